Source: an optimization exercise on an open RTL-to-GDS flow (aim: small area). Production flows keep margins and buffers that such runs may drop.
Function was checked by simulation only, so behaviour that the tests miss may differ from the original.
Order is by start time. A run may have started before the one above it ended, and the first run may already hold edits.
Not every run is shown, and edits may drop behaviour that the tests do not exercise.
In runs 11 to 23 the design's own scripts or RTL, not TritonCTS, make the clock network.
The clock port is modelled as an ideal driver, which makes a skipped or thinned clock tree look cheaper than it is; a real chip needs a root buffer or a tree.

[design.v]
module square(
		input clk,
		input rst,
		input [2:0] colour,
		input [7:0] in_x,
		input [6:0] in_y,
		input [7:0] width,
		input [6:0] height,
		input go_draw,
		output reg finish_draw,
		output reg [7:0] out_x,
		output reg [6:0] out_y,
		output reg [2:0] out_colour
	);
	reg [9:0] draw_twice;
	reg [7:0] offset_x;
	reg [6:0] offset_y;
	reg continue_draw;  
	always@(posedge clk) begin
		if (go_draw) begin
			continue_draw <= go_draw;
		end
		if(continue_draw) begin
			finish_draw <= 1'b0;
			out_x <= in_x + offset_x[7:0];
			out_y <= in_y + offset_y[6:0];
			out_colour <= colour;
			offset_x <= offset_x + 1'b1;
			if(offset_x == width)begin
				offset_x <= 8'b0;
				offset_y <= offset_y + 1'b1;
			end
			if(offset_y == height) begin  
				offset_y <= 7'b0;
				draw_twice <= draw_twice + 1'b1;
				if(draw_twice == 10'd700)
					finish_draw <= 1'b1;
				out_x <= in_x;
				out_y <= in_y;
			end
		end
		if (rst) begin draw_twice <= 0; offset_x <= 0; offset_y <= 0; continue_draw <= 0; finish_draw <= 0; out_x <= 0; out_y <= 0; out_colour <= 0; end
	end
endmodule
module square2(
		input clk,
		input rst,
		input [2:0] colour,
		input [7:0] in_x,
		input [6:0] in_y,
		input [7:0] width,
		input [6:0] height,
		input go_draw,
		output reg finish_draw,
		output reg [7:0] out_x,
		output reg [6:0] out_y,
		output reg [2:0] out_colour
	);
	reg [4:0] draw_twice;
	reg [7:0] offset_x;
	reg [6:0] offset_y;
	reg continue_draw;  
	always@(posedge clk) begin
		if (go_draw) begin
			continue_draw <= go_draw;		 
		end
		if(continue_draw) begin  
			finish_draw <= 1'b0;
			out_x <= in_x + offset_x[7:0];
			out_y <= in_y + offset_y[6:0];
			out_colour <= colour;
			offset_x <= offset_x + 1'b1;
			if(offset_x == width)begin
				offset_x <= 8'b0;
				offset_y <= offset_y + 1'b1;
			end
			if(offset_y == height) begin  
				offset_y <= 7'b0;
				draw_twice <= draw_twice + 1'b1;
				if(draw_twice == 5'd16)
					finish_draw <= 1'b1;
				out_x <= in_x;
				out_y <= in_y;
			end
		end
		if (rst) begin draw_twice <= 0; offset_x <= 0; offset_y <= 0; continue_draw <= 0; finish_draw <= 0; out_x <= 0; out_y <= 0; out_colour <= 0; end
	end
endmodule
module down_right_pipe(
		input clk,
		input rst,
		input [2:0] colour,
		input [7:0] in_x,
		input [6:0] in_y,
		input go_draw,
		output reg finish_draw,
		output reg [7:0] out_x,
		output reg [6:0] out_y,
		output reg [2:0] out_colour
	);
	wire f1, f2, f3, f4;
	wire [7:0] out_x1, out_x2, out_x3;
	wire [6:0] out_y1, out_y2, out_y3;
	wire [2:0] out_colour1, out_colour2, out_colour3;
	reg [1:0] counter;
	always@(posedge clk) begin
		finish_draw <= 1'b0;
		if (go_draw && (counter == 2'b000)) begin
			counter <= counter + 1'b1;
		end
		if (f1 && (counter == 2'b001)) begin
			counter <= counter + 1'b1;
		end
		if (f2 && (counter == 2'b010)) begin
			counter <= counter + 1'b1;
		end
		if (f3 && (counter == 2'b11)) begin
			finish_draw <= 1'b1;
			counter <= 2'b00;
		end
		if (rst) begin counter <= 0; finish_draw <= 0; end
	end
	always @(*)
	begin: display
		case (counter)
			2'b01: begin  
				out_x = out_x1;
				out_y = out_y1;
				out_colour = out_colour1;
			end
			2'b10: begin  
				out_x = out_x2;
				out_y = out_y2;
				out_colour = out_colour2;
			end
			2'b11: begin  
				out_x = out_x3;
				out_y = out_y3;
				out_colour = out_colour3;
			end
			default: begin  
				out_x = in_x+7'd4;
				out_y = in_y+7'd4;
				out_colour = colour;
			end
		endcase
	end
	square2 bg(
		.clk(clk),
		.rst(rst),
		.colour(3'b000),
		.in_x(in_x),
		.in_y(in_y),
		.width(8'd7),
		.height(7'd10),
		.go_draw(go_draw),
		.finish_draw(f1),
		.out_x(out_x1),
		.out_y(out_y1),
		.out_colour(out_colour1)
	);
	square dr1(
		.clk(clk),
		.rst(rst),
		.colour(colour),
		.in_x(in_x+7'd2),
		.in_y(in_y+7'd3),
		.width(8'd5),
		.height(7'd7),
		.go_draw(f1),
		.finish_draw(f2),
		.out_x(out_x2),
		.out_y(out_y2),
		.out_colour(out_colour2)
	);
	square dr2(
		.clk(clk),
		.rst(rst),
		.colour(3'b000),
		.in_x(in_x+7'd6),
		.in_y(in_y+7'd7),
		.width(8'd1),
		.height(7'd3),
		.go_draw(f2),
		.finish_draw(f3),
		.out_x(out_x3),
		.out_y(out_y3),
		.out_colour(out_colour3)
	);
endmodule
module up_right_pipe(
		input clk,
		input rst,
		input [2:0] colour,
		input [7:0] in_x,
		input [6:0] in_y,
		input go_draw,
		output reg finish_draw,
		output reg [7:0] out_x,
		output reg [6:0] out_y,
		output reg [2:0] out_colour
	);
	wire f1, f2, f3;
	wire [7:0] out_x1, out_x2, out_x3;
	wire [6:0] out_y1, out_y2, out_y3;
	wire [2:0] out_colour1, out_colour2, out_colour3;
	reg [2:0] counter;
	always@(posedge clk) begin
		finish_draw <= 1'b0;
		if (go_draw && (counter == 3'b000)) begin
			counter <= counter + 1'b1;
		end
		if (f1 && (counter == 3'b001)) begin
			counter <= counter + 1'b1;
		end
		if (f2 && (counter == 3'b010)) begin
			counter <= counter + 1'b1;
		end
		if (f3 && (counter == 3'b011)) begin
			finish_draw <= 1'b1;
			counter <= 3'd0;
		end
		if (rst) begin counter <= 0; finish_draw <= 0; end
	end
	always @(*)
	begin: display
		case (counter)
			3'b001: begin  
				out_x = out_x1;
				out_y = out_y1;
				out_colour = out_colour1;
			end
			3'b010: begin  
				out_x = out_x2;
				out_y = out_y2;
				out_colour = out_colour2;
			end
			3'b011: begin  
				out_x = out_x3;
				out_y = out_y3;
				out_colour = out_colour3;
			end
			default: begin  
				out_x = in_x+7'd4;
				out_y = in_y+7'd4;
				out_colour = colour;
			end
		endcase
	end
	square2 bg(
		.clk(clk),
		.rst(rst),
		.colour(3'b000),
		.in_x(in_x),
		.in_y(in_y),
		.width(8'd7),
		.height(7'd10),
		.go_draw(go_draw),
		.finish_draw(f1),
		.out_x(out_x1),
		.out_y(out_y1),
		.out_colour(out_colour1)
	);
	square ur1(
		.clk(clk),
		.rst(rst),
		.colour(colour),
		.in_x(in_x+7'd2),
		.in_y(in_y),
		.width(8'd5),
		.height(7'd7),
		.go_draw(f1),
		.finish_draw(f2),
		.out_x(out_x2),
		.out_y(out_y2),
		.out_colour(out_colour2)
	);
	square ur2(
		.clk(clk),
		.rst(rst),
		.colour(3'b000),
		.in_x(in_x+7'd6),
		.in_y(in_y),
		.width(8'd1),
		.height(7'd3),
		.go_draw(f2),
		.finish_draw(f3),
		.out_x(out_x3),
		.out_y(out_y3),
		.out_colour(out_colour3)
	);
endmodule
module down_left_pipe(
		input clk,
		input rst,
		input [2:0] colour,
		input [7:0] in_x,
		input [6:0] in_y,
		input go_draw,
		output reg finish_draw,
		output reg [7:0] out_x,
		output reg [6:0] out_y,
		output reg [2:0] out_colour
	);
	wire f1, f2, f3;
	wire [7:0] out_x1, out_x2, out_x3;
	wire [6:0] out_y1, out_y2, out_y3;
	wire [2:0] out_colour1, out_colour2, out_colour3;
	reg [1:0] counter;
	always@(posedge clk) begin
		finish_draw <= 1'b0;
		if (go_draw && (counter == 2'b00)) begin
			counter <= counter + 1'b1;
		end
		if (f1 && (counter == 2'b01)) begin
			counter <= counter + 1'b1;
		end
		if (f2 && (counter == 2'b10)) begin
			counter <= counter + 1'b1;
		end
		if (f3 && (counter == 2'b11)) begin
			finish_draw <= 1'b1;
			counter <= 2'b00;
		end
		if (rst) begin counter <= 0; finish_draw <= 0; end
	end
	always @(*)
	begin: display
		case (counter)
			2'b01: begin  
				out_x = out_x1;
				out_y = out_y1;
				out_colour = out_colour1;
			end
			2'b10: begin  
				out_x = out_x2;
				out_y = out_y2;
				out_colour = out_colour2;
			end
			2'b11: begin  
				out_x = out_x3;
				out_y = out_y3;
				out_colour = out_colour3;
			end
			default: begin  
				out_x = in_x+7'd4;
				out_y = in_y+7'd4;
				out_colour = colour;
			end
		endcase
	end
	square2 bg(
		.clk(clk),
		.rst(rst),
		.colour(3'b000),
		.in_x(in_x),
		.in_y(in_y),
		.width(8'd7),
		.height(7'd10),
		.go_draw(go_draw),
		.finish_draw(f1),
		.out_x(out_x1),
		.out_y(out_y1),
		.out_colour(out_colour1)
	);
	square dl1(
		.clk(clk),
		.rst(rst),
		.colour(colour),
		.in_x(in_x),
		.in_y(in_y+7'd3),
		.width(8'd5),
		.height(7'd7),
		.go_draw(f1),
		.finish_draw(f2),
		.out_x(out_x2),
		.out_y(out_y2),
		.out_colour(out_colour2)
	);
	square dl2(
		.clk(clk),
		.rst(rst),
		.colour(3'b000),
		.in_x(in_x),
		.in_y(in_y+7'd7),
		.width(8'd1),
		.height(7'd3),
		.go_draw(f2),
		.finish_draw(f3),
		.out_x(out_x3),
		.out_y(out_y3),
		.out_colour(out_colour3)
	);
endmodule
module up_left_pipe(
		input clk,
		input rst,
		input [2:0] colour,
		input [7:0] in_x,
		input [6:0] in_y,
		input go_draw,
		output reg finish_draw,
		output reg [7:0] out_x,
		output reg [6:0] out_y,
		output reg [2:0] out_colour
	);
	wire f1, f2, f3;
	wire [7:0] out_x1, out_x2, out_x3;
	wire [6:0] out_y1, out_y2, out_y3;
	wire [2:0] out_colour1, out_colour2, out_colour3;
	reg [1:0] counter;
	always@(posedge clk) begin
		finish_draw <= 1'b0;
		if (go_draw && (counter == 2'b00)) begin
			counter <= counter + 1'b1;
		end
		if (f1 && (counter == 2'b01)) begin
			counter <= counter + 1'b1;
		end
		if (f2 && (counter == 2'b10)) begin
			counter <= counter + 1'b1;
		end
		if (f3 && (counter == 2'b11)) begin
			finish_draw <= 1'b1;
			counter <= 2'b00;
		end
		if (rst) begin counter <= 0; finish_draw <= 0; end
	end
	always @(*)
	begin: display
		case (counter)
			2'b01: begin  
				out_x = out_x1;
				out_y = out_y1;
				out_colour = out_colour1;
			end
			2'b10: begin  
				out_x = out_x2;
				out_y = out_y2;
				out_colour = out_colour2;
			end
			2'b11: begin  
				out_x = out_x3;
				out_y = out_y3;
				out_colour = out_colour3;
			end
			default: begin  
				out_x = in_x+7'd4;
				out_y = in_y+7'd4;
				out_colour = colour;
			end
		endcase
	end
	square2 bg(
		.clk(clk),
		.rst(rst),
		.colour(3'b000),
		.in_x(in_x),
		.in_y(in_y),
		.width(8'd7),
		.height(7'd10),
		.go_draw(go_draw),
		.finish_draw(f1),
		.out_x(out_x1),
		.out_y(out_y1),
		.out_colour(out_colour1)
	);
	square ul1(
		.clk(clk),
		.rst(rst),
		.colour(colour),
		.in_x(in_x),
		.in_y(in_y),
		.width(8'd5),
		.height(7'd7),
		.go_draw(f1),
		.finish_draw(f2),
		.out_x(out_x2),
		.out_y(out_y2),
		.out_colour(out_colour2)
	);
	square ul2(
		.clk(clk),
		.rst(rst),
		.colour(3'b000),
		.in_x(in_x),
		.in_y(in_y),
		.width(8'd1),
		.height(7'd3),
		.go_draw(f2),
		.finish_draw(f3),
		.out_x(out_x3),
		.out_y(out_y3),
		.out_colour(out_colour3)
	);
endmodule
module hor_pipe(
		input clk,
		input rst,
		input [2:0] colour,
		input [7:0] in_x,
		input [6:0] in_y,
		input go_draw,
		output reg finish_draw,
		output reg [7:0] out_x,
		output reg [6:0] out_y,
		output reg [2:0] out_colour
	);
	wire f1, f2, f3;
	wire [7:0] out_x1, out_x2, out_x3;
	wire [6:0] out_y1, out_y2, out_y3;
	wire [2:0] out_colour1, out_colour2, out_colour3;
	reg [1:0] counter;
	always@(posedge clk) begin
		finish_draw <= 1'b0;
		if (go_draw && (counter == 2'b00)) begin
			counter <= counter + 1'b1;
		end
		if (f1 && (counter == 2'b01)) begin
			counter <= counter + 1'b1;
		end
		if (f2 && (counter == 2'b10)) begin
			counter <= counter + 1'b1;
		end
		if (f3 && (counter == 2'b11)) begin
			finish_draw <= 1'b1;
			counter <= 2'b00;
		end
		if (rst) begin counter <= 0; finish_draw <= 0; end
	end
	always @(*)
	begin: display
		case (counter)
			2'b01: begin  
				out_x = out_x1;
				out_y = out_y1;
				out_colour = out_colour1;
			end
			2'b10: begin  
				out_x = out_x2;
				out_y = out_y2;
				out_colour = out_colour2;
			end
			2'b11: begin  
				out_x = out_x3;
				out_y = out_y3;
				out_colour = out_colour3;
			end
			default: begin  
				out_x = in_x+7'd4;
				out_y = in_y+7'd4;
				out_colour = colour;
			end
		endcase
	end
	square2 bg(
		.clk(clk),
		.rst(rst),
		.colour(3'b000),
		.in_x(in_x),
		.in_y(in_y),
		.width(8'd7),
		.height(7'd10),
		.go_draw(go_draw),
		.finish_draw(f1),
		.out_x(out_x1),
		.out_y(out_y1),
		.out_colour(out_colour1)
	);
	square h1(
		.clk(clk),
		.rst(rst),
		.colour(colour),
		.in_x(in_x),
		.in_y(in_y+7'd3),
		.width(8'd7),
		.height(7'd4),
		.go_draw(f1),
		.finish_draw(f2),
		.out_x(out_x2),
		.out_y(out_y2),
		.out_colour(out_colour2)
	);
	square h2(
		.clk(clk),
		.rst(rst),
		.colour(3'b000),
		.in_x(in_x),
		.in_y(in_y),
		.width(8'd1),
		.height(7'd1),
		.go_draw(f2),
		.finish_draw(f3),
		.out_x(out_x3),
		.out_y(out_y3),
		.out_colour(out_colour3)
	);
endmodule
module ver_pipe(
		input clk,
		input rst,
		input [2:0] colour,
		input [7:0] in_x,
		input [6:0] in_y,
		input go_draw,
		output reg finish_draw,
		output reg [7:0] out_x,
		output reg [6:0] out_y,
		output reg [2:0] out_colour
	);
	wire f1, f2, f3;
	wire [7:0] out_x1, out_x2, out_x3;
	wire [6:0] out_y1, out_y2, out_y3;
	wire [2:0] out_colour1, out_colour2, out_colour3;
	reg [1:0] counter;
	always@(posedge clk) begin
		finish_draw <= 1'b0;
		if (go_draw && (counter == 2'b00)) begin
			counter <= counter + 1'b1;
		end
		if (f1 && (counter == 2'b01)) begin
			counter <= counter + 1'b1;
		end
		if (f2 && (counter == 2'b10)) begin
			counter <= counter + 1'b1;
		end
		if (f3 && (counter == 2'b11)) begin
			finish_draw <= 1'b1;
			counter <= 2'b00;
		end
		if (rst) begin counter <= 0; finish_draw <= 0; end
	end
	always @(*)
	begin: display
		case (counter)
			2'b01: begin  
				out_x = out_x1;
				out_y = out_y1;
				out_colour = out_colour1;
			end
			2'b10: begin  
				out_x = out_x2;
				out_y = out_y2;
				out_colour = out_colour2;
			end
			2'b11: begin  
				out_x = out_x3;
				out_y = out_y3;
				out_colour = out_colour3;
			end
			default: begin  
				out_x = in_x+7'd4;
				out_y = in_y+7'd4;
				out_colour = colour;
			end
		endcase
	end
	square2 bg(
		.clk(clk),
		.rst(rst),
		.colour(3'b000),
		.in_x(in_x),
		.in_y(in_y),
		.width(8'd7),
		.height(7'd10),
		.go_draw(go_draw),
		.finish_draw(f1),
		.out_x(out_x1),
		.out_y(out_y1),
		.out_colour(out_colour1)
	);
	square v1(
		.clk(clk),
		.rst(rst),
		.colour(colour),
		.in_x(in_x+7'd2),
		.in_y(in_y),
		.width(8'd3),
		.height(7'd10),
		.go_draw(f1),
		.finish_draw(f2),
		.out_x(out_x2),
		.out_y(out_y2),
		.out_colour(out_colour2)
	);
	square v2(
		.clk(clk),
		.rst(rst),
		.colour(3'b000),
		.in_x(in_x),
		.in_y(in_y),
		.width(8'd1),
		.height(7'd1),
		.go_draw(f2),
		.finish_draw(f3),
		.out_x(out_x3),
		.out_y(out_y3),
		.out_colour(out_colour3)
	);
endmodule
module pipe_make(
		input clk,
		input rst,
		input [2:0] colour,
		input [7:0] in_x,
		input [6:0] in_y,
		input [7:0] width,
		input [6:0] height,
		input go_draw,
		input [3:0] pipe_type,
		output reg finish_draw,
		output reg [7:0] out_x,
		output reg [6:0] out_y,
		output reg [2:0] out_colour
	);
	reg g0, g1, g2, g3 ,g4, g5;  
	wire f0, f1, f2, f3 ,f4, f5;  
	wire [7:0] out_x0, out_x1, out_x2, out_x3, out_x4, out_x5;
	wire [6:0] out_y0, out_y1, out_y2, out_y3, out_y4, out_y5;
	wire [2:0] out_colour0, out_colour1, out_colour2, out_colour3, out_colour4, out_colour5;
	always @(*)
	begin: display
		{g0, g1, g2, g3, g4, g5} = 6'b0;
		case (pipe_type)
			3'd0: begin  
				g0 = go_draw;
				out_x = out_x0;
				out_y = out_y0;
				out_colour = out_colour0;
				finish_draw = f0;
			end
			3'd1: begin  
				g1 = go_draw;
				out_x = out_x1;
				out_y = out_y1;
				out_colour = out_colour1;
				finish_draw = f1;
			end
			3'd2: begin  
				g2 = go_draw;
				out_x = out_x2;
				out_y = out_y2;
				out_colour = out_colour2;
				finish_draw = f2;
			end
			3'd3: begin  
				g3 = go_draw;
				out_x = out_x3;
				out_y = out_y3;
				out_colour = out_colour3;
				finish_draw = f3;
			end
			3'd4: begin  
				g4 = go_draw;
				out_x = out_x4;
				out_y = out_y4;
				out_colour = out_colour4;
				finish_draw = f4;
			end
			3'd5: begin  
				g5 = go_draw;
				out_x = out_x5;
				out_y = out_y5;
				out_colour = out_colour5;
				finish_draw = f5;
			end
			default: begin  
				g0 = go_draw;
				out_x = out_x0;
				out_y = out_y0;
				out_colour = out_colour0;
				finish_draw = f0;
			end
		endcase
	end
	ver_pipe vp(
		.clk(clk),
		.rst(rst),
		.colour(3'b010),
		.in_x(in_x),
		.in_y(in_y),
		.go_draw(g0),
		.finish_draw(f0),
		.out_x(out_x0),
		.out_y(out_y0),
		.out_colour(out_colour0)
	);
	hor_pipe hp(
		.clk(clk),
		.rst(rst),
		.colour(3'b010),
		.in_x(in_x),
		.in_y(in_y),
		.go_draw(g1),
		.finish_draw(f1),
		.out_x(out_x1),
		.out_y(out_y1),
		.out_colour(out_colour1)
	);
	up_left_pipe ulp(
		.clk(clk),
		.rst(rst),
		.colour(3'b010),
		.in_x(in_x),
		.in_y(in_y),
		.go_draw(g2),
		.finish_draw(f2),
		.out_x(out_x2),
		.out_y(out_y2),
		.out_colour(out_colour2)
	);
	up_right_pipe urp(
		.clk(clk),
		.rst(rst),
		.colour(3'b010),
		.in_x(in_x),
		.in_y(in_y),
		.go_draw(g3),
		.finish_draw(f3),
		.out_x(out_x3),
		.out_y(out_y3),
		.out_colour(out_colour3)
	);
	down_left_pipe dlp(
		.clk(clk),
		.rst(rst),
		.colour(3'b010),
		.in_x(in_x),
		.in_y(in_y),
		.go_draw(g4),
		.finish_draw(f4),
		.out_x(out_x4),
		.out_y(out_y4),
		.out_colour(out_colour4)
	);
	down_right_pipe drp(
		.clk(clk),
		.rst(rst),
		.colour(3'b010),
		.in_x(in_x),
		.in_y(in_y),
		.go_draw(g5),
		.finish_draw(f5),
		.out_x(out_x5),
		.out_y(out_y5),
		.out_colour(out_colour5)
	);
endmodule
[run.sh]
#!/bin/bash
# synth_recipe.tcl (not shown) runs the flow's synth.tcl, then flattens the netlist and writes it again
# the make line also repeats each setting of config.mk as NAME=value (left out here)
make -C /OpenROAD-flow-scripts/flow DESIGN_CONFIG=/design/flow/config.mk WORK_HOME=/design/flow/orfs CLKGATE_MAP_FILE= SYNTH_SCRIPT=/design/flow/synth_recipe.tcl finish
[config.mk]
export PLATFORM = sky130hd
export DESIGN_NAME = pipe_make
export DESIGN_NICKNAME = pipe_make
export VERILOG_FILES = /design/flow/design.v
export SDC_FILE = /design/flow/constraint.sdc
export NUM_CORES = 4
export LEC_CHECK = 0
export CAP_MARGIN = 20
export CORE_MARGIN = 2
export CORE_UTILIZATION = 40
export SLEW_MARGIN = 20
[constraint.sdc]
create_clock -name core_clock -period 10.0 [get_ports {clk}]
set_input_delay 2.0000 -clock core_clock [delete_from_list [all_inputs] [get_ports {clk}]]
set_output_delay 2.0000 -clock core_clock [all_outputs]
set_load 0.01 [all_outputs]
==> results of run 1 <==
[sequential cells by signal, indices dropped and copies added (netlist names), 10 cells and up]
name                flops
dlp.dl1.draw_twice     10
hp.h2.draw_twice       10
urp.ur2.draw_twice     10
ulp.ul2.draw_twice     10
vp.v1.draw_twice       10
drp.dr2.draw_twice     10
urp.ur1.draw_twice     10
dlp.dl2.draw_twice     10
hp.h1.draw_twice       10
ulp.ul1.draw_twice     10
vp.v2.draw_twice       10
drp.dr1.draw_twice     10
[per-layer routing]
layer / vias up / GRT usage
li1: 19700 / -
met1: 18900 / 0.317
met2: 1034 / 0.349
met3: 217 / 0.0394
met4: 6 / 0.0725
met5: - / 0
[cells by family after synthesis]
family	Yosys count
other	1
xor gates and xnor gates	449
adders and majority gates	401
and+or+nand+nor	2178
buffers and inverters	533
DFF	751
AOI/OAI and AO/OA	1128
muxes	141
[Yosys cell counts, drive strengths merged (74+ instances only)]
master / n / area, um2
dfxtp: 751 / 15000
nor2: 801 / 3030
inv: 215 / 807
a311oi: 106 / 928
mux2i: 110 / 1100
and3: 74 / 463
xnor2: 182 / 1590
o21ai: 236 / 1180
nor3: 161 / 862
clkbuf: 264 / 991
nand3: 176 / 881
nand2: 499 / 1870
nor2b: 96 / 601
nand4: 114 / 713
a222oi: 90 / 901
a211oi: 105 / 793
xor2: 267 / 2340
a21oi: 247 / 1240
ha: 365 / 4570
[path summary, 6_finish.rpt]
path,startpoint,to,slack [ns],cells past startpoint
worst max register to register,drp.dr1.continue_draw$_SDFFE_PP0P_,drp.dr1.draw_twice[8]$_SDFFE_PP0P_,7.13,8
worst max-delay path,pipe_type[3],out_colour[1],2.58,8
worst min-delay path,vp.v2.out_x[1]$_SDFFE_PP0P_,vp.v2.out_x[1]$_SDFFE_PP0P_,0.47,2
worst min register to register,vp.v2.out_x[1]$_SDFFE_PP0P_,vp.v2.out_x[1]$_SDFFE_PP0P_,0.47,2
[metrics by stage]
stage | cells | hold slack (ns)
after floorplan | 5583 | 0.432
after global placement | 6871 | 0.446
after detailed placement | 6871 | 0.455
after CTS | 7032 | 0.465
after global routing | 7033 | 0.490
final | 7035 | 0.467
[critical path, stage by stage]
cell	delay [ns]
clkdlybuf4s50_1	0.61
nor2_1	0.26
nand3b_1	0.43
o22ai_1	0.31
a221oi_1	0.09
o211ai_1	0.19
a21boi_0	0.81
clkdlybuf4s50_1	0.70
[cell type report]
cell class	instances	share of cell area
clock buffer	135	0.0545
inverter	218	0.0163
timing repair buffer	92	0.0147
sequential	751	0.299
clock inverter	26	0.00505
multi-input combinational	4299	0.573
antenna	2	0.0000995
tap	1512	0.0376
==> results.py, run 1 <==
metrics = {
    "floorplanning": {
        "coreArea_mm2": 0.114,
        "ios": 59,
        "initial_core_util": 0.402,
        "rows": 124,
        "dieArea_mm2": 0.117,
        "dieHeight_um": 343,
        "die_w_um": 343,
    },
    "setup_path": {
        "crit_type": "input pin to primary output",
        "crit_arrival_ns": 5.42,
        "cp-start-kind": "input pin",
        "critPathMaxFanout": 11,
        "worstPathRequired_ns": 8.00,
        "crit_path_end_kind": "primary output",
    },
    "cts": {
        "post_cts_buffers": 0,
        "clk_pin_slew_worst_paths_ns": 0.06,
        "clock_latency_ns": 0.67,
        "hold_buffers": 0,
        "clkSinkCount": 751,
        "h-tree-depth": 3,
        "cts_tree": "done",
        "cts_made_buffers": 88,
        "clockBufferDepth": 3,
        "ctsResizeCount": 0,
        "cts_root_buffer": "clkbuf_16",
    },
    "timing": {
        "rsz0062_at_grt": "no",
        "finalSetupTns_ns": 0,
        "fin_ws_ns": 2.58,
        "fmax_ghz": 0.135,
        "hold_viol_final": 0,
        "fin_crit_sh": 0.742,
        "slew_viol_final": 0,
        "setup_viol": 0,
        "fin_skew_ns": 0.0288,
        "relSlewSlack": 0.277,
        "worst_slew_pin_slew_ns": 1.08,
        "min_period_ns": 7.42,
    },
    "cells_and_area": {
        "multiInputGateArea_mm2": 0.0288,
        "fin_nets": 5891,
        "register_area_mm2": 0.0150,
        "utilization": 0.441,
        "mostFrequentLayoutCells": "nor2_1 (798), dfxtp_1 (751), nand2_1 (499)",
        "fillers": 11300,
        "layout_commonest_cell": "nor2_1",
        "drive_above_1_share": 0.0518,
        "syn_to_final_growth_pct": 9.73,
        "final_area_mm2": 0.0503,
    },
    "global_route": {
        "track_usage": 0.225,
        "grt_max_degree": 174,
        "overflow": 0,
        "grt_pass1_wl_um": 210000,
        "grt_pass1_vias": 36200,
        "antenna_found_initial": 4,
    },
    "synthesis": {
        "synth_simple_gate_area_frac": 0.226,
        "ys_async_sr_fraction": 0,
        "synth_cells": 5582,
        "ys_warn_count": 9,
        "synth_compound_area_frac": 0.169,
        "ys_ff_latch": 751,
        "postSynthAreaPerCell_um2": 8.22,
        "synthMuxAreaShare": 0.0316,
        "syn_area_mm2": 0.0459,
        "synth_cell_types": 73,
        "ys_seq_area_frac": 0.328,
        "synth_fa_ha_area_frac": 0.115,
        "synth_xor_xnor_area_share": 0.0857,
        "synth_flop_cell": "dfxtp_1",
        "synth_top_family_by_area": "simple AND/OR/NAND/NOR gates",
        "synth-edff-count": 0,
    },
    "route": {
        "viasPerCell": 5.66,
        "dr_wl_met2_um": 59500,
        "drcViolationCount": 0,
        "ant_nets": 0,
        "highest_layer": "met5",
        "met1Wirelength_um": 62600,
        "vias": 39800,
        "wl_met3_um": 9630,
        "wire_per_inst_um": 19.3,
        "firstDrtPassIters": 10,
        "routed_wl_um": 136000,
        "drtIter0Drc": 3413,
    },
    "placement": {
        "routabilityCongestion": 0.934,
        "placed_area_mm2": 0.0473,
        "post-place-ws_ns": 2.80,
        "portBuffers": 38,
        "dp_hpwl_um": 92900,
    },
    "run": {
        "cap_violations": 0,
    },
    "run_status": {
        "status": "timing/DRC/antenna clean",
    },
    "hold_path": {
        "hold_class": "flop to flop",
    },
}
Power of run 1 is not shown: the default activity estimate is doubtful for this run.
==> run 2: changes to the inputs <==
==> design.v (replaced) <==
module pm_shape #(
		parameter KIND = 0            
	) (
		input clk,
		input rst,
		input go,
		output reg [1:0] cnt,         
		output reg fin,
		output reg v1,                
		output reg v2,                
		output [4:0] t5,              
		output reg [2:0] u5,
		output [1:0] m3o,
		output [2:0] y7o
	);
	reg [1:0] m3;
	reg [2:0] y7;
	assign m3o = (KIND == 2) ? m3 : 2'd0;
	assign y7o = (KIND == 2) ? y7 : 3'd0;
	localparam N = (KIND == 0) ? 13 : (KIND == 1) ? 15 : 11;
	reg        run;       
	reg [N-1:0] T;
	assign t5 = T[4:0];
	reg f0, f1, f2, set1, set2;
	always @(*) begin
		f0 = (T[8:0] == 9'd336) && (u5 == 3'd0);             
		set1 = (T[8:0] == 9'd337) && (u5 == 3'd0);           
		case (KIND)
			0: begin  
				f1 = (T == 13'd4826) && (u5 == 3'd2);        
				set2 = (T == 13'd4827) && (u5 == 3'd2);
				f2 = v2 && (T[10:0] == 11'd86);              
			end
			1: begin  
				f1 = (T == 15'd23794);                       
				set2 = (T == 15'd23795);
				f2 = v2 && (T[10:0] == 11'd622);             
			end
			default: begin  
				f1 = (T[10:0] == 11'd84) && (m3 == 2'd0) && (y7 == 3'd0);   
				set2 = (T[10:0] == 11'd85) && (m3 == 2'd1) && (y7 == 3'd0);
				f2 = v2 && (T[10:0] == 11'd196) && (m3 == 2'd2);           
			end
		endcase
	end
	wire start = go & !run;
	always @(posedge clk) begin
		if (start) begin
			T <= {N{1'b1}}; u5 <= 3'd7; m3 <= 2'd3; y7 <= 3'd4;
		end else begin
			T <= T + 1'b1;
			if (&T[3:0]) u5 <= (u5 == 3'd4) ? 3'd0 : u5 + 1'b1;
			m3 <= (m3 == 2'd2) ? 2'd0 : m3 + 1'b1;
			if (T[0] && m3 == 2'd2) y7 <= (y7 == 3'd6) ? 3'd0 : y7 + 1'b1;
		end
		if (go) run <= 1'b1;
		if (run) begin
			if (set1) v1 <= 1'b1;
			if (set2) v2 <= 1'b1;
		end
		fin <= 1'b0;
		case (cnt)
			2'd0: if (go) cnt <= 2'd1;
			2'd1: if (f0) cnt <= 2'd2;
			2'd2: if (f1) cnt <= 2'd3;
			2'd3: if (f2) begin cnt <= 2'd0; fin <= 1'b1; end
		endcase
		if (rst) begin
			run <= 1'b0; v1 <= 1'b0; v2 <= 1'b0; cnt <= 2'd0; fin <= 1'b0;
		end
	end
endmodule
module pipe_make(
		input clk,
		input rst,
		input [2:0] colour,
		input [7:0] in_x,
		input [6:0] in_y,
		input [7:0] width,
		input [6:0] height,
		input go_draw,
		input [3:0] pipe_type,
		output finish_draw,
		output [7:0] out_x,
		output [6:0] out_y,
		output [2:0] out_colour
	);
	wire [2:0] s = (pipe_type > 4'd5) ? 3'd0 : pipe_type[2:0];
	wire [1:0] cnt [0:5];
	wire [5:0] fin, v1, v2;
	wire [4:0] t5 [0:5];
	wire [2:0] u5 [0:5];
	wire [1:0] m3 [0:5];
	wire [2:0] y7 [0:5];
	genvar i;
	generate
		for (i = 0; i < 6; i = i + 1) begin : shape
			pm_shape #(.KIND(i == 0 ? 0 : i == 1 ? 1 : 2)) u(
				.clk(clk), .rst(rst), .go(go_draw && s == i),
				.cnt(cnt[i]), .fin(fin[i]), .v1(v1[i]), .v2(v2[i]),
				.t5(t5[i]), .u5(u5[i]), .m3o(m3[i]), .y7o(y7[i]));
		end
	endgenerate
	wire [1:0] c = cnt[s];
	wire [4:0] t = t5[s];
	wire [2:0] u = u5[s];
	wire [1:0] m = m3[s];
	wire [2:0] y = y7[s];
	wire ver = (s == 3'd0);
	wire hor = (s == 3'd1);
	wire right = (s == 3'd3) || (s == 3'd5);
	wire down = (s == 3'd4) || (s == 3'd5);
	reg [6:0] j;
	reg [2:0] m6;
	reg [2:0] dx;
	reg [3:0] dy;
	reg zero, green;
	always @(*) begin
		j = 7'd0; m6 = 3'd0;
		zero = 1'b0; green = 1'b0;
		m6 = (t[0] ? 3'd3 : 3'd0) + (m == 2'd1 ? 3'd4 : m == 2'd2 ? 3'd2 : 3'd0);
		if (m6 >= 3'd6) m6 = m6 - 3'd6;
		case (c)
			2'd0: begin  
				dx = 3'd4; dy = 4'd4; green = 1'b1;
			end
			2'd1: begin  
				dx = t[2:0]; dy = {u, t[3]}; zero = (u == 3'd7);
			end
			2'd2: begin  
				zero = !v1[s]; green = v1[s];
				if (ver) begin         
					j = {u, t[3:0]} + 7'd38;
					if (j >= 7'd80) j = j - 7'd80;
					if (j >= 7'd40) j = j - 7'd40;
					dx = 3'd2 + j[1:0]; dy = j[5:2];
				end else if (hor) begin  
					j = {2'b0, t} - 7'd18;
					dx = j[2:0]; dy = 4'd3 + j[4:3];
				end else begin           
					dx = (right ? 3'd2 : 3'd0) + m6;
					dy = (down ? 4'd3 : 4'd0) + y;
				end
			end
			default: begin  
				zero = !v2[s];
				if (ver || hor) begin    
					dx = {2'b0, t[0]}; dy = 4'd0;
				end else begin           
					dx = (right ? 3'd6 : 3'd0) + m6[0];
					dy = (down ? 4'd7 : 4'd0) + ((m6 >= 3'd2) ? (m6 - 3'd2) >> 1 : (m6 + 3'd4) >> 1);
				end
			end
		endcase
	end
	wire [7:0] sx = in_x + dx;
	wire [6:0] sy = in_y + dy;
	assign finish_draw = fin[s];
	assign out_x = zero ? 8'd0 : sx;
	assign out_y = zero ? 7'd0 : sy;
	assign out_colour = {1'b0, green, 1'b0};
endmodule
==> run 2 against run 1 <==
  * First-iteration DRC count fell by 86%
  * Register-to-register slack improved by 0.48 ns
  * Worst setup slack got worse by 2.2 ns
  * Die area is 79% lower
  * Utilization grew 3.1 points
==> results.py, run 2 <==
metrics = {
    "run_status": {
        "status": "timing/DRC/antenna clean",
    },
    "timing": {
        "finalSetupTns_ns": 0,
        "fin_crit_sh": 0.965,
        "min_period_ns": 9.65,
        "fmax_ghz": 0.104,
        "setup_viol": 0,
        "slew_viol_final": 0,
        "hold_viol_final": 0,
        "fin_ws_ns": 0.355,
        "relSlewSlack": 0.452,
        "worst_slew_pin_slew_ns": 0.814,
        "fin_skew_ns": 0.00819,
    },
    "cells_and_area": {
        "fin_nets": 1294,
        "final_area_mm2": 0.0108,
        "largest_register_ffs": 72,
        "top_regs": "shape.u.T: 72 flops, shape.u.u5: 18 flops",
        "utilization": 0.472,
        "drive_above_1_share": 0.0842,
        "top_register": "shape.u.T",
        "diodes": 0,
        "layout_commonest_cell": "nand2_1",
        "mostFrequentLayoutCells": "nand2_1 (149), dfxtp_1 (146), nor2_1 (91)",
        "syn_to_final_growth_pct": 14.9,
    },
    "setup_path": {
        "worstPathRequired_ns": 8.00,
        "crit_type": "input pin to primary output",
        "cp_num_buf_inv": 3,
        "cp-start-kind": "input pin",
        "crit_slowest_cell": "clkdlybuf4s50_1",
        "crit_path_end_kind": "primary output",
        "max_stage_delay_ns": 0.53,
        "crit_family": "adder cells",
        "critPathMaxFanout": 30,
        "crit_arrival_ns": 7.65,
    },
    "synthesis": {
        "synth_cell_types": 87,
        "ys_async_sr_fraction": 0,
        "synth_cells": 1140,
        "synth_area_leader_cell": "dfxtp_1",
        "synth_flop_cell": "dfxtp_1",
        "postSynthAreaPerCell_um2": 8.21,
        "ys_seq_area_frac": 0.312,
        "ys_top_cells_by_area": "dfxtp_1 (31%), ha_1 (10%), nand2_1 (6.0%)",
        "syn_area_mm2": 0.00936,
        "synth_common_cells": "nand2_1 (149), dfxtp_1 (146), nor2_1 (91), ha_1 (76), inv_1 (61)",
        "ys_ff_latch": 146,
        "synth-edff-count": 0,
        "yosysMostFrequentCell": "nand2_1",
        "ys_warn_count": 4,
        "synth_top_area_frac": 0.312,
    },
    "global_route": {
        "track_usage": 0.195,
        "grt_pass1_vias": 7397,
        "grt_pass1_wl_um": 38200,
        "grt_max_degree": 43,
        "overflow": 0,
        "antenna_found_initial": 0,
    },
    "floorplanning": {
        "initial_core_util": 0.411,
        "dieArea_mm2": 0.0247,
        "coreArea_mm2": 0.0228,
        "ios": 59,
        "rows": 55,
        "die_w_um": 157,
        "dieHeight_um": 157,
    },
    "cts": {
        "cts_root_buffer": "clkbuf_16",
        "clkSinkCount": 146,
        "cts_made_buffers": 17,
        "h-tree-depth": 4,
        "clk_pin_slew_worst_paths_ns": 0.06,
        "hold_buffers": 0,
        "cts_tree": "done",
        "clockBufferDepth": 2,
        "clock_latency_ns": 0.43,
    },
    "placement": {
        "routabilityCongestion": 0.859,
        "dp_hpwl_um": 17600,
        "placed_area_mm2": 0.0101,
        "post-place-ws_ns": 0.157,
        "portBuffers": 38,
    },
    "route": {
        "routed_wl_um": 23700,
        "viasPerCell": 5.42,
        "firstDrtPassIters": 5,
        "drcViolationCount": 0,
        "drtIter0Drc": 461,
        "ant_nets": 0,
        "wire_per_inst_um": 15.8,
        "vias": 8135,
    },
    "run": {
        "cap_violations": 0,
    },
    "hold_path": {
        "hold_class": "flop to flop",
    },
}
run 2: cell types whose count changed after synthesis, sizes merged, moves of 237 or more:
cell,before,now
dfxtp,751,146
nand2,499,149
xor2,267,30
clkbuf,264,27
nor2,801,92
ha,365,76
run 2: cells by family (layout without fill, tap and decap cells):
| group | count (synthesis) | after routing | share of synthesized area |
|---|---|---|---|
| muxes | 23 | 23 | 0.0254 |
| AOI/OAI and AO/OA | 238 | 238 | 0.176 |
| DFF | 146 | 146 | 0.312 |
| buffers and inverters | 115 | 161 | 0.0547 |
| xor gates and xnor gates | 65 | 65 | 0.0608 |
| and+or+nand+nor | 472 | 472 | 0.261 |
| adders and majority gates | 80 | 80 | 0.110 |
| other | 1 | 2 | 0.000400 |
run 2: layer usage:
metal  routed length (um)  track usage  vias to the layer above  share of wire
met5                    0            0                        -              0
met2                10100        0.292                      176           0.43
met3                 1140       0.0306                       39          0.048
met4                  858       0.0931                        0          0.036
met1                11600        0.274                     3788           0.49
li1                     -            -                     4132              -
run 2: through the flow:
stage | hold WS [ns] | cells
after CTS | 0.442 | 1498
after global routing | 0.462 | 1500
after global placement | 0.423 | 1466
after detailed placement | 0.428 | 1466
final | 0.437 | 1500
after floorplan | 0.400 | 1141
run 2: path summary, 6_finish.rpt:
check / to / depth (start not counted) / from / slack, ns
worst max-delay path: out_y[6] / 26 / pipe_type[1] / 0.35
worst min-delay path: shape[0].u.T[0]$_SDFF_PP1_ / 1 / shape[0].u.T[0]$_SDFF_PP1_ / 0.44
worst max register to register: shape[2].u.cnt[1]$_SDFFE_PP0P_ / 7 / shape[2].u.T[3]$_SDFF_PP1_ / 7.61
worst min register to register: shape[0].u.T[0]$_SDFF_PP1_ / 1 / shape[0].u.T[0]$_SDFF_PP1_ / 0.44
run 2: final cells by class:
cell class                 instances  area [um2]
clock inverter                    13         175
clock buffer                      19         443
inverter                          64         240
sequential                       146        2920
tap                              313         392
timing repair buffer              65         631
multi-input combinational        880        5960
fill                            2219       12000
run 2: worst reg2reg max path, delay by kind of cell, from the launching register on:
kind             cells  cell delay (ns)
multiplexers         1             0.18
AO/OA/AOI/OAI        3             0.63
AND/OR/NAND/NOR      3             1.07
flip-flops           1             0.38
run 2: timing repair:
action | 4_1_cts | 5_1_grt
setup buffers | 0 | 1
endpoints found under the setup margin | 0 | 4
resized for setup | 0 | 6
endpoints found under the hold margin | 0 | 0
Power of run 2 is not shown: the default activity estimate is doubtful for this run.
==> run 3: changes to the inputs <==
--- a/config.mk
+++ b/config.mk
@@ -8,4 +8,7 @@
 export CAP_MARGIN = 20
 export CORE_MARGIN = 2
 export CORE_UTILIZATION = 40
+export CTS_BUF_LIST = sky130_fd_sc_hd__clkbuf_8
+export CTS_CLUSTER_DIAMETER = 200
+export CTS_CLUSTER_SIZE = 50
 export SLEW_MARGIN = 20
==> run 3 against run 2 <==
  * Hold slack better by 0.0075 ns
  * Still clean
  * Count of clock-buffer cells in the layout fell by 1
  * Critical path type unchanged
  * Worst setup slack better by 0.013 ns
  * Cell count stayed put
  * Via count barely moved
  * Routed wire length decreased by 0.34%
  * Synthesized cell count unchanged
  * Flip-flop and latch count did not move
==> results.py, run 3 <==
metrics = {
    "route": {
        "firstDrtPassIters": 5,
        "routed_wl_um": 23600,
        "wire_per_inst_um": 15.8,
        "drtIter0Drc": 446,
        "drcViolationCount": 0,
        "viasPerCell": 5.42,
        "vias": 8129,
        "ant_nets": 0,
    },
    "hold_path": {
        "hold_class": "flop to flop",
    },
    "timing": {
        "hold_viol_final": 0,
        "fin_crit_sh": 0.963,
        "fin_skew_ns": 0.0108,
        "slew_viol_final": 0,
        "min_period_ns": 9.63,
        "fin_ws_ns": 0.367,
        "hold_ws_ns": 0.444,
        "setup_viol": 0,
        "fmax_ghz": 0.104,
        "worst_slew_pin_slew_ns": 0.830,
        "relSlewSlack": 0.442,
    },
    "placement": {
        "routabilityCongestion": 0.859,
        "dp_cells": 1466,
        "post-place-ws_ns": 0.157,
        "portBuffers": 38,
        "dp_hpwl_um": 17600,
    },
    "setup_path": {
        "crit_arrival_ns": 7.63,
        "crit_start": "pipe_type[1]",
        "crit_path_end_kind": "primary output",
        "crit_slowest_cell": "clkdlybuf4s50_1",
        "ff2ff_setup_slack_ns": 7.61,
        "r2r-start": "shape[2].u.T[3]$_SDFF_PP1_",
        "max_stage_delay_ns": 0.53,
        "r2r.worst_path.cells": 7,
        "timing.critical_path.to": "out_y[6]",
        "critPathMaxFanout": 30,
        "cp-start-kind": "input pin",
        "timing.rr.end": "shape[2].u.cnt[1]$_SDFFE_PP0P_",
        "worstPathRequired_ns": 8.00,
        "crit_type": "input pin to primary output",
    },
    "synthesis": {
        "synth_simple_gate_area_frac": 0.261,
        "synth_top_area_frac": 0.312,
        "syn_area_mm2": 0.00936,
        "ys_top_cells_by_area": "dfxtp_1 (31%), ha_1 (10%), nand2_1 (6.0%)",
        "synth_cell_types": 87,
        "synth_fa_ha_area_frac": 0.110,
        "synth_flop_cell": "dfxtp_1",
        "ys_warn_count": 4,
        "postSynthAreaPerCell_um2": 8.21,
        "ys_ff_latch": 146,
        "yosysMostFrequentCell": "nand2_1",
        "synth_cells": 1140,
        "ys_async_sr_fraction": 0,
        "synth_common_cells": "nand2_1 (149), dfxtp_1 (146), nor2_1 (91), ha_1 (76), inv_1 (61)",
        "synthMuxAreaShare": 0.0254,
        "synth-edff-count": 0,
        "synth_compound_area_frac": 0.176,
        "synth_xor_xnor_area_share": 0.0608,
        "synth_area_leader_cell": "dfxtp_1",
        "ys_seq_area_frac": 0.312,
        "synth_top_family_by_area": "simple AND/OR/NAND/NOR gates",
    },
    "cells_and_area": {
        "finalNonFillerCells": 1500,
        "fin_nets": 1294,
        "register_area_mm2": 0.00292,
        "drive_above_1_share": 0.0842,
        "layout_commonest_cell": "nand2_1",
        "mostFrequentLayoutCells": "nand2_1 (149), dfxtp_1 (146), nor2_1 (91)",
        "top_register": "shape.u.T",
        "multiInputGateArea_mm2": 0.00596,
        "largest_register_ffs": 72,
        "top_regs": "shape.u.T: 72 flops, shape.u.u5: 18 flops",
        "diodes": 0,
        "syn_to_final_growth_pct": 12.9,
        "fillers": 2243,
    },
    "floorplanning": {
        "dieHeight_um": 157,
        "initial_core_util": 0.411,
        "ios": 59,
        "coreArea_mm2": 0.0228,
        "die_w_um": 157,
        "rows": 55,
        "dieArea_mm2": 0.0247,
    },
    "global_route": {
        "track_usage": 0.194,
        "grt_pass1_vias": 7392,
        "grt_max_degree": 43,
        "overflow": 0,
        "grt_pass1_wl_um": 38100,
        "antenna_found_initial": 0,
    },
    "cts": {
        "clock_latency_ns": 0.45,
        "clockBufferDepth": 2,
        "cts_made_buffers": 17,
        "clk_pin_slew_worst_paths_ns": 0.08,
        "cts_tree": "done",
        "h-tree-depth": 4,
        "clkSinkCount": 146,
        "hold_buffers": 0,
        "cts_root_buffer": "clkbuf_8",
    },
    "run": {
        "cap_violations": 0,
    },
    "run_status": {
        "status": "timing/DRC/antenna clean",
    },
}
[run 3: cell families (layout without fill, tap and decap cells)]
kind of cell | count (synthesis) | after routing
xor gates and xnor gates | 65 | 65
AOI/OAI and AO/OA | 238 | 238
muxes | 23 | 23
and+or+nand+nor | 472 | 472
DFF | 146 | 146
buffers and inverters | 115 | 161
adders and majority gates | 80 | 80
other | 1 | 2
[run 3: area by class of cell]
| cell class | count | share of cell area |
|---|---|---|
| Sequential cell | 146 | 0.277 |
| Timing Repair Buffer | 65 | 0.0597 |
| Tap cell | 313 | 0.0371 |
| Clock inverter | 14 | 0.0169 |
| Multi-Input combinational cell | 880 | 0.564 |
| Clock buffer | 18 | 0.0234 |
| Inverter | 64 | 0.0227 |
[run 3: worst max-delay path: cells and delay by family]
kind	cells	cell delay, ns
mux	1	0.16
buf+inv	3	1.23
xor+xnor	3	0.40
fa+ha+maj	5	1.68
compound gates	6	1.42
simple gates	8	0.72
[run 3: how the worst min path moves through the flow]
| stage | depth (start not counted) | startpoint | to |
|---|---|---|---|
| 2_1_floorplan | 1 | shape[0].u.T[0]$_SDFF_PP1_ | shape[0].u.T[0]$_SDFF_PP1_ |
| 3_3_place_gp | 1 | shape[0].u.T[0]$_SDFF_PP1_ | shape[0].u.T[0]$_SDFF_PP1_ |
| 3_5_place_dp | 1 | shape[0].u.T[0]$_SDFF_PP1_ | shape[0].u.T[0]$_SDFF_PP1_ |
| 4_1_cts | 1 | shape[0].u.T[0]$_SDFF_PP1_ | shape[0].u.T[0]$_SDFF_PP1_ |
| 5_1_grt | 1 | shape[0].u.T[0]$_SDFF_PP1_ | shape[0].u.T[0]$_SDFF_PP1_ |
| 6_report | 1 | shape[0].u.T[0]$_SDFF_PP1_ | shape[0].u.T[0]$_SDFF_PP1_ |
[run 3: through the flow]
stage / setup TNS [ns] / instance area [um2] / utilization
after floorplan: 0 / 9370 / -
after global placement: 0 / 10100 / 0.443
after detailed placement: 0 / 10100 / 0.443
after CTS: 0 / 10500 / 0.461
after global routing: -0.00592 / 10600 / 0.464
final: 0 / 10600 / 0.464
[run 3: per-layer routing]
layer  global-route usage  wire length [um]  up-vias
li1                     -                 -     4124
met5                    0                 0        -
met2                0.298             10100      185
met3               0.0344              1270       30
met4               0.0633               535        0
met1                0.275             11700     3790
[run 3: what timing repair did]
item,in CTS,in global routing
buffers inserted,0,1
resized for setup,0,6
endpoints found under the setup margin,0,4
Power of run 3 is not shown: the default activity estimate is doubtful for this run.
==> run 4: changes to the inputs <==
==> flow/run.sh (new file) <==
#!/bin/bash
# Own layout flow: the standard ORFS flow with three changes to how the
# layout is made:
#  - synthesis leaves adders to ABC instead of mapping them to the library's
#    half/full adder cells first (ADDER_MAP_FILE empty); registers, their
#    names and cell types are the same as in the standard synthesis;
#  - the port buffers are the smallest buffer (buf_1) instead of a delay cell;
#  - clock tree synthesis uses clkbuf_8 and no dummy loads.
set -euo pipefail
bash standard.sh \
  ADDER_MAP_FILE= \
  "BUFFER_PORTS_ARGS=-buffer_cell sky130_fd_sc_hd__buf_1" \
  "CTS_ARGS=-sink_clustering_enable -repair_clock_nets -buf_list sky130_fd_sc_hd__clkbuf_8 -dont_use_dummy_load -sink_clustering_size 40 -sink_clustering_max_diameter 150" \
  finish > flow_make.log 2>&1
==> standard.sh (new file) <==
#!/bin/bash
# synth_recipe.tcl (not shown) runs the flow's synth.tcl, then flattens the netlist and writes it again
# the make line also repeats each setting of config.mk as NAME=value (left out here)
make -C /OpenROAD-flow-scripts/flow DESIGN_CONFIG=/design/flow/config.mk WORK_HOME=/design/flow/orfs CLKGATE_MAP_FILE= SYNTH_SCRIPT=/design/flow/synth_recipe.tcl "${@:-finish}"
--- a/config.mk
+++ b/config.mk
@@ -8,7 +8,4 @@
 export CAP_MARGIN = 20
 export CORE_MARGIN = 2
 export CORE_UTILIZATION = 40
-export CTS_BUF_LIST = sky130_fd_sc_hd__clkbuf_8
-export CTS_CLUSTER_DIAMETER = 200
-export CTS_CLUSTER_SIZE = 50
 export SLEW_MARGIN = 20
removed: run.sh
==> run 4 against run 3 <==
  * Still clean on timing, DRC and antenna
  * Cell area decreased by 18%
  * Hold slack improved by 0.029 ns
  * Clock skew increased by 0.018 ns
  * Die area decreased by 13%
  * First-iteration DRC count increased by 26%
  * Area after synthesis decreased by 13%
  * Count of clock-buffer cells in the layout decreased by 1
  * Critical path depth decreased by 12
  * Worst setup slack improved by 1.5 ns
  * Non-clock buffer count decreased by 21
  * Synthesized cell count decreased by 12%
  * Routed wire length decreased by 13%
  * Highest routed layer unchanged
==> results.py, run 4 <==
metrics = {
    "run_status": {
        "status": "timing/DRC/antenna clean",
    },
    "synthesis": {
        "synth_xor_xnor_area_share": 0.0604,
        "synth_cell_types": 88,
        "yosysMostFrequentCell": "dfxtp_1",
        "ys_warn_count": 4,
        "synth_common_cells": "dfxtp_1 (146), nand2_1 (112), nor2_1 (103), a21oi_1 (73), o21ai_0 (70)",
        "synth_area_leader_cell": "dfxtp_1",
        "synthMuxAreaShare": 0.0452,
        "ys_top_cells_by_area": "dfxtp_1 (36%), nand2_1 (5.2%), nor2_1 (4.8%)",
        "ys_seq_area_frac": 0.361,
        "synth_top_area_frac": 0.361,
        "synth_cells": 1005,
        "synth_top_family_by_area": "simple AND/OR/NAND/NOR gates",
        "ys_ff_latch": 146,
        "ys_async_sr_fraction": 0,
        "synth_flop_cell": "dfxtp_1",
        "syn_area_mm2": 0.00810,
        "synth-edff-count": 0,
        "postSynthAreaPerCell_um2": 8.06,
        "synth_compound_area_frac": 0.198,
        "synth_simple_gate_area_frac": 0.290,
        "synth_fa_ha_area_frac": 0.00664,
    },
    "floorplanning": {
        "rows": 52,
        "initial_core_util": 0.404,
        "die_w_um": 146,
        "dieArea_mm2": 0.0214,
        "ios": 59,
        "dieHeight_um": 146,
        "coreArea_mm2": 0.0200,
    },
    "timing": {
        "rsz0062_at_grt": "no",
        "fmax_ghz": 0.123,
        "fin_skew_ns": 0.0283,
        "hold_viol_final": 0,
        "finalSetupTns_ns": 0,
        "fin_crit_sh": 0.811,
        "setup_viol": 0,
        "min_period_ns": 8.11,
        "slew_viol_final": 0,
        "worst_slew_pin_slew_ns": 0.927,
        "relSlewSlack": 0.382,
    },
    "cts": {
        "hold_buffers": 0,
        "cts_root_buffer": "clkbuf_8",
        "clkSinkCount": 146,
        "post_cts_buffers": 0,
        "cts_made_buffers": 17,
        "cts_tree": "done",
        "ctsResizeCount": 0,
        "clockBufferDepth": 2,
        "clk_pin_slew_worst_paths_ns": 0.06,
        "clock_latency_ns": 0.47,
        "h-tree-depth": 4,
    },
    "setup_path": {
        "ff2ff_setup_slack_ns": 7.61,
        "cp-start-kind": "input pin",
        "crit_arrival_ns": 6.11,
        "critPathMaxFanout": 29,
        "worstPathRequired_ns": 8.00,
        "crit_path_end_kind": "primary output",
        "r2r.worst_path.cells": 9,
        "crit_type": "input pin to primary output",
    },
    "cells_and_area": {
        "top_register": "shape.u.T",
        "top_regs": "shape.u.T: 72 flops, shape.u.u5: 18 flops",
        "drive_above_1_share": 0.0637,
        "mostFrequentLayoutCells": "dfxtp_1 (146), nand2_1 (112), nor2_1 (103)",
        "diodes": 0,
        "syn_to_final_growth_pct": 6.56,
        "layout_commonest_cell": "dfxtp_1",
        "largest_register_ffs": 72,
        "fin_nets": 1062,
        "fillers": 2088,
    },
    "route": {
        "drtIter0Drc": 563,
        "ant_nets": 0,
        "routed_wl_um": 20700,
        "drcViolationCount": 0,
        "firstDrtPassIters": 6,
        "wire_per_inst_um": 16.0,
        "vias": 7267,
        "viasPerCell": 5.63,
    },
    "global_route": {
        "overflow": 0,
        "track_usage": 0.197,
        "grt_pass1_vias": 6616,
        "antenna_found_initial": 0,
        "grt_pass1_wl_um": 34000,
        "grt_max_degree": 37,
    },
    "hold_path": {
        "hold_class": "flop to flop",
        "worstHoldPathCells": 2,
    },
    "placement": {
        "routabilityCongestion": 0.964,
        "portBuffers": 38,
        "dp_hpwl_um": 15200,
    },
    "run": {
        "cap_violations": 0,
    },
}
## run 4: cell families (layout without fill, tap and decap cells)
family	after synthesis	in the layout
fa+ha+maj	5	5
xor+xnor	55	55
simple gates	453	453
buf+inv	70	84
mux	32	32
other cells	1	2
compound gates	243	243
flops	146	146
## run 4: final cells by class
| cell class | count | area [um2] | share of cell area |
|---|---|---|---|
| Multi-Input combinational cell | 790 | 4870 | 0.563 |
| Tap cell | 270 | 338 | 0.0391 |
| Inverter | 23 | 86.3 | 0.0100 |
| Clock buffer | 17 | 234 | 0.0271 |
| Sequential cell | 146 | 2920 | 0.338 |
| Timing Repair Buffer | 44 | 189 | 0.0219 |
## run 4: through the flow
stage               hold WS (ns)  utilization  area, um2  cells  worst slack, ns
finish                     0.473        0.431       8640   1290             1.89
global route               0.515        0.431       8640   1290             1.55
floorplan                  0.403            -       8110   1006             3.24
CTS                        0.477        0.431       8640   1290             1.94
detailed placement         0.463        0.419       8400   1273             1.96
global placement           0.448        0.419       8400   1273             1.97
## run 4: critical path, stage by stage
cell       delay, ns
clkbuf_2        0.52
buf_4           0.34
or3_1           0.15
and2_1          0.56
o221ai_1        0.40
or3_1           0.43
nor2_1          0.19
a2111oi_4       0.07
a211oi_2        0.38
a21o_1          0.22
nand4_1         0.12
a21boi_1        0.22
mux2_1          0.35
buf_1           0.13
## run 4: path summary, 6_finish.rpt
check	start	end
worst max register to register	shape[1].u.T[1]$_SDFF_PP1_	shape[1].u.T[12]$_SDFF_PP1_
worst max-delay path	pipe_type[0]	out_y[5]
worst min register to register	shape[1].u.run$_SDFFE_PP0P_	shape[1].u.run$_SDFFE_PP0P_
worst min-delay path	shape[1].u.run$_SDFFE_PP0P_	shape[1].u.run$_SDFFE_PP0P_
## run 4: routing by layer
layer | track usage | vias to the layer above | wire (um)
li1 | - | 3643 | -
met1 | 0.275 | 3399 | 10000
met2 | 0.295 | 193 | 8880
met3 | 0.0506 | 32 | 1260
met4 | 0.0660 | 0 | 503
met5 | 0 | - | 0
Power of run 4 is not shown: the default activity estimate is doubtful for this run.
==> run 5: changes to the inputs <==
--- a/flow/run.sh
+++ b/flow/run.sh
@@ -10,5 +10,5 @@
 bash standard.sh \
   ADDER_MAP_FILE= \
   "BUFFER_PORTS_ARGS=-buffer_cell sky130_fd_sc_hd__buf_1" \
-  "CTS_ARGS=-sink_clustering_enable -repair_clock_nets -buf_list sky130_fd_sc_hd__clkbuf_8 -dont_use_dummy_load -sink_clustering_size 40 -sink_clustering_max_diameter 150" \
+  "CTS_ARGS=-sink_clustering_enable -repair_clock_nets -buf_list sky130_fd_sc_hd__clkbuf_8 -dont_use_dummy_load" \
   finish > flow_make.log 2>&1
==> run 5 against run 4 <==
  * Cell count is the same
  * Register-to-register slack is essentially flat
  * First-iteration DRC count is the same
  * Die area is the same
  * Area after synthesis is the same
  * Global-route usage is the same
  * Via count is the same
  * Critical path depth is the same
  * Routed wire length is the same
  * Count of clock-buffer cells in the layout is the same
  * Clock skew is the same
  * Worst setup slack is the same
  * Largest cell class unchanged
  * Highest routed layer unchanged
==> results.py, run 5 <==
metrics = {
    "run_status": {
        "status": "timing/DRC/antenna clean",
    },
    "setup_path": {
        "crit_arrival_ns": 6.11,
        "critPathMaxFanout": 29,
        "cp-start-kind": "input pin",
        "r2r-start": "shape[1].u.T[1]$_SDFF_PP1_",
        "crit_start": "pipe_type[0]",
        "crit_path_end_kind": "primary output",
        "ff2ff_setup_slack_ns": 7.61,
        "worstPathRequired_ns": 8.00,
        "r2r.worst_path.cells": 9,
        "timing.critical_path.to": "out_y[5]",
        "crit_type": "input pin to primary output",
        "timing.rr.end": "shape[1].u.T[12]$_SDFF_PP1_",
    },
    "global_route": {
        "grt_max_degree": 37,
        "overflow": 0,
        "grt_pass1_vias": 6616,
        "track_usage": 0.197,
        "grt_pass1_wl_um": 34000,
        "antenna_found_initial": 0,
    },
    "synthesis": {
        "synth_common_cells": "dfxtp_1 (146), nand2_1 (112), nor2_1 (103), a21oi_1 (73), o21ai_0 (70)",
        "synth_flop_cell": "dfxtp_1",
        "synth_cells": 1005,
        "ys_ff_latch": 146,
        "synth-edff-count": 0,
        "postSynthAreaPerCell_um2": 8.06,
        "syn_area_mm2": 0.00810,
        "ys_warn_count": 4,
        "ys_async_sr_fraction": 0,
        "yosysMostFrequentCell": "dfxtp_1",
        "synth_area_leader_cell": "dfxtp_1",
        "synth_top_area_frac": 0.361,
        "synth_cell_types": 88,
        "ys_seq_area_frac": 0.361,
        "ys_top_cells_by_area": "dfxtp_1 (36%), nand2_1 (5.2%), nor2_1 (4.8%)",
    },
    "cells_and_area": {
        "mostFrequentLayoutCells": "dfxtp_1 (146), nand2_1 (112), nor2_1 (103)",
        "top_register": "shape.u.T",
        "largest_register_ffs": 72,
        "top_regs": "shape.u.T: 72 flops, shape.u.u5: 18 flops",
        "fin_nets": 1062,
        "diodes": 0,
        "layout_commonest_cell": "dfxtp_1",
        "syn_to_final_growth_pct": 6.56,
        "drive_above_1_share": 0.0637,
    },
    "cts": {
        "clock_latency_ns": 0.47,
        "clkSinkCount": 146,
        "post_cts_buffers": 0,
        "h-tree-depth": 4,
        "cts_tree": "done",
        "cts_root_buffer": "clkbuf_8",
        "cts_made_buffers": 17,
        "ctsResizeCount": 0,
        "clk_pin_slew_worst_paths_ns": 0.06,
        "hold_buffers": 0,
        "clockBufferDepth": 2,
    },
    "timing": {
        "fin_crit_sh": 0.811,
        "rsz0062_at_grt": "no",
        "fin_skew_ns": 0.0283,
        "setup_viol": 0,
        "finalSetupTns_ns": 0,
        "fmax_ghz": 0.123,
        "relSlewSlack": 0.382,
        "slew_viol_final": 0,
        "min_period_ns": 8.11,
        "hold_viol_final": 0,
        "worst_slew_pin_slew_ns": 0.927,
    },
    "route": {
        "firstDrtPassIters": 6,
        "wire_per_inst_um": 16.0,
        "viasPerCell": 5.63,
        "drcViolationCount": 0,
        "drtIter0Drc": 563,
        "routed_wl_um": 20700,
        "ant_nets": 0,
        "vias": 7267,
    },
    "placement": {
        "routabilityCongestion": 0.964,
        "portBuffers": 38,
        "dp_hpwl_um": 15200,
    },
    "floorplanning": {
        "coreArea_mm2": 0.0200,
        "rows": 52,
        "dieHeight_um": 146,
        "dieArea_mm2": 0.0214,
        "ios": 59,
        "initial_core_util": 0.404,
        "die_w_um": 146,
    },
    "hold_path": {
        "hold_class": "flop to flop",
    },
    "run": {
        "cap_violations": 0,
    },
}
## run 5: cell counts after synthesis
Identical to the previous run, type by type.
## run 5: cell type report
| class | count | area, um2 |
|---|---|---|
| Fill cell | 2088 | 11400 |
| Clock buffer | 17 | 234 |
| Multi-Input combinational cell | 790 | 4870 |
| Inverter | 23 | 86.3 |
| Sequential cell | 146 | 2920 |
| Timing Repair Buffer | 44 | 189 |
| Tap cell | 270 | 338 |
## run 5: cell families (layout without fill, tap and decap cells)
family	after synthesis	after routing	synth area share
adder cells (fa/ha/maj)	5	5	0.00664
AND/OR/NAND/NOR	453	453	0.290
XOR/XNOR	55	55	0.0604
other	1	2	0.000463
multiplexers	32	32	0.0452
buffers and inverters	70	84	0.0394
flip-flops	146	146	0.361
AO/OA/AOI/OAI	243	243	0.198
## run 5: how the worst min path moves through the flow
stage	from	to	slack (ns)	depth (start not counted)
finish	shape[1].u.run$_SDFFE_PP0P_	shape[1].u.run$_SDFFE_PP0P_	0.47	2
floorplan	shape[3].u.T[0]$_SDFF_PP1_	shape[3].u.T[0]$_SDFF_PP1_	0.40	1
detailed placement	shape[1].u.run$_SDFFE_PP0P_	shape[1].u.run$_SDFFE_PP0P_	0.46	2
CTS	shape[1].u.run$_SDFFE_PP0P_	shape[1].u.run$_SDFFE_PP0P_	0.48	2
global placement	shape[1].u.run$_SDFFE_PP0P_	shape[1].u.run$_SDFFE_PP0P_	0.45	2
global route	shape[5].u.run$_SDFFE_PP0P_	shape[5].u.run$_SDFFE_PP0P_	0.51	2
## run 5: routing by layer
metal,GRT usage,part of all wire,vias up
li1,-,-,3643
met1,0.275,0.48,3399
met2,0.295,0.43,193
met3,0.0506,0.061,32
met4,0.0660,0.024,0
met5,0,0,-
## run 5: worst max-delay path: stages
cell,delay (ns)
clkbuf_2,0.52
buf_4,0.34
or3_1,0.15
and2_1,0.56
o221ai_1,0.40
or3_1,0.43
nor2_1,0.19
a2111oi_4,0.07
a211oi_2,0.38
a21o_1,0.22
nand4_1,0.12
a21boi_1,0.22
mux2_1,0.35
buf_1,0.13
## run 5: through the flow
stage	instance area, um2	setup slack (ns)	utilization	std cells	hold WS [ns]
6_report	8640	1.89	0.431	1290	0.473
5_1_grt	8640	1.55	0.431	1290	0.515
4_1_cts	8640	1.94	0.431	1290	0.477
3_5_place_dp	8400	1.96	0.419	1273	0.463
3_3_place_gp	8400	1.97	0.419	1273	0.448
2_1_floorplan	8110	3.24	-	1006	0.403
Power of run 5 is not shown: the default activity estimate is doubtful for this run.
==> run 6: changes to the inputs <==
--- a/design.v
+++ b/design.v
@@ -6,8 +6,8 @@
 		input go,
 		output reg [1:0] cnt,         
 		output reg fin,
-		output reg v1,                
-		output reg v2,                
+		output v1,                    
+		output v2,                    
 		output [4:0] t5,              
 		output reg [2:0] u5,
 		output [1:0] m3o,
@@ -18,7 +18,10 @@
 	assign m3o = (KIND == 2) ? m3 : 2'd0;
 	assign y7o = (KIND == 2) ? y7 : 3'd0;
 	localparam N = (KIND == 0) ? 13 : (KIND == 1) ? 15 : 11;
-	reg        run;       
+	reg [1:0]  ph;
+	wire run = (ph != 2'd0);
+	assign v1 = ph[1];
+	assign v2 = (ph == 2'd3);
 	reg [N-1:0] T;
 	assign t5 = T[4:0];
 	reg f0, f1, f2, set1, set2;
@@ -53,11 +56,12 @@
 			m3 <= (m3 == 2'd2) ? 2'd0 : m3 + 1'b1;
 			if (T[0] && m3 == 2'd2) y7 <= (y7 == 3'd6) ? 3'd0 : y7 + 1'b1;
 		end
-		if (go) run <= 1'b1;
-		if (run) begin
-			if (set1) v1 <= 1'b1;
-			if (set2) v2 <= 1'b1;
-		end
+		case (ph)
+			2'd0: if (go) ph <= 2'd1;
+			2'd1: if (set1) ph <= 2'd2;
+			2'd2: if (set2) ph <= 2'd3;
+			default: ;
+		endcase
 		fin <= 1'b0;
 		case (cnt)
 			2'd0: if (go) cnt <= 2'd1;
@@ -66,7 +70,7 @@
 			2'd3: if (f2) begin cnt <= 2'd0; fin <= 1'b1; end
 		endcase
 		if (rst) begin
-			run <= 1'b0; v1 <= 1'b0; v2 <= 1'b0; cnt <= 2'd0; fin <= 1'b0;
+			ph <= 2'd0; cnt <= 2'd0; fin <= 1'b0;
 		end
 	end
 endmodule
==> flow/run.sh (replaced) <==
#!/bin/bash
# Own layout flow: the standard ORFS flow (standard.sh) with these changes
# to how the layout is made:
#  - synthesis (flow/synth.tcl) is the standard synthesis script, but
#    adders are left to ABC instead of being mapped to the library's adder
#    cells first (ADDER_MAP_FILE empty), and ABC uses an area-oriented script;
#    registers, their names and cell types are those of the standard synthesis;
#  - the port buffers are the smallest buffer (buf_1) instead of a delay cell;
#  - clock tree synthesis uses clkbuf_8 and no dummy loads.
# The make output goes to flow_make.log; each ORFS step logs to orfs/logs/.
set -euo pipefail
export OWN_WORK_DIR="$(pwd)"
export OWN_FLOW_DIR="$(pwd)/flow"
bash standard.sh \
  SYNTH_SCRIPT="$OWN_FLOW_DIR/synth.tcl" \
  ADDER_MAP_FILE= \
  "BUFFER_PORTS_ARGS=-buffer_cell sky130_fd_sc_hd__buf_1" \
  "CTS_ARGS=-sink_clustering_enable -repair_clock_nets -buf_list sky130_fd_sc_hd__clkbuf_8 -dont_use_dummy_load" \
  finish > flow_make.log 2>&1
==> flow/abc_area.script (new file) <==
strash
&get -n
&st
&dc2
&dch -f
&nf -a -R 1000
&st
&dc2
&dch -f
&nf -a -R 1000
&st
&dc2
&dch -f
&nf -a -R 1000
&put
==> flow/synth.tcl (new file) <==
# The standard synthesis (synth_recipe.tcl, which sources ORFS's synth.tcl
# and then flattens and renames), with one change: ABC maps the logic with an
# area-oriented script (flow/abc_area.script). Registers are mapped before
# ABC runs, so their count, names and cells are the standard synthesis's.
proc abc {args} {
  set i [lsearch -exact $args -script]
  if {$i >= 0} { lset args [expr {$i + 1}] $::env(OWN_FLOW_DIR)/abc_area.script }
  yosys abc {*}$args
}
source $::env(OWN_WORK_DIR)/synth_recipe.tcl
==> run 6 against run 5 <==
  * Area after synthesis down 13%
  * Still clean on timing, DRC and antenna
  * Via count down 6.5%
  * Largest cell class unchanged
  * Maximum frequency down 14%
  * Utilization up 2.1 points
==> results.py, run 6 <==
metrics = {
    "cells_and_area": {
        "syn_to_final_growth_pct": 10.9,
        "multiInputGateArea_mm2": 0.00415,
        "top_regs": "shape.u.T: 72 flops, shape.u.u5: 18 flops",
        "layout_commonest_cell": "nand2_1",
        "largest_register_ffs": 72,
        "final_area_mm2": 0.00779,
        "fin_nets": 1014,
        "register_area_mm2": 0.00280,
        "diodes": 0,
        "top_register": "shape.u.T",
        "fillers": 1768,
        "mostFrequentLayoutCells": "nand2_1 (154), dfxtp_1 (140), nor2_1 (94)",
        "drive_above_1_share": 0.0360,
    },
    "timing": {
        "fmax_ghz": 0.106,
        "hold_ws_ns": 0.480,
        "min_period_ns": 9.43,
        "finalSetupTns_ns": 0,
        "setup_viol": 0,
        "fin_crit_sh": 0.943,
        "relSlewSlack": 0.552,
        "worst_slew_pin_slew_ns": 0.667,
        "hold_viol_final": 0,
        "fin_skew_ns": 0.0265,
        "rsz0062_at_grt": "no",
        "slew_viol_final": 0,
    },
    "synthesis": {
        "synth_top_family_by_area": "simple AND/OR/NAND/NOR gates",
        "synth_common_cells": "nand2_1 (154), dfxtp_1 (140), nor2_1 (95), o21ai_0 (82), a21oi_1 (51)",
        "ys_warn_count": 4,
        "postSynthAreaPerCell_um2": 7.75,
        "synth_cells": 906,
        "yosysMostFrequentCell": "nand2_1",
        "ys_top_cells_by_area": "dfxtp_1 (40%), nand2_1 (8.2%), o21ai_0 (5.8%)",
        "syn_area_mm2": 0.00702,
        "synth_area_leader_cell": "dfxtp_1",
        "synth_xor_xnor_area_share": 0.0674,
        "synth_flop_cell": "dfxtp_1",
        "synth_top_area_frac": 0.399,
        "ys_async_sr_fraction": 0,
        "synth-edff-count": 0,
        "synth_simple_gate_area_frac": 0.315,
        "synthMuxAreaShare": 0,
        "ys_seq_area_frac": 0.399,
        "synth_cell_types": 45,
        "ys_ff_latch": 140,
        "synth_compound_area_frac": 0.204,
        "synth_fa_ha_area_frac": 0,
    },
    "setup_path": {
        "critPathMaxFanout": 8,
        "worstPathRequired_ns": 8.00,
        "cp_num_buf_inv": 3,
        "cp-start-kind": "input pin",
        "crit_path_end_kind": "primary output",
        "r2r-start": "shape[3].u.T[8]$_SDFF_PP1_",
        "path_common_cell": "nand2_1",
        "crit_family": "simple AND/OR/NAND/NOR gates",
        "max_stage_delay_ns": 0.39,
        "worst-path-stages": 31,
        "crit_arrival_ns": 7.43,
        "crit_type": "input pin to primary output",
        "crit_slowest_cell": "nor3_4",
        "timing.rr.end": "shape[3].u.cnt[0]$_SDFFE_PP0P_",
        "ff2ff_setup_slack_ns": 7.53,
        "r2r.worst_path.cells": 8,
    },
    "run": {
        "cap_violations": 0,
    },
    "hold_path": {
        "hold_class": "flop to flop",
        "worst_hold_path.endpoint": "shape[1].u.T[14]$_SDFF_PP1_",
        "worstHoldPathCells": 1,
        "hold_path_startpoint": "shape[1].u.T[14]$_SDFF_PP1_",
    },
    "cts": {
        "clkSinkCount": 140,
        "cts_made_buffers": 17,
        "cts_root_buffer": "clkbuf_8",
        "clock_latency_ns": 0.46,
        "h-tree-depth": 4,
        "cts_tree": "done",
        "clockBufferDepth": 2,
        "clk_pin_slew_worst_paths_ns": 0.05,
    },
    "floorplanning": {
        "ios": 59,
        "die_w_um": 136,
        "dieHeight_um": 136,
        "coreArea_mm2": 0.0172,
        "rows": 48,
        "initial_core_util": 0.407,
        "dieArea_mm2": 0.0186,
    },
    "route": {
        "wire_per_inst_um": 15.8,
        "drcViolationCount": 0,
        "drtIter0Drc": 637,
        "ant_nets": 0,
        "firstDrtPassIters": 5,
        "routed_wl_um": 18900,
        "viasPerCell": 5.68,
        "vias": 6793,
    },
    "placement": {
        "dp_hpwl_um": 14100,
        "portBuffers": 38,
        "placed_area_mm2": 0.00752,
        "routabilityCongestion": 0.998,
    },
    "global_route": {
        "overflow": 0,
        "grt_max_degree": 30,
        "track_usage": 0.206,
        "grt_pass1_vias": 5839,
        "grt_pass1_wl_um": 30000,
        "antenna_found_initial": 0,
    },
    "run_status": {
        "status": "timing/DRC/antenna clean",
    },
}
==> run 6: changes by cell type in the layout (fill, tap and decap cells not counted), moves of 16 or more <==
cell / previous run / this run
inv_1: 21 / 0
nand2_1: 112 / 154
a21oi_1: 73 / 49
clkinv_1: 0 / 20
mux2i_1: 22 / 0
and2_1: 17 / 1
==> run 6: per-layer routing <==
layer / global-route usage / part of all wire
met2: 0.309 / 0.44
met1: 0.286 / 0.47
met5: 0 / 0
met4: 0.0752 / 0.026
met3: 0.0511 / 0.061
==> run 6: logic make-up after synthesis <==
group,count (synthesis)
buffers and inverters,23
AOI/OAI and AO/OA,231
other,1
xor gates and xnor gates,54
and+or+nand+nor,457
DFF,140
==> run 6: worst max path at each step <==
stage                  from       end  slack (ns)
3_3_place_gp   pipe_type[1]  out_y[6]        0.43
5_1_grt        pipe_type[1]  out_y[6]       0.008
2_1_floorplan  pipe_type[1]  out_y[6]        0.99
4_1_cts        pipe_type[1]  out_y[6]        0.26
3_5_place_dp   pipe_type[1]  out_y[6]        0.29
6_report       pipe_type[1]  out_y[6]        0.57
==> run 6: layout make-up <==
type	count	share of cell area
Inverter	20	0.00964
Tap cell	225	0.0362
Multi-Input combinational cell	744	0.533
Clock buffer	17	0.0300
Timing Repair Buffer	51	0.0309
Sequential cell	140	0.360
==> run 6: what timing repair did <==
| item | CTS | global route |
|---|---|---|
| endpoints found under the setup margin | 0 | 3 |
| resized for setup | 0 | 7 |
| hold buffers | 0 | 0 |
| setup buffers | 0 | 0 |
==> run 6: stage by stage <==
stage,std cells,worst slack (ns),util
after global placement,1180,0.432,0.437
after floorplan,907,0.994,-
final,1197,0.571,0.452
after global routing,1197,0.00846,0.452
after detailed placement,1180,0.292,0.437
after CTS,1197,0.258,0.450
Power of run 6 is not shown: the default activity estimate is doubtful for this run.
==> run 7: changes to the inputs <==
--- a/flow/run.sh
+++ b/flow/run.sh
@@ -15,5 +15,5 @@
   SYNTH_SCRIPT="$OWN_FLOW_DIR/synth.tcl" \
   ADDER_MAP_FILE= \
   "BUFFER_PORTS_ARGS=-buffer_cell sky130_fd_sc_hd__buf_1" \
-  "CTS_ARGS=-sink_clustering_enable -repair_clock_nets -buf_list sky130_fd_sc_hd__clkbuf_8 -dont_use_dummy_load" \
+  "CTS_ARGS=-sink_clustering_enable -repair_clock_nets -buf_list sky130_fd_sc_hd__clkbuf_4 -root_buf sky130_fd_sc_hd__clkbuf_16 -dont_use_dummy_load" \
   finish > flow_make.log 2>&1
==> run 7 against run 6 <==
  * Still clean on timing, DRC and antenna
  * Sequential share of layout area increased by 0.42 points
  * Critical path depth unchanged
  * Clock skew increased by 0.013 ns
  * Worst setup slack improved by 0.032 ns
  * Count of clock-buffer cells in the layout unchanged
  * Flip-flop and latch count unchanged
  * Maximum frequency increased by 0.34%
  * Critical path type unchanged
  * Highest routed layer unchanged
==> results.py, run 7 <==
metrics = {
    "run": {
        "cap_violations": 0,
    },
    "timing": {
        "worst_slew_pin_slew_ns": 0.675,
        "hold_viol_final": 0,
        "rsz0062_at_grt": "no",
        "min_period_ns": 9.40,
        "finalSetupTns_ns": 0,
        "setup_viol": 0,
        "relSlewSlack": 0.546,
        "fin_skew_ns": 0.0393,
        "fmax_ghz": 0.106,
        "slew_viol_final": 0,
        "fin_crit_sh": 0.940,
        "fin_ws_ns": 0.603,
    },
    "global_route": {
        "grt_max_degree": 30,
        "grt_pass1_wl_um": 29900,
        "overflow": 0,
        "track_usage": 0.206,
        "grt_pass1_vias": 5842,
        "antenna_found_initial": 0,
    },
    "setup_path": {
        "cp-start-kind": "input pin",
        "critPathMaxFanout": 8,
        "crit_arrival_ns": 7.40,
        "worstPathRequired_ns": 8.00,
        "crit_family": "simple AND/OR/NAND/NOR gates",
        "crit_type": "input pin to primary output",
        "crit_slowest_cell": "nor3_4",
        "cp_num_buf_inv": 3,
        "path_common_cell": "nand2_1",
        "max_stage_delay_ns": 0.38,
        "crit_path_end_kind": "primary output",
    },
    "cells_and_area": {
        "fin_nets": 1014,
        "layout_commonest_cell": "nand2_1",
        "register_area_mm2": 0.00280,
        "multiInputGateArea_mm2": 0.00415,
        "drive_above_1_share": 0.0360,
        "diodes": 0,
        "mostFrequentLayoutCells": "nand2_1 (154), dfxtp_1 (140), nor2_1 (94)",
        "syn_to_final_growth_pct": 9.62,
        "largest_register_ffs": 72,
        "fillers": 1785,
        "top_register": "shape.u.T",
        "top_regs": "shape.u.T: 72 flops, shape.u.u5: 18 flops",
    },
    "synthesis": {
        "synth_common_cells": "nand2_1 (154), dfxtp_1 (140), nor2_1 (95), o21ai_0 (82), a21oi_1 (51)",
        "synth_top_family_by_area": "simple AND/OR/NAND/NOR gates",
        "synth_simple_gate_area_frac": 0.315,
        "ys_async_sr_fraction": 0,
        "ys_ff_latch": 140,
        "syn_area_mm2": 0.00702,
        "synth_area_leader_cell": "dfxtp_1",
        "ys_warn_count": 4,
        "synth-edff-count": 0,
        "synth_fa_ha_area_frac": 0,
        "ys_top_cells_by_area": "dfxtp_1 (40%), nand2_1 (8.2%), o21ai_0 (5.8%)",
        "yosysMostFrequentCell": "nand2_1",
        "postSynthAreaPerCell_um2": 7.75,
        "synth_compound_area_frac": 0.204,
        "synth_cells": 906,
        "synth_top_area_frac": 0.399,
        "synth_flop_cell": "dfxtp_1",
        "synth_xor_xnor_area_share": 0.0674,
        "synth_cell_types": 45,
        "ys_seq_area_frac": 0.399,
        "synthMuxAreaShare": 0,
    },
    "cts": {
        "cts_root_buffer": "clkbuf_16",
        "clock_latency_ns": 0.39,
        "clk_pin_slew_worst_paths_ns": 0.07,
        "cts_made_buffers": 17,
        "h-tree-depth": 4,
        "clkSinkCount": 140,
        "cts_tree": "done",
        "clockBufferDepth": 2,
        "post_cts_buffers": 0,
    },
    "placement": {
        "routabilityCongestion": 0.998,
        "post-place-ws_ns": 0.292,
        "portBuffers": 38,
        "dp_hpwl_um": 14100,
    },
    "floorplanning": {
        "ios": 59,
        "die_w_um": 136,
        "dieArea_mm2": 0.0186,
        "initial_core_util": 0.407,
        "coreArea_mm2": 0.0172,
        "dieHeight_um": 136,
        "rows": 48,
    },
    "route": {
        "ant_nets": 0,
        "viasPerCell": 5.69,
        "vias": 6810,
        "drcViolationCount": 0,
        "routed_wl_um": 18800,
        "firstDrtPassIters": 7,
        "drtIter0Drc": 644,
        "wire_per_inst_um": 15.7,
    },
    "hold_path": {
        "hold_class": "flop to flop",
    },
    "run_status": {
        "status": "timing/DRC/antenna clean",
    },
}
-- run 7: cell types whose count changed in the layout (fill, tap and decap cells not counted) --
cell	delta
clkbuf_4	+16
clkbuf_16	+1
clkbuf_8	-17
-- run 7: path summary, 6_finish.rpt --
kind / start / end / slack (ns) / depth (start not counted)
worst max-delay path: pipe_type[1] / out_y[6] / 0.60 / 31
worst min register to register: shape[1].u.T[14]$_SDFF_PP1_ / shape[1].u.T[14]$_SDFF_PP1_ / 0.48 / 1
worst max register to register: shape[3].u.T[8]$_SDFF_PP1_ / shape[3].u.cnt[0]$_SDFFE_PP0P_ / 7.50 / 8
worst min-delay path: shape[1].u.T[14]$_SDFF_PP1_ / shape[1].u.T[14]$_SDFF_PP1_ / 0.48 / 1
-- run 7: cell type report --
type / count / area share
multi-input combinational: 744 / 0.539
sequential: 140 / 0.364
tap: 225 / 0.0366
timing repair buffer: 51 / 0.0312
clock buffer: 17 / 0.0189
inverter: 20 / 0.00975
-- run 7: kinds of logic (layout without fill, tap and decap cells) --
| group | after synthesis | count (layout) |
|---|---|---|
| AOI/OAI and AO/OA | 231 | 231 |
| xor gates and xnor gates | 54 | 54 |
| buffers and inverters | 23 | 88 |
| DFF | 140 | 140 |
| other | 1 | 2 |
| and+or+nand+nor | 457 | 457 |
-- run 7: what timing repair did --
action	in CTS	in global routing
resized for setup	0	7
setup endpoints to repair	0	3
hold buffers	0	0
-- run 7: layer usage --
metal	track usage	up-vias	part of all wire
met3	0.0467	35	0.064
met1	0.286	3175	0.47
met5	0	-	0
li1	-	3424	-
met4	0.0856	0	0.026
met2	0.307	176	0.44
-- run 7: metrics by stage --
step / utilization / hold slack (ns) / std cells / area [um2]
2_1_floorplan: - / 0.420 / 907 / 7030
3_3_place_gp: 0.437 / 0.459 / 1180 / 7520
3_5_place_dp: 0.437 / 0.468 / 1180 / 7520
4_1_cts: 0.445 / 0.481 / 1197 / 7670
5_1_grt: 0.447 / 0.512 / 1197 / 7700
6_report: 0.447 / 0.483 / 1197 / 7700
Power of run 7 is not shown: the default activity estimate is doubtful for this run.
==> run 8: changes to the inputs <==
--- a/flow/run.sh
+++ b/flow/run.sh
@@ -15,5 +15,5 @@
   SYNTH_SCRIPT="$OWN_FLOW_DIR/synth.tcl" \
   ADDER_MAP_FILE= \
   "BUFFER_PORTS_ARGS=-buffer_cell sky130_fd_sc_hd__buf_1" \
-  "CTS_ARGS=-sink_clustering_enable -repair_clock_nets -buf_list sky130_fd_sc_hd__clkbuf_4 -root_buf sky130_fd_sc_hd__clkbuf_16 -dont_use_dummy_load" \
+  "CTS_ARGS=-sink_clustering_enable -repair_clock_nets -buf_list sky130_fd_sc_hd__clkbuf_4 sky130_fd_sc_hd__clkbuf_8 -root_buf sky130_fd_sc_hd__clkbuf_16 -dont_use_dummy_load" \
   finish > flow_make.log 2>&1
==> run 8 against run 7 <==
  * The run now fails in 4_1_cts
  * Synthesized cell count unchanged
  * Area after synthesis unchanged
==> results.py, run 8 <==
metrics = {
    "run_status": {
        "status": "aborted with a tool error",
        "lastStage": "4_1_cts",
        "first-error": "[ERROR STA-0564] clock_tree_synthesis positional arguments not supported.",
    },
    "floorplanning": {
        "rows": 48,
        "dieHeight_um": 136,
        "ios": 59,
        "die_w_um": 136,
        "initial_core_util": 0.407,
    },
    "synthesis": {
        "synth_cells": 906,
        "synth_flop_cell": "dfxtp_1",
        "ys_warn_count": 4,
        "synth_common_cells": "nand2_1 (154), dfxtp_1 (140), nor2_1 (95), o21ai_0 (82), a21oi_1 (51)",
        "syn_area_mm2": 0.00702,
        "synth_cell_types": 45,
        "synth_area_leader_cell": "dfxtp_1",
        "ys_ff_latch": 140,
        "ys_async_sr_fraction": 0,
        "ys_top_cells_by_area": "dfxtp_1 (40%), nand2_1 (8.2%), o21ai_0 (5.8%)",
        "postSynthAreaPerCell_um2": 7.75,
        "ys_seq_area_frac": 0.399,
        "yosysMostFrequentCell": "nand2_1",
        "synth_top_area_frac": 0.399,
        "synth-edff-count": 0,
    },
    "placement": {
        "dp_cells": 1180,
        "portBuffers": 38,
        "dp_hpwl_um": 14100,
        "routabilityCongestion": 0.998,
        "post-place-ws_ns": 0.292,
    },
}
-- run 8: cell counts after synthesis --
Identical to the previous run, type by type.
-- run 8: worst min path at each step --
stage / slack [ns] / cells after the start / endpoint / from
2_1_floorplan: 0.42 / 1 / shape[2].u.T[0]$_SDFF_PP1_ / shape[2].u.T[0]$_SDFF_PP1_
3_5_place_dp: 0.47 / 1 / shape[0].u.T[0]$_SDFF_PP1_ / shape[0].u.T[0]$_SDFF_PP1_
3_3_place_gp: 0.46 / 1 / shape[0].u.T[0]$_SDFF_PP1_ / shape[0].u.T[0]$_SDFF_PP1_
-- run 8: logic make-up after synthesis --
logic type / synth area share
compound gates: 0.204
buf+inv: 0.0139
flops: 0.399
simple gates: 0.315
xor+xnor: 0.0674
other cells: 0.000534
-- run 8: through the flow --
step            util  instance area (um2)
3_5_place_dp   0.437                 7520
2_1_floorplan      -                 7030
3_3_place_gp   0.437                 7520
==> run 9: changes to the inputs <==
--- a/flow/run.sh
+++ b/flow/run.sh
@@ -15,5 +15,5 @@
   SYNTH_SCRIPT="$OWN_FLOW_DIR/synth.tcl" \
   ADDER_MAP_FILE= \
   "BUFFER_PORTS_ARGS=-buffer_cell sky130_fd_sc_hd__buf_1" \
-  "CTS_ARGS=-sink_clustering_enable -repair_clock_nets -buf_list sky130_fd_sc_hd__clkbuf_4 sky130_fd_sc_hd__clkbuf_8 -root_buf sky130_fd_sc_hd__clkbuf_16 -dont_use_dummy_load" \
+  "CTS_ARGS=-sink_clustering_enable -repair_clock_nets -buf_list {sky130_fd_sc_hd__clkbuf_4 sky130_fd_sc_hd__clkbuf_8} -root_buf sky130_fd_sc_hd__clkbuf_16 -dont_use_dummy_load" \
   finish > flow_make.log 2>&1
==> run 9 against run 8 <==
  * The run now finishes clean
  * Synthesized cell count unchanged
  * Area after synthesis unchanged
==> results.py, run 9 <==
metrics = {
    "synthesis": {
        "yosysMostFrequentCell": "nand2_1",
        "synth_cells": 906,
        "synth_area_leader_cell": "dfxtp_1",
        "synth_top_area_frac": 0.399,
        "ys_async_sr_fraction": 0,
        "ys_top_cells_by_area": "dfxtp_1 (40%), nand2_1 (8.2%), o21ai_0 (5.8%)",
        "postSynthAreaPerCell_um2": 7.75,
        "synth_cell_types": 45,
        "synth_common_cells": "nand2_1 (154), dfxtp_1 (140), nor2_1 (95), o21ai_0 (82), a21oi_1 (51)",
        "synth_flop_cell": "dfxtp_1",
        "syn_area_mm2": 0.00702,
        "synth-edff-count": 0,
        "ys_seq_area_frac": 0.399,
        "ys_ff_latch": 140,
        "ys_warn_count": 4,
    },
    "timing": {
        "hold_viol_final": 0,
        "relSlewSlack": 0.552,
        "fmax_ghz": 0.106,
        "setup_viol": 0,
        "rsz0062_at_grt": "no",
        "min_period_ns": 9.41,
        "finalSetupTns_ns": 0,
        "fin_skew_ns": 0.0259,
        "worst_slew_pin_slew_ns": 0.667,
        "fin_crit_sh": 0.941,
        "slew_viol_final": 0,
    },
    "hold_path": {
        "hold_class": "flop to flop",
        "worstHoldPathCells": 1,
        "hold_path_startpoint": "shape[1].u.T[14]$_SDFF_PP1_",
        "worst_hold_path.endpoint": "shape[1].u.T[14]$_SDFF_PP1_",
    },
    "cells_and_area": {
        "layout_commonest_cell": "nand2_1",
        "mostFrequentLayoutCells": "nand2_1 (154), dfxtp_1 (140), nor2_1 (94)",
        "top_regs": "shape.u.T: 72 flops, shape.u.u5: 18 flops",
        "drive_above_1_share": 0.0360,
        "fillers": 1769,
        "fin_nets": 1014,
        "largest_register_ffs": 72,
        "top_register": "shape.u.T",
        "diodes": 0,
        "final_area_mm2": 0.00780,
        "syn_to_final_growth_pct": 11.0,
    },
    "route": {
        "viasPerCell": 5.67,
        "vias": 6789,
        "routed_wl_um": 18900,
        "drtIter0Drc": 637,
        "wire_per_inst_um": 15.8,
        "ant_nets": 0,
        "firstDrtPassIters": 7,
        "drcViolationCount": 0,
    },
    "floorplanning": {
        "coreArea_mm2": 0.0172,
        "initial_core_util": 0.407,
        "rows": 48,
        "dieHeight_um": 136,
        "die_w_um": 136,
        "dieArea_mm2": 0.0186,
        "ios": 59,
    },
    "setup_path": {
        "crit_start": "pipe_type[1]",
        "ff2ff_setup_slack_ns": 7.52,
        "max_stage_delay_ns": 0.37,
        "crit_slowest_cell": "nor3_4",
        "r2r.worst_path.cells": 8,
        "worstPathRequired_ns": 8.00,
        "path_common_cell": "nand2_1",
        "timing.rr.end": "shape[3].u.cnt[0]$_SDFFE_PP0P_",
        "cp-start-kind": "input pin",
        "r2r-start": "shape[3].u.T[8]$_SDFF_PP1_",
        "crit_path_end_kind": "primary output",
        "crit_type": "input pin to primary output",
        "crit_arrival_ns": 7.41,
        "critPathMaxFanout": 8,
    },
    "global_route": {
        "grt_max_degree": 30,
        "antenna_found_initial": 0,
        "track_usage": 0.206,
        "grt_pass1_wl_um": 30000,
        "grt_pass1_vias": 5839,
        "overflow": 0,
    },
    "cts": {
        "clock_latency_ns": 0.38,
        "h-tree-depth": 4,
        "cts_tree": "done",
        "cts_root_buffer": "clkbuf_16",
        "clk_pin_slew_worst_paths_ns": 0.05,
        "cts_made_buffers": 17,
        "clockBufferDepth": 2,
        "clkSinkCount": 140,
    },
    "placement": {
        "routabilityCongestion": 0.998,
        "portBuffers": 38,
        "dp_hpwl_um": 14100,
        "placed_area_mm2": 0.00752,
    },
    "run_status": {
        "status": "timing/DRC/antenna clean",
    },
    "run": {
        "cap_violations": 0,
    },
}
## run 9: cell counts after synthesis
Identical to the previous run, type by type.
## run 9: through the flow
stage	setup WS (ns)	hold WS, ns	util	cells
3_3_place_gp	0.432	0.459	0.437	1180
6_report	0.592	0.480	0.452	1197
4_1_cts	0.258	0.478	0.451	1197
3_5_place_dp	0.292	0.468	0.437	1180
2_1_floorplan	0.994	0.420	-	907
5_1_grt	0.00846	0.506	0.452	1197
## run 9: logic make-up (layout without fill, tap and decap cells)
logic type | count (synthesis) | count (layout) | share of synthesized area
buffers and inverters | 23 | 88 | 0.0139
AO/OA/AOI/OAI | 231 | 231 | 0.204
XOR/XNOR | 54 | 54 | 0.0674
flip-flops | 140 | 140 | 0.399
other | 1 | 2 | 0.000534
AND/OR/NAND/NOR | 457 | 457 | 0.315
## run 9: worst max-delay path: cells and delay by family
family | cells | cell delay (ns)
and+or+nand+nor | 15 | 2.42
AOI/OAI and AO/OA | 10 | 1.97
buffers and inverters | 3 | 0.55
xor gates and xnor gates | 3 | 0.46
## run 9: worst max-delay path by stage
stage / endpoint / depth (start not counted)
after floorplan: out_y[6] / 28
after global placement: out_y[6] / 31
after detailed placement: out_y[6] / 31
after CTS: out_y[6] / 31
after global routing: out_y[6] / 30
final: out_y[6] / 31
## run 9: area by class of cell
| type | instances | area, um2 | share of cell area |
|---|---|---|---|
| Multi-Input combinational cell | 744 | 4150 | 0.533 |
| Sequential cell | 140 | 2800 | 0.359 |
| Tap cell | 225 | 282 | 0.0361 |
| Clock buffer | 17 | 245 | 0.0315 |
| Timing Repair Buffer | 51 | 240 | 0.0308 |
| Inverter | 20 | 75.1 | 0.00963 |
## run 9: metal layers
layer  global-route usage  wire length, um  vias up
li1                     -                -     3423
met1                0.286             8860     3142
met2                0.309             8370      189
met3               0.0511             1200       35
met4               0.0752              498        0
met5                    0                0        -
## run 9: repair_timing
| action | CTS | global route |
|---|---|---|
| buffers inserted | 0 | 0 |
| gates resized for setup | 0 | 7 |
| hold buffers | 0 | 0 |
| endpoints found under the setup margin | 0 | 3 |
Power of run 9 is not shown: the default activity estimate is doubtful for this run.
==> run 10: changes to the inputs <==
--- a/flow/run.sh
+++ b/flow/run.sh
@@ -15,5 +15,5 @@
   SYNTH_SCRIPT="$OWN_FLOW_DIR/synth.tcl" \
   ADDER_MAP_FILE= \
   "BUFFER_PORTS_ARGS=-buffer_cell sky130_fd_sc_hd__buf_1" \
-  "CTS_ARGS=-sink_clustering_enable -repair_clock_nets -buf_list {sky130_fd_sc_hd__clkbuf_4 sky130_fd_sc_hd__clkbuf_8} -root_buf sky130_fd_sc_hd__clkbuf_16 -dont_use_dummy_load" \
+  "CTS_ARGS=-sink_clustering_enable -repair_clock_nets -buf_list sky130_fd_sc_hd__clkbuf_8 -dont_use_dummy_load" \
   finish > flow_make.log 2>&1
--- a/config.mk
+++ b/config.mk
@@ -5,7 +5,7 @@
 export SDC_FILE = /design/flow/constraint.sdc
 export NUM_CORES = 4
 export LEC_CHECK = 0
-export CAP_MARGIN = 20
+export CAP_MARGIN = 5
 export CORE_MARGIN = 2
 export CORE_UTILIZATION = 40
-export SLEW_MARGIN = 20
+export SLEW_MARGIN = 5
==> run 10 against run 9 <==
  * Still clean
  * Critical path depth unchanged
  * Maximum frequency decreased by 0.22%
  * Synthesized cell count unchanged
  * Sequential share of layout area increased by 0.052 points
  * Die area unchanged
  * Non-clock buffer count unchanged
  * Count of clock-buffer cells in the layout unchanged
  * Flip-flop and latch count unchanged
  * Routed wire length about the same
==> results.py, run 10 <==
metrics = {
    "floorplanning": {
        "coreArea_mm2": 0.0172,
        "dieArea_mm2": 0.0186,
        "die_w_um": 136,
        "initial_core_util": 0.407,
        "rows": 48,
        "ios": 59,
        "dieHeight_um": 136,
    },
    "setup_path": {
        "critPathMaxFanout": 8,
        "cp-start-kind": "input pin",
        "crit_slowest_cell": "nor3_4",
        "path_common_cell": "nand2_1",
        "crit_arrival_ns": 7.43,
        "crit_path_end_kind": "primary output",
        "max_stage_delay_ns": 0.39,
        "crit_type": "input pin to primary output",
        "worstPathRequired_ns": 8.00,
    },
    "timing": {
        "fmax_ghz": 0.106,
        "worst_slew_pin_slew_ns": 0.667,
        "slew_viol_final": 0,
        "fin_skew_ns": 0.0265,
        "relSlewSlack": 0.552,
        "rsz0062_at_grt": "no",
        "finalSetupTns_ns": 0,
        "setup_viol": 0,
        "hold_viol_final": 0,
        "min_period_ns": 9.43,
        "fin_crit_sh": 0.943,
    },
    "synthesis": {
        "synth_cell_types": 45,
        "synth_common_cells": "nand2_1 (154), dfxtp_1 (140), nor2_1 (95), o21ai_0 (82), a21oi_1 (51)",
        "yosysMostFrequentCell": "nand2_1",
        "synth_cells": 906,
        "ys_ff_latch": 140,
        "synth_flop_cell": "dfxtp_1",
        "ys_async_sr_fraction": 0,
        "syn_area_mm2": 0.00702,
        "synth-edff-count": 0,
        "ys_seq_area_frac": 0.399,
        "synth_top_area_frac": 0.399,
        "ys_warn_count": 4,
        "postSynthAreaPerCell_um2": 7.75,
        "ys_top_cells_by_area": "dfxtp_1 (40%), nand2_1 (8.2%), o21ai_0 (5.8%)",
        "synth_area_leader_cell": "dfxtp_1",
    },
    "global_route": {
        "grt_pass1_vias": 5839,
        "grt_max_degree": 30,
        "grt_pass1_wl_um": 30000,
        "track_usage": 0.206,
        "antenna_found_initial": 0,
        "overflow": 0,
    },
    "cts": {
        "hold_buffers": 0,
        "cts_tree": "done",
        "clockBufferDepth": 2,
        "cts_root_buffer": "clkbuf_8",
        "clkSinkCount": 140,
        "post_cts_buffers": 0,
        "h-tree-depth": 4,
        "ctsResizeCount": 0,
        "cts_made_buffers": 17,
        "clock_latency_ns": 0.46,
        "clk_pin_slew_worst_paths_ns": 0.05,
    },
    "cells_and_area": {
        "drive_above_1_share": 0.0360,
        "fin_nets": 1014,
        "layout_commonest_cell": "nand2_1",
        "mostFrequentLayoutCells": "nand2_1 (154), dfxtp_1 (140), nor2_1 (94)",
        "top_regs": "shape.u.T: 72 flops, shape.u.u5: 18 flops",
        "diodes": 0,
        "largest_register_ffs": 72,
        "syn_to_final_growth_pct": 10.9,
        "top_register": "shape.u.T",
    },
    "route": {
        "ant_nets": 0,
        "firstDrtPassIters": 5,
        "drtIter0Drc": 637,
        "viasPerCell": 5.68,
        "routed_wl_um": 18900,
        "vias": 6793,
        "drcViolationCount": 0,
        "wire_per_inst_um": 15.8,
    },
    "run": {
        "cap_violations": 0,
    },
    "run_status": {
        "status": "timing/DRC/antenna clean",
    },
    "hold_path": {
        "hold_class": "flop to flop",
    },
    "placement": {
        "portBuffers": 38,
        "routabilityCongestion": 0.998,
        "dp_hpwl_um": 14100,
    },
}
run 10: cell count changes in the layout (fill, tap and decap cells not counted):
cell       delta
clkbuf_16     -1
clkbuf_8      +1
run 10: final timing paths:
| kind | slack, ns | cells after the start | endpoint | startpoint |
|---|---|---|---|---|
| worst max-delay path | 0.57 | 31 | out_y[6] | pipe_type[1] |
| worst min-delay path | 0.48 | 1 | shape[1].u.T[14]$_SDFF_PP1_ | shape[1].u.T[14]$_SDFF_PP1_ |
| worst max register to register | 7.53 | 8 | shape[3].u.cnt[0]$_SDFFE_PP0P_ | shape[3].u.T[8]$_SDFF_PP1_ |
| worst min register to register | 0.48 | 1 | shape[1].u.T[14]$_SDFF_PP1_ | shape[1].u.T[14]$_SDFF_PP1_ |
run 10: worst max-delay path, delay by kind of cell:
kind / cells / cell delay [ns]
xor+xnor: 3 / 0.46
compound gates: 10 / 1.98
simple gates: 15 / 2.44
buf+inv: 3 / 0.55
run 10: metal layers:
layer	track usage	part of all wire
met2	0.309	0.44
met3	0.0511	0.061
met5	0	0
met4	0.0752	0.026
met1	0.286	0.47
run 10: cell families (layout without fill, tap and decap cells):
kind of cell,count (synthesis),count (layout),synth area share
compound gates,231,231,0.204
xor+xnor,54,54,0.0674
buf+inv,23,88,0.0139
flops,140,140,0.399
other cells,1,2,0.000534
simple gates,457,457,0.315
run 10: cell type report:
class | instances | area (um2)
Tap cell | 225 | 282
Clock buffer | 17 | 234
Timing Repair Buffer | 51 | 240
Sequential cell | 140 | 2800
Multi-Input combinational cell | 744 | 4150
Fill cell | 1768 | 9450
Inverter | 20 | 75.1
run 10: stage by stage:
step                      setup WS, ns  utilization  instance area [um2]  std cells  hold slack (ns)
final                            0.571        0.452                 7790       1197            0.480
after global routing           0.00846        0.452                 7790       1197            0.506
after detailed placement         0.292        0.437                 7520       1180            0.468
after global placement           0.432        0.437                 7520       1180            0.459
after CTS                        0.258        0.450                 7760       1197            0.478
after floorplan                  0.994            -                 7030        907            0.420
Power of run 10 is not shown: the default activity estimate is doubtful for this run.
==> run 11: changes to the inputs <==
--- a/flow/run.sh
+++ b/flow/run.sh
@@ -6,14 +6,18 @@
 #    cells first (ADDER_MAP_FILE empty), and ABC uses an area-oriented script;
 #    registers, their names and cell types are those of the standard synthesis;
 #  - the port buffers are the smallest buffer (buf_1) instead of a delay cell;
-#  - clock tree synthesis uses clkbuf_8 and no dummy loads.
+#  - the clock tree is built by flow/cts_manual.tcl: the clock port drives
+#    a few clock buffers, each driving a group of nearby flip-flops.
 # The make output goes to flow_make.log; each ORFS step logs to orfs/logs/.
 set -euo pipefail
 export OWN_WORK_DIR="$(pwd)"
 export OWN_FLOW_DIR="$(pwd)/flow"
+export OWN_CTS_LEAVES=6
+export OWN_CTS_CELL=sky130_fd_sc_hd__clkbuf_16
+export OWN_CTS_ROOT=sky130_fd_sc_hd__clkbuf_8
 bash standard.sh \
   SYNTH_SCRIPT="$OWN_FLOW_DIR/synth.tcl" \
   ADDER_MAP_FILE= \
   "BUFFER_PORTS_ARGS=-buffer_cell sky130_fd_sc_hd__buf_1" \
-  "CTS_ARGS=-sink_clustering_enable -repair_clock_nets -buf_list sky130_fd_sc_hd__clkbuf_8 -dont_use_dummy_load" \
+  PRE_CTS_TCL="$OWN_FLOW_DIR/cts_manual.tcl" \
   finish > flow_make.log 2>&1
==> flow/cts_manual.tcl (new file) <==
# Clock tree by hand: the clock port drives a few clock buffers (directly, or
# through one root buffer), each placed at the centre of a group of
# flip-flops found by balanced k-means on their positions, and each driving the clock
# pins of its group. ORFS's cts.tcl then
# legalises the buffers and repairs timing as usual.
rename clock_tree_synthesis orfs_clock_tree_synthesis
proc clock_tree_synthesis {args} {
  set nleaf $::env(OWN_CTS_LEAVES)
  set cell $::env(OWN_CTS_CELL)
  set db [ord::get_db]
  set block [ord::get_db_block]
  set clknet [$block findNet clk]
  set sinks {}
  set xs {}
  set ys {}
  foreach it [$clknet getITerms] {
    set inst [$it getInst]
    set bb [$inst getBBox]
    lappend sinks $it
    lappend xs [expr {([$bb xMin] + [$bb xMax]) / 2.0}]
    lappend ys [expr {([$bb yMin] + [$bb yMax]) / 2.0}]
  }
  set n [llength $sinks]
  puts "manual cts: $n sinks, $nleaf leaves of $cell"
  # k-means, started from sinks spread along x
  set order [lsort -real -indices $xs]
  set cx {}
  set cy {}
  for {set k 0} {$k < $nleaf} {incr k} {
    set i [lindex $order [expr {int(($k + 0.5) * $n / $nleaf)}]]
    lappend cx [lindex $xs $i]
    lappend cy [lindex $ys $i]
  }
  # balanced k-means: each group takes at most ceil(n / nleaf) flip-flops;
  # sinks are handed out nearest pair first
  set cap [expr {($n + $nleaf - 1) / $nleaf}]
  set asg {}
  for {set iter 0} {$iter < 30} {incr iter} {
    set pairs {}
    for {set i 0} {$i < $n} {incr i} {
      for {set k 0} {$k < $nleaf} {incr k} {
        set dx [expr {[lindex $xs $i] - [lindex $cx $k]}]
        set dy [expr {[lindex $ys $i] - [lindex $cy $k]}]
        lappend pairs [list [expr {$dx * $dx + $dy * $dy}] $i $k]
      }
    }
    set pairs [lsort -real -index 0 $pairs]
    set asg [lrepeat $n -1]
    set used [lrepeat $nleaf 0]
    foreach p $pairs {
      lassign $p d i k
      if {[lindex $asg $i] >= 0} continue
      if {[lindex $used $k] >= $cap} continue
      lset asg $i $k
      lset used $k [expr {[lindex $used $k] + 1}]
    }
    for {set k 0} {$k < $nleaf} {incr k} {
      set sx 0.0; set sy 0.0; set c 0
      for {set i 0} {$i < $n} {incr i} {
        if {[lindex $asg $i] == $k} {
          set sx [expr {$sx + [lindex $xs $i]}]
          set sy [expr {$sy + [lindex $ys $i]}]
          incr c
        }
      }
      if {$c > 0} {
        lset cx $k [expr {$sx / $c}]
        lset cy $k [expr {$sy / $c}]
      }
    }
  }
  set master [$db findMaster $cell]
  set leafdrv $clknet
  if {[info exists ::env(OWN_CTS_ROOT)] && $::env(OWN_CTS_ROOT) ne ""} {
    set rinst [odb::dbInst_create $block [$db findMaster $::env(OWN_CTS_ROOT)] "clkbuf_root"]
    set leafdrv [odb::dbNet_create $block "clk_root"]
    $leafdrv setSigType CLOCK
    [$rinst findITerm A] connect $clknet
    [$rinst findITerm X] connect $leafdrv
    set rx 0.0; set ry 0.0
    for {set k 0} {$k < $nleaf} {incr k} {
      set rx [expr {$rx + [lindex $cx $k] / $nleaf}]
      set ry [expr {$ry + [lindex $cy $k] / $nleaf}]
    }
    $rinst setLocation [expr {int($rx)}] [expr {int($ry)}]
    $rinst setPlacementStatus PLACED
  }
  for {set k 0} {$k < $nleaf} {incr k} {
    set inst [odb::dbInst_create $block $master "clkbuf_leaf_$k"]
    set net [odb::dbNet_create $block "clk_leaf_$k"]
    $net setSigType CLOCK
    [$inst findITerm A] connect $leafdrv
    [$inst findITerm X] connect $net
    set cnt 0
    for {set i 0} {$i < $n} {incr i} {
      if {[lindex $asg $i] == $k} {
        set it [lindex $sinks $i]
        $it disconnect
        $it connect $net
        incr cnt
      }
    }
    $inst setLocation [expr {int([lindex $cx $k])}] [expr {int([lindex $cy $k])}]
    $inst setPlacementStatus PLACED
    puts "manual cts: leaf $k drives $cnt sinks"
  }
  $clknet setSigType CLOCK
  set_propagated_clock [all_clocks]
}
--- a/config.mk
+++ b/config.mk
@@ -5,7 +5,7 @@
 export SDC_FILE = /design/flow/constraint.sdc
 export NUM_CORES = 4
 export LEC_CHECK = 0
-export CAP_MARGIN = 5
+export CAP_MARGIN = 20
 export CORE_MARGIN = 2
 export CORE_UTILIZATION = 40
-export SLEW_MARGIN = 5
+export SLEW_MARGIN = 20
==> run 11 against run 10 <==
  * Still clean on timing, DRC and antenna
  * Cell area shrank 0.90%
  * Global-route usage fell by 0.87 points
  * Cell count is 0.84% lower
  * Maximum frequency is essentially flat
  * First-iteration DRC count shrank 1.1%
  * Critical path depth did not move
  * Utilization down 0.41 points
  * Routed wire length grew 0.38%
  * Synthesized cell count stayed put
  * Die area stayed put
  * Register-to-register slack hardly changed
  * Via count fell by 0.26%
  * Critical endpoint unchanged
==> results.py, run 11 <==
metrics = {
    "run_status": {
        "status": "timing/DRC/antenna clean",
    },
    "setup_path": {
        "worstPathRequired_ns": 8.00,
        "crit_path_end_kind": "primary output",
        "critPathMaxFanout": 8,
        "crit_type": "input pin to primary output",
        "crit_arrival_ns": 7.42,
        "cp-start-kind": "input pin",
        "path_common_cell": "nand2_1",
        "max_stage_delay_ns": 0.38,
        "ff2ff_setup_slack_ns": 7.54,
        "crit_slowest_cell": "nor3_4",
    },
    "synthesis": {
        "synth_top_area_frac": 0.399,
        "synth_cell_types": 45,
        "ys_top_cells_by_area": "dfxtp_1 (40%), nand2_1 (8.2%), o21ai_0 (5.8%)",
        "synth-edff-count": 0,
        "yosysMostFrequentCell": "nand2_1",
        "syn_area_mm2": 0.00702,
        "synth_area_leader_cell": "dfxtp_1",
        "ys_warn_count": 4,
        "postSynthAreaPerCell_um2": 7.75,
        "ys_async_sr_fraction": 0,
        "synth_common_cells": "nand2_1 (154), dfxtp_1 (140), nor2_1 (95), o21ai_0 (82), a21oi_1 (51)",
        "ys_ff_latch": 140,
        "ys_seq_area_frac": 0.399,
        "synth_flop_cell": "dfxtp_1",
        "synth_cells": 906,
    },
    "floorplanning": {
        "ios": 59,
        "dieArea_mm2": 0.0186,
        "dieHeight_um": 136,
        "coreArea_mm2": 0.0172,
        "rows": 48,
        "die_w_um": 136,
        "initial_core_util": 0.407,
    },
    "hold_path": {
        "hold_class": "flop to flop",
    },
    "route": {
        "vias": 6775,
        "drcViolationCount": 0,
        "drtIter0Drc": 630,
        "wire_per_inst_um": 16.0,
        "viasPerCell": 5.71,
        "firstDrtPassIters": 6,
        "ant_nets": 0,
        "routed_wl_um": 19000,
    },
    "cts": {
        "hold_buffers": 0,
        "clock_latency_ns": 0.44,
        "clk_pin_slew_worst_paths_ns": 0.12,
        "ctsResizeCount": 0,
        "post_cts_buffers": 0,
    },
    "timing": {
        "worst_slew_pin_slew_ns": 0.689,
        "finalSetupTns_ns": 0,
        "fin_skew_ns": 0.0219,
        "hold_ws_ns": 0.484,
        "min_period_ns": 9.42,
        "fin_crit_sh": 0.942,
        "rsz0062_at_grt": "no",
        "hold_viol_final": 0,
        "fmax_ghz": 0.106,
        "setup_viol": 0,
        "relSlewSlack": 0.537,
        "slew_viol_final": 0,
    },
    "placement": {
        "portBuffers": 38,
        "routabilityCongestion": 0.998,
        "placed_area_mm2": 0.00752,
        "dp_hpwl_um": 14100,
    },
    "cells_and_area": {
        "top_register": "shape.u.T",
        "largest_register_ffs": 72,
        "fin_nets": 1004,
        "final_area_mm2": 0.00772,
        "mostFrequentLayoutCells": "nand2_1 (154), dfxtp_1 (140), nor2_1 (94)",
        "diodes": 0,
        "drive_above_1_share": 0.0260,
        "syn_to_final_growth_pct": 9.89,
        "layout_commonest_cell": "nand2_1",
        "top_regs": "shape.u.T: 72 flops, shape.u.u5: 18 flops",
    },
    "global_route": {
        "grt_pass1_vias": 5803,
        "antenna_found_initial": 0,
        "overflow": 0,
        "grt_max_degree": 30,
        "grt_pass1_wl_um": 30000,
        "track_usage": 0.197,
    },
    "run": {
        "cap_violations": 0,
    },
}
[run 11: cell counts after synthesis]
No cell type changed its count.
[run 11: worst max-delay path, delay by kind of cell]
kind | cells | cell delay [ns]
xor+xnor | 3 | 0.49
compound gates | 10 | 1.96
buf+inv | 3 | 0.54
simple gates | 15 | 2.45
[run 11: logic make-up (layout without fill, tap and decap cells)]
kind of cell | after synthesis | count (layout) | synth area share
simple gates | 457 | 457 | 0.315
compound gates | 231 | 231 | 0.204
flops | 140 | 140 | 0.399
xor+xnor | 54 | 54 | 0.0674
buf+inv | 23 | 78 | 0.0139
other cells | 1 | 2 | 0.000534
[run 11: area by class of cell]
type	count	area, um2
fill	1772	9520
multi-input combinational	744	4150
sequential	140	2800
tap	225	282
timing repair buffer	51	240
buffer	7	164
inverter	20	75.1
[run 11: path summary, 6_finish.rpt]
path / start / end / cells after the start
hold / removal: shape[1].u.T[14]$_SDFF_PP1_ / shape[1].u.T[14]$_SDFF_PP1_ / 1
setup / recovery: pipe_type[1] / out_y[6] / 31
setup reg to reg: shape[3].u.T[8]$_SDFF_PP1_ / shape[3].u.cnt[0]$_SDFFE_PP0P_ / 8
hold reg to reg: shape[1].u.T[14]$_SDFF_PP1_ / shape[1].u.T[14]$_SDFF_PP1_ / 1
[run 11: stage by stage]
step | setup slack [ns] | util | std cells
global placement | 0.432 | 0.437 | 1180
global route | 0.0202 | 0.448 | 1187
finish | 0.578 | 0.448 | 1187
detailed placement | 0.292 | 0.437 | 1180
floorplan | 0.994 | - | 907
CTS | 0.226 | 0.446 | 1187
[run 11: routing by layer]
metal,track usage,routed length [um]
met5,0,0
met4,0.0417,411
met3,0.0215,1070
met2,0.313,8440
met1,0.288,9070
Power of run 11 is not shown: the default activity estimate is doubtful for this run.
==> run 12: changes to the inputs <==
--- a/flow/run.sh
+++ b/flow/run.sh
@@ -12,7 +12,7 @@
 set -euo pipefail
 export OWN_WORK_DIR="$(pwd)"
 export OWN_FLOW_DIR="$(pwd)/flow"
-export OWN_CTS_LEAVES=6
+export OWN_CTS_LEAVES=5
 export OWN_CTS_CELL=sky130_fd_sc_hd__clkbuf_16
 export OWN_CTS_ROOT=sky130_fd_sc_hd__clkbuf_8
 bash standard.sh \
--- a/config.mk
+++ b/config.mk
@@ -8,4 +8,5 @@
 export CAP_MARGIN = 20
 export CORE_MARGIN = 2
 export CORE_UTILIZATION = 40
+export GPL_TIMING_DRIVEN = 0
 export SLEW_MARGIN = 20
==> run 12 against run 11 <==
  * Flip-flop and latch count is the same
  * Worst setup slack lost 0.0014 ns
  * Clock skew shrank 0.0088 ns
  * Cell count is essentially flat
  * Area after synthesis is the same
  * Critical path depth shrank 1
  * Maximum frequency is essentially flat
  * Die area is the same
  * Synthesized cell count is the same
  * Routed wire length shrank 2.9%
  * Utilization grew 0.29 points
  * Largest cell class unchanged
==> results.py, run 12 <==
metrics = {
    "cells_and_area": {
        "mostFrequentLayoutCells": "nand2_1 (153), dfxtp_1 (140), nor2_1 (93)",
        "top_regs": "shape.u.T: 72 flops, shape.u.u5: 18 flops",
        "diodes": 0,
        "largest_register_ffs": 72,
        "finalNonFillerCells": 1188,
        "register_area_mm2": 0.00280,
        "drive_above_1_share": 0.0343,
        "multiInputGateArea_mm2": 0.00420,
        "syn_to_final_growth_pct": 10.6,
        "layout_commonest_cell": "nand2_1",
        "fin_nets": 1005,
        "top_register": "shape.u.T",
        "fillers": 1755,
    },
    "hold_path": {
        "worst_hold_path.endpoint": "shape[1].u.T[14]$_SDFF_PP1_",
        "worstHoldPathCells": 1,
        "hold_path_startpoint": "shape[1].u.T[14]$_SDFF_PP1_",
        "hold_class": "flop to flop",
    },
    "placement": {
        "portBuffers": 38,
        "dp_hpwl_um": 13800,
        "routabilityCongestion": 0.916,
        "dp_cells": 1172,
    },
    "synthesis": {
        "synth_fa_ha_area_frac": 0,
        "synth_cells": 906,
        "ys_ff_latch": 140,
        "ys_top_cells_by_area": "dfxtp_1 (40%), nand2_1 (8.2%), o21ai_0 (5.8%)",
        "synth_cell_types": 45,
        "synth_xor_xnor_area_share": 0.0674,
        "syn_area_mm2": 0.00702,
        "ys_warn_count": 4,
        "synth_flop_cell": "dfxtp_1",
        "ys_async_sr_fraction": 0,
        "postSynthAreaPerCell_um2": 7.75,
        "ys_seq_area_frac": 0.399,
        "synth_simple_gate_area_frac": 0.315,
        "synth_area_leader_cell": "dfxtp_1",
        "synthMuxAreaShare": 0,
        "synth_compound_area_frac": 0.204,
        "synth_top_family_by_area": "simple AND/OR/NAND/NOR gates",
        "synth-edff-count": 0,
        "synth_top_area_frac": 0.399,
        "yosysMostFrequentCell": "nand2_1",
        "synth_common_cells": "nand2_1 (154), dfxtp_1 (140), nor2_1 (95), o21ai_0 (82), a21oi_1 (51)",
    },
    "setup_path": {
        "path_common_cell": "nand2_1",
        "crit_arrival_ns": 7.42,
        "crit_path_end_kind": "primary output",
        "r2r-start": "shape[3].u.T[8]$_SDFF_PP1_",
        "critPathMaxFanout": 18,
        "ff2ff_setup_slack_ns": 7.60,
        "max_stage_delay_ns": 0.49,
        "timing.rr.end": "shape[3].u.cnt[0]$_SDFFE_PP0P_",
        "cp-start-kind": "input pin",
        "r2r.worst_path.cells": 8,
        "crit_type": "input pin to primary output",
        "crit_slowest_cell": "a21oi_4",
        "worstPathRequired_ns": 8.00,
    },
    "cts": {
        "clock_latency_ns": 0.42,
        "hold_buffers": 0,
        "clk_pin_slew_worst_paths_ns": 0.10,
    },
    "route": {
        "vias": 6637,
        "drtIter0Drc": 491,
        "ant_nets": 0,
        "wire_per_inst_um": 15.5,
        "drcViolationCount": 0,
        "viasPerCell": 5.59,
        "firstDrtPassIters": 8,
        "routed_wl_um": 18400,
    },
    "floorplanning": {
        "coreArea_mm2": 0.0172,
        "die_w_um": 136,
        "dieArea_mm2": 0.0186,
        "rows": 48,
        "initial_core_util": 0.407,
        "ios": 59,
        "dieHeight_um": 136,
    },
    "global_route": {
        "grt_max_degree": 30,
        "grt_pass1_vias": 5818,
        "antenna_found_initial": 0,
        "overflow": 0,
        "grt_pass1_wl_um": 29300,
        "track_usage": 0.192,
    },
    "timing": {
        "fmax_ghz": 0.106,
        "worst_slew_pin_slew_ns": 0.699,
        "min_period_ns": 9.42,
        "fin_skew_ns": 0.0130,
        "fin_crit_sh": 0.942,
        "relSlewSlack": 0.530,
        "slew_viol_final": 0,
        "hold_viol_final": 0,
        "setup_viol": 0,
    },
    "run": {
        "cap_violations": 0,
    },
    "run_status": {
        "status": "timing/DRC/antenna clean",
    },
}
-- run 12: cell count changes in the layout (fill, tap and decap cells not counted), moves of 2 or more --
cell	change
o21ai_0	-2
nor2_4	+2
o21ai_1	+2
a21oi_1	-2
a21oi_4	+3
-- run 12: how the worst max path moves through the flow --
stage / start / slack, ns / depth (start not counted) / end
after global routing: pipe_type[1] / -0.03 / 31 / out_y[6]
after detailed placement: pipe_type[1] / -0.24 / 30 / out_y[6]
final: pipe_type[1] / 0.58 / 30 / out_y[6]
after global placement: pipe_type[1] / -0.38 / 30 / out_y[6]
after floorplan: pipe_type[1] / 0.99 / 28 / out_y[6]
after CTS: pipe_type[1] / 0.07 / 30 / out_y[6]
-- run 12: cell type report --
| type | count | share of cell area |
|---|---|---|
| repair buffers | 50 | 0.0317 |
| multi-input cells | 744 | 0.541 |
| plain buffers | 9 | 0.0208 |
| inverters | 20 | 0.00967 |
| flip-flops and latches | 140 | 0.361 |
| well taps | 225 | 0.0362 |
-- run 12: metal layers --
layer / global-route usage / wire [um] / vias to the layer above
met4: 0.0544 / 546 / 0
met1: 0.279 / 8860 / 3077
met2: 0.303 / 8180 / 120
li1: - / - / 3411
met5: 0 / 0 / -
met3: 0.0141 / 858 / 29
-- run 12: per-stage QoR --
step                area, um2  hold slack, ns  TNS, ns   util  worst slack [ns]
floorplan                7030           0.420        0      -             0.994
global placement         7450           0.464   -0.847  0.432            -0.378
detailed placement       7480           0.466   -0.464  0.434            -0.236
CTS                      7620           0.486        0  0.442            0.0674
global route             7770           0.501  -0.0289  0.451           -0.0289
finish                   7770           0.485        0  0.451             0.577
-- run 12: cells by family after synthesis --
group | after synthesis
other | 1
AOI/OAI and AO/OA | 231
buffers and inverters | 23
and+or+nand+nor | 457
xor gates and xnor gates | 54
DFF | 140
-- run 12: critical path: cells and delay by family --
kind | cells | cell delay, ns
simple gates | 14 | 2.01
xor+xnor | 3 | 0.47
buf+inv | 2 | 0.34
compound gates | 11 | 2.56
-- run 12: what timing repair did --
action,CTS,global route
pin swaps,0,1
resized for setup,2,14
setup buffers,0,10
endpoints found under the setup margin,3,5
Power of run 12 is not shown: the default activity estimate is doubtful for this run.
==> run 13: changes to the inputs <==
--- a/config.mk
+++ b/config.mk
@@ -8,5 +8,6 @@
 export CAP_MARGIN = 20
 export CORE_MARGIN = 2
 export CORE_UTILIZATION = 40
+export GPL_ROUTABILITY_DRIVEN = 0
 export GPL_TIMING_DRIVEN = 0
 export SLEW_MARGIN = 20
==> run 13 against run 12 <==
  * Utilization stayed put
  * Synthesized cell count stayed put
  * Cell count stayed put
  * Largest cell class unchanged
==> results.py, run 13 <==
metrics = {
    "global_route": {
        "grt_pass1_wl_um": 29300,
        "overflow": 0,
        "track_usage": 0.192,
        "grt_pass1_vias": 5818,
        "antenna_found_initial": 0,
        "grt_max_degree": 30,
    },
    "timing": {
        "relSlewSlack": 0.530,
        "slew_viol_final": 0,
        "fin_crit_sh": 0.942,
        "hold_viol_final": 0,
        "worst_slew_pin_slew_ns": 0.699,
        "fin_skew_ns": 0.0130,
        "fmax_ghz": 0.106,
        "min_period_ns": 9.42,
        "setup_viol": 0,
        "hold_ws_ns": 0.485,
    },
    "route": {
        "wire_per_inst_um": 15.5,
        "vias": 6637,
        "ant_nets": 0,
        "drtIter0Drc": 491,
        "viasPerCell": 5.59,
        "drcViolationCount": 0,
        "routed_wl_um": 18400,
        "firstDrtPassIters": 8,
    },
    "hold_path": {
        "hold_class": "flop to flop",
        "hold_path_startpoint": "shape[1].u.T[14]$_SDFF_PP1_",
        "worst_hold_path.endpoint": "shape[1].u.T[14]$_SDFF_PP1_",
        "worstHoldPathCells": 1,
    },
    "cells_and_area": {
        "largest_register_ffs": 72,
        "final_area_mm2": 0.00777,
        "drive_above_1_share": 0.0343,
        "layout_commonest_cell": "nand2_1",
        "fin_nets": 1005,
        "top_regs": "shape.u.T: 72 flops, shape.u.u5: 18 flops",
        "syn_to_final_growth_pct": 10.6,
        "top_register": "shape.u.T",
        "diodes": 0,
        "fillers": 1755,
        "finalNonFillerCells": 1188,
        "mostFrequentLayoutCells": "nand2_1 (153), dfxtp_1 (140), nor2_1 (93)",
        "utilization": 0.451,
    },
    "setup_path": {
        "ff2ff_setup_slack_ns": 7.60,
        "crit_slowest_cell": "a21oi_4",
        "max_stage_delay_ns": 0.49,
        "crit_arrival_ns": 7.42,
        "worstPathRequired_ns": 8.00,
        "crit_type": "input pin to primary output",
        "path_common_cell": "nand2_1",
        "crit_path_end_kind": "primary output",
        "cp-start-kind": "input pin",
        "r2r-start": "shape[3].u.T[8]$_SDFF_PP1_",
        "critPathMaxFanout": 18,
        "r2r.worst_path.cells": 8,
        "timing.rr.end": "shape[3].u.cnt[0]$_SDFFE_PP0P_",
    },
    "floorplanning": {
        "initial_core_util": 0.407,
        "ios": 59,
        "rows": 48,
        "die_w_um": 136,
        "dieArea_mm2": 0.0186,
        "dieHeight_um": 136,
        "coreArea_mm2": 0.0172,
    },
    "placement": {
        "dp_cells": 1172,
        "portBuffers": 38,
        "dp_hpwl_um": 13800,
        "placed_area_mm2": 0.00748,
    },
    "synthesis": {
        "postSynthAreaPerCell_um2": 7.75,
        "ys_async_sr_fraction": 0,
        "ys_seq_area_frac": 0.399,
        "syn_area_mm2": 0.00702,
        "yosysMostFrequentCell": "nand2_1",
        "synth_top_area_frac": 0.399,
        "synth_cells": 906,
        "ys_warn_count": 4,
        "ys_ff_latch": 140,
        "ys_top_cells_by_area": "dfxtp_1 (40%), nand2_1 (8.2%), o21ai_0 (5.8%)",
        "synth_common_cells": "nand2_1 (154), dfxtp_1 (140), nor2_1 (95), o21ai_0 (82), a21oi_1 (51)",
        "synth_flop_cell": "dfxtp_1",
        "synth_cell_types": 45,
        "synth-edff-count": 0,
        "synth_area_leader_cell": "dfxtp_1",
    },
    "run": {
        "cap_violations": 0,
    },
    "cts": {
        "clk_pin_slew_worst_paths_ns": 0.10,
        "clock_latency_ns": 0.42,
    },
    "run_status": {
        "status": "timing/DRC/antenna clean",
    },
}
## run 13: cells by family (layout without fill, tap and decap cells)
group                  after synthesis  count (layout)  share of synthesized area
AO/OA/AOI/OAI                      231             231                      0.204
flip-flops                         140             140                      0.399
buffers and inverters               23              79                     0.0139
AND/OR/NAND/NOR                    457             457                      0.315
XOR/XNOR                            54              54                     0.0674
other                                1               2                   0.000534
## run 13: worst max-delay path, delay by kind of cell
| kind | cells | cell delay [ns] |
|---|---|---|
| AOI/OAI and AO/OA | 11 | 2.56 |
| and+or+nand+nor | 14 | 2.01 |
| xor gates and xnor gates | 3 | 0.47 |
| buffers and inverters | 2 | 0.34 |
## run 13: routing by layer
layer	vias up	wire (um)	GRT usage
li1	3411	-	-
met5	-	0	0
met4	0	546	0.0544
met1	3077	8860	0.279
met3	29	858	0.0141
met2	120	8180	0.303
## run 13: area by class of cell
| cell class | count | area (um2) | area share |
|---|---|---|---|
| well taps | 225 | 282 | 0.0362 |
| multi-input cells | 744 | 4200 | 0.541 |
| inverters | 20 | 75.1 | 0.00967 |
| repair buffers | 50 | 246 | 0.0317 |
| flip-flops and latches | 140 | 2800 | 0.361 |
| plain buffers | 9 | 161 | 0.0208 |
## run 13: what timing repair did
action                     CTS  global route
hold buffers                 0             0
pin swaps                    0             1
resized for setup            2            14
buffers inserted             0            10
setup endpoints to repair    3             5
## run 13: worst max path at each step
stage / start / endpoint / depth (start not counted)
6_report: pipe_type[1] / out_y[6] / 30
5_1_grt: pipe_type[1] / out_y[6] / 31
4_1_cts: pipe_type[1] / out_y[6] / 30
3_5_place_dp: pipe_type[1] / out_y[6] / 30
3_3_place_gp: pipe_type[1] / out_y[6] / 30
2_1_floorplan: pipe_type[1] / out_y[6] / 28
## run 13: metrics by stage
step	setup WS (ns)	setup TNS, ns
global placement	-0.378	-0.847
finish	0.577	0
CTS	0.0674	0
floorplan	0.994	0
global route	-0.0289	-0.0289
detailed placement	-0.236	-0.464
Power of run 13 is not shown: the default activity estimate is doubtful for this run.
==> run 14: changes to the inputs <==
--- a/config.mk
+++ b/config.mk
@@ -8,6 +8,4 @@
 export CAP_MARGIN = 20
 export CORE_MARGIN = 2
 export CORE_UTILIZATION = 40
-export GPL_ROUTABILITY_DRIVEN = 0
-export GPL_TIMING_DRIVEN = 0
 export SLEW_MARGIN = 20
==> run 14 against run 13 <==
  * Sequential share of layout area increased by 0.35 points
  * Register-to-register slack got worse by 0.06 ns
  * Flip-flop and latch count stayed put
  * First-iteration DRC count is 30% higher
  * Hold slack got worse by 0.0026 ns
  * Critical path type unchanged
==> results.py, run 14 <==
metrics = {
    "global_route": {
        "grt_max_degree": 30,
        "track_usage": 0.194,
        "grt_pass1_wl_um": 29600,
        "grt_pass1_vias": 5760,
        "overflow": 0,
        "antenna_found_initial": 0,
    },
    "route": {
        "vias": 6725,
        "viasPerCell": 5.67,
        "ant_nets": 0,
        "routed_wl_um": 18800,
        "wire_per_inst_um": 15.8,
        "firstDrtPassIters": 6,
        "drcViolationCount": 0,
        "drtIter0Drc": 636,
    },
    "synthesis": {
        "synth_top_family_by_area": "simple AND/OR/NAND/NOR gates",
        "synth_fa_ha_area_frac": 0,
        "ys_top_cells_by_area": "dfxtp_1 (40%), nand2_1 (8.2%), o21ai_0 (5.8%)",
        "ys_ff_latch": 140,
        "synthMuxAreaShare": 0,
        "synth_flop_cell": "dfxtp_1",
        "ys_async_sr_fraction": 0,
        "synth_top_area_frac": 0.399,
        "syn_area_mm2": 0.00702,
        "synth_simple_gate_area_frac": 0.315,
        "synth_xor_xnor_area_share": 0.0674,
        "synth_compound_area_frac": 0.204,
        "ys_seq_area_frac": 0.399,
        "synth_common_cells": "nand2_1 (154), dfxtp_1 (140), nor2_1 (95), o21ai_0 (82), a21oi_1 (51)",
        "synth_cell_types": 45,
        "synth_cells": 906,
        "synth_area_leader_cell": "dfxtp_1",
        "ys_warn_count": 4,
        "yosysMostFrequentCell": "nand2_1",
        "synth-edff-count": 0,
        "postSynthAreaPerCell_um2": 7.75,
    },
    "cells_and_area": {
        "drive_above_1_share": 0.0250,
        "top_register": "shape.u.T",
        "largest_register_ffs": 72,
        "top_regs": "shape.u.T: 72 flops, shape.u.u5: 18 flops",
        "fin_nets": 1003,
        "diodes": 0,
        "utilization": 0.446,
        "layout_commonest_cell": "nand2_1",
        "multiInputGateArea_mm2": 0.00415,
        "mostFrequentLayoutCells": "nand2_1 (154), dfxtp_1 (140), nor2_1 (94)",
        "fillers": 1769,
        "register_area_mm2": 0.00280,
        "syn_to_final_growth_pct": 9.53,
    },
    "setup_path": {
        "max_stage_delay_ns": 0.38,
        "crit_arrival_ns": 7.43,
        "path_common_cell": "nand2_1",
        "worstPathRequired_ns": 8.00,
        "critPathMaxFanout": 8,
        "crit_type": "input pin to primary output",
        "r2r.worst_path.cells": 8,
        "cp-start-kind": "input pin",
        "timing.rr.end": "shape[3].u.cnt[0]$_SDFFE_PP0P_",
        "r2r-start": "shape[3].u.T[8]$_SDFF_PP1_",
        "ff2ff_setup_slack_ns": 7.54,
        "crit_slowest_cell": "nor3_4",
        "crit_path_end_kind": "primary output",
    },
    "cts": {
        "hold_buffers": 0,
        "clock_latency_ns": 0.40,
        "post_cts_buffers": 0,
        "clk_pin_slew_worst_paths_ns": 0.11,
        "ctsResizeCount": 0,
    },
    "floorplanning": {
        "die_w_um": 136,
        "dieHeight_um": 136,
        "coreArea_mm2": 0.0172,
        "rows": 48,
        "dieArea_mm2": 0.0186,
        "ios": 59,
        "initial_core_util": 0.407,
    },
    "hold_path": {
        "worst_hold_path.endpoint": "shape[1].u.T[14]$_SDFF_PP1_",
        "worstHoldPathCells": 1,
        "hold_path_startpoint": "shape[1].u.T[14]$_SDFF_PP1_",
        "hold_class": "flop to flop",
    },
    "timing": {
        "relSlewSlack": 0.546,
        "finalSetupTns_ns": 0,
        "hold_viol_final": 0,
        "rsz0062_at_grt": "no",
        "slew_viol_final": 0,
        "min_period_ns": 9.43,
        "fin_ws_ns": 0.575,
        "fin_crit_sh": 0.943,
        "fin_skew_ns": 0.00659,
        "worst_slew_pin_slew_ns": 0.676,
        "setup_viol": 0,
        "fmax_ghz": 0.106,
    },
    "run": {
        "cap_violations": 0,
    },
    "placement": {
        "portBuffers": 38,
        "routabilityCongestion": 0.998,
        "post-place-ws_ns": 0.292,
        "dp_hpwl_um": 14100,
    },
    "run_status": {
        "status": "timing/DRC/antenna clean",
    },
}
[run 14: cell counts after synthesis]
No cell type changed its count.
[run 14: layout make-up]
class,instances,share of cell area
multi-input combinational,744,0.540
sequential,140,0.364
tap,225,0.0366
timing repair buffer,51,0.0312
buffer,6,0.0181
inverter,20,0.00976
[run 14: worst max-delay path by stage]
stage	start	to	slack, ns
global placement	pipe_type[1]	out_y[6]	0.43
CTS	pipe_type[1]	out_y[6]	0.26
detailed placement	pipe_type[1]	out_y[6]	0.29
finish	pipe_type[1]	out_y[6]	0.57
global route	pipe_type[1]	out_y[6]	0.008
floorplan	pipe_type[1]	out_y[6]	0.99
[run 14: layer usage]
metal,vias to the layer above,global-route usage,wire length (um)
met5,-,0,0
met4,0,0.0405,461
met3,26,0.0170,1030
met2,165,0.310,8300
met1,3133,0.285,8970
li1,3401,-,-
[run 14: cells by family (layout without fill, tap and decap cells)]
family	Yosys count	in the layout
DFF	140	140
AOI/OAI and AO/OA	231	231
xor gates and xnor gates	54	54
buffers and inverters	23	77
other	1	2
and+or+nand+nor	457	457
[run 14: worst max-delay path, delay by kind of cell]
kind | cells | cell delay (ns)
and+or+nand+nor | 15 | 2.51
AOI/OAI and AO/OA | 10 | 1.82
buffers and inverters | 3 | 0.55
xor gates and xnor gates | 3 | 0.52
[run 14: through the flow]
step                      cells  area [um2]  hold slack, ns
after floorplan             907        7030           0.420
after global placement     1180        7520           0.459
after detailed placement   1180        7520           0.468
after CTS                  1186        7660           0.488
after global routing       1186        7690           0.511
final                      1186        7690           0.483
Power of run 14 is not shown: the default activity estimate is doubtful for this run.
==> run 15: changes to the inputs <==
--- a/flow/run.sh
+++ b/flow/run.sh
@@ -13,6 +13,9 @@
 export OWN_WORK_DIR="$(pwd)"
 export OWN_FLOW_DIR="$(pwd)/flow"
 export OWN_CTS_LEAVES=5
+export OWN_CTS_MAX_LEAVES=9
+export OWN_CTS_TRIES=16
+export OWN_CTS_SLEW=0.112
 export OWN_CTS_CELL=sky130_fd_sc_hd__clkbuf_16
 export OWN_CTS_ROOT=sky130_fd_sc_hd__clkbuf_8
 bash standard.sh \
--- a/flow/cts_manual.tcl
+++ b/flow/cts_manual.tcl
@@ -4,8 +4,8 @@
 # pins of its group. ORFS's cts.tcl then
 # legalises the buffers and repairs timing as usual.
 rename clock_tree_synthesis orfs_clock_tree_synthesis
-proc clock_tree_synthesis {args} {
-  set nleaf $::env(OWN_CTS_LEAVES)
+set ::own_cts_id 0
+proc own_cts_build {nleaf mode} {
   set cell $::env(OWN_CTS_CELL)
   set db [ord::get_db]
   set block [ord::get_db_block]
@@ -13,7 +13,14 @@
   set sinks {}
   set xs {}
   set ys {}
+  # sinks in name order, so that every start is the same whatever the order
+  # of the net's pins
+  set byname {}
   foreach it [$clknet getITerms] {
+    lappend byname [list [[$it getInst] getName] $it]
+  }
+  foreach pair [lsort -index 0 $byname] {
+    set it [lindex $pair 1]
     set inst [$it getInst]
     set bb [$inst getBBox]
     lappend sinks $it
@@ -21,9 +28,23 @@
     lappend ys [expr {([$bb yMin] + [$bb yMax]) / 2.0}]
   }
   set n [llength $sinks]
-  puts "manual cts: $n sinks, $nleaf leaves of $cell"
-  # k-means, started from sinks spread along x
-  set order [lsort -real -indices $xs]
+  puts "manual cts: $n sinks, $nleaf leaves of $cell, start $mode"
+  # k-means start: sinks spread along x, y, x+y or x-y (modes 0-3), or
+  # picked at random (modes 4 and up, seeded by the mode)
+  set keys {}
+  expr {srand($mode + 1)}
+  for {set i 0} {$i < $n} {incr i} {
+    set x [lindex $xs $i]
+    set y [lindex $ys $i]
+    switch -- $mode {
+      0 { lappend keys $x }
+      1 { lappend keys $y }
+      2 { lappend keys [expr {$x + $y}] }
+      3 { lappend keys [expr {$x - $y}] }
+      default { lappend keys [expr {rand()}] }
+    }
+  }
+  set order [lsort -real -indices $keys]
   set cx {}
   set cy {}
   for {set k 0} {$k < $nleaf} {incr k} {
@@ -72,8 +93,8 @@
   set master [$db findMaster $cell]
   set leafdrv $clknet
   if {[info exists ::env(OWN_CTS_ROOT)] && $::env(OWN_CTS_ROOT) ne ""} {
-    set rinst [odb::dbInst_create $block [$db findMaster $::env(OWN_CTS_ROOT)] "clkbuf_root"]
-    set leafdrv [odb::dbNet_create $block "clk_root"]
+    set rinst [odb::dbInst_create $block [$db findMaster $::env(OWN_CTS_ROOT)] "clkbuf_root_${::own_cts_id}"]
+    set leafdrv [odb::dbNet_create $block "clk_root_${::own_cts_id}"]
     $leafdrv setSigType CLOCK
     [$rinst findITerm A] connect $clknet
     [$rinst findITerm X] connect $leafdrv
@@ -86,8 +107,8 @@
     $rinst setPlacementStatus PLACED
   }
   for {set k 0} {$k < $nleaf} {incr k} {
-    set inst [odb::dbInst_create $block $master "clkbuf_leaf_$k"]
-    set net [odb::dbNet_create $block "clk_leaf_$k"]
+    set inst [odb::dbInst_create $block $master "clkbuf_leaf_${::own_cts_id}_$k"]
+    set net [odb::dbNet_create $block "clk_leaf_${::own_cts_id}_$k"]
     $net setSigType CLOCK
     [$inst findITerm A] connect $leafdrv
     [$inst findITerm X] connect $net
@@ -105,5 +126,62 @@
     puts "manual cts: leaf $k drives $cnt sinks"
   }
   $clknet setSigType CLOCK
+}
+
+# Undo own_cts_build: every clock pin back on the clock port's net.
+proc own_cts_remove {} {
+  incr ::own_cts_id
+  set block [ord::get_db_block]
+  set clknet [$block findNet clk]
+  foreach inst [$block getInsts] {
+    set name [$inst getName]
+    if {[string match clkbuf_leaf_* $name] || [string match clkbuf_root_* $name]} {
+      odb::dbInst_destroy $inst
+    }
+  }
+  foreach net [$block getNets] {
+    set name [$net getName]
+    if {[string match clk_leaf_* $name] || [string match clk_root_* $name]} {
+      foreach it [$net getITerms] {
+        $it disconnect
+        $it connect $clknet
+      }
+      odb::dbNet_destroy $net
+    }
+  }
+}
+
+# The worst slew at a flip-flop clock pin, from placement parasitics.
+proc own_cts_worst_slew {} {
+  estimate_parasitics -placement
+  set worst 0
+  foreach pin [get_pins -hierarchical */CLK] {
+    set s [get_property $pin slew_max]
+    if {$s > $worst} { set worst $s }
+  }
+  return $worst
+}
+
+# Use the fewest leaf buffers (from OWN_CTS_LEAVES up) whose estimated worst
+# clock-pin slew is within OWN_CTS_SLEW ns; for each count try OWN_CTS_TRIES
+# k-means starts and keep the one with the lowest estimated slew.
+proc clock_tree_synthesis {args} {
   set_propagated_clock [all_clocks]
+  set nleaf $::env(OWN_CTS_LEAVES)
+  while 1 {
+    set best -1
+    set bestw 1e9
+    for {set mode 0} {$mode < $::env(OWN_CTS_TRIES)} {incr mode} {
+      own_cts_build $nleaf $mode
+      set w [own_cts_worst_slew]
+      puts "manual cts: $nleaf leaves, start $mode, estimated worst clock-pin slew $w"
+      own_cts_remove
+      if {$w < $bestw} { set bestw $w; set best $mode }
+    }
+    if {$bestw <= $::env(OWN_CTS_SLEW) || $nleaf >= $::env(OWN_CTS_MAX_LEAVES)} break
+    incr nleaf
+  }
+  own_cts_build $nleaf $best
+  set w [own_cts_worst_slew]
+  puts "manual cts: chose $nleaf leaves, start $best, estimated worst clock-pin slew $w"
 }
==> run 15 against run 14 <==
  * Clock skew grew 0.0050 ns
  * Utilization grew 0.15 points
  * Worst setup slack gained 0.011 ns
  * Sequential share of layout area shrank 0.12 points
==> results.py, run 15 <==
metrics = {
    "run_status": {
        "status": "timing/DRC/antenna clean",
    },
    "setup_path": {
        "crit_arrival_ns": 7.41,
        "crit_slowest_cell": "nor3_4",
        "worstPathRequired_ns": 8.00,
        "crit_path_end_kind": "primary output",
        "path_common_cell": "nand2_1",
        "max_stage_delay_ns": 0.38,
        "crit_type": "input pin to primary output",
        "critPathMaxFanout": 8,
        "ff2ff_setup_slack_ns": 7.54,
        "cp-start-kind": "input pin",
    },
    "floorplanning": {
        "coreArea_mm2": 0.0172,
        "initial_core_util": 0.407,
        "dieHeight_um": 136,
        "dieArea_mm2": 0.0186,
        "die_w_um": 136,
        "rows": 48,
        "ios": 59,
    },
    "cells_and_area": {
        "mostFrequentLayoutCells": "nand2_1 (154), dfxtp_1 (140), nor2_1 (94)",
        "diodes": 0,
        "finalNonFillerCells": 1187,
        "fin_nets": 1004,
        "top_register": "shape.u.T",
        "top_regs": "shape.u.T: 72 flops, shape.u.u5: 18 flops",
        "drive_above_1_share": 0.0260,
        "layout_commonest_cell": "nand2_1",
        "utilization": 0.448,
        "syn_to_final_growth_pct": 9.89,
        "fillers": 1768,
        "largest_register_ffs": 72,
    },
    "timing": {
        "slew_viol_final": 0,
        "fin_crit_sh": 0.941,
        "hold_viol_final": 0,
        "min_period_ns": 9.41,
        "setup_viol": 0,
        "worst_slew_pin_slew_ns": 0.682,
        "fin_skew_ns": 0.0116,
        "fmax_ghz": 0.106,
        "relSlewSlack": 0.542,
        "rsz0062_at_grt": "no",
        "finalSetupTns_ns": 0,
    },
    "synthesis": {
        "ys_ff_latch": 140,
        "synth_simple_gate_area_frac": 0.315,
        "synth_cells": 906,
        "synth_top_area_frac": 0.399,
        "ys_seq_area_frac": 0.399,
        "yosysMostFrequentCell": "nand2_1",
        "synth_flop_cell": "dfxtp_1",
        "synthMuxAreaShare": 0,
        "synth_fa_ha_area_frac": 0,
        "synth-edff-count": 0,
        "synth_cell_types": 45,
        "synth_top_family_by_area": "simple AND/OR/NAND/NOR gates",
        "synth_xor_xnor_area_share": 0.0674,
        "synth_common_cells": "nand2_1 (154), dfxtp_1 (140), nor2_1 (95), o21ai_0 (82), a21oi_1 (51)",
        "syn_area_mm2": 0.00702,
        "synth_area_leader_cell": "dfxtp_1",
        "postSynthAreaPerCell_um2": 7.75,
        "ys_async_sr_fraction": 0,
        "ys_warn_count": 4,
        "synth_compound_area_frac": 0.204,
        "ys_top_cells_by_area": "dfxtp_1 (40%), nand2_1 (8.2%), o21ai_0 (5.8%)",
    },
    "placement": {
        "dp_hpwl_um": 14100,
        "portBuffers": 38,
        "dp_cells": 1180,
        "routabilityCongestion": 0.998,
    },
    "route": {
        "drcViolationCount": 0,
        "viasPerCell": 5.71,
        "wire_per_inst_um": 15.8,
        "vias": 6773,
        "firstDrtPassIters": 8,
        "drtIter0Drc": 547,
        "routed_wl_um": 18800,
        "ant_nets": 0,
    },
    "global_route": {
        "track_usage": 0.195,
        "grt_max_degree": 30,
        "grt_pass1_vias": 5768,
        "grt_pass1_wl_um": 29800,
        "overflow": 0,
        "antenna_found_initial": 0,
    },
    "run": {
        "cap_violations": 0,
    },
    "cts": {
        "clk_pin_slew_worst_paths_ns": 0.09,
        "hold_buffers": 0,
        "clock_latency_ns": 0.42,
        "post_cts_buffers": 0,
    },
    "hold_path": {
        "hold_class": "flop to flop",
    },
}
[run 15: stage by stage]
step | hold WS, ns | setup WS, ns | cell area, um2
after global placement | 0.459 | 0.432 | 7520
after detailed placement | 0.468 | 0.292 | 7520
after CTS | 0.485 | 0.258 | 7690
final | 0.486 | 0.586 | 7720
after global routing | 0.510 | 0.0239 | 7720
after floorplan | 0.420 | 0.994 | 7030
[run 15: layout make-up]
cell class / instances / area, um2 / area share
Inverter: 20 / 75.1 / 0.00973
Tap cell: 225 / 282 / 0.0365
Timing Repair Buffer: 51 / 240 / 0.0311
Sequential cell: 140 / 2800 / 0.363
Buffer: 7 / 164 / 0.0212
Multi-Input combinational cell: 744 / 4150 / 0.538
[run 15: kinds of logic (layout without fill, tap and decap cells)]
logic type      after synthesis  in the layout
compound gates              231            231
xor+xnor                     54             54
buf+inv                      23             78
flops                       140            140
other cells                   1              2
simple gates                457            457
[run 15: layer usage]
metal  up-vias  track usage  share of wire  routed length, um
li1       3406            -              -                  -
met1      3159        0.284           0.47               8910
met2       172        0.311           0.44               8340
met3        36       0.0189          0.055               1040
met4         0       0.0440          0.027                514
met5         -            0              0                  0
[run 15: final timing paths]
| check | from | endpoint | depth (start not counted) |
|---|---|---|---|
| max | pipe_type[1] | out_y[6] | 31 |
| min | shape[1].u.T[14]$_SDFF_PP1_ | shape[1].u.T[14]$_SDFF_PP1_ | 1 |
| max reg2reg | shape[3].u.T[8]$_SDFF_PP1_ | shape[3].u.cnt[0]$_SDFFE_PP0P_ | 8 |
| min reg2reg | shape[1].u.T[14]$_SDFF_PP1_ | shape[1].u.T[14]$_SDFF_PP1_ | 1 |
[run 15: what timing repair did]
item,4_1_cts,5_1_grt
gates resized for setup,0,7
hold endpoints to repair,0,0
setup endpoints to repair,0,3
[run 15: critical path: cells and delay by family]
kind	cells	cell delay [ns]
AO/OA/AOI/OAI	10	1.84
XOR/XNOR	3	0.52
buffers and inverters	3	0.54
AND/OR/NAND/NOR	15	2.50
Power of run 15 is not shown: the default activity estimate is doubtful for this run.
==> run 16: changes to the inputs <==
--- a/design.v
+++ b/design.v
@@ -19,9 +19,9 @@
 	assign y7o = (KIND == 2) ? y7 : 3'd0;
 	localparam N = (KIND == 0) ? 13 : (KIND == 1) ? 15 : 11;
 	reg [1:0]  ph;
-	wire run = (ph != 2'd0);
+	wire run = ph[0] | ph[1];
 	assign v1 = ph[1];
-	assign v2 = (ph == 2'd3);
+	assign v2 = ph[1] & !ph[0];
 	reg [N-1:0] T;
 	assign t5 = T[4:0];
 	reg f0, f1, f2, set1, set2;
@@ -57,9 +57,9 @@
 			if (T[0] && m3 == 2'd2) y7 <= (y7 == 3'd6) ? 3'd0 : y7 + 1'b1;
 		end
 		case (ph)
-			2'd0: if (go) ph <= 2'd1;
-			2'd1: if (set1) ph <= 2'd2;
-			2'd2: if (set2) ph <= 2'd3;
+			2'b00: if (go) ph <= 2'b01;
+			2'b01: if (set1) ph <= 2'b11;
+			2'b11: if (set2) ph <= 2'b10;
 			default: ;
 		endcase
 		fin <= 1'b0;
@@ -106,7 +106,7 @@
 		end
 	endgenerate
 	wire [1:0] c = cnt[s];
-	wire [4:0] t = t5[s];
+	wire [4:0] t = {t5[1][4] & (s == 3'd1), t5[s][3:0]};
 	wire [2:0] u = u5[s];
 	wire [1:0] m = m3[s];
 	wire [2:0] y = y7[s];
==> run 16 against run 15 <==
  * Synthesized cell count fell by 2.0%
  * Worst setup slack gained 0.011 ns
  * Sequential share of layout area increased by 0.41 points
  * Area after synthesis is 0.41% lower
  * Die area fell by 0.40%
  * Flip-flop and latch count did not move
==> results.py, run 16 <==
metrics = {
    "cts": {
        "clock_latency_ns": 0.41,
        "clk_pin_slew_worst_paths_ns": 0.10,
        "hold_buffers": 0,
    },
    "floorplanning": {
        "die_w_um": 136,
        "coreArea_mm2": 0.0172,
        "dieArea_mm2": 0.0186,
        "initial_core_util": 0.407,
        "dieHeight_um": 136,
        "ios": 59,
        "rows": 48,
    },
    "setup_path": {
        "critPathMaxFanout": 16,
        "path_common_cell": "a21oi_1",
        "cp-start-kind": "input pin",
        "crit_type": "input pin to primary output",
        "crit_slowest_cell": "o31ai_1",
        "crit_arrival_ns": 7.40,
        "crit_path_end_kind": "primary output",
        "max_stage_delay_ns": 0.30,
        "r2r-start": "shape[1].u.T[0]$_SDFF_PP1_",
        "worstPathRequired_ns": 8.00,
        "crit_start": "pipe_type[1]",
    },
    "cells_and_area": {
        "largest_register_ffs": 72,
        "drive_above_1_share": 0.0224,
        "fin_nets": 981,
        "top_register": "shape.u.T",
        "diodes": 0,
        "layout_commonest_cell": "nand2_1",
        "syn_to_final_growth_pct": 9.11,
        "top_regs": "shape.u.T: 72 flops, shape.u.u5: 18 flops",
        "mostFrequentLayoutCells": "nand2_1 (146), dfxtp_1 (140), nor2_1 (88)",
    },
    "timing": {
        "fmax_ghz": 0.106,
        "finalSetupTns_ns": 0,
        "fin_crit_sh": 0.940,
        "relSlewSlack": 0.465,
        "min_period_ns": 9.40,
        "fin_skew_ns": 0.00773,
        "setup_viol": 0,
        "worst_slew_pin_slew_ns": 0.782,
        "rsz0062_at_grt": "no",
        "hold_viol_final": 0,
        "slew_viol_final": 0,
        "hold_ws_ns": 0.464,
    },
    "synthesis": {
        "synth_cells": 888,
        "ys_top_cells_by_area": "dfxtp_1 (40%), nand2_1 (7.8%), xnor2_1 (5.1%)",
        "synth_area_leader_cell": "dfxtp_1",
        "syn_area_mm2": 0.00699,
        "synth_flop_cell": "dfxtp_1",
        "yosysMostFrequentCell": "nand2_1",
        "synth_top_area_frac": 0.401,
        "ys_seq_area_frac": 0.401,
        "synth-edff-count": 0,
        "ys_ff_latch": 140,
        "ys_warn_count": 4,
        "postSynthAreaPerCell_um2": 7.87,
        "ys_async_sr_fraction": 0,
        "synth_cell_types": 51,
        "synth_common_cells": "nand2_1 (146), dfxtp_1 (140), nor2_1 (89), a21oi_1 (64), o21ai_0 (64)",
    },
    "route": {
        "firstDrtPassIters": 6,
        "ant_nets": 0,
        "vias": 6575,
        "drcViolationCount": 0,
        "wire_per_inst_um": 15.7,
        "drtIter0Drc": 624,
        "routed_wl_um": 18300,
        "viasPerCell": 5.65,
    },
    "hold_path": {
        "hold_path_startpoint": "shape[4].u.T[0]$_SDFF_PP1_",
        "hold_class": "flop to flop",
    },
    "global_route": {
        "antenna_found_initial": 0,
        "grt_max_degree": 31,
        "overflow": 0,
        "grt_pass1_vias": 5757,
        "track_usage": 0.193,
        "grt_pass1_wl_um": 29400,
    },
    "placement": {
        "portBuffers": 38,
        "routabilityCongestion": 1.00,
        "dp_hpwl_um": 13600,
    },
    "run": {
        "cap_violations": 0,
    },
    "run_status": {
        "status": "timing/DRC/antenna clean",
    },
}
[run 16: logic make-up after synthesis]
kind of cell,Yosys count,synth area share
XOR/XNOR,56,0.0701
AND/OR/NAND/NOR,444,0.310
multiplexers,1,0.00143
adder cells (fa/ha/maj),1,0.00143
flip-flops,140,0.401
AO/OA/AOI/OAI,225,0.203
other,1,0.000536
buffers and inverters,20,0.0123
[run 16: worst max-delay path, delay by kind of cell]
family                    cells  cell delay [ns]
buffers and inverters         4             0.85
xor gates and xnor gates      2             0.28
and+or+nand+nor              12             2.07
AOI/OAI and AO/OA            12             2.20
[run 16: per-stage QoR]
stage                util  instances  instance area, um2  setup slack (ns)
global placement    0.435       1158                7470             0.516
global route        0.444       1164                7630            0.0424
detailed placement  0.435       1158                7470             0.391
finish              0.444       1164                7630             0.597
CTS                 0.443       1164                7600             0.380
floorplan               -        889                7000             0.723
[run 16: routing by layer]
| layer | up-vias | GRT usage | share of wire |
|---|---|---|---|
| met2 | 190 | 0.305 | 0.43 |
| li1 | 3355 | - | - |
| met4 | 0 | 0.0278 | 0.015 |
| met5 | - | 0 | 0 |
| met3 | 16 | 0.0242 | 0.072 |
| met1 | 3014 | 0.286 | 0.49 |
[run 16: area by class of cell]
| type | count | area (um2) |
|---|---|---|
| fill | 1784 | 9550 |
| multi-input combinational | 729 | 4130 |
| sequential | 140 | 2800 |
| tap | 225 | 282 |
| timing repair buffer | 47 | 210 |
| buffer | 6 | 139 |
| inverter | 17 | 63.8 |
[run 16: path summary, 6_finish.rpt]
| path | to | depth (start not counted) | slack [ns] |
|---|---|---|---|
| max | out_y[5] | 30 | 0.60 |
| min | shape[4].u.T[0]$_SDFF_PP1_ | 1 | 0.46 |
| max reg2reg | shape[1].u.T[14]$_SDFF_PP1_ | 10 | 7.22 |
| min reg2reg | shape[4].u.T[0]$_SDFF_PP1_ | 1 | 0.46 |
[run 16: what timing repair did]
action / 4_1_cts / 5_1_grt
setup buffers: 0 / 0
resized for setup: 0 / 7
endpoints found under the setup margin: 0 / 3
endpoints found under the hold margin: 0 / 0
Power of run 16 is not shown: the default activity estimate is doubtful for this run.
==> run 17: changes to the inputs <==
--- a/flow/run.sh
+++ b/flow/run.sh
@@ -21,6 +21,7 @@
 bash standard.sh \
   SYNTH_SCRIPT="$OWN_FLOW_DIR/synth.tcl" \
   ADDER_MAP_FILE= \
+  SYNTH_INSBUF=0 \
   "BUFFER_PORTS_ARGS=-buffer_cell sky130_fd_sc_hd__buf_1" \
   PRE_CTS_TCL="$OWN_FLOW_DIR/cts_manual.tcl" \
   finish > flow_make.log 2>&1
==> run 17 against run 16 <==
  * Critical path depth is 2 lower
  * Clock skew rose by 0.0016 ns
  * Maximum frequency up 0.34%
  * Cell area about the same
  * Sequential share of layout area hardly changed
  * Utilization about the same
  * Via count increased by 0.78%
  * Global-route usage up 0.11 points
  * Area after synthesis down 0.32%
  * Flip-flop and latch count stayed put
  * Worst setup slack improved by 0.032 ns
==> results.py, run 17 <==
metrics = {
    "run_status": {
        "status": "timing/DRC/antenna clean",
    },
    "timing": {
        "relSlewSlack": 0.509,
        "fin_crit_sh": 0.937,
        "fin_skew_ns": 0.00933,
        "hold_viol_final": 0,
        "rsz0062_at_grt": "no",
        "fmax_ghz": 0.107,
        "worst_slew_pin_slew_ns": 0.718,
        "min_period_ns": 9.37,
        "fin_ws_ns": 0.629,
        "slew_viol_final": 0,
        "setup_viol": 0,
        "finalSetupTns_ns": 0,
    },
    "cts": {
        "post_cts_buffers": 0,
        "clock_latency_ns": 0.43,
        "clk_pin_slew_worst_paths_ns": 0.09,
        "ctsResizeCount": 0,
        "hold_buffers": 0,
    },
    "cells_and_area": {
        "layout_commonest_cell": "nand2_1",
        "diodes": 0,
        "syn_to_final_growth_pct": 9.57,
        "top_regs": "shape.u.T: 72 flops, shape.u.u5: 18 flops",
        "fin_nets": 982,
        "mostFrequentLayoutCells": "nand2_1 (146), dfxtp_1 (140), nor2_1 (89)",
        "top_register": "shape.u.T",
        "register_area_mm2": 0.00280,
        "fillers": 1805,
        "drive_above_1_share": 0.0191,
        "utilization": 0.445,
        "multiInputGateArea_mm2": 0.00412,
        "largest_register_ffs": 72,
    },
    "setup_path": {
        "worstPathRequired_ns": 8.00,
        "critPathMaxFanout": 11,
        "cp-start-kind": "input pin",
        "r2r.worst_path.cells": 10,
        "crit_slowest_cell": "a21oi_1",
        "path_common_cell": "a21oi_1",
        "crit_type": "input pin to primary output",
        "crit_arrival_ns": 7.37,
        "max_stage_delay_ns": 0.33,
        "timing.rr.end": "shape[1].u.T[14]$_SDFF_PP1_",
        "ff2ff_setup_slack_ns": 7.23,
        "r2r-start": "shape[1].u.T[0]$_SDFF_PP1_",
        "crit_path_end_kind": "primary output",
    },
    "route": {
        "viasPerCell": 5.69,
        "firstDrtPassIters": 8,
        "drtIter0Drc": 577,
        "wire_per_inst_um": 15.7,
        "routed_wl_um": 18300,
        "ant_nets": 0,
        "drcViolationCount": 0,
        "vias": 6626,
    },
    "synthesis": {
        "ys_ff_latch": 140,
        "synth_common_cells": "nand2_1 (146), dfxtp_1 (140), nor2_1 (89), a21oi_1 (64), o21ai_0 (64)",
        "synth_cell_types": 50,
        "syn_area_mm2": 0.00697,
        "synth_area_leader_cell": "dfxtp_1",
        "synth_cells": 885,
        "ys_async_sr_fraction": 0,
        "ys_top_cells_by_area": "dfxtp_1 (40%), nand2_1 (7.9%), xnor2_1 (5.2%)",
        "synth-edff-count": 0,
        "yosysMostFrequentCell": "nand2_1",
        "ys_seq_area_frac": 0.402,
        "synth_flop_cell": "dfxtp_1",
        "ys_warn_count": 4,
        "synth_top_area_frac": 0.402,
        "postSynthAreaPerCell_um2": 7.88,
    },
    "global_route": {
        "track_usage": 0.194,
        "overflow": 0,
        "antenna_found_initial": 0,
        "grt_max_degree": 31,
        "grt_pass1_vias": 5789,
        "grt_pass1_wl_um": 29700,
    },
    "placement": {
        "routabilityCongestion": 0.932,
        "post-place-ws_ns": 0.451,
        "portBuffers": 38,
        "dp_hpwl_um": 13700,
    },
    "hold_path": {
        "hold_path_startpoint": "shape[4].u.T[0]$_SDFF_PP1_",
        "hold_class": "flop to flop",
        "worst_hold_path.endpoint": "shape[4].u.T[0]$_SDFF_PP1_",
        "worstHoldPathCells": 1,
    },
    "run": {
        "cap_violations": 0,
    },
    "floorplanning": {
        "dieHeight_um": 136,
        "dieArea_mm2": 0.0185,
        "rows": 48,
        "coreArea_mm2": 0.0172,
        "initial_core_util": 0.406,
        "die_w_um": 136,
        "ios": 59,
    },
}
## run 17: worst max-delay path by stage
stage,startpoint,to,cells after the start
6_report,pipe_type[1],out_y[5],28
5_1_grt,pipe_type[1],out_y[5],28
4_1_cts,pipe_type[1],out_y[6],29
3_5_place_dp,pipe_type[1],out_y[6],29
3_3_place_gp,pipe_type[1],out_y[5],28
2_1_floorplan,pipe_type[1],out_y[5],25
## run 17: per-layer routing
layer,share of wire,vias up,track usage
met3,0.061,32,0.0157
met2,0.42,190,0.300
met4,0.023,0,0.0353
met5,0,-,0
li1,-,3346,-
met1,0.50,3058,0.295
## run 17: worst max-delay path: cells and delay by family
| kind | cells | cell delay, ns |
|---|---|---|
| compound gates | 12 | 2.58 |
| simple gates | 11 | 1.96 |
| buf+inv | 3 | 0.58 |
| xor+xnor | 2 | 0.27 |
## run 17: metrics by stage
step	hold slack, ns	instance area (um2)	std cells
after floorplan	0.395	6970	886
after global placement	0.439	7470	1158
after detailed placement	0.439	7470	1158
after CTS	0.467	7630	1165
after global routing	0.493	7640	1165
final	0.467	7640	1165
## run 17: final cells by class
type,instances,area share
repair buffers,47,0.0275
well taps,225,0.0369
flip-flops and latches,140,0.367
plain buffers,7,0.0215
multi-input cells,729,0.539
inverters,17,0.00836
## run 17: cell families (layout without fill, tap and decap cells)
kind of cell,count (synthesis),count (layout),synth area share
multiplexers,1,1,0.00144
other,1,2,0.000538
XOR/XNOR,56,56,0.0704
flip-flops,140,140,0.402
AO/OA/AOI/OAI,225,225,0.204
adder cells (fa/ha/maj),1,1,0.00144
buffers and inverters,17,71,0.00915
AND/OR/NAND/NOR,444,444,0.311
Power of run 17 is not shown: the default activity estimate is doubtful for this run.
==> run 18: changes to the inputs <==
--- a/flow/run.sh
+++ b/flow/run.sh
@@ -21,7 +21,6 @@
 bash standard.sh \
   SYNTH_SCRIPT="$OWN_FLOW_DIR/synth.tcl" \
   ADDER_MAP_FILE= \
-  SYNTH_INSBUF=0 \
   "BUFFER_PORTS_ARGS=-buffer_cell sky130_fd_sc_hd__buf_1" \
   PRE_CTS_TCL="$OWN_FLOW_DIR/cts_manual.tcl" \
   finish > flow_make.log 2>&1
--- a/config.mk
+++ b/config.mk
@@ -7,5 +7,5 @@
 export LEC_CHECK = 0
 export CAP_MARGIN = 20
 export CORE_MARGIN = 2
-export CORE_UTILIZATION = 40
+export CORE_UTILIZATION = 55
 export SLEW_MARGIN = 20
==> run 18 against run 17 <==
  * Highest routed layer unchanged
  * Critical path depth rose by 1
  * Synthesized cell count rose by 0.34%
  * Critical path type unchanged
  * Hold slack got worse by 0.0050 ns
  * Sequential share of layout area rose by 0.29 points
  * First-iteration DRC count rose by 14%
  * Cell area fell by 0.79%
  * Register-to-register slack got worse by 0.06 ns
==> results.py, run 18 <==
metrics = {
    "floorplanning": {
        "coreArea_mm2": 0.0125,
        "initial_core_util": 0.559,
        "dieArea_mm2": 0.0136,
        "rows": 41,
        "ios": 59,
        "die_w_um": 117,
        "dieHeight_um": 117,
    },
    "setup_path": {
        "cp-start-kind": "input pin",
        "critPathMaxFanout": 9,
        "crit_path_end_kind": "primary output",
        "crit_type": "input pin to primary output",
        "worstPathRequired_ns": 8.00,
        "max_stage_delay_ns": 0.41,
        "r2r.worst_path.cells": 10,
        "path_common_cell": "a21oi_1",
        "crit_arrival_ns": 7.37,
        "crit_slowest_cell": "or3_1",
    },
    "run_status": {
        "status": "timing/DRC/antenna clean",
    },
    "route": {
        "vias": 6738,
        "drcViolationCount": 0,
        "wire_per_inst_um": 16.5,
        "drtIter0Drc": 660,
        "firstDrtPassIters": 6,
        "routed_wl_um": 18400,
        "ant_nets": 0,
        "viasPerCell": 6.05,
    },
    "synthesis": {
        "ys_async_sr_fraction": 0,
        "synth_flop_cell": "dfxtp_1",
        "ys_ff_latch": 140,
        "postSynthAreaPerCell_um2": 7.87,
        "synth_cell_types": 51,
        "syn_area_mm2": 0.00699,
        "synth_area_leader_cell": "dfxtp_1",
        "synth_top_area_frac": 0.401,
        "synth-edff-count": 0,
        "yosysMostFrequentCell": "nand2_1",
        "ys_warn_count": 4,
        "ys_seq_area_frac": 0.401,
        "ys_top_cells_by_area": "dfxtp_1 (40%), nand2_1 (7.8%), xnor2_1 (5.1%)",
        "synth_common_cells": "nand2_1 (146), dfxtp_1 (140), nor2_1 (89), a21oi_1 (64), o21ai_0 (64)",
        "synth_cells": 888,
    },
    "cts": {
        "clock_latency_ns": 0.42,
        "hold_buffers": 0,
        "clk_pin_slew_worst_paths_ns": 0.09,
    },
    "timing": {
        "fin_skew_ns": 0.0130,
        "fmax_ghz": 0.107,
        "fin_crit_sh": 0.937,
        "worst_slew_pin_slew_ns": 0.990,
        "setup_viol": 0,
        "finalSetupTns_ns": 0,
        "hold_ws_ns": 0.462,
        "hold_viol_final": 0,
        "relSlewSlack": 0.323,
        "min_period_ns": 9.37,
        "slew_viol_final": 0,
    },
    "cells_and_area": {
        "finalNonFillerCells": 1113,
        "fillers": 1203,
        "top_regs": "shape.u.T: 72 flops, shape.u.u5: 18 flops",
        "top_register": "shape.u.T",
        "mostFrequentLayoutCells": "nand2_1 (146), dfxtp_1 (140), nor2_1 (89)",
        "fin_nets": 983,
        "syn_to_final_growth_pct": 8.36,
        "drive_above_1_share": 0.0191,
        "layout_commonest_cell": "nand2_1",
        "largest_register_ffs": 72,
        "diodes": 0,
    },
    "global_route": {
        "track_usage": 0.265,
        "antenna_found_initial": 0,
        "grt_max_degree": 31,
        "grt_pass1_wl_um": 29200,
        "grt_pass1_vias": 5899,
        "overflow": 0,
    },
    "hold_path": {
        "hold_class": "flop to flop",
        "worstHoldPathCells": 1,
    },
    "run": {
        "cap_violations": 0,
    },
    "placement": {
        "routabilityCongestion": 0.907,
        "portBuffers": 38,
        "dp_cells": 1105,
        "dp_hpwl_um": 14100,
    },
}
[run 18: cell type report]
class,instances,area (um2),share of cell area
buffer,7,164,0.0216
inverter,17,63.8,0.00842
sequential,140,2800,0.370
tap,172,215,0.0284
multi-input combinational,729,4110,0.543
timing repair buffer,48,218,0.0287
[run 18: repair_timing]
action                                  in CTS  in global routing
endpoints found under the setup margin       0                  2
resized for setup                            0                  1
setup buffers                                0                  0
[run 18: worst paths after layout]
path	start	endpoint	slack, ns
worst max-delay path	pipe_type[2]	out_y[5]	0.63
worst min-delay path	shape[0].u.T[0]$_SDFF_PP1_	shape[0].u.T[0]$_SDFF_PP1_	0.46
worst max register to register	shape[1].u.T[0]$_SDFF_PP1_	shape[1].u.T[14]$_SDFF_PP1_	7.17
worst min register to register	shape[0].u.T[0]$_SDFF_PP1_	shape[0].u.T[0]$_SDFF_PP1_	0.46
[run 18: per-stage QoR]
stage                     cell area [um2]  utilization  setup slack (ns)
final                                7580        0.605             0.634
after global routing                 7580        0.605          -0.00950
after CTS                            7560        0.604             0.568
after detailed placement             7400        0.591             0.581
after global placement               7400        0.591             0.801
after floorplan                      7000            -             0.723
[run 18: kinds of logic (layout without fill, tap and decap cells)]
logic type      after synthesis  count (layout)  synth area share
fa+ha+maj                     1               1           0.00143
simple gates                444             444             0.310
other cells                   1               2          0.000536
buf+inv                      20              72            0.0123
mux                           1               1           0.00143
compound gates              225             225             0.203
flops                       140             140             0.401
xor+xnor                     56              56            0.0701
[run 18: routing by layer]
layer | GRT usage | part of all wire
met5 | 0 | 0
met4 | 0.0392 | 0.018
met3 | 0.0192 | 0.062
met2 | 0.446 | 0.45
met1 | 0.381 | 0.47
[run 18: worst max-delay path, delay by kind of cell]
kind                   cells  cell delay, ns
AND/OR/NAND/NOR           12            2.37
AO/OA/AOI/OAI             12            2.31
XOR/XNOR                   2            0.22
buffers and inverters      3            0.47
Power of run 18 is not shown: the default activity estimate is doubtful for this run.
==> run 19: changes to the inputs <==
--- a/config.mk
+++ b/config.mk
@@ -7,5 +7,5 @@
 export LEC_CHECK = 0
 export CAP_MARGIN = 20
 export CORE_MARGIN = 2
-export CORE_UTILIZATION = 55
+export CORE_UTILIZATION = 30
 export SLEW_MARGIN = 20
==> run 19 against run 18 <==
  * Register-to-register slack improved by 0.05 ns
  * Synthesized cell count unchanged
  * First-iteration DRC count rose by 20%
  * Routed wire length up 1.0%
  * Cell area increased by 2.4%
  * Area after synthesis unchanged
  * Clock skew shrank 0.0039 ns
  * Critical endpoint is now out_y[6]
  * Hold slack improved by 0.014 ns
  * Still clean
  * Cell count increased by 13%
==> results.py, run 19 <==
metrics = {
    "global_route": {
        "grt_pass1_wl_um": 30300,
        "grt_pass1_vias": 5854,
        "overflow": 0,
        "antenna_found_initial": 2,
        "track_usage": 0.148,
        "grt_max_degree": 31,
    },
    "cells_and_area": {
        "mostFrequentLayoutCells": "nand2_1 (146), dfxtp_1 (140), nor2_1 (89)",
        "top_register": "shape.u.T",
        "top_regs": "shape.u.T: 72 flops, shape.u.u5: 18 flops",
        "largest_register_ffs": 72,
        "layout_commonest_cell": "nand2_1",
        "fin_nets": 983,
        "utilization": 0.341,
        "drive_above_1_share": 0.0202,
        "syn_to_final_growth_pct": 11.0,
    },
    "setup_path": {
        "worstPathRequired_ns": 8.00,
        "cp_num_buf_inv": 4,
        "crit_path_end_kind": "primary output",
        "cp-start-kind": "input pin",
        "critPathMaxFanout": 11,
        "max_stage_delay_ns": 0.55,
        "path_common_cell": "a21oi_1",
        "crit_family": "compound AO/OA/AOI/OAI gates",
        "crit_arrival_ns": 7.30,
        "crit_type": "input pin to primary output",
        "crit_slowest_cell": "a222oi_1",
        "worst-path-stages": 28,
        "r2r.worst_path.cells": 10,
    },
    "synthesis": {
        "synth_top_family_by_area": "simple AND/OR/NAND/NOR gates",
        "synth_fa_ha_area_frac": 0.00143,
        "synth_cells": 888,
        "synth_flop_cell": "dfxtp_1",
        "syn_area_mm2": 0.00699,
        "synth_top_area_frac": 0.401,
        "synth-edff-count": 0,
        "synth_compound_area_frac": 0.203,
        "synth_cell_types": 51,
        "yosysMostFrequentCell": "nand2_1",
        "ys_warn_count": 4,
        "ys_ff_latch": 140,
        "synth_xor_xnor_area_share": 0.0701,
        "ys_seq_area_frac": 0.401,
        "ys_top_cells_by_area": "dfxtp_1 (40%), nand2_1 (7.8%), xnor2_1 (5.1%)",
        "synthMuxAreaShare": 0.00143,
        "synth_common_cells": "nand2_1 (146), dfxtp_1 (140), nor2_1 (89), a21oi_1 (64), o21ai_0 (64)",
        "postSynthAreaPerCell_um2": 7.87,
        "ys_async_sr_fraction": 0,
        "synth_area_leader_cell": "dfxtp_1",
        "synth_simple_gate_area_frac": 0.310,
    },
    "cts": {
        "hold_buffers": 0,
        "clk_pin_slew_worst_paths_ns": 0.09,
        "clock_latency_ns": 0.42,
    },
    "route": {
        "routed_wl_um": 18600,
        "firstDrtPassIters": 8,
        "viasPerCell": 5.33,
        "drtIter0Drc": 789,
        "drcViolationCount": 0,
        "wire_per_inst_um": 14.8,
        "vias": 6685,
        "ant_nets": 0,
    },
    "placement": {
        "portBuffers": 38,
        "routabilityCongestion": 0.888,
        "post-place-ws_ns": 0.641,
        "dp_hpwl_um": 13900,
    },
    "timing": {
        "min_period_ns": 9.30,
        "rsz0062_at_grt": "no",
        "fin_ws_ns": 0.704,
        "slew_viol_final": 0,
        "fin_crit_sh": 0.930,
        "setup_viol": 0,
        "finalSetupTns_ns": 0,
        "fmax_ghz": 0.108,
        "hold_viol_final": 0,
        "worst_slew_pin_slew_ns": 0.819,
        "fin_skew_ns": 0.00908,
        "relSlewSlack": 0.440,
    },
    "floorplanning": {
        "rows": 55,
        "dieHeight_um": 157,
        "initial_core_util": 0.307,
        "coreArea_mm2": 0.0228,
        "die_w_um": 157,
        "ios": 59,
        "dieArea_mm2": 0.0245,
    },
    "run": {
        "cap_violations": 0,
    },
    "hold_path": {
        "worstHoldPathCells": 1,
        "hold_class": "flop to flop",
    },
    "run_status": {
        "status": "timing/DRC/antenna clean",
    },
}
[run 19: cell count changes in the layout (fill, tap and decap cells not counted), sizes merged]
cell   delta
diode     +1
[run 19: layout make-up]
class,instances,area [um2]
Sequential cell,140,2800
Fill cell,2461,15000
Timing Repair Buffer,48,218
Multi-Input combinational cell,729,4120
Inverter,17,63.8
Antenna cell,1,2.50
Tap cell,313,392
Buffer,7,164
[run 19: worst register-to-register path, delay by kind of cell, from the launching register on]
kind          cells  cell delay [ns]
xor+xnor          1             0.12
simple gates      9             2.01
flops             1             0.52
[run 19: worst paths after layout]
| kind | end | from | slack, ns |
|---|---|---|---|
| max | out_y[6] | pipe_type[2] | 0.70 |
| min | shape[4].u.T[0]$_SDFF_PP1_ | shape[4].u.T[0]$_SDFF_PP1_ | 0.48 |
| max reg2reg | shape[1].u.T[14]$_SDFF_PP1_ | shape[1].u.T[0]$_SDFF_PP1_ | 7.22 |
| min reg2reg | shape[4].u.T[0]$_SDFF_PP1_ | shape[4].u.T[0]$_SDFF_PP1_ | 0.48 |
[run 19: cells by family after synthesis]
family / after synthesis
AOI/OAI and AO/OA: 225
xor gates and xnor gates: 56
adders and majority gates: 1
buffers and inverters: 20
DFF: 140
muxes: 1
other: 1
and+or+nand+nor: 444
[run 19: routing by layer]
metal / global-route usage / wire [um] / vias to the layer above
met2: 0.235 / 7850 / 188
met1: 0.217 / 9030 / 3115
met3: 0.0197 / 1290 / 25
met4: 0.0249 / 361 / 2
li1: - / - / 3355
met5: 0 / 13 / -
[run 19: per-stage QoR]
step	area, um2	cells	hold slack (ns)
floorplan	7000	889	0.395
global placement	7580	1247	0.449
detailed placement	7580	1247	0.449
CTS	7750	1254	0.471
global route	7760	1255	0.495
finish	7760	1255	0.476
[run 19: repair_timing]
item                       in CTS  in global routing
setup buffers                   0                  0
setup endpoints to repair       0                  2
resized for setup               0                  3
hold endpoints to repair        0                  0
Power of run 19 is not shown: the default activity estimate is doubtful for this run.
==> run 20: changes to the inputs <==
--- a/flow/run.sh
+++ b/flow/run.sh
@@ -21,6 +21,7 @@
 bash standard.sh \
   SYNTH_SCRIPT="$OWN_FLOW_DIR/synth.tcl" \
   ADDER_MAP_FILE= \
+  RECOVER_POWER=100 \
   "BUFFER_PORTS_ARGS=-buffer_cell sky130_fd_sc_hd__buf_1" \
   PRE_CTS_TCL="$OWN_FLOW_DIR/cts_manual.tcl" \
   finish > flow_make.log 2>&1
--- a/config.mk
+++ b/config.mk
@@ -7,5 +7,5 @@
 export LEC_CHECK = 0
 export CAP_MARGIN = 20
 export CORE_MARGIN = 2
-export CORE_UTILIZATION = 30
+export CORE_UTILIZATION = 40
 export SLEW_MARGIN = 20
==> run 20 against run 19 <==
  * The layout now fails its checks (capacitance limit, slew limit)
  * Critical path depth grew 3
  * Clock skew is 0.0013 ns lower
  * Hold slack worse by 0.012 ns
  * Worst setup slack worse by 0.093 ns
  * Cell area fell by 1.8%
  * Highest routed layer is now met4
==> results.py, run 20 <==
metrics = {
    "setup_path": {
        "crit_family": "compound AO/OA/AOI/OAI gates",
        "crit_slowest_cell": "or2_1",
        "cp-start-kind": "input pin",
        "crit_arrival_ns": 7.39,
        "max_stage_delay_ns": 0.29,
        "cp_num_buf_inv": 4,
        "critPathMaxFanout": 16,
        "crit_type": "input pin to primary output",
        "path_common_cell": "a21oi_1",
        "worstPathRequired_ns": 8.00,
        "crit_path_end_kind": "primary output",
    },
    "route": {
        "drtIter0Drc": 606,
        "routed_wl_um": 18300,
        "vias": 6562,
        "ant_nets": 0,
        "wire_per_inst_um": 15.7,
        "drcViolationCount": 0,
        "viasPerCell": 5.64,
        "firstDrtPassIters": 7,
    },
    "synthesis": {
        "synth_cells": 888,
        "ys_seq_area_frac": 0.401,
        "synth_area_leader_cell": "dfxtp_1",
        "postSynthAreaPerCell_um2": 7.87,
        "syn_area_mm2": 0.00699,
        "ys_top_cells_by_area": "dfxtp_1 (40%), nand2_1 (7.8%), xnor2_1 (5.1%)",
        "synth_cell_types": 51,
        "synth-edff-count": 0,
        "synth_flop_cell": "dfxtp_1",
        "synth_top_area_frac": 0.401,
        "ys_async_sr_fraction": 0,
        "ys_ff_latch": 140,
        "ys_warn_count": 4,
        "synth_common_cells": "nand2_1 (146), dfxtp_1 (140), nor2_1 (89), a21oi_1 (64), o21ai_0 (64)",
        "yosysMostFrequentCell": "nand2_1",
    },
    "global_route": {
        "grt_max_degree": 31,
        "track_usage": 0.193,
        "grt_pass1_wl_um": 29400,
        "antenna_found_initial": 0,
        "grt_pass1_vias": 5757,
        "overflow": 0,
    },
    "timing": {
        "hold_viol_final": 0,
        "worst_slew_pin_slew_ns": 1.61,
        "fmax_ghz": 0.107,
        "finalSetupTns_ns": 0,
        "slew_viol_final": 31,
        "rsz0062_at_grt": "no",
        "setup_viol": 0,
        "min_period_ns": 9.39,
        "relSlewSlack": -0.0753,
        "fin_skew_ns": 0.00774,
        "fin_crit_sh": 0.939,
    },
    "placement": {
        "placed_area_mm2": 0.00747,
        "dp_hpwl_um": 13600,
        "portBuffers": 38,
        "dp_cells": 1158,
        "routabilityCongestion": 1.00,
    },
    "run": {
        "cap_violations": 1,
    },
    "cells_and_area": {
        "diodes": 0,
        "top_regs": "shape.u.T: 72 flops, shape.u.u5: 18 flops",
        "syn_to_final_growth_pct": 8.95,
        "layout_commonest_cell": "nand2_1",
        "utilization": 0.444,
        "fin_nets": 981,
        "largest_register_ffs": 72,
        "drive_above_1_share": 0.0192,
        "mostFrequentLayoutCells": "nand2_1 (146), dfxtp_1 (140), nor2_1 (88)",
        "top_register": "shape.u.T",
        "final_area_mm2": 0.00762,
        "finalNonFillerCells": 1164,
    },
    "run_status": {
        "so.violations": "capacitance limit, slew limit",
        "status": "failed layout checks",
    },
    "floorplanning": {
        "dieArea_mm2": 0.0186,
        "die_w_um": 136,
        "dieHeight_um": 136,
        "coreArea_mm2": 0.0172,
        "rows": 48,
        "ios": 59,
        "initial_core_util": 0.407,
    },
    "cts": {
        "post_cts_buffers": 0,
        "clock_latency_ns": 0.41,
        "clk_pin_slew_worst_paths_ns": 0.10,
        "hold_buffers": 0,
    },
    "hold_path": {
        "hold_class": "flop to flop",
    },
}
[run 20: area by class of cell]
type	instances	area (um2)
flip-flops and latches	140	2800
multi-input cells	729	4130
plain buffers	6	139
inverters	17	63.8
fillers	1788	9560
well taps	225	282
repair buffers	47	203
[run 20: layer usage]
layer  wire [um]  global-route usage
met2        7830               0.305
met3        1280              0.0242
met1        8890               0.286
met4         266              0.0278
met5           0                   0
[run 20: worst reg2reg max path, delay by kind of cell, from the launching register on]
| kind | cells | cell delay [ns] |
|---|---|---|
| flip-flops | 1 | 0.52 |
| AND/OR/NAND/NOR | 9 | 2.01 |
| XOR/XNOR | 1 | 0.12 |
[run 20: logic make-up after synthesis]
logic type	share of synthesized area
buf+inv	0.0123
other cells	0.000536
fa+ha+maj	0.00143
flops	0.401
xor+xnor	0.0701
mux	0.00143
compound gates	0.203
simple gates	0.310
[run 20: path summary, 6_finish.rpt]
kind                         startpoint                          end  slack [ns]  depth (start not counted)
max                        pipe_type[1]                     out_y[6]        0.61                         31
min reg2reg  shape[4].u.T[0]$_SDFF_PP1_   shape[4].u.T[0]$_SDFF_PP1_        0.46                          1
min          shape[4].u.T[0]$_SDFF_PP1_   shape[4].u.T[0]$_SDFF_PP1_        0.46                          1
max reg2reg  shape[1].u.T[0]$_SDFF_PP1_  shape[1].u.T[14]$_SDFF_PP1_        7.22                         10
[run 20: per-stage QoR]
| stage | hold WS (ns) | setup WS, ns |
|---|---|---|
| floorplan | 0.395 | 0.723 |
| global placement | 0.437 | 0.516 |
| detailed placement | 0.443 | 0.391 |
| CTS | 0.470 | 0.380 |
| global route | 0.484 | 0.0307 |
| finish | 0.464 | 0.612 |
[run 20: what timing repair did]
action                                  in CTS  in global routing
endpoints found under the hold margin        0                  0
endpoints found under the setup margin       0                  3
gates resized for setup                      0                  7
Power of run 20 is not shown: the default activity estimate is doubtful for this run.
==> run 21: changes to the inputs <==
--- a/flow/run.sh
+++ b/flow/run.sh
@@ -17,11 +17,10 @@
 export OWN_CTS_TRIES=16
 export OWN_CTS_SLEW=0.112
 export OWN_CTS_CELL=sky130_fd_sc_hd__clkbuf_16
-export OWN_CTS_ROOT=sky130_fd_sc_hd__clkbuf_8
+export OWN_CTS_ROOT=sky130_fd_sc_hd__clkbuf_4
 bash standard.sh \
   SYNTH_SCRIPT="$OWN_FLOW_DIR/synth.tcl" \
   ADDER_MAP_FILE= \
-  RECOVER_POWER=100 \
   "BUFFER_PORTS_ARGS=-buffer_cell sky130_fd_sc_hd__buf_1" \
   PRE_CTS_TCL="$OWN_FLOW_DIR/cts_manual.tcl" \
   finish > flow_make.log 2>&1
--- a/flow/cts_manual.tcl
+++ b/flow/cts_manual.tcl
@@ -96,8 +96,8 @@
     set rinst [odb::dbInst_create $block [$db findMaster $::env(OWN_CTS_ROOT)] "clkbuf_root_${::own_cts_id}"]
     set leafdrv [odb::dbNet_create $block "clk_root_${::own_cts_id}"]
     $leafdrv setSigType CLOCK
-    [$rinst findITerm A] connect $clknet
-    [$rinst findITerm X] connect $leafdrv
+    [own_cts_pin $rinst in] connect $clknet
+    [own_cts_pin $rinst out] connect $leafdrv
     set rx 0.0; set ry 0.0
     for {set k 0} {$k < $nleaf} {incr k} {
       set rx [expr {$rx + [lindex $cx $k] / $nleaf}]
@@ -110,8 +110,8 @@
     set inst [odb::dbInst_create $block $master "clkbuf_leaf_${::own_cts_id}_$k"]
     set net [odb::dbNet_create $block "clk_leaf_${::own_cts_id}_$k"]
     $net setSigType CLOCK
-    [$inst findITerm A] connect $leafdrv
-    [$inst findITerm X] connect $net
+    [own_cts_pin $inst in] connect $leafdrv
+    [own_cts_pin $inst out] connect $net
     set cnt 0
     for {set i 0} {$i < $n} {incr i} {
       if {[lindex $asg $i] == $k} {
@@ -126,6 +126,15 @@
     puts "manual cts: leaf $k drives $cnt sinks"
   }
   $clknet setSigType CLOCK
+}
+
+# A buffer's or inverter's input and output pins.
+proc own_cts_pin {inst dir} {
+  foreach it [$inst getITerms] {
+    if {$dir eq "in" && [$it isInputSignal]} { return $it }
+    if {$dir eq "out" && [$it isOutputSignal]} { return $it }
+  }
+  error "no $dir pin on [$inst getName]"
 }
 
 # Undo own_cts_build: every clock pin back on the clock port's net.
==> run 21 against run 20 <==
  * Largest cell class unchanged
  * Cell count barely moved
  * Synthesized cell count did not move
  * Register-to-register slack is essentially flat
  * Utilization up 0.17 points
  * Flip-flop and latch count unchanged
  * Maximum frequency shrank 0.38%
  * Global-route usage is 0.10 points higher
  * Cell area is 0.39% higher
  * Hold slack worse by 0.0030 ns
  * Clock skew about the same
  * The run now finishes clean
  * Critical path type unchanged
  * Sequential share of layout area fell by 0.14 points
==> results.py, run 21 <==
metrics = {
    "run_status": {
        "status": "timing/DRC/antenna clean",
    },
    "global_route": {
        "track_usage": 0.194,
        "grt_pass1_wl_um": 29500,
        "antenna_found_initial": 1,
        "overflow": 0,
        "grt_max_degree": 31,
        "grt_pass1_vias": 5763,
    },
    "hold_path": {
        "worstHoldPathCells": 1,
        "worst_hold_path.endpoint": "shape[4].u.T[0]$_SDFF_PP1_",
        "hold_path_startpoint": "shape[4].u.T[0]$_SDFF_PP1_",
        "hold_class": "flop to flop",
    },
    "setup_path": {
        "crit_slowest_cell": "or2_1",
        "crit_family": "compound AO/OA/AOI/OAI gates",
        "path_common_cell": "a21oi_1",
        "crit_arrival_ns": 7.42,
        "crit_path_end_kind": "primary output",
        "worstPathRequired_ns": 8.00,
        "crit_type": "input pin to primary output",
        "cp-start-kind": "input pin",
        "r2r-start": "shape[1].u.T[0]$_SDFF_PP1_",
        "timing.rr.end": "shape[1].u.T[14]$_SDFF_PP1_",
        "max_stage_delay_ns": 0.29,
        "r2r.worst_path.cells": 10,
        "critPathMaxFanout": 16,
        "ff2ff_setup_slack_ns": 7.23,
        "cp_num_buf_inv": 4,
    },
    "floorplanning": {
        "dieArea_mm2": 0.0186,
        "initial_core_util": 0.407,
        "rows": 48,
        "die_w_um": 136,
        "ios": 59,
        "coreArea_mm2": 0.0172,
        "dieHeight_um": 136,
    },
    "cells_and_area": {
        "syn_to_final_growth_pct": 9.38,
        "top_register": "shape.u.T",
        "largest_register_ffs": 72,
        "fillers": 1778,
        "utilization": 0.445,
        "mostFrequentLayoutCells": "nand2_1 (146), dfxtp_1 (140), nor2_1 (88)",
        "drive_above_1_share": 0.0234,
        "fin_nets": 982,
        "multiInputGateArea_mm2": 0.00413,
        "layout_commonest_cell": "nand2_1",
        "register_area_mm2": 0.00280,
        "diodes": 0,
        "top_regs": "shape.u.T: 72 flops, shape.u.u5: 18 flops",
    },
    "placement": {
        "routabilityCongestion": 1.00,
        "post-place-ws_ns": 0.391,
        "dp_hpwl_um": 13600,
        "portBuffers": 38,
    },
    "synthesis": {
        "synth_flop_cell": "dfxtp_1",
        "synth-edff-count": 0,
        "synth_common_cells": "nand2_1 (146), dfxtp_1 (140), nor2_1 (89), a21oi_1 (64), o21ai_0 (64)",
        "ys_ff_latch": 140,
        "synth_top_area_frac": 0.401,
        "yosysMostFrequentCell": "nand2_1",
        "synth_area_leader_cell": "dfxtp_1",
        "ys_async_sr_fraction": 0,
        "syn_area_mm2": 0.00699,
        "ys_top_cells_by_area": "dfxtp_1 (40%), nand2_1 (7.8%), xnor2_1 (5.1%)",
        "synth_cell_types": 51,
        "ys_warn_count": 4,
        "postSynthAreaPerCell_um2": 7.87,
        "ys_seq_area_frac": 0.401,
        "synth_cells": 888,
    },
    "route": {
        "drtIter0Drc": 590,
        "firstDrtPassIters": 7,
        "dr_wl_met2_um": 7840,
        "vias": 6622,
        "wl_met3_um": 1320,
        "highest_layer": "met5",
        "wire_per_inst_um": 15.8,
        "viasPerCell": 5.68,
        "drcViolationCount": 0,
        "met1Wirelength_um": 8960,
        "ant_nets": 0,
        "routed_wl_um": 18400,
    },
    "timing": {
        "hold_ws_ns": 0.461,
        "rsz0062_at_grt": "no",
        "min_period_ns": 9.42,
        "fin_ws_ns": 0.576,
        "worst_slew_pin_slew_ns": 0.772,
        "fmax_ghz": 0.106,
        "slew_viol_final": 0,
        "fin_skew_ns": 0.00822,
        "finalSetupTns_ns": 0,
        "setup_viol": 0,
        "relSlewSlack": 0.472,
        "hold_viol_final": 0,
        "fin_crit_sh": 0.942,
    },
    "cts": {
        "post_cts_buffers": 0,
        "clock_latency_ns": 0.53,
        "clk_pin_slew_worst_paths_ns": 0.09,
    },
    "run": {
        "cap_violations": 0,
    },
}
[run 21: layer usage]
metal  global-route usage  vias up
li1                     -     3353
met1                0.288     3044
met2                0.305      200
met3               0.0254       23
met4               0.0289        2
met5                    0        -
[run 21: final cells by class]
cell class | instances | area share
Tap cell | 225 | 0.0368
Sequential cell | 140 | 0.366
Multi-Input combinational cell | 729 | 0.540
Timing Repair Buffer | 47 | 0.0275
Buffer | 7 | 0.0206
Inverter | 17 | 0.00834
[run 21: metrics by stage]
stage | instance area, um2 | std cells
6_report | 7650 | 1165
5_1_grt | 7650 | 1165
4_1_cts | 7620 | 1165
3_5_place_dp | 7470 | 1158
3_3_place_gp | 7470 | 1158
2_1_floorplan | 7000 | 889
[run 21: worst max path at each step]
stage                            start  endpoint  slack (ns)  cells after the start
after CTS                 pipe_type[1]  out_y[6]        0.38                     30
final                     pipe_type[1]  out_y[5]        0.58                     30
after floorplan           pipe_type[1]  out_y[5]        0.72                     25
after global routing      pipe_type[1]  out_y[6]        0.01                     31
after global placement    pipe_type[1]  out_y[6]        0.52                     30
after detailed placement  pipe_type[1]  out_y[6]        0.39                     30
[run 21: kinds of logic (layout without fill, tap and decap cells)]
| family | Yosys count | in the layout | share of synthesized area |
|---|---|---|---|
| simple gates | 444 | 444 | 0.310 |
| fa+ha+maj | 1 | 1 | 0.00143 |
| compound gates | 225 | 225 | 0.203 |
| mux | 1 | 1 | 0.00143 |
| other cells | 1 | 2 | 0.000536 |
| xor+xnor | 56 | 56 | 0.0701 |
| buf+inv | 20 | 71 | 0.0123 |
| flops | 140 | 140 | 0.401 |
[run 21: repair_timing]
action | in CTS | in global routing
gates resized for setup | 0 | 7
hold buffers | 0 | 0
endpoints found under the setup margin | 0 | 3
Power of run 21 is not shown: the default activity estimate is doubtful for this run.
==> run 22: changes to the inputs <==
--- a/design.v
+++ b/design.v
@@ -157,8 +157,14 @@
 			end
 		endcase
 	end
-	wire [7:0] sx = in_x + dx;
-	wire [6:0] sy = in_y + dy;
+	reg [7:0] px;
+	reg [6:0] py;
+	always @(posedge clk) begin
+		px <= in_x;
+		py <= in_y;
+	end
+	wire [7:0] sx = ((c == 2'd0) ? in_x : px) + dx;
+	wire [6:0] sy = ((c == 2'd0) ? in_y : py) + dy;
 	assign finish_draw = fin[s];
 	assign out_x = zero ? 8'd0 : sx;
 	assign out_y = zero ? 7'd0 : sy;
--- a/flow/run.sh
+++ b/flow/run.sh
@@ -17,7 +17,7 @@
 export OWN_CTS_TRIES=16
 export OWN_CTS_SLEW=0.112
 export OWN_CTS_CELL=sky130_fd_sc_hd__clkbuf_16
-export OWN_CTS_ROOT=sky130_fd_sc_hd__clkbuf_4
+export OWN_CTS_ROOT=sky130_fd_sc_hd__clkbuf_8
 bash standard.sh \
   SYNTH_SCRIPT="$OWN_FLOW_DIR/synth.tcl" \
   ADDER_MAP_FILE= \
--- a/flow/cts_manual.tcl
+++ b/flow/cts_manual.tcl
@@ -96,8 +96,8 @@
     set rinst [odb::dbInst_create $block [$db findMaster $::env(OWN_CTS_ROOT)] "clkbuf_root_${::own_cts_id}"]
     set leafdrv [odb::dbNet_create $block "clk_root_${::own_cts_id}"]
     $leafdrv setSigType CLOCK
-    [own_cts_pin $rinst in] connect $clknet
-    [own_cts_pin $rinst out] connect $leafdrv
+    [$rinst findITerm A] connect $clknet
+    [$rinst findITerm X] connect $leafdrv
     set rx 0.0; set ry 0.0
     for {set k 0} {$k < $nleaf} {incr k} {
       set rx [expr {$rx + [lindex $cx $k] / $nleaf}]
@@ -110,8 +110,8 @@
     set inst [odb::dbInst_create $block $master "clkbuf_leaf_${::own_cts_id}_$k"]
     set net [odb::dbNet_create $block "clk_leaf_${::own_cts_id}_$k"]
     $net setSigType CLOCK
-    [own_cts_pin $inst in] connect $leafdrv
-    [own_cts_pin $inst out] connect $net
+    [$inst findITerm A] connect $leafdrv
+    [$inst findITerm X] connect $net
     set cnt 0
     for {set i 0} {$i < $n} {incr i} {
       if {[lindex $asg $i] == $k} {
@@ -126,15 +126,6 @@
     puts "manual cts: leaf $k drives $cnt sinks"
   }
   $clknet setSigType CLOCK
-}
-
-# A buffer's or inverter's input and output pins.
-proc own_cts_pin {inst dir} {
-  foreach it [$inst getITerms] {
-    if {$dir eq "in" && [$it isInputSignal]} { return $it }
-    if {$dir eq "out" && [$it isOutputSignal]} { return $it }
-  }
-  error "no $dir pin on [$inst getName]"
 }
 
 # Undo own_cts_build: every clock pin back on the clock port's net.
==> run 22 against run 21 <==
  * Critical endpoint is now out_y[6]
  * Highest routed layer is now met4
  * Via count up 3.2%
  * Largest cell class unchanged
  * Routed wire length up 3.8%
  * Global-route usage down 0.68 points
==> results.py, run 22 <==
metrics = {
    "setup_path": {
        "crit_start": "pipe_type[1]",
        "crit_slowest_cell": "maj3_1",
        "crit_type": "input pin to primary output",
        "critPathMaxFanout": 18,
        "cp-start-kind": "input pin",
        "r2r-start": "shape[1].u.T[0]$_SDFF_PP1_",
        "max_stage_delay_ns": 0.42,
        "worstPathRequired_ns": 8.00,
        "crit_arrival_ns": 7.46,
        "crit_path_end_kind": "primary output",
    },
    "cells_and_area": {
        "largest_register_ffs": 72,
        "mostFrequentLayoutCells": "dfxtp_1 (155), nand2_1 (148), nor2_1 (105)",
        "fin_nets": 1028,
        "finalNonFillerCells": 1220,
        "multiInputGateArea_mm2": 0.00433,
        "utilization": 0.441,
        "diodes": 0,
        "register_area_mm2": 0.00310,
        "top_regs": "shape.u.T: 72 flops, shape.u.u5: 18 flops",
        "layout_commonest_cell": "dfxtp_1",
        "syn_to_final_growth_pct": 9.05,
        "top_register": "shape.u.T",
        "drive_above_1_share": 0.0223,
        "fillers": 1874,
        "final_area_mm2": 0.00818,
    },
    "synthesis": {
        "ys_ff_latch": 155,
        "syn_area_mm2": 0.00750,
        "synth_common_cells": "dfxtp_1 (155), nand2_1 (149), nor2_1 (106), o21ai_0 (61), a21oi_1 (52)",
        "ys_top_cells_by_area": "dfxtp_1 (41%), nand2_1 (7.5%), nor2_1 (5.3%)",
        "ys_warn_count": 4,
        "yosysMostFrequentCell": "dfxtp_1",
        "synth_area_leader_cell": "dfxtp_1",
        "synth_cells": 932,
        "ys_async_sr_fraction": 0,
        "synth-edff-count": 0,
        "synth_top_area_frac": 0.414,
        "ys_seq_area_frac": 0.414,
        "synth_cell_types": 54,
        "synth_flop_cell": "dfxtp_1",
        "postSynthAreaPerCell_um2": 8.04,
    },
    "global_route": {
        "grt_pass1_vias": 6150,
        "overflow": 0,
        "track_usage": 0.187,
        "antenna_found_initial": 0,
        "grt_pass1_wl_um": 31300,
        "grt_max_degree": 30,
    },
    "hold_path": {
        "hold_class": "flop to flop",
        "hold_path_startpoint": "shape[0].u.T[0]$_SDFF_PP1_",
    },
    "placement": {
        "placed_area_mm2": 0.00800,
        "dp_hpwl_um": 14200,
        "dp_cells": 1213,
        "routabilityCongestion": 0.889,
        "portBuffers": 38,
    },
    "cts": {
        "clk_pin_slew_worst_paths_ns": 0.10,
        "post_cts_buffers": 0,
        "hold_buffers": 0,
        "clock_latency_ns": 0.43,
    },
    "floorplanning": {
        "coreArea_mm2": 0.0185,
        "dieArea_mm2": 0.0199,
        "initial_core_util": 0.405,
        "die_w_um": 141,
        "ios": 59,
        "dieHeight_um": 141,
        "rows": 50,
    },
    "run": {
        "cap_violations": 0,
    },
    "timing": {
        "worst_slew_pin_slew_ns": 0.933,
        "fmax_ghz": 0.106,
        "min_period_ns": 9.46,
        "fin_crit_sh": 0.946,
        "fin_skew_ns": 0.00915,
        "setup_viol": 0,
        "slew_viol_final": 0,
        "hold_viol_final": 0,
        "relSlewSlack": 0.376,
        "finalSetupTns_ns": 0,
    },
    "route": {
        "drcViolationCount": 0,
        "routed_wl_um": 19100,
        "wire_per_inst_um": 15.7,
        "drtIter0Drc": 607,
        "vias": 6834,
        "viasPerCell": 5.60,
        "firstDrtPassIters": 5,
        "ant_nets": 0,
    },
    "run_status": {
        "status": "timing/DRC/antenna clean",
    },
}
==> run 22: cell types whose count changed in the layout (fill, tap and decap cells not counted), moves of 5 or more <==
cell / previous run / this run
a31oi_1: 12 / 25
nor2_1: 88 / 105
o21a_1: 8 / 3
and2_0: 19 / 11
o211ai_1: 8 / 3
a222oi_1: 15 / 9
nor3_1: 42 / 35
mux2i_1: 1 / 14
dfxtp_1: 140 / 155
xor2_1: 15 / 20
nor4b_1: 4 / 13
a21oi_1: 61 / 52
==> run 22: final timing paths <==
kind	slack (ns)	cells past startpoint	end
hold / removal	0.47	1	shape[0].u.T[0]$_SDFF_PP1_
hold reg to reg	0.47	1	shape[0].u.T[0]$_SDFF_PP1_
setup reg to reg	7.61	11	shape[1].u.T[14]$_SDFF_PP1_
setup / recovery	0.54	28	out_y[6]
==> run 22: cells by family (layout without fill, tap and decap cells) <==
logic type      Yosys count  after routing  share of synthesized area
flops                   155            155                      0.414
simple gates            465            465                      0.303
other cells               1              2                   0.000500
fa+ha+maj                 1              1                    0.00134
compound gates          219            219                      0.184
mux                      14             14                     0.0187
xor+xnor                 57             57                     0.0666
buf+inv                  20             73                     0.0115
==> run 22: repair_timing <==
action                                  in CTS  in global routing
hold endpoints to repair                     0                  0
gates resized for setup                      0                  4
endpoints found under the setup margin       0                  2
==> run 22: layout make-up <==
class | count | area share
Timing Repair Buffer | 49 | 0.0275
Buffer | 7 | 0.0200
Inverter | 17 | 0.00781
Tap cell | 234 | 0.0358
Multi-Input combinational cell | 758 | 0.529
Sequential cell | 155 | 0.380
==> run 22: per-layer routing <==
layer / up-vias / track usage / wire [um] / part of all wire
met3: 30 / 0.0129 / 789 / 0.041
met2: 147 / 0.302 / 8430 / 0.44
met1: 3142 / 0.273 / 9410 / 0.49
met4: 0 / 0.0442 / 505 / 0.026
met5: - / 0 / 0 / 0
li1: 3515 / - / - / -
==> run 22: critical path: cells and delay by family <==
| family | cells | cell delay, ns |
|---|---|---|
| AO/OA/AOI/OAI | 11 | 2.35 |
| XOR/XNOR | 3 | 0.67 |
| adder cells (fa/ha/maj) | 1 | 0.42 |
| buffers and inverters | 7 | 1.21 |
| AND/OR/NAND/NOR | 6 | 0.79 |
==> run 22: stage by stage <==
step | worst slack, ns | hold WS, ns
2_1_floorplan | 0.793 | 0.400
3_3_place_gp | 0.546 | 0.426
3_5_place_dp | 0.452 | 0.437
4_1_cts | 0.444 | 0.464
5_1_grt | -0.0136 | 0.509
6_report | 0.540 | 0.466
Power of run 22 is not shown: the default activity estimate is doubtful for this run.
==> run 23: changes to the inputs <==
--- a/flow/run.sh
+++ b/flow/run.sh
@@ -6,8 +6,12 @@
 #    cells first (ADDER_MAP_FILE empty), and ABC uses an area-oriented script;
 #    registers, their names and cell types are those of the standard synthesis;
 #  - the port buffers are the smallest buffer (buf_1) instead of a delay cell;
-#  - the clock tree is built by flow/cts_manual.tcl: the clock port drives
-#    a few clock buffers, each driving a group of nearby flip-flops.
+#  - the clock tree is built by flow/cts_manual.tcl instead of TritonCTS:
+#    the clock port drives one root buffer (clkbuf_8), which drives a few
+#    clkbuf_16 leaf buffers, each placed at the centre of a group of nearby
+#    flip-flops (balanced k-means) and driving their clock pins. It uses the
+#    fewest leaves (5 to 9) whose estimated worst clock-pin slew is within
+#    112 ps; ORFS's cts.tcl then legalises the buffers and repairs timing.
 # The make output goes to flow_make.log; each ORFS step logs to orfs/logs/.
 set -euo pipefail
 export OWN_WORK_DIR="$(pwd)"
==> run 23 against run 22 <==
  * Critical path depth is the same
  * Hold slack is the same
  * First-iteration DRC count is the same
  * Utilization is the same
  * Still clean on timing, DRC and antenna
  * Flip-flop and latch count is the same
  * Cell area is the same
  * Register-to-register slack is essentially flat
  * Clock skew is the same
  * Routed wire length is the same
  * Die area is the same
==> results.py, run 23 <==
metrics = {
    "floorplanning": {
        "initial_core_util": 0.405,
        "ios": 59,
        "coreArea_mm2": 0.0185,
        "rows": 50,
        "dieArea_mm2": 0.0199,
        "die_w_um": 141,
        "dieHeight_um": 141,
    },
    "synthesis": {
        "ys_warn_count": 4,
        "ys_async_sr_fraction": 0,
        "synth_area_leader_cell": "dfxtp_1",
        "ys_ff_latch": 155,
        "synth_top_area_frac": 0.414,
        "synth-edff-count": 0,
        "synth_cells": 932,
        "yosysMostFrequentCell": "dfxtp_1",
        "synth_cell_types": 54,
        "ys_top_cells_by_area": "dfxtp_1 (41%), nand2_1 (7.5%), nor2_1 (5.3%)",
        "synth_common_cells": "dfxtp_1 (155), nand2_1 (149), nor2_1 (106), o21ai_0 (61), a21oi_1 (52)",
        "syn_area_mm2": 0.00750,
        "synth_flop_cell": "dfxtp_1",
        "postSynthAreaPerCell_um2": 8.04,
        "ys_seq_area_frac": 0.414,
    },
    "placement": {
        "portBuffers": 38,
        "dp_cells": 1213,
        "routabilityCongestion": 0.889,
        "placed_area_mm2": 0.00800,
        "post-place-ws_ns": 0.452,
        "dp_hpwl_um": 14200,
    },
    "setup_path": {
        "r2r-start": "shape[1].u.T[0]$_SDFF_PP1_",
        "crit_slowest_cell": "maj3_1",
        "ff2ff_setup_slack_ns": 7.61,
        "timing.rr.end": "shape[1].u.T[14]$_SDFF_PP1_",
        "crit_type": "input pin to primary output",
        "cp_num_buf_inv": 7,
        "critPathMaxFanout": 18,
        "crit_family": "compound AO/OA/AOI/OAI gates",
        "cp-start-kind": "input pin",
        "r2r.worst_path.cells": 11,
        "worstPathRequired_ns": 8.00,
        "max_stage_delay_ns": 0.42,
        "crit_path_end_kind": "primary output",
        "crit_arrival_ns": 7.46,
    },
    "route": {
        "met1Wirelength_um": 9410,
        "dr_wl_met2_um": 8430,
        "routed_wl_um": 19100,
        "viasPerCell": 5.60,
        "highest_layer": "met4",
        "wire_per_inst_um": 15.7,
        "vias": 6834,
        "wl_met3_um": 789,
        "drcViolationCount": 0,
        "drtIter0Drc": 607,
        "firstDrtPassIters": 5,
        "ant_nets": 0,
    },
    "timing": {
        "setup_viol": 0,
        "fin_skew_ns": 0.00915,
        "finalSetupTns_ns": 0,
        "fmax_ghz": 0.106,
        "relSlewSlack": 0.376,
        "slew_viol_final": 0,
        "min_period_ns": 9.46,
        "fin_crit_sh": 0.946,
        "fin_ws_ns": 0.540,
        "worst_slew_pin_slew_ns": 0.933,
        "hold_viol_final": 0,
    },
    "global_route": {
        "grt_max_degree": 30,
        "antenna_found_initial": 0,
        "track_usage": 0.187,
        "overflow": 0,
        "grt_pass1_wl_um": 31300,
        "grt_pass1_vias": 6150,
    },
    "hold_path": {
        "hold_class": "flop to flop",
        "hold_path_startpoint": "shape[0].u.T[0]$_SDFF_PP1_",
        "worst_hold_path.endpoint": "shape[0].u.T[0]$_SDFF_PP1_",
        "worstHoldPathCells": 1,
    },
    "cells_and_area": {
        "mostFrequentLayoutCells": "dfxtp_1 (155), nand2_1 (148), nor2_1 (105)",
        "final_area_mm2": 0.00818,
        "finalNonFillerCells": 1220,
        "layout_commonest_cell": "dfxtp_1",
        "diodes": 0,
        "fin_nets": 1028,
        "syn_to_final_growth_pct": 9.05,
        "drive_above_1_share": 0.0223,
        "largest_register_ffs": 72,
        "top_regs": "shape.u.T: 72 flops, shape.u.u5: 18 flops",
        "top_register": "shape.u.T",
    },
    "cts": {
        "clk_pin_slew_worst_paths_ns": 0.10,
        "post_cts_buffers": 0,
        "clock_latency_ns": 0.43,
        "hold_buffers": 0,
    },
    "run_status": {
        "status": "timing/DRC/antenna clean",
    },
    "run": {
        "cap_violations": 0,
    },
}
==> run 23: cell counts after synthesis <==
No cell type changed its count.
==> run 23: cells by family after synthesis <==
group / count (synthesis) / synth area share
simple gates: 465 / 0.303
buf+inv: 20 / 0.0115
other cells: 1 / 0.000500
flops: 155 / 0.414
mux: 14 / 0.0187
compound gates: 219 / 0.184
xor+xnor: 57 / 0.0666
fa+ha+maj: 1 / 0.00134
==> run 23: layout make-up <==
class / count / area, um2
Fill cell: 1874 / 10300
Multi-Input combinational cell: 758 / 4330
Sequential cell: 155 / 3100
Tap cell: 234 / 293
Timing Repair Buffer: 49 / 225
Buffer: 7 / 164
Inverter: 17 / 63.8
==> run 23: timing repair <==
action	in CTS	in global routing
endpoints found under the hold margin	0	0
endpoints found under the setup margin	0	2
gates resized for setup	0	4
==> run 23: worst max path at each step <==
stage                 startpoint       end  slack (ns)  cells past startpoint
global route        pipe_type[1]  out_y[5]       -0.01                     29
finish              pipe_type[1]  out_y[6]        0.54                     28
CTS                 pipe_type[1]  out_y[6]        0.44                     29
global placement    pipe_type[1]  out_y[6]        0.55                     29
detailed placement  pipe_type[1]  out_y[6]        0.45                     29
floorplan           pipe_type[1]  out_y[6]        0.79                     24
==> run 23: per-stage QoR <==
stage               utilization  hold slack [ns]
finish                    0.441            0.466
global route              0.441            0.509
CTS                       0.441            0.464
detailed placement        0.432            0.437
global placement          0.432            0.426
floorplan                     -            0.400
==> run 23: per-layer routing <==
metal / track usage / vias up
li1: - / 3515
met1: 0.273 / 3142
met2: 0.302 / 147
met3: 0.0129 / 30
met4: 0.0442 / 0
met5: 0 / -
Power of run 23 is not shown: the default activity estimate is doubtful for this run.

[afterwards: timing with drivers on the ports]
The results above use ideal ports. As a check the final layouts listed here were re-extracted and re-timed, cells and wires unchanged.
Step 1, drivers: a clkbuf_16 drives clk and a buf_2 each remaining input, both assumed.
Step 2 also shifts input and output timing later by t, the mid clock arrival at the registers, as if the neighbouring blocks saw the same clock.
Slacks: ideal / step 1 / step 2; pairs: ideal / step 1.
run | t, ns | setup slack, ns | hold slack, ns | worst setup path after step 2 | pins driven straight from the clock port
run 1 | 0.726 | 2.575 / 2.491 / 2.491 | 0.467 / 0.467 / 0.467 | input to output | 1
run 2 | 0.472 | 0.355 / 0.330 / 0.330 | 0.437 / 0.437 / 0.437 | input to output | 1
run 3 | 0.494 | 0.367 / 0.343 / 0.343 | 0.444 / 0.444 / 0.444 | input to output | 1
run 4 | 0.495 | 1.889 / 1.849 / 1.849 | 0.473 / 0.473 / 0.473 | input to output | 1
run 5 | 0.495 | 1.889 / 1.849 / 1.849 | 0.473 / 0.473 / 0.473 | input to output | 1
run 6 | 0.485 | 0.571 / 0.519 / 0.519 | 0.480 / 0.480 / 0.480 | input to output | 1
run 7 | 0.407 | 0.603 / 0.552 / 0.552 | 0.483 / 0.483 / 0.483 | input to output | 1
run 9 | 0.408 | 0.592 / 0.540 / 0.540 | 0.480 / 0.480 / 0.480 | input to output | 1
run 10 | 0.485 | 0.571 / 0.519 / 0.519 | 0.480 / 0.480 / 0.480 | input to output | 1
run 11 | 0.460 | 0.578 / 0.521 / 0.521 | 0.484 / 0.484 / 0.484 | input to output | 1
run 12 | 0.444 | 0.577 / 0.525 / 0.525 | 0.485 / 0.485 / 0.485 | input to output | 1
run 13 | 0.444 | 0.577 / 0.525 / 0.525 | 0.485 / 0.485 / 0.485 | input to output | 1
run 14 | 0.435 | 0.575 / 0.517 / 0.517 | 0.483 / 0.483 / 0.483 | input to output | 1
run 15 | 0.451 | 0.586 / 0.533 / 0.533 | 0.486 / 0.486 / 0.486 | input to output | 1
run 16 | 0.450 | 0.597 / 0.577 / 0.577 | 0.464 / 0.464 / 0.464 | input to output | 1
run 17 | 0.458 | 0.629 / 0.606 / 0.606 | 0.467 / 0.467 / 0.467 | input to output | 1
run 18 | 0.443 | 0.634 / 0.593 / 0.593 | 0.462 / 0.462 / 0.462 | input to output | 1
run 19 | 0.458 | 0.704 / 0.649 / 0.649 | 0.476 / 0.476 / 0.476 | input to output | 1
run 20 | 0.449 | 0.612 / 0.591 / 0.591 | 0.464 / 0.464 / 0.464 | input to output | 1
run 21 | 0.566 | 0.576 / 0.556 / 0.556 | 0.461 / 0.461 / 0.461 | input to output | 1
run 22 | 0.472 | 0.540 / 0.519 / 0.519 | 0.466 / 0.466 / 0.466 | input to output | 1
run 23 | 0.472 | 0.540 / 0.519 / 0.519 | 0.466 / 0.466 / 0.466 | input to output | 1
For run 1, which loses most, drivers alone change the setup slack by -0.084 ns; drivers and shift together by -0.084 ns.
